Background: an optimization exercise with open tools, aiming at small area and a short achievable clock period. Do not read the settings as production practice. Where RTL was checked, it was by simulation tests only, not by an equivalence proof against the original. Order is by start time. A run may have started before the one above it ended, and the first run may already hold edits. Not every run is shown, and edits may drop behaviour that the tests do not exercise. The RTL of runs 2, 3, 5 and 7 was laid out without a check of its function. No activity file was given, so power comes from the tool's default toggle rates.

`flow/run.sh`:
```
#!/bin/bash
# synth_recipe.tcl (not shown) runs the flow's synth.tcl, then flattens the netlist and writes it again
# the make line also repeats each setting of config.mk as NAME=value (left out here)
make -C /OpenROAD-flow-scripts/flow DESIGN_CONFIG=/design/flow/config.mk WORK_HOME=/design/flow/orfs CLKGATE_MAP_FILE= SYNTH_SCRIPT=/design/flow/synth_recipe.tcl finish
```
`flow/config.mk`:
```
export PLATFORM = sky130hd
export DESIGN_NAME = CPU
export DESIGN_NICKNAME = CPU
export VERILOG_FILES = /design/flow/design.v
export SDC_FILE = /design/flow/constraint.sdc
export NUM_CORES = 4
export LEC_CHECK = 0
export CAP_MARGIN = 20
export CELL_PAD_IN_SITES_DETAIL_PLACEMENT = 1
export CORE_MARGIN = 2
export CORE_UTILIZATION = 30
export PLACE_DENSITY = 0.38
export SETUP_SLACK_MARGIN = 0.5
export SLEW_MARGIN = 20
```
`flow/constraint.sdc`:
```
create_clock -name core_clock -period 12.0 [get_ports {clk}]
set_input_delay 2.4000 -clock core_clock [delete_from_list [all_inputs] [get_ports {clk}]]
set_output_delay 2.4000 -clock core_clock [all_outputs]
set_load 0.01 [all_outputs]
```
`flow/design.v`:
```
`timescale 1ns / 1ps
module PC(
    input clk,
    input RST,
    input [31:0]newpc,
    output reg [31:0]pc
    );
    always@(posedge clk or negedge RST) begin
        if (RST == 0) pc <= 0;
        else pc <= newpc;
    end
endmodule
module PCHelper(
    input [31:0] pc,
    input [15:0] immd16,
    input [25:0] immd26,
    input [1:0] sel,
    output reg [31:0] newpc
    );
    wire [31:0]exd_immd16 = { {16{immd16[15]}}, immd16};
    always@(*) begin
        case (sel)
            2'b00 : newpc = pc + 4;
            2'b01 : newpc = (pc + 4 + (exd_immd16 << 2));
            2'b10 : newpc = {pc[31:28], immd26, 2'b00};
            2'b11 : newpc = pc;
        endcase
    end
endmodule
`timescale 1ns / 1ps
module Decoder(
    input [31:0] ins,
    output [5:0] op,
    output [5:0] func,
    output [4:0] sftamt,
    output [4:0] rs,
    output [4:0] rt,
    output [4:0] rd,
    output [15:0] immd16,
    output [25:0] immd26
    );
    assign op = ins[31:26];
    assign func = ins[5:0];
    assign sftamt = ins[10:6];
    assign rs = ins[25:21];
    assign rt = ins[20:16];
    assign rd = ins[15:11];
    assign immd16 = ins[15:0];
    assign immd26 = ins[25:0];
endmodule
`timescale 1ns / 1ps
module CU (
    input [5:0]Op,
    input [5:0]Func,
    input ZERO,
    input SIGN,
    output ALUScrA,
    output reg ALUScrB,
    output DB,
    output reg RegWr,
    output nRD,
    output nWR,
    output RegDst,
    output ExtSel,
    output reg [1:0]PCSel,
    output reg [2:0]ALUop
    );
    assign ALUScrA = (Op == 6'b000000 && Func == 6'b000000) ? 1'b1 : 1'b0;
    always@(*) begin
        case (Op)
            6'b001000, 6'b001101, 6'b101011, 6'b100011 : ALUScrB = 1'b1;
            default : ALUScrB = 1'b0;
        endcase
    end
    assign DB = (Op == 6'b100011) ? 1'b1 : 1'b0;
    always@(*) begin
        case (Op)
            6'b101011, 6'b000100, 6'b000101, 6'b000111, 6'b000010, 6'b111111 : RegWr = 0;
            default : RegWr = 1;
        endcase
    end
    assign nRD = (Op == 6'b100011) ? 0 : 1;
    assign nWR = (Op == 6'b101011) ? 0: 1;
    assign RegDst = (Op == 6'b100011 || Op ==6'b001000 || Op == 6'b001101) ? 1'b0 : 1'b1;
    assign ExtSel = (Op == 6'b001101) ? 1'b0 : 1'b1;
    always@(*) begin
        case (Op) 
            6'b000100 : PCSel = ZERO == 1 ? 2'b01 : 2'b00;
            6'b000101 : PCSel = ZERO == 0 ? 2'b01 : 2'b00;
            6'b000111 : PCSel = (SIGN == 0 && ZERO == 0) ? 2'b01 : 2'b00;
            6'b000010 : PCSel = 2'b10;
            6'b111111 : PCSel = 2'b11;
            default : PCSel =  2'b00;
        endcase
    end
    always@(*) begin
        case (Op)
            6'b000000 : begin
                case(Func)
                    6'b100000 : ALUop = 3'b000;
                    6'b100011 : ALUop = 3'b001;
                    6'b100100 : ALUop = 3'b010;
                    6'b100101 : ALUop = 3'b011;
                    6'b000000 : ALUop = 3'b110;
                    6'b101010 : ALUop = 3'b101;
                    default : ALUop = 3'b000;  
                endcase
            end
            6'b001101 : ALUop = 3'b011;
            6'b000100, 6'b000101, 6'b000111 : ALUop = 3'b001;
            default : ALUop = 3'b000;
        endcase
    end
endmodule
`timescale 1ns / 1ps
module RegFile(
    input CLK,
    input RST,
    input RegWre,
    input [4:0] ReadReg1,
    input [4:0] ReadReg2,
    input [4:0] WriteReg,
    input [31:0] WriteData,
    output [31:0] ReadData1,
    output [31:0] ReadData2
    );
    reg [31:0] regFile[1:31];
    genvar i;
    generate
        for (i = 1; i < 32; i = i + 1) begin : r
            always @ (posedge CLK or negedge RST) begin
                if (RST==0)
                    regFile[i] <= 0;
                else if(RegWre == 1 && WriteReg == i)
                    regFile[i] <= WriteData;
            end
        end
    endgenerate
    assign ReadData1 = (ReadReg1 == 0) ? 0 : regFile[ReadReg1];
    assign ReadData2 = (ReadReg2 == 0) ? 0 : regFile[ReadReg2];
endmodule
`timescale 1ns/ 1ps
module Extend(
    input [15:0] immd16,
    input extSel,
    output [31:0] exd_immd
    );
    wire e;
    assign e = extSel & immd16[15];
    assign exd_immd = {{16{e}}, immd16};
endmodule
`timescale 1ns / 1ps
module ALU32(
    input [2:0] ALUopcode,
    input [31:0] rega,
    input [31:0] regb,
    output reg [31:0] result,
    output zero,
    output sign
    );
    assign zero = (result==0)?1:0;
    assign sign = result[31];
    always @(*) begin
        case (ALUopcode)
            3'b000 : result = rega + regb;
            3'b001 : result = rega - regb;
            3'b010 : result = rega & regb;
            3'b011 : result = rega | regb;
            3'b100 : result = (rega < regb)?1:0; 
            3'b101 : begin 
                if (rega<regb &&(( rega[31] == 0 && regb[31]==0) ||
                    (rega[31] == 1 && regb[31]==1))) result = 1;
                else if (rega[31] == 0 && regb[31]==1) result = 0;
                else if ( rega[31] == 1 && regb[31]==0) result = 1;
                else result = 0;
            end
            3'b110 : result = regb << rega;
            default : begin
                result = 32'h00000000;
            end
        endcase
    end
endmodule
`timescale 1ns / 1ps
module CPU (
    input clk,
    input RST,
    output [31:0] imem_addr,
    input  [31:0] imem_data,
    output [31:0] dmem_addr,
    output [31:0] dmem_wdata,
    output dmem_we,
    input  [31:0] dmem_rdata
    );
    wire [31:0] pc;
    wire [31:0] newpc;
    wire [15:0] immd16;
    wire [25:0] immd26;
    wire [1:0]PCSel;
    PC pcinstance(
        .clk(clk),
        .RST(RST),
        .newpc(newpc),
        .pc(pc)
    );
    PCHelper pchelper(
        .pc(pc),
        .immd16(immd16),
        .immd26(immd26),
        .sel(PCSel),
        .newpc(newpc)
    );
    wire [31:0]ins;
    assign imem_addr = pc;
    assign ins = imem_data;
    wire [5:0] op;
    wire [5:0] func;
    wire [4:0] rs;
    wire [4:0] rt;
    wire [4:0] rd;
    wire [4:0] sftamt;
    Decoder decoder(
        .ins(ins),
        .op(op),
        .func(func),
        .rs(rs),
        .rt(rt),
        .rd(rd),
        .immd16(immd16),
        .immd26(immd26),
        .sftamt(sftamt)
    );
    wire ZERO;
    wire SIGN;
    wire ALUScrA;
    wire ALUScrB;
    wire DB;
    wire RegWr;
    wire nRD;
    wire nWR;
    wire RegDst;
    wire ExtSel;
    wire [2:0]ALUop;
    CU cu(
        .Op(op),
        .Func(func),
        .ZERO(ZERO),
        .SIGN(SIGN),
        .ALUScrA(ALUScrA),
        .ALUScrB(ALUScrB),
        .DB(DB),
        .RegWr(RegWr),
        .nRD(nRD),
        .nWR(nWR),
        .RegDst(RegDst),
        .ExtSel(ExtSel),
        .PCSel(PCSel),
        .ALUop(ALUop)
    );
    wire [31:0] ReadData1;
    wire [31:0] ReadData2;
    wire [4:0] WriteReg;
    assign WriteReg = RegDst == 1'b0 ? rt : rd;
    wire [31:0] RegWriteData;
    wire [31:0] ALUResult;
    wire [31:0] RAMOut;
    assign RegWriteData = DB == 1'b0 ? ALUResult : RAMOut;
    RegFile regfile(
        .CLK(clk),
        .RST(RST),
        .RegWre(RegWr),
        .ReadReg1(rs),
        .ReadReg2(rt),
        .WriteReg(WriteReg),
        .WriteData(RegWriteData),
        .ReadData1(ReadData1),
        .ReadData2(ReadData2)
    );
    wire [31:0] exd_immd;
    Extend extend(
        .immd16(immd16),
        .extSel(ExtSel),
        .exd_immd(exd_immd)
    );
    wire [31:0] ALUa;
    wire [31:0] zexd_sftamt;
    assign zexd_sftamt = {{27{1'b0}}, sftamt};
    assign ALUa = ALUScrA == 1'b0 ? ReadData1 : zexd_sftamt;
    wire [31:0] ALUb;
    assign ALUb = ALUScrB == 1'b0 ? ReadData2 : exd_immd;
    ALU32 alu32(
        .ALUopcode(ALUop),
        .rega(ALUa),
        .regb(ALUb),
        .result(ALUResult),
        .zero(ZERO),
        .sign(SIGN)
    );
    assign dmem_addr = ALUResult;
    assign dmem_wdata = ReadData2;
    assign dmem_we = (nWR == 0);
    assign RAMOut = dmem_rdata;
endmodule
```
==> out/summary.json, run 1 <==
{
  "status": "no timing/DRC/antenna violations",
  "sequential_element_share_of_the_synthesized_area": 0.414,
  "setup_slack_ps": 640,
  "powerDensity_nw_per_um2": 254,
  "synth.distinct_cells": 99,
  "report.final.slew_viol_count": 0,
  "setup_viol_count_final": 0,
  "first_global_vias": 64600,
  "grt_first_pass_wirelength_um": 576000,
  "globalRouteMet1Util": 0.511,
  "path_clk_slew_ps": 60,
  "worst_pin_slew_ps": 1260,
  "sum_neg_setup_slack_ps": 0,
  "clk_root_buffer_cell": "clkbuf_16",
  "detail_route.first_pass.iterations": 6,
  "post-route-util": 0.363,
  "grt_start_max_net_pins": 148,
  "crit_end_category": "output port",
  "cts_tree": "yes",
  "grt_use_met2": 0.612,
  "timing.critical_path.required_ps": 9600,
  "detailedPlacementHpwl_um": 289000,
  "rows": 166,
  "arr_time_crit_path_ps": 8960,
  "grt_busiest_layer": "met2",
  "netlist_instances": 7324,
  "synth.avg_cell_area_um2": 8.44,
  "clock_tree.htree_level_count": 4,
  "design.core.area_um2": 205000,
  "rsz_0062_raised_after_global_routing": "yes",
  "synthTopCellsByArea": "dfrtp_1 41%, o21ai_0 8.8%, nand2_1 6.9%",
  "post_route_cells_drive_above_1_share": 0.148,
  "cell_taking_the_most_area_after_synthesis": "dfrtp_1",
  "cts.sink_count": 1022,
  "async_reset_ff_frac": 1.00,
  "min-delay-path-class": "reg2reg",
  "met3_usage": 0.0870,
  "cts-hold-fix-buffers": 0,
  "route.vias.total": 66600,
  "irDropWorstVdd_mv": 0.206,
  "gr-usage-all-layers": 0.396,
  "grt_antenna_before_repair": 47,
  "io_buffer_count": 160,
  "final_cell_count_no_fill": 10300,
  "mappedNetlistArea_um2": 61800,
  "die-area_um2": 210000,
  "crit_path_start_kind": "input pin",
  "drt-wirelength-per-cell_um": 41.5,
  "leakagePower_nw": 34.0,
  "clock_skew_ps": 58.7,
  "period_needed_ps": 11360,
  "y_dimension_of_the_die_um": 458,
  "timing_hold_violations_final": 0,
  "via_per_inst": 6.48,
  "synthMostInstantiatedCell": "nand2_1",
  "synth.cells.most_frequent": "1142 x nand2_1, 1083 x o21ai_0, 1022 x dfrtp_1",
  "max_freq_mhz": 88.0,
  "drc": 0,
  "initial_core_util": 0.302,
  "critical_path.max_fanout": 22,
  "tritoncts.num_buffers": 131,
  "grt_overflow": 0,
  "worstSkewPairLatency_ps": 830,
  "dpl-instance-area_um2": 69200,
  "max-cap-violations": 0,
  "antenna_left": 0,
  "floorplan.io_pins": 163,
  "drtIter0Drc": 8495,
  "place_worst_setup_slack_ps": -679,
  "synth_edf_count": 0,
  "yosys_warnings": 38,
  "max-clock-path-buffers": 3,
  "synth_flop_type": "dfrtp_1",
  "stdcell_area_um2": 74300,
  "fin_crit_sh": 0.947,
  "gp_congestion": 0.978,
  "register_bit_count_reported_by_yosys": 1022,
  "criticalPathCategory": "in2out",
  "postRouteWirelength_um": 426000,
  "dieWidth_um": 458,
  "synth.top_cell.area_share": 0.414,
  "post-place-cells": 9987,
  "worst_slew_margin_rel": 0.159,
  "area_growth_syn_to_layout_pct": 20.3,
  "final_nets": 7657
}
[routing by layer]
metal	vias up	routed length, µm
met4	24	28100
met2	3875	188000
li1	27200	-
met3	1115	36900
met1	34300	173000
met5	-	152
[placed cells by master (no fill, tap or decap), types with 63 or more instances in the layout]
cell	n
nand2_1	1111
o21ai_0	1066
dfrtp_1	1022
and3_1	616
buf_4	494
nand3_1	272
a22oi_1	255
nor2_1	206
a2111oi_0	167
nand4_1	164
a21oi_1	161
clkdlybuf4s50_1	149
inv_1	143
clkbuf_16	134
ha_1	128
mux2_2	111
a221oi_1	99
mux2i_1	75
nor3_1	63
[per-stage QoR]
step / total power [mW] / hold slack, ps
after floorplan: 9.89 / 450
after global placement: 14.4 / 465
after detailed placement: 14.5 / 474
after CTS: 18.7 / 488
after global routing: 19.7 / 521
final: 18.9 / 485
[what timing repair did]
item / CTS / global route
gates resized for setup: 46 / 62
endpoints found under the setup margin: 22 / 16
pin swaps: 6 / 8
setup buffers: 11 / 13
[sequential cells by signal, indices dropped and copies added (netlist names)]
signal           count
regfile.regFile    992
pcinstance.pc       30
[kinds of logic (layout without fill, tap and decap cells)]
kind of cell / Yosys count / count (layout) / synth area share
AO/OA/AOI/OAI: 2222 / 2222 / 0.232
XOR/XNOR: 73 / 73 / 0.0103
adder cells (fa/ha/maj): 134 / 134 / 0.0275
buffers and inverters: 845 / 1069 / 0.0537
flip-flops: 1022 / 1022 / 0.414
multiplexers: 214 / 214 / 0.0379
other: 1 / 30 / 0.0000607
AND/OR/NAND/NOR: 2813 / 2813 / 0.225
[final timing paths]
path | cells past startpoint | slack [ps] | endpoint | from
max in group asynchronous | 3 | 8010 | regfile.regFile[30][27] | RST
max | 27 | 640 | dmem_addr[26] | imem_data[18]
max reg2reg | 36 | 3330 | pcinstance.pc[24] | regfile.regFile[9][0]
min in group asynchronous | 1 | 1630 | pcinstance.pc[28] | RST
min reg2reg | 2 | 490 | regfile.regFile[2][1] | regfile.regFile[2][1]
min | 2 | 490 | regfile.regFile[2][1] | regfile.regFile[2][1]
[critical path, cell delays in order]
cell             delay, ps
buf_6                  220
or3b_2                 340
nor2_4                 120
buf_4                  220
buf_4                  330
a2111oi_0              800
nand4_1                350
o21ai_1                210
buf_4                  250
nand2_1                120
ha_1                   330
buf_4                  170
inv_1                   80
a21oi_1                 70
o41a_1                 140
a211o_1                300
a2111oi_4              360
buf_4                  210
o211a_1                200
o21a_2                 220
a21o_1                 140
a21oi_1                 70
o21ai_2                160
xor2_2                 250
buf_4                  150
a21o_1                 120
clkdlybuf4s50_1        540
[cell type report]
type	count	area [µm²]
antenna	28	70.1
clock inverter	39	597
tap	2688	3360
timing repair buffer	695	6100
multi-input combinational	5458	34300
fill	23500	130000
inverter	149	559
sequential	1022	25600
clock buffer	186	3780
[report_power, final]
| group | switching [mW] | internal (mW) |
|---|---|---|
| combinational | 5.35 | 2.75 |
| sequential | 1.72 | 4.95 |
| clock | 1.74 | 2.40 |
| total | 8.82 | 10.1 |
==> run 2: changes to the inputs <==
==> flow/design.v (replaced) <==
`timescale 1ns / 1ps
module CPU (
    input clk,
    input RST,
    output [31:0] imem_addr,
    input  [31:0] imem_data,
    output [31:0] dmem_addr,
    output [31:0] dmem_wdata,
    output dmem_we,
    input  [31:0] dmem_rdata
    );
    wire [31:0] ins = imem_data;
    wire [5:0]  op  = ins[31:26];
    wire [4:0]  rs  = ins[25:21];
    wire [4:0]  rt  = ins[20:16];
    wire [4:0]  rd  = ins[15:11];
    wire [4:0]  sa  = ins[10:6];
    wire [5:0]  fn  = ins[5:0];
    wire [15:0] imm = ins[15:0];
    wire op_r    = (op == 6'h00);
    wire op_addi = (op == 6'h08);
    wire op_ori  = (op == 6'h0d);
    wire op_lw   = (op == 6'h23);
    wire op_sw   = (op == 6'h2b);
    wire op_beq  = (op == 6'h04);
    wire op_bne  = (op == 6'h05);
    wire op_bgtz = (op == 6'h07);
    wire op_j    = (op == 6'h02);
    wire op_halt = (op == 6'h3f);
    wire f_sub = op_r & (fn == 6'h23);
    wire f_and = op_r & (fn == 6'h24);
    wire f_or  = op_r & (fn == 6'h25);
    wire f_sll = op_r & (fn == 6'h00);
    wire f_slt = op_r & (fn == 6'h2a);
    wire no_wr = op_sw | op_beq | op_bne | op_bgtz | op_j | op_halt;
    wire wr_rt = op_lw | op_addi | op_ori;
    wire is_branch = op_beq | op_bne | op_bgtz;
    wire sel_add = ~(wr_rt | f_sub | f_and | f_or | f_sll | f_slt);
    reg [31:0] rf [1:31];   
    reg [31:1] valid;
    wire [31:0] wdata;
    wire [4:0]  wa = wr_rt ? rt : rd;
    wire        we = ~no_wr;
    genvar i;
    generate
        for (i = 1; i < 32; i = i + 1) begin : r
            wire wen = we & (wa == i);
            always @(posedge clk)
                rf[i] <= ({32{wen}} & wdata) | ({32{~wen}} & rf[i]);
        end
    endgenerate
    always @(posedge clk or negedge RST) begin
        if (!RST) valid <= 31'd0;
        else if (we && wa != 5'd0) valid[wa] <= 1'b1;
    end
    wire [31:0] s1, s2;
    assign s1[0] = 1'b0;
    assign s2[0] = 1'b0;
    generate
        for (i = 1; i < 32; i = i + 1) begin : sel
            assign s1[i] = valid[i] & (rs == i);
            assign s2[i] = valid[i] & (rt == i);
        end
    endgenerate
    reg [31:0] a, b;
    integer k;
    always @(*) begin
        a = 32'd0;
        b = 32'd0;
        for (k = 1; k < 32; k = k + 1) begin
            a = a | ({32{s1[k]}} & rf[k]);
            b = b | ({32{s2[k]}} & rf[k]);
        end
    end
    wire [31:0] simm = {{16{imm[15]}}, imm};
    wire [31:0] asum = a + simm;
    wire        sub  = f_sub | f_slt | is_branch;
    wire [32:0] dsum = {1'b0, a} + {1'b0, b ^ {32{sub}}} + {32'd0, sub};
    wire [31:0] d    = dsum[31:0];
    wire        lt   = (a[31] ^ b[31]) ? a[31] : d[31];
    wire [31:0] ob   = op_ori ? {16'd0, imm} : b;
    wire [31:0] shl  = b << sa;
    wire [31:0] alu =
        ({32{op_addi}}          & asum) |
        ({32{sel_add | f_sub}}  & d) |
        ({32{f_and}}            & (a & b)) |
        ({32{f_or | op_ori}}    & (a | ob)) |
        ({32{f_sll}}            & shl) |
        ({32{f_slt}}            & {31'd0, lt});
    assign wdata = op_lw ? dmem_rdata : alu;
    assign dmem_addr  = asum;
    assign dmem_wdata = b;
    assign dmem_we    = op_sw;
    reg [31:2] pc;
    assign imem_addr = {pc, 2'b00};
    wire [31:2] pc4  = pc + 30'd1;
    wire [31:2] pcbr = pc4 + {{14{imm[15]}}, imm};
    wire eq   = (a == b);
    wire taken = (op_beq & eq) | (op_bne & ~eq) | (op_bgtz & ~eq & ~d[31]);
    wire [31:2] npc = op_halt ? pc :
                      op_j    ? {pc[31:28], ins[25:0]} :
                      taken   ? pcbr : pc4;
    always @(posedge clk or negedge RST) begin
        if (!RST) pc <= 30'd0;
        else pc <= npc;
    end
endmodule
==> run 2 against run 1 <==
Against the previous run:
- flip-flop and latch count up 31
- still clean on timing, DRC and antenna
- maximum frequency increased by 0.95%
- critical path depth shrank 4
- clock power fell by 4%
- first-iteration DRC count shrank 5.3%
- via count shrank 27%
- largest power group is now sequential cells
- hold slack better by 91 ps
- register-to-register slack gained 730 ps
- sequential share of layout area up 14 points
- clock skew grew 11 ps
- cell area down 14%
==> out/summary.json, run 2 <==
{
  "grt_antenna_before_repair": {"value": 10, "change": "-79%"},
  "period_needed": {"value": 11250, "unit": "ps", "change": "-107 ps"},
  "worst_hold_startpoint": "pc[5]",
  "grt_overflow": {"value": 0, "change": "unchanged"},
  "ff2ff_path_depth": {"value": 23, "change": "-36%"},
  "grt_first_pass_wirelength": {"value": 437000, "unit": "µm", "change": "-24%"},
  "powerDensity": {"value": 218, "unit": "nW/µm²", "change": "-14%"},
  "leakagePower": {"value": 22.4, "unit": "nW", "change": "-34%"},
  "mostFrequentLayoutCell": "edfxtp_1",
  "synth.top_cell.area_share": {"value": 0.559, "change": "+0.145"},
  "y_dimension_of_the_die": {"value": 425, "unit": "µm", "change": "-7.1%"},
  "worstSkewPairLatency": {"value": 810, "unit": "ps", "change": "-20 ps"},
  "status": "no timing/DRC/antenna violations",
  "yosys_warnings": {"value": 2, "change": "-95%"},
  "post_cts_buffers": {"value": 0, "change": "-11"},
  "drt-wirelength-per-cell": {"value": 46.2, "unit": "µm", "change": "+11%"},
  "detailedPlacementHpwl": {"value": 216000, "unit": "µm", "change": "-25%"},
  "min-delay-path-class": "reg2reg",
  "sum_neg_setup_slack": {"value": 0, "unit": "ps", "change": "unchanged"},
  "timing.reg2reg.setup_slack": {"value": 4060, "unit": "ps", "change": "+730 ps"},
  "whs": {"value": 576, "unit": "ps", "change": "+91.3 ps"},
  "cts-hold-fix-buffers": {"value": 0, "change": "unchanged"},
  "max-clock-path-buffers": {"value": 3, "change": "unchanged"},
  "rsz_0062_raised_after_global_routing": "yes",
  "sequential_element_share_of_the_synthesized_area": {"value": 0.588, "change": "+0.174"},
  "synth.avg_cell_area": {"value": 12.2, "unit": "µm²", "change": "+45%"},
  "worst_pin_slew": {"value": 1250, "unit": "ps", "change": "-15.9 ps"},
  "synthMostInstantiatedCell": "edfxtp_1",
  "timing_hold_violations_final": {"value": 0, "change": "unchanged"},
  "critical_path.max_stage_delay": {"value": 580, "unit": "ps", "change": "-220 ps"},
  "postRouteWirelength": {"value": 330000, "unit": "µm", "change": "-23%"},
  "gp_congestion": {"value": 0.975, "change": "-0.31%"},
  "clk_root_buffer_cell": "clkbuf_16",
  "gr-usage-all-layers": {"value": 0.355, "change": "-0.0402"},
  "criticalPathCategory": "in2out",
  "clock_skew": {"value": 70.2, "unit": "ps", "change": "+11.4 ps"},
  "irDropWorstVdd": {"value": 0.143, "unit": "mV", "change": "-31%"},
  "path_clk_slew": {"value": 70, "unit": "ps", "change": "about the same"},
  "synth_flop_type": "edfxtp_1",
  "post-route-util": {"value": 0.363, "change": "about the same"},
  "critical_path.max_fanout": {"value": 17, "change": "-23%"},
  "area_growth_syn_to_layout": {"value": 20.2, "unit": "%", "change": "about the same"},
  "ctsResizeCount": {"value": 17, "change": "-63%"},
  "via_per_inst": {"value": 6.78, "change": "+4.5%"},
  "dieWidth": {"value": 425, "unit": "µm", "change": "-7.1%"},
  "drtIter0Drc": {"value": 8045, "change": "-5.3%"},
  "cell_taking_the_most_area_after_synthesis": "edfxtp_1",
  "synth.distinct_cells": {"value": 88, "change": "-11%"},
  "route.vias.total": {"value": 48400, "change": "-27%"},
  "cts.sink_count": {"value": 1053, "change": "+3.0%"},
  "whs_endpoint": "pc[5]",
  "mappedNetlistArea": {"value": 53300, "unit": "µm²", "change": "-14%"},
  "cts_tree": "yes",
  "max_freq": {"value": 88.9, "unit": "MHz", "change": "+0.95%"},
  "tritoncts.num_buffers": {"value": 121, "change": "-7.6%"},
  "arr_time_crit_path": {"value": 8850, "unit": "ps", "change": "-110 ps"},
  "fin_crit_sh": {"value": 0.938, "change": "-0.00890"},
  "synth.cells.most_frequent": "992 x edfxtp_1, 688 x a22oi_1, 323 x nand2_1",
  "mostFrequentLayoutCells": "992 x edfxtp_1, 688 x a22oi_1, 323 x nand2_1",
  "antenna_left": {"value": 0, "change": "unchanged"},
  "rr_startpoint": "valid[28]",
  "floorplan.io_pins": {"value": 163, "change": "unchanged"},
  "drc": {"value": 0, "change": "unchanged"},
  "crit_path_start_kind": "input pin",
  "critical_path.cell_chain": "clkdlybuf4s15_2 > and3b_1 > and3_2 > a32oi_1 > nand4_1 > nor4_4 > inv_2 > ha_1 > fa_1 > a21o_1 > a21oi_1 > o21bai_1 > a21oi_1 > o21bai_1 > a21oi_2 > buf_4 > a311oi_1 > o2111ai_1 > a31oi_1 > a211o_1 > a21oi_1 > xnor2_1 > clkdlybuf4s50_1",
  "hold_depth": {"value": 2, "change": "unchanged"},
  "async_reset_ff_frac": {"value": 0.0579, "change": "-0.942"},
  "fillCellCount": {"value": 18700, "change": "-21%"},
  "worst_path_max_delay_cell": "clkdlybuf4s50_1",
  "netlist_instances": {"value": 4364, "change": "-40%"},
  "synthTopCellsByArea": "edfxtp_1 56%, a22oi_1 9.7%, ha_1 3.2%",
  "synth_edf_count": {"value": 992, "change": "+992"},
  "setup_viol_count_final": {"value": 0, "change": "unchanged"},
  "crit_end_category": "output port",
  "cell_with_the_most_instances_on_the_worst_path": "a21oi_1",
  "final_nets": {"value": 4894, "change": "-36%"},
  "io_buffer_count": {"value": 160, "change": "unchanged"},
  "register_bit_count_reported_by_yosys": {"value": 1053, "change": "+3.0%"},
  "post_route_cells_drive_above_1_share": {"value": 0.144, "change": "-0.00408"},
  "design.core.area": {"value": 176000, "unit": "µm²", "change": "-14%"},
  "timing.critical_path.required": {"value": 9600, "unit": "ps", "change": "about the same"},
  "detail_route.first_pass.iterations": {"value": 9, "change": "+3"},
  "worst_slew_margin_rel": {"value": 0.170, "change": "+0.0106"},
  "max-cap-violations": {"value": 0, "change": "unchanged"},
  "grt_start_max_net_pins": {"value": 62, "change": "-58%"},
  "first_global_vias": {"value": 47300, "change": "-27%"},
  "report.final.slew_viol_count": {"value": 0, "change": "unchanged"},
  "initial_core_util": {"value": 0.302, "change": "about the same"},
  "clock_tree.htree_level_count": {"value": 3, "change": "-1"},
  "die-area": {"value": 181000, "unit": "µm²", "change": "-14%"},
  "rows": {"value": 154, "change": "-7.2%"}
}
-- run 2: changes by cell type after synthesis, sizes merged, moves of 69 or more --
cell     previous run  this run
nand3             272       157
a22oi             256       688
edfxtp              0       992
mux2              112        12
nor2              268       164
clkbuf            618       207
dfrtp            1022        61
nand4             164        95
o21ai            1090        96
and3              618        82
a2111oi           185         6
nand2            1144       323
inv               147        46
-- run 2: per-stage QoR --
stage,instance area (µm²),std cells,setup slack [ps],total power [mW]
after floorplan,53300,4365,2190,7.54
after global placement,59700,6903,-643,9.94
after detailed placement,59700,6905,-714,9.94
after CTS,64000,7135,509,13.9
after global routing,64000,7136,475,14.4
final,64000,7145,746,13.9
-- run 2: worst max-delay path by stage --
stage / from / end / slack [ps]
after floorplan: imem_data[22] / dmem_addr[31] / 2190
after global placement: imem_data[21] / dmem_addr[31] / -640
after detailed placement: imem_data[21] / dmem_addr[31] / -710
after CTS: imem_data[21] / dmem_addr[31] / 510
after global routing: imem_data[24] / dmem_addr[30] / 480
final: imem_data[24] / dmem_addr[30] / 750
-- run 2: logic make-up (layout without fill, tap and decap cells) --
logic type	count (synthesis)	in the layout	synth area share
buffers and inverters	328	759	0.0241
adders and majority gates	139	139	0.0331
muxes	108	108	0.0206
other	1	11	0.0000704
AOI/OAI and AO/OA	1480	1480	0.206
and+or+nand+nor	1110	1110	0.104
DFF	1053	1053	0.588
xor gates and xnor gates	145	145	0.0241
-- run 2: report_power, final --
part           total (mW)  leakage [nW]  switching, mW  internal (mW)
sequential           5.46          9.72          0.340           5.12
combinational        4.51          10.6           3.09           1.43
clock                3.97          2.02           1.68           2.29
-- run 2: layer usage --
layer	vias to the layer above	wire (µm)	GRT usage
met5	-	10	0
met4	2	22200	0.201
met3	970	33800	0.0735
met2	3786	144000	0.544
met1	25100	130000	0.467
li1	18500	-	-
-- run 2: layout make-up --
type / count / area [µm²] / share of cell area
well taps: 2340 / 2930 / 0.0457
repair buffers: 482 / 4120 / 0.0644
clock inverters: 90 / 1100 / 0.0172
inverters: 47 / 176 / 0.00275
flip-flops and latches: 1053 / 31300 / 0.489
multi-input cells: 2984 / 21300 / 0.332
clock buffers: 140 / 3120 / 0.0487
diodes: 9 / 22.5 / 0.000352
-- run 2: worst max-delay path: cells and delay by family --
family          cells  cell delay (ps)
buf+inv             4             1230
xor+xnor            1              190
fa+ha+maj           2              700
compound gates     12             2820
simple gates        4             1500
==> run 3: changes to the inputs <==
--- a/flow/config.mk
+++ b/flow/config.mk
@@ -10,5 +10,7 @@
 export CORE_MARGIN = 2
-export CORE_UTILIZATION = 30
-export PLACE_DENSITY = 0.38
-export SETUP_SLACK_MARGIN = 0.5
+export CORE_UTILIZATION = 40
+export CTS_BUF_LIST = sky130_fd_sc_hd__clkbuf_8
+export CTS_CLUSTER_SIZE = 20
+export PLACE_DENSITY = 0.5
+export SETUP_SLACK_MARGIN = 4.5
 export SLEW_MARGIN = 20
==> run 3 against run 2 <==
Against the previous run:
- critical path depth grew 2
- still clean on timing, DRC and antenna
- count of clock-buffer cells in the layout up 46
- die area decreased by 25%
- largest cell class unchanged
- clock skew is 29 ps higher
- synthesized cell count stayed put
- sequential power is essentially flat
- combinational power up 15%
- via count rose by 5.5%
- sequential share of layout area fell by 2.7 points
==> out/summary.json, run 3 <==
{
  "status": "no timing/DRC/antenna violations",
  "worst_slew_margin_rel": {"value": 0.221, "change": "+0.0508"},
  "cts-hold-fix-buffers": {"value": 0, "change": "unchanged"},
  "netlist_instances": {"value": 4364, "change": "unchanged"},
  "drtIter0Drc": {"value": 10300, "change": "+28%"},
  "setup_slack": {"value": 2200, "unit": "ps", "change": "+1450 ps"},
  "synth.distinct_cells": {"value": 88, "change": "unchanged"},
  "antenna_left": {"value": 0, "change": "unchanged"},
  "sequential_element_share_of_the_synthesized_area": {"value": 0.588, "change": "unchanged"},
  "tritoncts.num_buffers": {"value": 182, "change": "+50%"},
  "max_freq": {"value": 102, "unit": "MHz", "change": "+15%"},
  "powerDensity": {"value": 206, "unit": "nW/µm²", "change": "-5.2%"},
  "mappedNetlistArea": {"value": 53300, "unit": "µm²", "change": "unchanged"},
  "critical_path.max_fanout": {"value": 11, "change": "-6"},
  "cell_with_the_most_instances_on_the_worst_path": "buf_4",
  "timing_hold_violations_final": {"value": 0, "change": "unchanged"},
  "rsz_0062_raised_after_global_routing": "yes",
  "postRouteWirelength": {"value": 311000, "unit": "µm", "change": "-5.7%"},
  "synth_edf_count": {"value": 992, "change": "unchanged"},
  "area_growth_syn_to_layout_pct": 27.1,
  "detail_route.first_pass.iterations": {"value": 10, "change": "+1"},
  "place_worst_setup_slack": {"value": 370, "unit": "ps", "change": "+1080 ps"},
  "cell_taking_the_most_area_after_synthesis": "edfxtp_1",
  "async_reset_ff_frac": {"value": 0.0579, "change": "unchanged"},
  "critical_path.max_stage_delay": {"value": 640, "unit": "ps", "change": "+60 ps"},
  "sum_neg_setup_slack": {"value": 0, "unit": "ps", "change": "unchanged"},
  "worst-path-buf-inv": {"value": 7, "change": "+3"},
  "mostFrequentLayoutCell": "edfxtp_1",
  "worst_path_dominant_cell_family": "compound AO/OA/AOI/OAI gates",
  "route.vias.total": {"value": 51100, "change": "+5.5%"},
  "setup_viol_count_final": {"value": 0, "change": "unchanged"},
  "initial_core_util": {"value": 0.404, "change": "+0.102"},
  "synth.top_cell.area_share": {"value": 0.559, "change": "unchanged"},
  "cts.sink_count": {"value": 1053, "change": "unchanged"},
  "path_clk_slew": {"value": 60, "unit": "ps", "change": "about the same"},
  "criticalPathCategory": "in2out",
  "io_buffer_count": {"value": 160, "change": "unchanged"},
  "design.core.area": {"value": 132000, "unit": "µm²", "change": "-25%"},
  "grt_start_max_net_pins": {"value": 62, "change": "unchanged"},
  "grt_antenna_before_repair": {"value": 14, "change": "+4"},
  "irDropWorstVdd": {"value": 0.113, "unit": "mV", "change": "-21%"},
  "synth_mux_area_frac": {"value": 0.0206, "change": "unchanged"},
  "period_needed": {"value": 9800, "unit": "ps", "change": "-1450 ps"},
  "die-area": {"value": 136000, "unit": "µm²", "change": "-25%"},
  "synth_flop_type": "edfxtp_1",
  "grt_overflow": {"value": 0, "change": "unchanged"},
  "register_bit_count_reported_by_yosys": {"value": 1053, "change": "unchanged"},
  "grt_first_pass_wirelength": {"value": 417000, "unit": "µm", "change": "-4.6%"},
  "drc": {"value": 0, "change": "unchanged"},
  "worstSkewPairLatency": {"value": 960, "unit": "ps", "change": "+150 ps"},
  "fin_crit_sh": {"value": 0.817, "change": "-0.121"},
  "cts_tree": "yes",
  "post_route_cells_drive_above_1_share": {"value": 0.252, "change": "+0.108"},
  "clock_skew": {"value": 98.8, "unit": "ps", "change": "+28.7 ps"},
  "drt-wirelength-per-cell": {"value": 45.1, "unit": "µm", "change": "-2.2%"},
  "max-cap-violations": {"value": 0, "change": "unchanged"},
  "arr_time_crit_path": {"value": 7400, "unit": "ps", "change": "-1450 ps"},
  "worst_pin_slew": {"value": 1170, "unit": "ps", "change": "-76.2 ps"},
  "synth_compound_area_frac": {"value": 0.206, "change": "unchanged"},
  "gp_congestion": {"value": 1.00, "change": "+2.7%"},
  "final_nets": {"value": 5182, "change": "+5.9%"},
  "max-clock-path-buffers": {"value": 3, "change": "unchanged"},
  "leakagePower": {"value": 24.6, "unit": "nW", "change": "+10%"},
  "clk_root_buffer_cell": "clkbuf_8",
  "dieWidth": {"value": 369, "unit": "µm", "change": "-13%"},
  "via_per_inst": {"value": 7.42, "change": "+9.4%"},
  "timing.critical_path.required": {"value": 9600, "unit": "ps", "change": "about the same"},
  "synthSimpleGateAreaFrac": {"value": 0.104, "change": "unchanged"},
  "yosys_warnings": {"value": 2, "change": "unchanged"},
  "detailedPlacementHpwl": {"value": 191000, "unit": "µm", "change": "-11%"},
  "gr-usage-all-layers": {"value": 0.445, "change": "+0.0891"},
  "clock_tree.htree_level_count": {"value": 4, "change": "+1"},
  "mostFrequentLayoutCells": "992 x edfxtp_1, 669 x a22oi_1, 405 x buf_4",
  "worst_path_max_delay_cell": "nor4_4",
  "y_dimension_of_the_die": {"value": 369, "unit": "µm", "change": "-13%"},
  "floorplan.io_pins": {"value": 163, "change": "unchanged"},
  "synth.avg_cell_area": {"value": 12.2, "unit": "µm²", "change": "unchanged"},
  "main_combinational_cell_family_by_area_after_synthesis": "compound AO/OA/AOI/OAI gates",
  "rows": {"value": 133, "change": "-14%"},
  "synthTopCellsByArea": "edfxtp_1 56%, a22oi_1 9.7%, ha_1 3.2%",
  "synth_fa_ha_area_frac": {"value": 0.0331, "change": "unchanged"},
  "synth_xor_xnor_area_share": {"value": 0.0241, "change": "unchanged"},
  "crit_path_start_kind": "input pin",
  "synthMostInstantiatedCell": "edfxtp_1",
  "synth.cells.most_frequent": "992 x edfxtp_1, 688 x a22oi_1, 323 x nand2_1",
  "report.final.slew_viol_count": {"value": 0, "change": "unchanged"},
  "first_global_vias": {"value": 49600, "change": "+5.0%"},
  "crit_end_category": "output port",
  "min-delay-path-class": "reg2reg"
}
[run 3: area by class of cell]
| class | instances | area, µm² |
|---|---|---|
| Multi-Input combinational cell | 2992 | 23700 |
| Tap cell | 1755 | 2200 |
| Clock inverter | 143 | 1000 |
| Timing Repair Buffer | 701 | 6690 |
| Antenna cell | 12 | 30.0 |
| Inverter | 47 | 180 |
| Fill cell | 13400 | 64100 |
| Sequential cell | 1053 | 31300 |
| Clock buffer | 186 | 2560 |
[run 3: cells by family after synthesis]
| logic type | count (synthesis) |
|---|---|
| AOI/OAI and AO/OA | 1480 |
| and+or+nand+nor | 1110 |
| DFF | 1053 |
| buffers and inverters | 328 |
| xor gates and xnor gates | 145 |
| adders and majority gates | 139 |
| muxes | 108 |
| other | 1 |
[run 3: tightest hold or removal path, delay by kind of cell (launching register included)]
family	cells	cell delay [ps]
AOI/OAI and AO/OA	1	60
and+or+nand+nor	1	60
DFF	1	390
[run 3: report_power, final]
| group | leakage (nW) | switching, mW | total (mW) | internal [mW] |
|---|---|---|---|---|
| Combinational | 12.9 | 3.32 | 5.20 | 1.87 |
| Sequential | 9.72 | 0.347 | 5.46 | 5.12 |
| Clock | 1.98 | 1.64 | 3.32 | 1.68 |
| Total | 24.6 | 5.31 | 14.0 | 8.67 |
[run 3: stage by stage]
| step | hold slack [ps] | std cells | area, µm² | power (mW) | util |
|---|---|---|---|---|---|
| floorplan | 464 | 4365 | 53900 | 7.61 | - |
| global placement | 543 | 6263 | 58800 | 9.67 | 0.446 |
| detailed placement | 542 | 6264 | 58900 | 9.71 | 0.447 |
| CTS | 555 | 6786 | 66000 | 13.5 | 0.501 |
| global route | 602 | 6880 | 67700 | 14.4 | 0.514 |
| finish | 546 | 6889 | 67700 | 14.0 | 0.514 |
[run 3: timing repair]
item / CTS / global route
resized for setup: 557 / 213
setup buffers: 184 / 87
pin swaps: 137 / 144
cloned: 9 / 3
endpoints found under the setup margin: 941 / 409
[run 3: worst paths after layout]
check                         startpoint       endpoint  slack [ps]  depth (start not counted)
max                        imem_data[22]  dmem_addr[31]        2200                         25
min                               pc[20]         pc[20]         550                          2
max reg2reg                    valid[22]           flop        5710                         25
min reg2reg                       pc[20]         pc[20]         550                          2
max in group asynchronous            RST         pc[29]        9720                          2
min in group asynchronous            RST      valid[30]        1660                          2
[run 3: layer usage]
layer  vias to the layer above  global-route usage  part of all wire
li1                      19200                   -                 -
met1                     25400               0.536              0.35
met2                      4939               0.646              0.42
met3                      1573               0.175              0.14
met4                        16               0.317             0.090
met5                         -             0.00677           0.00087
==> run 4: changes to the inputs <==
--- a/flow/design.v
+++ b/flow/design.v
@@ -1,2 +1,13 @@
 `timescale 1ns / 1ps
+module ReadPort (input [32*31-1:0] regs, input [31:1] sel, output reg [31:0] d);
+    integer k;
+    always @(*) begin
+        d = 32'd0;
+        for (k = 1; k < 32; k = k + 1)
+            d = d | ({32{sel[k]}} & regs[32*(k-1) +: 32]);
+    end
+endmodule
+module AddrAdd (input [31:0] a, input [15:0] imm, output [31:0] s);
+    assign s = a + {{16{imm[15]}}, imm};
+endmodule
 module CPU (
@@ -38,3 +49,2 @@
     wire sel_add = ~(wr_rt | f_sub | f_and | f_or | f_sll | f_slt);
-    reg [31:0] rf [1:31];   
     reg [31:1] valid;
@@ -43,10 +53,2 @@
     wire        we = ~no_wr;
-    genvar i;
-    generate
-        for (i = 1; i < 32; i = i + 1) begin : r
-            wire wen = we & (wa == i);
-            always @(posedge clk)
-                rf[i] <= ({32{wen}} & wdata) | ({32{~wen}} & rf[i]);
-        end
-    endgenerate
     always @(posedge clk or negedge RST) begin
@@ -55,23 +57,21 @@
     end
-    wire [31:0] s1, s2;
-    assign s1[0] = 1'b0;
-    assign s2[0] = 1'b0;
+    wire [32*31-1:0] regs;
+    wire [31:1] s1, s2;
+    genvar i;
     generate
-        for (i = 1; i < 32; i = i + 1) begin : sel
+        for (i = 1; i < 32; i = i + 1) begin : r
+            reg [31:0] q;
+            always @(posedge clk)
+                if (we && wa == i) q <= wdata;
             assign s1[i] = valid[i] & (rs == i);
             assign s2[i] = valid[i] & (rt == i);
+            assign regs[32*(i-1) +: 32] = q;
         end
     endgenerate
-    reg [31:0] a, b;
-    integer k;
-    always @(*) begin
-        a = 32'd0;
-        b = 32'd0;
-        for (k = 1; k < 32; k = k + 1) begin
-            a = a | ({32{s1[k]}} & rf[k]);
-            b = b | ({32{s2[k]}} & rf[k]);
-        end
-    end
+    wire [31:0] a, b;
+    ReadPort u_rp1 (.regs(regs), .sel(s1), .d(a));
+    ReadPort u_rp2 (.regs(regs), .sel(s2), .d(b));
     wire [31:0] simm = {{16{imm[15]}}, imm};
-    wire [31:0] asum = a + simm;
+    wire [31:0] asum;
+    AddrAdd u_aadd (.a(a), .imm(imm), .s(asum));
     wire        sub  = f_sub | f_slt | is_branch;
@@ -96,3 +96,3 @@
     wire [31:2] pc4  = pc + 30'd1;
-    wire [31:2] pcbr = pc4 + {{14{imm[15]}}, imm};
+    wire [31:2] pcbr = pc + {{14{imm[15]}}, imm} + 30'd1;
     wire eq   = (a == b);
==> flow/config.mk (replaced) <==
export PLATFORM = sky130hd
export DESIGN_NAME = CPU
export DESIGN_NICKNAME = CPU
export VERILOG_FILES = /design/flow/design.v
export SDC_FILE = /design/flow/constraint.sdc
export NUM_CORES = 4
export LEC_CHECK = 0
export CAP_MARGIN = 10
export CELL_PAD_IN_SITES_DETAIL_PLACEMENT = 1
export CORE_MARGIN = 2
export CORE_UTILIZATION = 45
export CTS_BUF_LIST = sky130_fd_sc_hd__clkbuf_16
export CTS_CLUSTER_DIAMETER = 60
export CTS_CLUSTER_SIZE = 24
export PLACE_DENSITY = 0.55
export SETUP_SLACK_MARGIN = 4.0
export SLEW_MARGIN = 10
export SYNTH_HIERARCHICAL = 1
export SYNTH_MINIMUM_KEEP_SIZE = 0
export TNS_END_PERCENT = 5
==> run 4 against run 3 <==
Against the previous run:
- worst setup slack improved by 740 ps
- global-route usage fell by 3.0 points
- synthesized cell count shrank 2.6%
- sequential share of layout area rose by 2.2 points
- final cell count down 9.7%
==> out/summary.json, run 4 <==
{
  "post_route_cells_drive_above_1_share": {"value": 0.220, "change": "-0.0322"},
  "timing_hold_violations_final": {"value": 0, "change": "unchanged"},
  "cts_tree": "yes",
  "netlist_instances": {"value": 4251, "change": "-2.6%"},
  "clk_root_buffer_cell": "clkbuf_16",
  "mostFrequentLayoutCells": "992 x edfxtp_1, 766 x a22oi_1, 259 x buf_4",
  "status": "no timing/DRC/antenna violations",
  "max-clock-path-buffers": {"value": 3, "change": "unchanged"},
  "synthSimpleGateAreaFrac": {"value": 0.100, "change": "-0.00403"},
  "mappedNetlistArea": {"value": 53500, "unit": "µm²", "change": "+0.41%"},
  "irDropWorstVdd": {"value": 0.138, "unit": "mV", "change": "+22%"},
  "path_clk_slew": {"value": 70, "unit": "ps", "change": "about the same"},
  "design.core.area": {"value": 118000, "unit": "µm²", "change": "-11%"},
  "post-place-cells": {"value": 5804, "change": "-7.3%"},
  "synth_xor_xnor_area_share": {"value": 0.0203, "change": "-0.00379"},
  "yosys_warnings": {"value": 8, "change": "+6"},
  "clock_skew": {"value": 36.3, "unit": "ps", "change": "-62.5 ps"},
  "grt_antenna_before_repair": {"value": 7, "change": "-7"},
  "setup_viol_count_final": {"value": 0, "change": "unchanged"},
  "detail_route.first_pass.iterations": {"value": 6, "change": "-4"},
  "area_growth_syn_to_layout_pct": 20.9,
  "max-cap-violations": {"value": 0, "change": "unchanged"},
  "synth_mux_area_frac": {"value": 0.0211, "change": "+0.000547"},
  "powerDensity": {"value": 202, "unit": "nW/µm²", "change": "-2.2%"},
  "final_cell_count_no_fill": {"value": 6222, "change": "-9.7%"},
  "grt_first_pass_wirelength": {"value": 353000, "unit": "µm", "change": "-15%"},
  "dpl-instance-area": {"value": 57600, "unit": "µm²", "change": "-2.2%"},
  "fillCellCount": {"value": 11600, "change": "-14%"},
  "grt_overflow": {"value": 0, "change": "unchanged"},
  "hold_depth": {"value": 1, "change": "-1"},
  "min-delay-path-class": "reg2reg",
  "first_global_vias": {"value": 46000, "change": "-7.2%"},
  "crit_end_category": "output port",
  "synthTopCellsByArea": "edfxtp_1 56%, a22oi_1 11%, ha_1 3.1%",
  "floorplan.io_pins": {"value": 163, "change": "unchanged"},
  "synth.top_cell.area_share": {"value": 0.557, "change": "-0.00229"},
  "synth.distinct_cells": {"value": 94, "change": "+6.8%"},
  "stdcell_area": {"value": 64700, "unit": "µm²", "change": "-4.5%"},
  "report.final.slew_viol_count": {"value": 0, "change": "unchanged"},
  "total_power": {"value": 13.1, "unit": "mW", "change": "-6.6%"},
  "register_bit_count_reported_by_yosys": {"value": 1053, "change": "unchanged"},
  "ff2ff_path_depth": {"value": 14, "change": "-44%"},
  "worst_pin_slew": {"value": 1420, "unit": "ps", "change": "+249 ps"},
  "main_combinational_cell_family_by_area_after_synthesis": "compound AO/OA/AOI/OAI gates",
  "synth_flop_type": "edfxtp_1",
  "final_nets": {"value": 4806, "change": "-7.3%"},
  "rsz_0062_raised_after_global_routing": "yes",
  "synth.cells.most_frequent": "992 x edfxtp_1, 773 x a22oi_1, 225 x clkbuf_1",
  "timing.critical_path.required": {"value": 9600, "unit": "ps", "change": "about the same"},
  "tritoncts.num_buffers": {"value": 96, "change": "-47%"},
  "drc": {"value": 0, "change": "unchanged"},
  "cts-hold-fix-buffers": {"value": 0, "change": "unchanged"},
  "worst_slew_margin_rel": {"value": 0.0509, "change": "-0.170"},
  "cell_taking_the_most_area_after_synthesis": "edfxtp_1",
  "period_needed": {"value": 9060, "unit": "ps", "change": "-743 ps"},
  "max_ffs_per_register": 992,
  "synth_compound_area_frac": {"value": 0.215, "change": "+0.00886"},
  "worstSkewPairLatency": {"value": 710, "unit": "ps", "change": "-250 ps"},
  "async_reset_ff_frac": {"value": 0.0579, "change": "unchanged"},
  "synth_fa_ha_area_frac": {"value": 0.0320, "change": "-0.00107"},
  "synth.avg_cell_area": {"value": 12.6, "unit": "µm²", "change": "+3.1%"},
  "leading_registers_by_flop_count": "r.q (992), valid (31), pc (30)",
  "y_dimension_of_the_die": {"value": 349, "unit": "µm", "change": "-5.5%"},
  "critical_path.max_fanout": {"value": 16, "change": "+5"},
  "leakagePower": {"value": 22.6, "unit": "nW", "change": "-8.0%"},
  "grt_start_max_net_pins": {"value": 62, "change": "unchanged"},
  "route.vias.total": {"value": 46500, "change": "-8.9%"},
  "multi_input_combinational_cell_area": {"value": 23000, "unit": "µm²", "change": "-2.9%"},
  "place_worst_setup_slack": {"value": 1470, "unit": "ps", "change": "+1100 ps"},
  "largest_register_by_flop_count": "r.q",
  "drtIter0Drc": {"value": 7132, "change": "-31%"},
  "max_freq": {"value": 110, "unit": "MHz", "change": "+8.2%"},
  "sum_neg_setup_slack": {"value": 0, "unit": "ps", "change": "unchanged"},
  "crit_path_start_kind": "input pin",
  "clock_tree.htree_level_count": {"value": 3, "change": "-1"},
  "cts.sink_count": {"value": 1053, "change": "unchanged"},
  "dieWidth": {"value": 349, "unit": "µm", "change": "-5.5%"},
  "gr-usage-all-layers": {"value": 0.414, "change": "-0.0301"},
  "detailedPlacementHpwl": {"value": 151000, "unit": "µm", "change": "-21%"},
  "via_per_inst": {"value": 7.48, "change": "+0.82%"},
  "arr_time_crit_path": {"value": 6660, "unit": "ps", "change": "-740 ps"},
  "postRouteWirelength": {"value": 259000, "unit": "µm", "change": "-17%"},
  "rows": {"value": 126, "change": "-5.3%"},
  "io_buffer_count": {"value": 160, "change": "unchanged"},
  "sequential_element_share_of_the_synthesized_area": {"value": 0.585, "change": "-0.00241"},
  "antenna_left": {"value": 0, "change": "unchanged"},
  "initial_core_util": {"value": 0.454, "change": "+0.0494"},
  "criticalPathCategory": "in2out",
  "synth_edf_count": {"value": 992, "change": "unchanged"},
  "synthMostInstantiatedCell": "edfxtp_1",
  "setup_slack": {"value": 2940, "unit": "ps", "change": "+743 ps"},
  "gp_congestion": {"value": 0.948, "change": "-5.4%"},
  "mostFrequentLayoutCell": "edfxtp_1",
  "whs": {"value": 478, "unit": "ps", "change": "-67.9 ps"},
  "ff_latch_area": {"value": 31300, "unit": "µm²", "change": "unchanged"},
  "fin_crit_sh": {"value": 0.755, "change": "-0.0619"},
  "die-area": {"value": 122000, "unit": "µm²", "change": "-11%"},
  "post-route-util": {"value": 0.548, "change": "+0.0347"},
  "drt-wirelength-per-cell": {"value": 41.7, "unit": "µm", "change": "-7.7%"}
}
==> run 4: cell families (layout without fill, tap and decap cells) <==
family / count (synthesis) / count (layout)
AO/OA/AOI/OAI: 1510 / 1513
flip-flops: 1053 / 1053
AND/OR/NAND/NOR: 1019 / 1044
buffers and inverters: 318 / 722
adder cells (fa/ha/maj): 135 / 135
XOR/XNOR: 122 / 122
multiplexers: 93 / 93
other: 1 / 4
==> run 4: area by class of cell <==
type | instances | share of cell area
clock inverter | 79 | 0.0134
sequential | 1053 | 0.484
tap | 1536 | 0.0297
clock buffer | 98 | 0.0379
inverter | 39 | 0.00226
multi-input combinational | 2909 | 0.356
timing repair buffer | 506 | 0.0762
antenna | 2 | 0.0000774
==> run 4: timing repair <==
action	4_1_cts	5_1_grt
endpoints found under the setup margin	869	581
resized for setup	409	85
pin swaps	117	48
setup buffers	161	41
cloned	32	3
==> run 4: worst paths after layout <==
| kind | from | to | slack (ps) |
|---|---|---|---|
| max | imem_data[24] | dmem_addr[29] | 2940 |
| min | pc[31] | pc[31] | 480 |
| max reg2reg | valid[1] | r[8].q[15] | 5370 |
| min reg2reg | pc[31] | pc[31] | 480 |
| max in group asynchronous | RST | valid[27] | 9510 |
| min in group asynchronous | RST | pc[15] | 1890 |
==> run 4: Yosys stat by module (local to each module, per instance) <==
module	cells inside	copies in the design	flip-flops and latches	area (µm²)
ReadPort	733	2	0	5340
CPU	2544	1	1053	41100
AddrAdd	241	1	0	1740
==> run 4: routing by layer <==
layer	vias up	routed length, µm	global-route usage
li1	18400	-	-
met1	23500	89700	0.491
met2	3542	114000	0.636
met3	1076	33400	0.139
met4	8	21700	0.290
met5	-	257	0
==> run 4: power breakdown <==
part / internal, mW / leakage, nW / switching (mW)
sequential: 5.04 / 9.77 / 0.342
clock: 1.65 / 1.61 / 1.63
combinational: 1.53 / 11.3 / 2.86
total: 8.22 / 22.6 / 4.83
==> run 4: critical path, stage by stage <==
cell	delay (ps)
buf_12	120
nor3b_4	610
and3_2	740
a22oi_1	220
nand3_1	140
or4_4	230
ha_4	230
o21a_1	200
o211ai_1	210
o21bai_4	210
buf_6	130
buf_6	80
buf_6	90
o211ai_1	90
buf_4	170
a2111o_1	370
nand2_2	100
xnor2_2	120
buf_2	160
==> run 5: changes to the inputs <==
--- a/flow/design.v
+++ b/flow/design.v
@@ -1,12 +1,20 @@
 `timescale 1ns / 1ps
-module ReadPort (input [32*31-1:0] regs, input [31:1] sel, output reg [31:0] d);
+module RegDec (input [4:0] r, input [31:1] valid, output [31:1] sel);
+    genvar i;
+    generate
+        for (i = 1; i < 32; i = i + 1) begin : d
+            assign sel[i] = valid[i] & (r == i);
+        end
+    endgenerate
+endmodule
+module ReadPortN (input [32*31-1:0] regs, input [31:1] sel, output reg [31:0] dn);
     integer k;
     always @(*) begin
-        d = 32'd0;
+        dn = 32'hffffffff;
         for (k = 1; k < 32; k = k + 1)
-            d = d | ({32{sel[k]}} & regs[32*(k-1) +: 32]);
+            dn = dn & ~({32{sel[k]}} & regs[32*(k-1) +: 32]);
     end
 endmodule
-module AddrAdd (input [31:0] a, input [15:0] imm, output [31:0] s);
-    assign s = a + {{16{imm[15]}}, imm};
+module AddrAdd (input [31:0] an, input [15:0] imm, output [31:0] s);
+    assign s = ~(an - {{16{imm[15]}}, imm});
 endmodule
@@ -65,4 +73,2 @@
                 if (we && wa == i) q <= wdata;
-            assign s1[i] = valid[i] & (rs == i);
-            assign s2[i] = valid[i] & (rt == i);
             assign regs[32*(i-1) +: 32] = q;
@@ -70,8 +76,12 @@
     endgenerate
-    wire [31:0] a, b;
-    ReadPort u_rp1 (.regs(regs), .sel(s1), .d(a));
-    ReadPort u_rp2 (.regs(regs), .sel(s2), .d(b));
+    RegDec u_dec1 (.r(rs), .valid(valid), .sel(s1));
+    RegDec u_dec2 (.r(rt), .valid(valid), .sel(s2));
+    wire [31:0] an, bn;
+    ReadPortN u_rp1 (.regs(regs), .sel(s1), .dn(an));
+    ReadPortN u_rp2 (.regs(regs), .sel(s2), .dn(bn));
+    wire [31:0] a = ~an;
+    wire [31:0] b = ~bn;
     wire [31:0] simm = {{16{imm[15]}}, imm};
     wire [31:0] asum;
-    AddrAdd u_aadd (.a(a), .imm(imm), .s(asum));
+    AddrAdd u_aadd (.an(an), .imm(imm), .s(asum));
     wire        sub  = f_sub | f_slt | is_branch;
==> flow/flow/run.sh (new file) <==
#!/bin/bash
# The standard ORFS layout, except that the port buffers are plain buf_2 cells
# (the resizer would otherwise pick a larger delay buffer for every port).
# The make output of the whole flow goes to flow_make.log in the work folder;
# ORFS keeps each tool's own log under orfs/logs/.
set -euo pipefail
bash standard.sh "BUFFER_PORTS_ARGS=-inputs -outputs -buffer_cell sky130_fd_sc_hd__buf_2" finish > flow_make.log 2>&1
==> flow/standard.sh (new file) <==
#!/bin/bash
# synth_recipe.tcl (not shown) runs the flow's synth.tcl, then flattens the netlist and writes it again
# the make line also repeats each setting of config.mk as NAME=value (left out here)
make -C /OpenROAD-flow-scripts/flow DESIGN_CONFIG=/design/flow/config.mk WORK_HOME=/design/flow/orfs CLKGATE_MAP_FILE= SYNTH_SCRIPT=/design/flow/synth_recipe.tcl "${@:-finish}"
removed: flow/run.sh
==> run 5 against run 4 <==
Against the previous run:
- highest routed layer unchanged
- register-to-register slack lost 400 ps
- flip-flop and latch count is the same
- still clean
- count of clock-buffer cells in the layout shrank 5
- utilization shrank 1.8 points
- global-route usage shrank 4.3 points
- maximum frequency grew 2.5%
- clock skew shrank 8.2 ps
==> out/summary.json, run 5 <==
{
  "total_power": {"value": 12.7, "unit": "mW", "change": "-2.5%"},
  "synth.top_cell.area_share": {"value": 0.551, "change": "-0.00582"},
  "hold_depth": {"value": 1, "change": "unchanged"},
  "initial_core_util": {"value": 0.452, "change": "-0.00123"},
  "largest_register_by_flop_count": "r.q",
  "rows": {"value": 127, "change": "+0.79%"},
  "timing_hold_violations_final": {"value": 0, "change": "unchanged"},
  "cell_taking_the_most_area_after_synthesis": "edfxtp_1",
  "area_growth_syn_to_layout_pct": 17.3,
  "whs": {"value": 531, "unit": "ps", "change": "+53.0 ps"},
  "powerDensity": {"value": 201, "unit": "nW/µm²", "change": "-0.57%"},
  "synth_mux_area_frac": {"value": 0.0162, "change": "-0.00496"},
  "post_route_cells_drive_above_1_share": {"value": 0.222, "change": "+0.00186"},
  "via_per_inst": {"value": 7.25, "change": "-3.0%"},
  "sum_neg_setup_slack": {"value": 0, "unit": "ps", "change": "unchanged"},
  "worst_path_dominant_cell_family": "simple AND/OR/NAND/NOR gates",
  "arr_time_crit_path": {"value": 6440, "unit": "ps", "change": "-220 ps"},
  "netlist_instances": {"value": 4246, "change": "-0.12%"},
  "io_buffer_count": {"value": 160, "change": "unchanged"},
  "synth.cells.most_frequent": "992 x edfxtp_1, 518 x a22oi_1, 218 x nand4_1",
  "timing.critical_path.required": {"value": 9600, "unit": "ps", "change": "about the same"},
  "setup_slack": {"value": 3160, "unit": "ps", "change": "+219 ps"},
  "clk_root_buffer_cell": "clkbuf_16",
  "critical_path.max_stage_delay": {"value": 550, "unit": "ps", "change": "-190 ps"},
  "main_combinational_cell_family_by_area_after_synthesis": "compound AO/OA/AOI/OAI gates",
  "mostFrequentLayoutCell": "edfxtp_1",
  "cell_with_the_most_instances_on_the_worst_path": "buf_6",
  "detailedPlacementHpwl": {"value": 139000, "unit": "µm", "change": "-7.7%"},
  "synthMostInstantiatedCell": "edfxtp_1",
  "gp_congestion": {"value": 0.953, "change": "+0.56%"},
  "path_clk_slew": {"value": 80, "unit": "ps", "change": "about the same"},
  "worst_pin_slew": {"value": 1350, "unit": "ps", "change": "-67.6 ps"},
  "register_bit_count_reported_by_yosys": {"value": 1053, "change": "unchanged"},
  "dpl-instance-area": {"value": 57100, "unit": "µm²", "change": "-0.85%"},
  "ff_latch_area": {"value": 31300, "unit": "µm²", "change": "unchanged"},
  "max-cap-violations": {"value": 0, "change": "unchanged"},
  "cts-hold-fix-buffers": {"value": 0, "change": "unchanged"},
  "clock_skew": {"value": 28.1, "unit": "ps", "change": "-8.24 ps"},
  "place_worst_setup_slack": {"value": 1970, "unit": "ps", "change": "+502 ps"},
  "worst_path_max_delay_cell": "nand4_1",
  "die-area": {"value": 123000, "unit": "µm²", "change": "+1.0%"},
  "synthSimpleGateAreaFrac": {"value": 0.0961, "change": "-0.00392"},
  "postRouteWirelength": {"value": 235000, "unit": "µm", "change": "-9.2%"},
  "synth.distinct_cells": {"value": 98, "change": "+4.3%"},
  "mostFrequentLayoutCells": "992 x edfxtp_1, 518 x a22oi_1, 222 x buf_4",
  "clock_tree.htree_level_count": {"value": 3, "change": "unchanged"},
  "seqPwrFrac": {"value": 0.415, "change": "+0.003"},
  "criticalPathCategory": "in2out",
  "cts.sink_count": {"value": 1053, "change": "unchanged"},
  "report.final.slew_viol_count": {"value": 0, "change": "unchanged"},
  "min-delay-path-class": "reg2reg",
  "tritoncts.num_buffers": {"value": 93, "change": "-3.1%"},
  "cts_tree": "yes",
  "clock_network_power_share": {"value": 0.257, "change": "+0.006"},
  "crit_end_category": "output port",
  "status": "no timing/DRC/antenna violations",
  "yosys_warnings": {"value": 8, "change": "unchanged"},
  "sequential_element_share_of_the_synthesized_area": {"value": 0.579, "change": "-0.00612"},
  "synth.avg_cell_area": {"value": 12.7, "unit": "µm²", "change": "+1.2%"},
  "synth_compound_area_frac": {"value": 0.222, "change": "+0.00650"},
  "critical_path.max_fanout": {"value": 7, "change": "-9"},
  "final_nets": {"value": 4727, "change": "-1.6%"},
  "drtIter0Drc": {"value": 6328, "change": "-11%"},
  "design.core.area": {"value": 119000, "unit": "µm²", "change": "+1.3%"},
  "multi_input_combinational_cell_area": {"value": 22800, "unit": "µm²", "change": "-1.2%"},
  "floorplan.io_pins": {"value": 163, "change": "unchanged"},
  "leakagePower": {"value": 22.3, "unit": "nW", "change": "-1.3%"},
  "synth_fa_ha_area_frac": {"value": 0.0319, "change": "-0.000103"},
  "grt_start_max_net_pins": {"value": 62, "change": "unchanged"},
  "synth_flop_type": "edfxtp_1",
  "async_reset_ff_frac": {"value": 0.0579, "change": "unchanged"},
  "intPower": {"value": 8.09, "unit": "mW", "change": "-1.7%"},
  "y_dimension_of_the_die": {"value": 351, "unit": "µm", "change": "+0.52%"},
  "period_needed": {"value": 8840, "unit": "ps", "change": "-219 ps"},
  "irDropWorstVdd": {"value": 0.114, "unit": "mV", "change": "-17%"},
  "drc": {"value": 0, "change": "unchanged"},
  "max_freq": {"value": 113, "unit": "MHz", "change": "+2.5%"},
  "first_global_vias": {"value": 45000, "change": "-2.3%"},
  "crit_path_start_kind": "input pin",
  "worst_slew_margin_rel": {"value": 0.0994, "change": "+0.0485"},
  "fin_crit_sh": {"value": 0.736, "change": "-0.0182"},
  "critical_path.cell_chain": "buf_12 > and2_4 > and3_4 > buf_6 > a22o_1 > a221oi_2 > nand4_1 > nor3_4 > buf_6 > ha_4 > a21oi_4 > nand2b_4 > o21ai_4 > o311ai_4 > a31o_4 > or3b_1 > nand3_2 > buf_6",
  "max-clock-path-buffers": {"value": 3, "change": "unchanged"},
  "setup_viol_count_final": {"value": 0, "change": "unchanged"},
  "gr-usage-all-layers": {"value": 0.372, "change": "-0.0427"},
  "grt_antenna_before_repair": {"value": 3, "change": "-4"},
  "drt-wirelength-per-cell": {"value": 37.9, "unit": "µm", "change": "-9.1%"},
  "rsz_0062_raised_after_global_routing": "yes",
  "worstSkewPairLatency": {"value": 720, "unit": "ps", "change": "about the same"},
  "comb_power_share": {"value": 0.328, "change": "-0.008"},
  "synth_xor_xnor_area_share": {"value": 0.0215, "change": "+0.00122"},
  "detail_route.first_pass.iterations": {"value": 7, "change": "+1"},
  "grt_overflow": {"value": 0, "change": "unchanged"},
  "leading_registers_by_flop_count": "r.q (992), valid (31), pc (30)",
  "power_switching": {"value": 4.64, "unit": "mW", "change": "-3.9%"},
  "power.switching_fraction": {"value": 0.365, "change": "-0.00548"},
  "dieWidth": {"value": 351, "unit": "µm", "change": "+0.52%"},
  "critical_path_depth": {"value": 18, "change": "-1"},
  "antenna_left": {"value": 0, "change": "unchanged"},
  "stdcell_area": {"value": 63400, "unit": "µm²", "change": "-1.9%"},
  "mappedNetlistArea": {"value": 54100, "unit": "µm²", "change": "+1.1%"},
  "route.vias.total": {"value": 45100, "change": "-3.0%"},
  "synth_edf_count": {"value": 992, "change": "unchanged"},
  "worst-path-buf-inv": {"value": 4, "change": "-2"},
  "max_ffs_per_register": {"value": 992, "change": "unchanged"},
  "synthTopCellsByArea": "edfxtp_1 55%, a22oi_1 7.2%, a22o_1 3.1%",
  "grt_first_pass_wirelength": {"value": 326000, "unit": "µm", "change": "-7.5%"},
  "ff2ff_path_depth": {"value": 21, "change": "+7"},
  "fillCellCount": {"value": 11900, "change": "+2.3%"}
}
-- run 5: timing repair --
action | in CTS | in global routing
pin swaps | 116 | 60
setup endpoints to repair | 371 | 548
buffers inserted | 106 | 25
gates resized for setup | 257 | 62
cloned | 10 | 5
-- run 5: cells by family after synthesis --
kind of cell,after synthesis
other,1
muxes,69
and+or+nand+nor,937
xor gates and xnor gates,133
adders and majority gates,136
buffers and inverters,387
AOI/OAI and AO/OA,1530
DFF,1053
-- run 5: stage by stage --
stage	cells	util
CTS	6186	0.525
detailed placement	5896	0.478
finish	6220	0.531
global route	6216	0.531
floorplan	4247	-
global placement	5896	0.478
-- run 5: layout make-up --
cell class / count / area share
clock buffers: 93 / 0.0367
inverters: 117 / 0.00692
repair buffers: 445 / 0.0563
flip-flops and latches: 1053 / 0.494
well taps: 1612 / 0.0318
diodes: 4 / 0.000158
clock inverters: 81 / 0.0153
multi-input cells: 2815 / 0.359
-- run 5: per-layer routing --
metal  global-route usage  wire length [µm]
met1                0.477             89200
met2                0.589            107000
met3               0.0787             25500
met4                0.202             13400
met5                    0                13
-- run 5: modules after synthesis (local to each module, per instance) --
module	flops+latches	cells inside
CPU	1053	2493
ReadPortN	0	701
AddrAdd	0	257
RegDec	0	47
-- run 5: final timing paths --
path	start	end	slack (ps)
min in group asynchronous	RST	valid[13]	1870
setup reg to reg	valid[29]	r[14].q[26]	4970
hold reg to reg	valid[8]	valid[8]	530
setup / recovery	imem_data[24]	dmem_addr[29]	3160
hold / removal	valid[8]	valid[8]	530
max in group asynchronous	RST	pc[10]	9530
-- run 5: power groups by stage --
stage	registers, mW	clock network (mW)	logic [mW]
floorplan	5.26	0	2.05
global placement	5.32	0	3.54
detailed placement	5.33	0	3.60
CTS	5.27	3.29	3.93
global route	5.29	3.42	4.43
finish	5.28	3.27	4.18
==> run 6: changes to the inputs <==
--- a/flow/design.v
+++ b/flow/design.v
@@ -1,20 +1,12 @@
 `timescale 1ns / 1ps
-module RegDec (input [4:0] r, input [31:1] valid, output [31:1] sel);
-    genvar i;
-    generate
-        for (i = 1; i < 32; i = i + 1) begin : d
-            assign sel[i] = valid[i] & (r == i);
-        end
-    endgenerate
-endmodule
-module ReadPortN (input [32*31-1:0] regs, input [31:1] sel, output reg [31:0] dn);
+module ReadPort (input [32*31-1:0] regs, input [31:1] sel, output reg [31:0] d);
     integer k;
     always @(*) begin
-        dn = 32'hffffffff;
+        d = 32'd0;
         for (k = 1; k < 32; k = k + 1)
-            dn = dn & ~({32{sel[k]}} & regs[32*(k-1) +: 32]);
+            d = d | ({32{sel[k]}} & regs[32*(k-1) +: 32]);
     end
 endmodule
-module AddrAdd (input [31:0] an, input [15:0] imm, output [31:0] s);
-    assign s = ~(an - {{16{imm[15]}}, imm});
+module AddrAdd (input [31:0] a, input [15:0] imm, output [31:0] s);
+    assign s = a + {{16{imm[15]}}, imm};
 endmodule
@@ -73,2 +65,4 @@
                 if (we && wa == i) q <= wdata;
+            assign s1[i] = valid[i] & (rs == i);
+            assign s2[i] = valid[i] & (rt == i);
             assign regs[32*(i-1) +: 32] = q;
@@ -76,12 +70,8 @@
     endgenerate
-    RegDec u_dec1 (.r(rs), .valid(valid), .sel(s1));
-    RegDec u_dec2 (.r(rt), .valid(valid), .sel(s2));
-    wire [31:0] an, bn;
-    ReadPortN u_rp1 (.regs(regs), .sel(s1), .dn(an));
-    ReadPortN u_rp2 (.regs(regs), .sel(s2), .dn(bn));
-    wire [31:0] a = ~an;
-    wire [31:0] b = ~bn;
+    wire [31:0] a, b;
+    ReadPort u_rp1 (.regs(regs), .sel(s1), .d(a));
+    ReadPort u_rp2 (.regs(regs), .sel(s2), .d(b));
     wire [31:0] simm = {{16{imm[15]}}, imm};
     wire [31:0] asum;
-    AddrAdd u_aadd (.an(an), .imm(imm), .s(asum));
+    AddrAdd u_aadd (.a(a), .imm(imm), .s(asum));
     wire        sub  = f_sub | f_slt | is_branch;
==> run 6 against run 5 <==
Against the previous run:
- sequential share of layout area is 0.10 points higher
- worst setup slack worse by 200 ps
- register-to-register slack improved by 30 ps
- sequential power is 1% higher
- first-iteration DRC count is 8.4% higher
- count of clock-buffer cells in the layout rose by 4
- non-clock buffer count rose by 10
- hold slack got worse by 53 ps
- largest cell class unchanged
- largest power group unchanged
==> out/summary.json, run 6 <==
{
  "sum_neg_setup_slack": {"value": 0, "unit": "ps", "change": "unchanged"},
  "detail_route.wirelength.met1": {"value": 90300, "unit": "µm", "change": "+1.3%"},
  "cts.sink_count": {"value": 1053, "change": "unchanged"},
  "leakagePower": {"value": 22.4, "unit": "nW", "change": "about the same"},
  "path_clk_slew": {"value": 80, "unit": "ps", "change": "about the same"},
  "max-clock-path-buffers": {"value": 3, "change": "unchanged"},
  "timing.critical_path.required": {"value": 9600, "unit": "ps", "change": "about the same"},
  "route.vias.total": {"value": 45600, "change": "+1.1%"},
  "die-area": {"value": 122000, "unit": "µm²", "change": "-1.0%"},
  "grt_overflow": {"value": 0, "change": "unchanged"},
  "highest_metal_used": "met5",
  "io_buffer_count": {"value": 160, "change": "unchanged"},
  "criticalPathCategory": "in2out",
  "status": "no timing/DRC/antenna violations",
  "timing_hold_violations_final": {"value": 0, "change": "unchanged"},
  "drt-wirelength-per-cell": {"value": 40.6, "unit": "µm", "change": "+7.2%"},
  "grt_antenna_before_repair": {"value": 13, "change": "+10"},
  "max-cap-violations": {"value": 0, "change": "unchanged"},
  "rr_startpoint": "valid[25]",
  "timing.reg2reg.setup_slack": {"value": 5000, "unit": "ps", "change": "+30 ps"},
  "postRouteWirelength": {"value": 250000, "unit": "µm", "change": "+6.3%"},
  "max_freq": {"value": 111, "unit": "MHz", "change": "-2.2%"},
  "fin_crit_sh": {"value": 0.753, "change": "+0.0163"},
  "clock_tree.htree_level_count": {"value": 3, "change": "unchanged"},
  "mostFrequentLayoutCells": "992 x edfxtp_1, 752 x a22oi_1, 233 x buf_4",
  "synth.top_cell.area_share": {"value": 0.557, "change": "+0.00582"},
  "clock_skew": {"value": 74.5, "unit": "ps", "change": "+46.4 ps"},
  "synth.avg_cell_area": {"value": 12.6, "unit": "µm²", "change": "-1.2%"},
  "netlist_instances": {"value": 4251, "change": "+0.12%"},
  "rsz_0062_raised_after_global_routing": "yes",
  "crit_path_start_kind": "input pin",
  "synth_xor_xnor_area_share": {"value": 0.0203, "change": "-0.00122"},
  "clk_root_buffer_cell": "clkbuf_16",
  "design.core.area": {"value": 118000, "unit": "µm²", "change": "-1.3%"},
  "gr-usage-all-layers": {"value": 0.401, "change": "+0.0288"},
  "setup_slack": {"value": 2970, "unit": "ps", "change": "-196 ps"},
  "place_worst_setup_slack": {"value": 2360, "unit": "ps", "change": "+389 ps"},
  "largest_register_by_flop_count": "r.q",
  "cell_taking_the_most_area_after_synthesis": "edfxtp_1",
  "grt_start_max_net_pins": {"value": 62, "change": "unchanged"},
  "leading_registers_by_flop_count": "r.q (992), valid (31), pc (30)",
  "rows": {"value": 126, "change": "-0.79%"},
  "detailed_routed_wire_length_on_met3": {"value": 28900, "unit": "µm", "change": "+13%"},
  "worst_hold_startpoint": "pc[31]",
  "synth.cells.most_frequent": "992 x edfxtp_1, 773 x a22oi_1, 225 x clkbuf_1",
  "cts_tree": "yes",
  "post-route-util": {"value": 0.537, "change": "+0.00597"},
  "powerDensity": {"value": 202, "unit": "nW/µm²", "change": "+0.78%"},
  "y_dimension_of_the_die": {"value": 349, "unit": "µm", "change": "-0.52%"},
  "mostFrequentLayoutCell": "edfxtp_1",
  "synth_mux_area_frac": {"value": 0.0211, "change": "+0.00496"},
  "detail_route.first_pass.iterations": {"value": 8, "change": "+1"},
  "worst_pin_slew": {"value": 1330, "unit": "ps", "change": "-19.6 ps"},
  "critical_path.max_fanout": {"value": 16, "change": "+9"},
  "drtIter0Drc": {"value": 6858, "change": "+8.4%"},
  "synth.distinct_cells": {"value": 94, "change": "-4.1%"},
  "worstReg2RegEnd": "r[21].q[30]",
  "main_combinational_cell_family_by_area_after_synthesis": "compound AO/OA/AOI/OAI gates",
  "post_route_cells_drive_above_1_share": {"value": 0.232, "change": "+0.0102"},
  "routed_length_on_met2": {"value": 112000, "unit": "µm", "change": "+4.4%"},
  "report.final.slew_viol_count": {"value": 0, "change": "unchanged"},
  "mappedNetlistArea": {"value": 53500, "unit": "µm²", "change": "-1.0%"},
  "timing.critical_path.from": "imem_data[25]",
  "crit_end_category": "output port",
  "period_needed": {"value": 9030, "unit": "ps", "change": "+196 ps"},
  "setup_viol_count_final": {"value": 0, "change": "unchanged"},
  "grt_first_pass_wirelength": {"value": 343000, "unit": "µm", "change": "+5.0%"},
  "final_nets": {"value": 4743, "change": "+0.34%"},
  "synth_edf_count": {"value": 992, "change": "unchanged"},
  "synth_flop_type": "edfxtp_1",
  "first_global_vias": {"value": 45000, "change": "+0.10%"},
  "synth_fa_ha_area_frac": {"value": 0.0320, "change": "+0.000103"},
  "area_growth_syn_to_layout_pct": 18.3,
  "synthTopCellsByArea": "edfxtp_1 56%, a22oi_1 11%, ha_1 3.1%",
  "ff2ff_path_depth": {"value": 19, "change": "-9.5%"},
  "hold_depth": {"value": 1, "change": "unchanged"},
  "worst_slew_margin_rel": {"value": 0.112, "change": "+0.0121"},
  "final_cell_count_no_fill": {"value": 6168, "change": "-0.84%"},
  "irDropWorstVdd": {"value": 0.143, "unit": "mV", "change": "+25%"},
  "tritoncts.num_buffers": {"value": 96, "change": "+3.2%"},
  "whs_endpoint": "pc[31]",
  "post-place-cells": {"value": 5801, "change": "-1.6%"},
  "register_bit_count_reported_by_yosys": {"value": 1053, "change": "unchanged"},
  "worstSkewPairLatency": {"value": 750, "unit": "ps", "change": "+30 ps"},
  "via_per_inst": {"value": 7.39, "change": "+2.0%"},
  "synthMostInstantiatedCell": "edfxtp_1",
  "synth_compound_area_frac": {"value": 0.215, "change": "-0.00650"},
  "antenna_left": {"value": 0, "change": "unchanged"},
  "async_reset_ff_frac": {"value": 0.0579, "change": "unchanged"},
  "yosys_warnings": {"value": 8, "change": "unchanged"},
  "initial_core_util": {"value": 0.454, "change": "+0.00123"},
  "detailedPlacementHpwl": {"value": 147000, "unit": "µm", "change": "+6.0%"},
  "dieWidth": {"value": 349, "unit": "µm", "change": "-0.52%"},
  "synthSimpleGateAreaFrac": {"value": 0.100, "change": "+0.00392"},
  "arr_time_crit_path": {"value": 6630, "unit": "ps", "change": "+190 ps"},
  "drc": {"value": 0, "change": "unchanged"},
  "floorplan.io_pins": {"value": 163, "change": "unchanged"},
  "whs": {"value": 478, "unit": "ps", "change": "-53.3 ps"},
  "sequential_element_share_of_the_synthesized_area": {"value": 0.585, "change": "+0.00612"},
  "gp_congestion": {"value": 0.915, "change": "-4.0%"},
  "max_ffs_per_register": {"value": 992, "change": "unchanged"},
  "min-delay-path-class": "reg2reg"
}
run 6: how the worst max path moves through the flow:
stage	to	slack (ps)
2_1_floorplan	dmem_addr[31]	3870
3_3_place_gp	dmem_addr[28]	2400
3_5_place_dp	dmem_addr[28]	2360
4_1_cts	dmem_addr[31]	3160
5_1_grt	dmem_addr[31]	2980
6_report	dmem_addr[31]	2970
run 6: layout make-up:
| class | instances | area (µm²) |
|---|---|---|
| sequential | 1053 | 31300 |
| timing repair buffer | 455 | 3750 |
| tap | 1536 | 1920 |
| antenna | 7 | 17.5 |
| inverter | 39 | 146 |
| multi-input combinational | 2897 | 22800 |
| clock buffer | 97 | 2430 |
| fill | 11700 | 54600 |
| clock inverter | 84 | 952 |
run 6: power breakdown:
group          total, mW  switching, mW  internal (mW)  leakage, nW
Clock               3.30           1.66           1.64         1.65
Combinational       4.16           2.80           1.36         10.9
Sequential          5.34          0.293           5.05         9.77
Total               12.8           4.76           8.04         22.4
run 6: logic make-up (layout without fill, tap and decap cells):
group	Yosys count	count (layout)
other	1	9
multiplexers	93	93
AND/OR/NAND/NOR	1019	1034
buffers and inverters	318	675
XOR/XNOR	122	122
adder cells (fa/ha/maj)	135	135
flip-flops	1053	1053
AO/OA/AOI/OAI	1510	1511
run 6: worst max-delay path: stages:
cell and delay [ps]:
clkbuf_16 130, and3b_2 230, and3_4 260, buf_12 210, a22oi_2 180, nand4_1 410
or4_4 630, ha_4 300, o21a_1 140, o211ai_1 110, o21bai_4 210, a22oi_4 300
a311oi_4 180, o311a_1 390, or3_4 400, buf_6 140
run 6: routing by layer:
metal,global-route usage,vias to the layer above
li1,-,18300
met3,0.119,899
met5,0.00560,-
met4,0.258,2
met2,0.626,3214
met1,0.483,23200
run 6: what timing repair did:
action	4_1_cts	5_1_grt
buffers inserted	122	30
hold buffers	0	0
gates resized for setup	233	58
pin swaps	110	43
cloned	23	3
setup endpoints to repair	669	409
endpoints found under the hold margin	0	0
run 6: modules after synthesis, one instance, submodules excluded:
| module | flops+latches | times used | cells | area (µm²) |
|---|---|---|---|---|
| CPU | 1053 | 1 | 2544 | 41100 |
| AddrAdd | 0 | 1 | 241 | 1740 |
| ReadPort | 0 | 2 | 733 | 5340 |
run 6: stage by stage:
step / area [µm²] / total power, mW
2_1_floorplan: 53900 / 7.35
3_3_place_gp: 56700 / 8.87
3_5_place_dp: 56700 / 8.95
4_1_cts: 62600 / 12.5
5_1_grt: 63300 / 13.2
6_report: 63300 / 12.8
==> run 7: changes to the inputs <==
--- a/flow/design.v
+++ b/flow/design.v
@@ -1,12 +1,20 @@
 `timescale 1ns / 1ps
-module ReadPort (input [32*31-1:0] regs, input [31:1] sel, output reg [31:0] d);
+module RegDec (input [4:0] r, input [31:1] valid, output [31:1] sel);
+    genvar i;
+    generate
+        for (i = 1; i < 32; i = i + 1) begin : d
+            assign sel[i] = valid[i] & (r == i);
+        end
+    endgenerate
+endmodule
+module ReadPortN (input [32*31-1:0] regs, input [31:1] sel, output reg [31:0] dn);
     integer k;
     always @(*) begin
-        d = 32'd0;
+        dn = 32'hffffffff;
         for (k = 1; k < 32; k = k + 1)
-            d = d | ({32{sel[k]}} & regs[32*(k-1) +: 32]);
+            dn = dn & ~({32{sel[k]}} & regs[32*(k-1) +: 32]);
     end
 endmodule
-module AddrAdd (input [31:0] a, input [15:0] imm, output [31:0] s);
-    assign s = a + {{16{imm[15]}}, imm};
+module AddrAdd (input [31:0] an, input [15:0] imm, output [31:0] s);
+    assign s = ~(an - {{16{imm[15]}}, imm});
 endmodule
@@ -65,4 +73,2 @@
                 if (we && wa == i) q <= wdata;
-            assign s1[i] = valid[i] & (rs == i);
-            assign s2[i] = valid[i] & (rt == i);
             assign regs[32*(i-1) +: 32] = q;
@@ -70,8 +76,12 @@
     endgenerate
-    wire [31:0] a, b;
-    ReadPort u_rp1 (.regs(regs), .sel(s1), .d(a));
-    ReadPort u_rp2 (.regs(regs), .sel(s2), .d(b));
+    RegDec u_dec1 (.r(rs), .valid(valid), .sel(s1));
+    RegDec u_dec2 (.r(rt), .valid(valid), .sel(s2));
+    wire [31:0] an, bn;
+    ReadPortN u_rp1 (.regs(regs), .sel(s1), .dn(an));
+    ReadPortN u_rp2 (.regs(regs), .sel(s2), .dn(bn));
+    wire [31:0] a = ~an;
+    wire [31:0] b = ~bn;
     wire [31:0] simm = {{16{imm[15]}}, imm};
     wire [31:0] asum;
-    AddrAdd u_aadd (.a(a), .imm(imm), .s(asum));
+    AddrAdd u_aadd (.an(an), .imm(imm), .s(asum));
     wire        sub  = f_sub | f_slt | is_branch;
--- a/flow/config.mk
+++ b/flow/config.mk
@@ -10,7 +10,7 @@
 export CORE_MARGIN = 2
-export CORE_UTILIZATION = 45
+export CORE_UTILIZATION = 50
 export CTS_BUF_LIST = sky130_fd_sc_hd__clkbuf_16
-export CTS_CLUSTER_DIAMETER = 60
-export CTS_CLUSTER_SIZE = 24
-export PLACE_DENSITY = 0.55
+export CTS_CLUSTER_DIAMETER = 80
+export CTS_CLUSTER_SIZE = 30
+export PLACE_DENSITY = 0.6
 export SETUP_SLACK_MARGIN = 4.0
==> run 7 against run 6 <==
Against the previous run:
- still clean on timing, DRC and antenna
- flip-flop and latch count stayed put
- area after synthesis grew 1.1%
- sequential power decreased by 0.9%
- cell area is 0.92% lower
- routed wire length decreased by 4.7%
- count of clock-buffer cells in the layout down 48
- critical path type unchanged
- largest cell class unchanged
==> out/summary.json, run 7 <==
{
  "status": "no timing/DRC/antenna violations",
  "ff2ff_path_depth": {"value": 34, "change": "+15"},
  "whs_endpoint": "valid[20]",
  "gp_congestion": {"value": 0.993, "change": "+8.6%"},
  "y_dimension_of_the_die": {"value": 333, "unit": "µm", "change": "-4.6%"},
  "route.vias.total": {"value": 46100, "change": "+1.1%"},
  "grt_antenna_before_repair": {"value": 4, "change": "-9"},
  "cts_tree": "yes",
  "max-cap-violations": {"value": 0, "change": "unchanged"},
  "powerDensity": {"value": 186, "unit": "nW/µm²", "change": "-8.1%"},
  "post-place-cells": {"value": 5678, "change": "-2.1%"},
  "total_power": {"value": 11.7, "unit": "mW", "change": "-8.9%"},
  "first_global_vias": {"value": 46600, "change": "+3.5%"},
  "worstReg2RegEnd": "r[14].q[26]",
  "largest_register_by_flop_count": "r.q",
  "criticalPathCategory": "in2out",
  "drt-wirelength-per-cell": {"value": 39.9, "unit": "µm", "change": "-1.8%"},
  "min-delay-path-class": "reg2reg",
  "cell_taking_the_most_area_after_synthesis": "edfxtp_1",
  "mappedNetlistArea": {"value": 54100, "unit": "µm²", "change": "+1.1%"},
  "dieWidth": {"value": 333, "unit": "µm", "change": "-4.6%"},
  "rr_startpoint": "valid[16]",
  "cts.sink_count": {"value": 1053, "change": "unchanged"},
  "synth.cells.most_frequent": "992 x edfxtp_1, 518 x a22oi_1, 218 x nand4_1",
  "critical_path.max_fanout": {"value": 7, "change": "-9"},
  "crit_end_category": "output port",
  "design.core.area": {"value": 107000, "unit": "µm²", "change": "-9.1%"},
  "grt_overflow": {"value": 0, "change": "unchanged"},
  "clock_skew": {"value": 54.5, "unit": "ps", "change": "-20.0 ps"},
  "comb_power_share": {"value": 0.369, "change": "+0.044"},
  "yosys_warnings": {"value": 8, "change": "unchanged"},
  "worst_path_max_delay_cell": "nand4_1",
  "final_nets": {"value": 4752, "change": "+0.19%"},
  "detailedPlacementHpwl": {"value": 136000, "unit": "µm", "change": "-8.0%"},
  "power_switching": {"value": 4.39, "unit": "mW", "change": "-7.8%"},
  "intPower": {"value": 7.27, "unit": "mW", "change": "-9.6%"},
  "critical_path.max_stage_delay": {"value": 510, "unit": "ps", "change": "-120 ps"},
  "drc": {"value": 0, "change": "unchanged"},
  "gr-usage-all-layers": {"value": 0.420, "change": "+0.0197"},
  "max_ffs_per_register": {"value": 992, "change": "unchanged"},
  "path_clk_slew": {"value": 100, "unit": "ps", "change": "+20 ps"},
  "fin_crit_sh": {"value": 0.736, "change": "-0.0172"},
  "synth_edf_count": {"value": 992, "change": "unchanged"},
  "crit_path_start_kind": "input pin",
  "detail_route.first_pass.iterations": {"value": 7, "change": "-1"},
  "worst_hold_startpoint": "valid[20]",
  "floorplan.io_pins": {"value": 163, "change": "unchanged"},
  "via_per_inst": {"value": 7.71, "change": "+4.2%"},
  "tritoncts.num_buffers": {"value": 47, "change": "-51%"},
  "worstSkewPairLatency": {"value": 720, "unit": "ps", "change": "-30 ps"},
  "clk_root_buffer_cell": "clkbuf_16",
  "arr_time_crit_path": {"value": 6430, "unit": "ps", "change": "-200 ps"},
  "synth.avg_cell_area": {"value": 12.7, "unit": "µm²", "change": "+1.2%"},
  "max-clock-path-buffers": {"value": 3, "change": "unchanged"},
  "synthTopCellsByArea": "edfxtp_1 55%, a22oi_1 7.2%, a22o_1 3.1%",
  "register_bit_count_reported_by_yosys": {"value": 1053, "change": "unchanged"},
  "sequential_element_share_of_the_synthesized_area": {"value": 0.579, "change": "-0.00612"},
  "clock_network_power_share": {"value": 0.177, "change": "-0.081"},
  "clock_tree.htree_level_count": {"value": 2, "change": "-1"},
  "synth_flop_type": "edfxtp_1",
  "period_needed": {"value": 8830, "unit": "ps", "change": "-206 ps"},
  "mostFrequentLayoutCells": "992 x edfxtp_1, 518 x a22oi_1, 230 x buf_4",
  "timing.reg2reg.setup_slack": {"value": 4920, "unit": "ps", "change": "-80 ps"},
  "report.final.slew_viol_count": {"value": 0, "change": "unchanged"},
  "netlist_instances": {"value": 4246, "change": "-0.12%"},
  "hold_depth": {"value": 1, "change": "unchanged"},
  "drtIter0Drc": {"value": 6758, "change": "-1.5%"},
  "worst_pin_slew": {"value": 1370, "unit": "ps", "change": "+39.8 ps"},
  "power.switching_fraction": {"value": 0.376, "change": "+0.00444"},
  "timing.critical_path.required": {"value": 9600, "unit": "ps", "change": "about the same"},
  "post_route_cells_drive_above_1_share": {"value": 0.221, "change": "-0.0107"},
  "initial_core_util": {"value": 0.504, "change": "+0.0506"},
  "rows": {"value": 120, "change": "-4.8%"},
  "rsz_0062_raised_after_global_routing": "yes",
  "mostFrequentLayoutCell": "edfxtp_1",
  "async_reset_ff_frac": {"value": 0.0579, "change": "unchanged"},
  "leading_registers_by_flop_count": "r.q (992), valid (31), pc (30)",
  "area_growth_syn_to_layout_pct": 16.0,
  "sum_neg_setup_slack": {"value": 0, "unit": "ps", "change": "unchanged"},
  "critical_path.cell_chain": "buf_12 > and3b_4 > and3_4 > buf_12 > buf_6 > a221oi_2 > nand4_1 > nor3_4 > buf_6 > ha_4 > and4_1 > o211ai_1 > nand4_1 > buf_6 > a21o_4 > a21oi_4 > buf_6 > xor2_1 > buf_2",
  "synth.top_cell.area_share": {"value": 0.551, "change": "-0.00582"},
  "io_buffer_count": {"value": 160, "change": "unchanged"},
  "grt_start_max_net_pins": {"value": 62, "change": "unchanged"},
  "worst_slew_margin_rel": {"value": 0.0860, "change": "-0.0256"},
  "leakagePower": {"value": 22.1, "unit": "nW", "change": "-1.1%"},
  "synthMostInstantiatedCell": "edfxtp_1",
  "max_freq": {"value": 113, "unit": "MHz", "change": "+2.3%"},
  "synth.distinct_cells": {"value": 98, "change": "+4.3%"},
  "postRouteWirelength": {"value": 239000, "unit": "µm", "change": "-4.7%"},
  "timing.critical_path.from": "imem_data[21]",
  "timing_hold_violations_final": {"value": 0, "change": "unchanged"},
  "worst_path_dominant_cell_family": "simple AND/OR/NAND/NOR gates",
  "antenna_left": {"value": 0, "change": "unchanged"},
  "cell_with_the_most_instances_on_the_worst_path": "buf_6",
  "irDropWorstVdd": {"value": 0.165, "unit": "mV", "change": "+15%"},
  "setup_viol_count_final": {"value": 0, "change": "unchanged"},
  "seqPwrFrac": {"value": 0.454, "change": "+0.037"},
  "worst-path-buf-inv": {"value": 7, "change": "+4"},
  "die-area": {"value": 111000, "unit": "µm²", "change": "-8.9%"},
  "final_cell_count_no_fill": {"value": 5984, "change": "-3.0%"},
  "grt_first_pass_wirelength": {"value": 335000, "unit": "µm", "change": "-2.1%"}
}
run 7: cell count changes after synthesis, sizes merged, moves of 44 or more:
cell,delta
inv,+77
or4,-66
nor2,-44
a22oi,-256
nand3,-126
nand4,+67
a22o,+127
a221oi,+145
nor3,+66
run 7: cells by family after synthesis:
group | synth area share
AO/OA/AOI/OAI | 0.222
XOR/XNOR | 0.0215
adder cells (fa/ha/maj) | 0.0319
buffers and inverters | 0.0334
flip-flops | 0.579
multiplexers | 0.0162
other | 0.0000694
AND/OR/NAND/NOR | 0.0961
run 7: worst max path at each step:
stage	end	slack [ps]	depth (start not counted)
floorplan	dmem_addr[26]	4140	17
CTS	dmem_addr[29]	3470	18
detailed placement	dmem_addr[20]	2080	18
finish	dmem_addr[16]	3170	19
global route	dmem_addr[31]	3150	19
global placement	dmem_addr[26]	2270	18
run 7: power groups by stage:
| stage | sequential [mW] | clock, mW | combinational, mW |
|---|---|---|---|
| finish | 5.29 | 2.07 | 4.30 |
| global route | 5.30 | 2.17 | 4.52 |
| CTS | 5.27 | 2.05 | 3.97 |
| detailed placement | 5.31 | 0 | 3.56 |
| global placement | 5.30 | 0 | 3.47 |
| floorplan | 5.26 | 0 | 2.05 |
run 7: repair_timing:
action	CTS	global route
hold endpoints to repair	0	0
gates cloned	29	2
buffers inserted	160	34
pin swaps	154	89
resized for setup	350	79
endpoints found under the setup margin	364	594
hold buffers	0	0
run 7: modules after synthesis, one instance, submodules excluded:
module,area [µm²],flops+latches,cells,copies in the design
CPU,40700,1053,2493,1
ReadPortN,5500,0,701,2
AddrAdd,1730,0,257,1
RegDec,318,0,47,2
run 7: layer usage:
| layer | vias to the layer above | track usage | part of all wire |
|---|---|---|---|
| li1 | 18200 | - | - |
| met1 | 23300 | 0.521 | 0.35 |
| met2 | 3605 | 0.649 | 0.44 |
| met3 | 913 | 0.117 | 0.13 |
| met4 | 6 | 0.269 | 0.075 |
| met5 | - | 0 | 0.00016 |
run 7: stage by stage:
step	utilization	area (µm²)	hold slack (ps)	setup slack (ps)
6_report	0.585	62700	524	3170
5_1_grt	0.585	62700	540	3150
4_1_cts	0.578	62000	513	3470
3_5_place_dp	0.529	56700	493	2080
3_3_place_gp	0.529	56700	483	2270
2_1_floorplan	-	54100	433	4140
run 7: cell type report:
class                           count  area [µm²]
Tap cell                         1403        1760
Fill cell                       10500       44500
Antenna cell                        4        10.0
Clock inverter                     27         304
Sequential cell                  1053       31300
Inverter                          117         439
Clock buffer                       49        1230
Multi-Input combinational cell   2822       23100
Timing Repair Buffer              509        4600
==> run 8: changes to the inputs <==
--- a/flow/design.v
+++ b/flow/design.v
@@ -105,4 +105,11 @@
     assign imem_addr = {pc, 2'b00};
-    wire [31:2] pc4  = pc + 30'd1;
-    wire [31:2] pcbr = pc + {{14{imm[15]}}, imm} + 30'd1;
+    wire [17:2] pc_lo = pc[17:2];
+    wire [31:18] pc_hi = pc[31:18];
+    wire [16:0] lo4  = {1'b0, pc_lo} + 17'd1;
+    wire [16:0] lobr = {1'b0, pc_lo} + {1'b0, imm} + 17'd1;
+    wire [31:18] hi_inc = pc_hi + 14'd1;
+    wire [31:18] hi_dec = pc_hi - 14'd1;
+    wire [31:2] pc4  = {lo4[16] ? hi_inc : pc_hi, lo4[15:0]};
+    wire [31:18] hibr = lobr[16] ? (imm[15] ? pc_hi : hi_inc) : (imm[15] ? hi_dec : pc_hi);
+    wire [31:2] pcbr = {hibr, lobr[15:0]};
     wire eq   = (a == b);
--- a/flow/config.mk
+++ b/flow/config.mk
@@ -12,4 +12,4 @@
 export CTS_BUF_LIST = sky130_fd_sc_hd__clkbuf_16
-export CTS_CLUSTER_DIAMETER = 80
-export CTS_CLUSTER_SIZE = 30
+export CTS_CLUSTER_DIAMETER = 70
+export CTS_CLUSTER_SIZE = 26
 export PLACE_DENSITY = 0.6
==> run 8 against run 7 <==
Against the previous run:
- now fails the layout checks on capacitance limit, slew limit
- sequential share of layout area up 0.62 points
- maximum frequency down 0.53%
- worst setup slack worse by 47 ps
- register-to-register slack worse by 230 ps
- largest cell class unchanged
==> out/summary.json, run 8 <==
{
  "max_freq": {"value": 113, "unit": "MHz", "change": "-0.53%"},
  "grt_overflow": {"value": 0, "change": "unchanged"},
  "arr_time_crit_path": {"value": 6470, "unit": "ps", "change": "+40 ps"},
  "period_needed": {"value": 8870, "unit": "ps", "change": "+46.8 ps"},
  "timing_hold_violations_final": {"value": 0, "change": "unchanged"},
  "leakagePower": {"value": 21.8, "unit": "nW", "change": "-1.3%"},
  "floorplan.io_pins": {"value": 163, "change": "unchanged"},
  "rsz_0062_raised_after_global_routing": "yes",
  "worst_slew_margin_rel": {"value": -0.0377, "change": "-0.124"},
  "post_route_cells_drive_above_1_share": {"value": 0.222, "change": "+0.000396"},
  "drc": {"value": 0, "change": "unchanged"},
  "crit_end_category": "output port",
  "fin_crit_sh": {"value": 0.740, "change": "+0.00390"},
  "io_buffer_count": {"value": 160, "change": "unchanged"},
  "cts_tree": "yes",
  "route.vias.total": {"value": 44900, "change": "-2.6%"},
  "sequential_element_share_of_the_synthesized_area": {"value": 0.586, "change": "+0.00638"},
  "mostFrequentLayoutCell": "edfxtp_1",
  "gp_congestion": {"value": 0.969, "change": "-2.4%"},
  "final_nets": {"value": 4615, "change": "-2.9%"},
  "detail_route.first_pass.iterations": {"value": 10, "change": "+3"},
  "report.final.slew_viol_count": {"value": 3, "change": "+3"},
  "clock_skew": {"value": 68.2, "unit": "ps", "change": "+13.7 ps"},
  "timing.critical_path.required": {"value": 9600, "unit": "ps", "change": "about the same"},
  "design.core.area": {"value": 106000, "unit": "µm²", "change": "-1.4%"},
  "powerDensity": {"value": 193, "unit": "nW/µm²", "change": "+3.8%"},
  "first_global_vias": {"value": 44700, "change": "-4.1%"},
  "postRouteWirelength": {"value": 235000, "unit": "µm", "change": "-1.6%"},
  "cts.sink_count": {"value": 1053, "change": "unchanged"},
  "final_cell_count_no_fill": {"value": 5868, "change": "-1.9%"},
  "antenna_left": {"value": 0, "change": "unchanged"},
  "checkFailReasons": "capacitance limit, slew limit",
  "grt_antenna_before_repair": {"value": 5, "change": "+1"},
  "synth_edf_count": {"value": 992, "change": "unchanged"},
  "min-delay-path-class": "reg2reg",
  "setup_viol_count_final": {"value": 0, "change": "unchanged"},
  "cts-hold-fix-buffers": {"value": 0, "change": "unchanged"},
  "synth.avg_cell_area": {"value": 12.9, "unit": "µm²", "change": "+1.0%"},
  "post-place-cells": {"value": 5572, "change": "-1.9%"},
  "synth.top_cell.area_share": {"value": 0.557, "change": "+0.00607"},
  "initial_core_util": {"value": 0.506, "change": "+0.00153"},
  "mostFrequentLayoutCells": "992 x edfxtp_1, 513 x a22oi_1, 223 x buf_4",
  "max-cap-violations": {"value": 1, "change": "+1"},
  "sum_neg_setup_slack": {"value": 0, "unit": "ps", "change": "unchanged"},
  "die-area": {"value": 110000, "unit": "µm²", "change": "-1.1%"},
  "critical_path.cell_chain": "buf_12 > nor3_4 > buf_12 > and3_4 > buf_6 > a22o_1 > a221oi_4 > nand4_1 > nor3_4 > buf_6 > ha_4 > buf_6 > o211ai_1 > a21oi_2 > o21ai_4 > o311ai_4 > buf_12 > a31o_4 > or3b_1 > nand3_2 > buf_6",
  "clk_root_buffer_cell": "clkbuf_16",
  "via_per_inst": {"value": 7.66, "change": "-0.65%"},
  "clock_tree.htree_level_count": {"value": 3, "change": "+1"},
  "area_growth_syn_to_layout_pct": 15.8,
  "yosys_warnings": {"value": 8, "change": "unchanged"},
  "synth.distinct_cells": {"value": 97, "change": "-1.0%"},
  "worst_pin_slew": {"value": 1540, "unit": "ps", "change": "+169 ps"},
  "tritoncts.num_buffers": {"value": 67, "change": "+43%"},
  "worstSkewPairLatency": {"value": 700, "unit": "ps", "change": "-20 ps"},
  "rows": {"value": 119, "change": "-0.83%"},
  "critical_path.max_stage_delay": {"value": 570, "unit": "ps", "change": "+60 ps"},
  "mappedNetlistArea": {"value": 53500, "unit": "µm²", "change": "-1.1%"},
  "leading_registers_by_flop_count": "r.q (992), valid (31), pc (30)",
  "grt_start_max_net_pins": {"value": 62, "change": "unchanged"},
  "synth.cells.most_frequent": "992 x edfxtp_1, 513 x a22oi_1, 215 x nand4_1",
  "gr-usage-all-layers": {"value": 0.417, "change": "-0.00321"},
  "total_power": {"value": 12.0, "unit": "mW", "change": "+2.6%"},
  "detailedPlacementHpwl": {"value": 137000, "unit": "µm", "change": "+1.2%"},
  "max_ffs_per_register": {"value": 992, "change": "unchanged"},
  "drt-wirelength-per-cell": {"value": 40.0, "unit": "µm", "change": "+0.32%"},
  "status": "finished with violations",
  "register_bit_count_reported_by_yosys": {"value": 1053, "change": "unchanged"},
  "cell_with_the_most_instances_on_the_worst_path": "buf_6",
  "critical_path.max_fanout": {"value": 6, "change": "-1"},
  "drtIter0Drc": {"value": 7212, "change": "+6.7%"},
  "irDropWorstVdd": {"value": 0.120, "unit": "mV", "change": "-27%"},
  "max-clock-path-buffers": {"value": 3, "change": "unchanged"},
  "synthTopCellsByArea": "edfxtp_1 56%, a22oi_1 7.2%, a22o_1 3.1%",
  "worst-path-buf-inv": {"value": 7, "change": "unchanged"},
  "netlist_instances": {"value": 4157, "change": "-2.1%"},
  "path_clk_slew": {"value": 90, "unit": "ps", "change": "about the same"},
  "dieWidth": {"value": 331, "unit": "µm", "change": "-0.54%"},
  "synth_flop_type": "edfxtp_1",
  "worst_path_dominant_cell_family": "simple AND/OR/NAND/NOR gates",
  "y_dimension_of_the_die": {"value": 331, "unit": "µm", "change": "-0.54%"},
  "async_reset_ff_frac": {"value": 0.0579, "change": "unchanged"},
  "crit_path_start_kind": "input pin",
  "criticalPathCategory": "in2out",
  "largest_register_by_flop_count": "r.q",
  "worst_path_max_delay_cell": "nand4_1",
  "cell_taking_the_most_area_after_synthesis": "edfxtp_1",
  "grt_first_pass_wirelength": {"value": 325000, "unit": "µm", "change": "-3.2%"},
  "synthMostInstantiatedCell": "edfxtp_1"
}
## run 8: changes by cell type after synthesis, sizes merged, moves of 10 or more
cell and change:
o21ai +10, mux2 +10, ha -11, nand2b +10, a21oi -10, nand2 -20
nand3 -10
## run 8: kinds of logic (layout without fill, tap and decap cells)
kind of cell	after synthesis	in the layout	synth area share
AOI/OAI and AO/OA	1489	1491	0.218
xor gates and xnor gates	129	129	0.0213
adders and majority gates	125	125	0.0297
buffers and inverters	391	688	0.0340
DFF	1053	1053	0.586
muxes	84	84	0.0187
other	1	5	0.0000701
and+or+nand+nor	885	902	0.0927
## run 8: worst reg2reg max path: cells and delay by family, from the launching register on
kind | cells | cell delay, ps
AO/OA/AOI/OAI | 9 | 2800
flip-flops | 1 | 630
adder cells (fa/ha/maj) | 1 | 370
XOR/XNOR | 2 | 310
buffers and inverters | 2 | 570
AND/OR/NAND/NOR | 6 | 2550
## run 8: Yosys stat by module, one instance, submodules excluded
module / flops+latches / times used / cells
CPU: 1053 / 1 / 2404
ReadPortN: 0 / 2 / 701
AddrAdd: 0 / 1 / 257
RegDec: 0 / 2 / 47
## run 8: path summary, 6_finish.rpt
kind                               start             to  slack [ps]  cells after the start
hold reg to reg                   pc[31]         pc[31]         470                      1
setup reg to reg                valid[2]         pc[30]        4690                     20
max in group asynchronous            RST          pc[7]        9500                      2
hold / removal                    pc[31]         pc[31]         470                      1
min in group asynchronous            RST         pc[26]        1920                      2
setup / recovery           imem_data[24]  dmem_addr[29]        3130                     21
## run 8: metrics by stage
stage,cell area (µm²),setup WS [ps],utilization,hold WS [ps]
floorplan,53500,4040,-,433
global placement,56100,2140,0.531,454
detailed placement,56100,2020,0.531,465
CTS,61500,3340,0.582,477
global route,61900,3120,0.586,488
finish,61900,3130,0.586,474
## run 8: timing repair
item | in CTS | in global routing
pin swaps | 131 | 46
gates resized for setup | 296 | 38
setup buffers | 128 | 17
cloned | 25 | 4
endpoints found under the setup margin | 596 | 579
## run 8: final cells by class
| class | instances | area (µm²) |
|---|---|---|
| tap | 1391 | 1740 |
| clock buffer | 68 | 1700 |
| sequential | 1053 | 31300 |
| antenna | 3 | 7.51 |
| clock inverter | 51 | 648 |
| fill | 10300 | 43800 |
| inverter | 117 | 439 |
| multi-input combinational | 2733 | 22300 |
| timing repair buffer | 452 | 3780 |
## run 8: per-layer routing
metal | vias up | wire length (µm) | part of all wire | track usage
met5 | - | 56 | 0.00024 | 0
met1 | 22800 | 84300 | 0.36 | 0.524
met2 | 3487 | 106000 | 0.45 | 0.649
met4 | 8 | 17000 | 0.072 | 0.268
met3 | 828 | 27800 | 0.12 | 0.0993
li1 | 17800 | - | - | -
## run 8: report_power, final
group / switching, mW / total (mW) / internal, mW
Combinational: 2.75 / 4.05 / 1.29
Clock: 1.45 / 2.61 / 1.15
Sequential: 0.262 / 5.30 / 5.04
==> run 9: changes to the inputs <==
--- a/flow/design.v
+++ b/flow/design.v
@@ -1,2 +1,5 @@
 `timescale 1ns / 1ps
+module AddSub (input [31:0] an, input [31:0] bn, input sub, output [31:0] d);
+    assign d = ~an + (~bn ^ {32{sub}}) + {31'd0, sub};
+endmodule
 module RegDec (input [4:0] r, input [31:1] valid, output [31:1] sel);
@@ -87,4 +90,4 @@
     wire        sub  = f_sub | f_slt | is_branch;
-    wire [32:0] dsum = {1'b0, a} + {1'b0, b ^ {32{sub}}} + {32'd0, sub};
-    wire [31:0] d    = dsum[31:0];
+    wire [31:0] d;
+    AddSub u_addsub (.an(an), .bn(bn), .sub(sub), .d(d));
     wire        lt   = (a[31] ^ b[31]) ? a[31] : d[31];
@@ -92,5 +95,6 @@
     wire [31:0] shl  = b << sa;
+    wire        use_asum = op_addi | op_lw | op_sw;
     wire [31:0] alu =
-        ({32{op_addi}}          & asum) |
-        ({32{sel_add | f_sub}}  & d) |
+        ({32{use_asum}}         & asum) |
+        ({32{(sel_add & ~op_sw) | f_sub}} & d) |
         ({32{f_and}}            & (a & b)) |
@@ -100,3 +104,3 @@
     assign wdata = op_lw ? dmem_rdata : alu;
-    assign dmem_addr  = asum;
+    assign dmem_addr  = alu;
     assign dmem_wdata = b;
==> run 9 against run 8 <==
Against the previous run:
- now clean on timing, DRC and antenna
- via count grew 2.5%
- register-to-register slack lost 160 ps
- non-clock buffer count grew 80
- critical path depth grew 4
- routed wire length grew 7.4%
- sequential share of layout area shrank 0.90 points
- cell area grew 1.8%
- hold slack gained 28 ps
- sequential power is essentially flat
- power grew 1.7%
- highest routed layer unchanged
==> out/summary.json, run 9 <==
{
  "max-cap-violations": {"value": 0, "change": "-1"},
  "synth.cells.most_frequent": "992 x edfxtp_1, 524 x a22oi_1, 223 x nand4_1",
  "powerDensity": {"value": 193, "unit": "nW/µm²", "change": "about the same"},
  "gp_congestion": {"value": 1.02, "change": "+5.4%"},
  "seqPwrFrac": {"value": 0.438, "change": "-0.005"},
  "antenna_left": {"value": 0, "change": "unchanged"},
  "grt_first_pass_wirelength": {"value": 349000, "unit": "µm", "change": "+7.5%"},
  "timing.reg2reg.setup_slack": {"value": 4530, "unit": "ps", "change": "-160 ps"},
  "final_nets": {"value": 4647, "change": "+0.69%"},
  "synth_flop_type": "edfxtp_1",
  "synth.top_cell.area_share": {"value": 0.554, "change": "-0.00290"},
  "synthTopCellsByArea": "edfxtp_1 55%, a22oi_1 7.3%, a22o_1 3.1%",
  "timing_hold_violations_final": {"value": 0, "change": "unchanged"},
  "synth_mux_area_frac": {"value": 0.0298, "change": "+0.0112"},
  "worstReg2RegEnd": "pc[26]",
  "worst-path-buf-inv": {"value": 5, "change": "-2"},
  "rr_startpoint": "valid[28]",
  "synthMostInstantiatedCell": "edfxtp_1",
  "cts_tree": "yes",
  "drc": {"value": 0, "change": "unchanged"},
  "max_ffs_per_register": {"value": 992, "change": "unchanged"},
  "fin_crit_sh": {"value": 0.840, "change": "+0.100"},
  "io_buffer_count": {"value": 160, "change": "unchanged"},
  "detail_route.first_pass.iterations": {"value": 10, "change": "unchanged"},
  "intPower": {"value": 7.50, "unit": "mW", "change": "+0.16%"},
  "min-delay-path-class": "reg2reg",
  "drt-wirelength-per-cell": {"value": 42.5, "unit": "µm", "change": "+6.4%"},
  "leakagePower": {"value": 22.4, "unit": "nW", "change": "+2.6%"},
  "worst_path_max_delay_cell": "nand4_1",
  "dieWidth": {"value": 332, "unit": "µm", "change": "+0.26%"},
  "cell_with_the_most_instances_on_the_worst_path": "nor3_4",
  "worstSkewPairLatency": {"value": 730, "unit": "ps", "change": "+30 ps"},
  "sequential_element_share_of_the_synthesized_area": {"value": 0.582, "change": "-0.00305"},
  "period_needed": {"value": 10080, "unit": "ps", "change": "+1200 ps"},
  "floorplan.io_pins": {"value": 163, "change": "unchanged"},
  "die-area": {"value": 110000, "unit": "µm²", "change": "+0.52%"},
  "final_cell_count_no_fill": {"value": 5923, "change": "+0.94%"},
  "report.final.slew_viol_count": {"value": 0, "change": "-3"},
  "crit_path_start_kind": "input pin",
  "cts.sink_count": {"value": 1053, "change": "unchanged"},
  "worst_pin_slew": {"value": 1200, "unit": "ps", "change": "-340 ps"},
  "y_dimension_of_the_die": {"value": 332, "unit": "µm", "change": "+0.26%"},
  "post_route_cells_drive_above_1_share": {"value": 0.256, "change": "+0.0340"},
  "synth.distinct_cells": {"value": 102, "change": "+5.2%"},
  "grt_start_max_net_pins": {"value": 62, "change": "unchanged"},
  "synth_fa_ha_area_frac": {"value": 0.0295, "change": "-0.000155"},
  "criticalPathCategory": "in2out",
  "ff2ff_path_depth": {"value": 28, "change": "+40%"},
  "first_global_vias": {"value": 45800, "change": "+2.4%"},
  "irDropWorstVdd": {"value": 0.157, "unit": "mV", "change": "+30%"},
  "gr-usage-all-layers": {"value": 0.447, "change": "+0.0295"},
  "mostFrequentLayoutCells": "992 x edfxtp_1, 524 x a22oi_1, 310 x buf_4",
  "register_bit_count_reported_by_yosys": {"value": 1053, "change": "unchanged"},
  "crit_end_category": "output port",
  "comb_power_share": {"value": 0.337, "change": "about the same"},
  "status": "no timing/DRC/antenna violations",
  "worst_path_dominant_cell_family": "simple AND/OR/NAND/NOR gates",
  "rows": {"value": 120, "change": "+0.84%"},
  "mappedNetlistArea": {"value": 53800, "unit": "µm²", "change": "+0.52%"},
  "via_per_inst": {"value": 7.77, "change": "+1.5%"},
  "worst_hold_startpoint": "pc[31]",
  "clock_network_power_share": {"value": 0.226, "change": "+0.008"},
  "drtIter0Drc": {"value": 7686, "change": "+6.6%"},
  "postRouteWirelength": {"value": 252000, "unit": "µm", "change": "+7.4%"},
  "synth_compound_area_frac": {"value": 0.209, "change": "-0.00858"},
  "worst_slew_margin_rel": {"value": 0.195, "change": "+0.232"},
  "clock_skew": {"value": 78.8, "unit": "ps", "change": "+10.6 ps"},
  "yosys_warnings": {"value": 8, "change": "unchanged"},
  "initial_core_util": {"value": 0.503, "change": "-0.00300"},
  "clk_root_buffer_cell": "clkbuf_16",
  "clock_tree.htree_level_count": {"value": 3, "change": "unchanged"},
  "mostFrequentLayoutCell": "edfxtp_1",
  "power.switching_fraction": {"value": 0.383, "change": "+0.00970"},
  "max-clock-path-buffers": {"value": 3, "change": "unchanged"},
  "max_freq": {"value": 99.2, "unit": "MHz", "change": "-12%"},
  "path_clk_slew": {"value": 70, "unit": "ps", "change": "-20 ps"},
  "cts-hold-fix-buffers": {"value": 0, "change": "unchanged"},
  "tritoncts.num_buffers": {"value": 69, "change": "+3.0%"},
  "grt_antenna_before_repair": {"value": 14, "change": "+9"},
  "main_combinational_cell_family_by_area_after_synthesis": "compound AO/OA/AOI/OAI gates",
  "design.core.area": {"value": 107000, "unit": "µm²", "change": "+1.1%"},
  "largest_register_by_flop_count": "r.q",
  "hold_depth": {"value": 1, "change": "unchanged"},
  "whs_endpoint": "pc[31]",
  "detailedPlacementHpwl": {"value": 144000, "unit": "µm", "change": "+4.7%"},
  "grt_overflow": {"value": 0, "change": "unchanged"},
  "critical_path.max_fanout": {"value": 16, "change": "+10"},
  "whs": {"value": 501, "unit": "ps", "change": "+27.6 ps"},
  "route.vias.total": {"value": 46000, "change": "+2.5%"},
  "area_growth_syn_to_layout_pct": 17.3,
  "leading_registers_by_flop_count": "r.q (992), valid (31), pc (30)",
  "rsz_0062_raised_after_global_routing": "yes",
  "synth.avg_cell_area": {"value": 13.1, "unit": "µm²", "change": "+2.1%"},
  "setup_viol_count_final": {"value": 0, "change": "unchanged"},
  "sum_neg_setup_slack": {"value": 0, "unit": "ps", "change": "unchanged"},
  "post-place-cells": {"value": 5534, "change": "-0.68%"},
  "total_power": {"value": 12.2, "unit": "mW", "change": "+1.7%"},
  "async_reset_ff_frac": {"value": 0.0579, "change": "unchanged"},
  "critical_path.max_stage_delay": {"value": 510, "unit": "ps", "change": "-60 ps"},
  "synthSimpleGateAreaFrac": {"value": 0.0908, "change": "-0.00193"},
  "timing.critical_path.required": {"value": 9600, "unit": "ps", "change": "about the same"},
  "power_switching": {"value": 4.67, "unit": "mW", "change": "+4.4%"},
  "synth_edf_count": {"value": 992, "change": "unchanged"},
  "arr_time_crit_path": {"value": 7680, "unit": "ps", "change": "+1210 ps"},
  "fillCellCount": {"value": 10400, "change": "+1.2%"},
  "netlist_instances": {"value": 4092, "change": "-1.6%"},
  "cell_taking_the_most_area_after_synthesis": "edfxtp_1",
  "synth_xor_xnor_area_share": {"value": 0.0225, "change": "+0.00119"}
}
run 9: cell count changes in the layout (fill, tap and decap cells not counted), sizes merged, moves of 10 or more:
| cell | delta |
|---|---|
| inv | +26 |
| a21oi | -39 |
| a22oi | +11 |
| o21bai | -10 |
| a221o | -15 |
| mux2i | -31 |
| nor2 | -28 |
| o21a | -11 |
| a221oi | -28 |
| mux2 | +27 |
| buf | +83 |
| o211ai | -12 |
| a222oi | +31 |
| mux4 | +27 |
run 9: how the worst max path moves through the flow:
stage	slack, ps	from	cells after the start	end
5_1_grt	1850	imem_data[20]	25	dmem_addr[0]
4_1_cts	2150	imem_data[20]	23	dmem_addr[0]
6_report	1920	imem_data[20]	25	dmem_addr[0]
3_5_place_dp	1160	imem_data[17]	22	dmem_addr[0]
2_1_floorplan	3560	imem_data[16]	22	dmem_addr[0]
3_3_place_gp	1240	imem_data[18]	21	dmem_addr[0]
run 9: power groups by stage:
stage	Combinational, mW	Sequential, mW	Clock, mW
floorplan	1.99	5.22	0
global placement	3.37	5.28	0
detailed placement	3.45	5.29	0
CTS	3.83	5.28	2.73
global route	4.23	5.32	2.85
finish	4.10	5.32	2.75
run 9: repair_timing:
| item | CTS | global route |
|---|---|---|
| endpoints found under the setup margin | 267 | 48 |
| gates cloned | 30 | 3 |
| setup buffers | 194 | 27 |
| gates resized for setup | 341 | 38 |
| pin swaps | 178 | 61 |
run 9: per-layer routing:
layer | track usage | share of wire | wire [µm]
met1 | 0.542 | 0.34 | 86100
met2 | 0.660 | 0.43 | 109000
met3 | 0.157 | 0.14 | 34800
met4 | 0.329 | 0.086 | 21600
met5 | 0 | 0.00021 | 53
run 9: cell families after synthesis:
family | after synthesis
mux | 107
flops | 1053
compound gates | 1412
buf+inv | 408
fa+ha+maj | 125
simple gates | 852
xor+xnor | 134
other cells | 1
run 9: cell type report:
type                            instances  area [µm²]  area share
Clock buffer                           69        1730      0.0274
Tap cell                             1403        1760      0.0278
Sequential cell                      1053       31300       0.497
Antenna cell                            8        20.0    0.000317
Multi-Input combinational cell       2661       22600       0.359
Inverter                              139         524     0.00831
Clock inverter                         58         773      0.0123
Timing Repair Buffer                  532        4310      0.0683
run 9: worst reg2reg max path: cells and delay by family, from the launching register on:
kind / cells / cell delay, ps
AO/OA/AOI/OAI: 9 / 1670
XOR/XNOR: 3 / 420
adder cells (fa/ha/maj): 1 / 350
buffers and inverters: 6 / 1160
flip-flops: 1 / 650
AND/OR/NAND/NOR: 9 / 3050
run 9: Yosys stat by module (local to each module, per instance):
module / cells / copies in the design / cell area (µm²)
CPU: 2031 / 1 / 38300
ReadPortN: 701 / 2 / 5500
AddSub: 308 / 1 / 2110
AddrAdd: 257 / 1 / 1730
RegDec: 47 / 2 / 318
run 9: stage by stage:
stage | utilization | area [µm²] | worst slack, ps
finish | 0.590 | 63100 | 1920
global route | 0.590 | 63000 | 1850
CTS | 0.585 | 62500 | 2150
detailed placement | 0.528 | 56500 | 1160
global placement | 0.528 | 56500 | 1240
floorplan | - | 53900 | 3560
==> run 10: changes to the inputs <==
--- a/flow/design.v
+++ b/flow/design.v
@@ -1,5 +1,2 @@
 `timescale 1ns / 1ps
-module AddSub (input [31:0] an, input [31:0] bn, input sub, output [31:0] d);
-    assign d = ~an + (~bn ^ {32{sub}}) + {31'd0, sub};
-endmodule
 module RegDec (input [4:0] r, input [31:1] valid, output [31:1] sel);
@@ -90,4 +87,4 @@
     wire        sub  = f_sub | f_slt | is_branch;
-    wire [31:0] d;
-    AddSub u_addsub (.an(an), .bn(bn), .sub(sub), .d(d));
+    wire [32:0] dsum = {1'b0, a} + {1'b0, b ^ {32{sub}}} + {32'd0, sub};
+    wire [31:0] d    = dsum[31:0];
     wire        lt   = (a[31] ^ b[31]) ? a[31] : d[31];
@@ -95,6 +92,5 @@
     wire [31:0] shl  = b << sa;
-    wire        use_asum = op_addi | op_lw | op_sw;
     wire [31:0] alu =
-        ({32{use_asum}}         & asum) |
-        ({32{(sel_add & ~op_sw) | f_sub}} & d) |
+        ({32{op_addi}}          & asum) |
+        ({32{sel_add | f_sub}}  & d) |
         ({32{f_and}}            & (a & b)) |
@@ -104,3 +100,3 @@
     assign wdata = op_lw ? dmem_rdata : alu;
-    assign dmem_addr  = alu;
+    assign dmem_addr  = asum;
     assign dmem_wdata = b;
--- a/flow/config.mk
+++ b/flow/config.mk
@@ -7,3 +7,3 @@
 export LEC_CHECK = 0
-export CAP_MARGIN = 10
+export CAP_MARGIN = 20
 export CELL_PAD_IN_SITES_DETAIL_PLACEMENT = 1
@@ -16,3 +16,3 @@
 export SETUP_SLACK_MARGIN = 4.0
-export SLEW_MARGIN = 10
+export SLEW_MARGIN = 20
 export SYNTH_HIERARCHICAL = 1
==> run 10 against run 9 <==
Against the previous run:
- now fails the layout checks on capacitance limit, slew limit
- critical path depth shrank 4
- count of clock-buffer cells in the layout shrank 1
- routed wire length shrank 6.9%
- first-iteration DRC count shrank 7.4%
- synthesized cell count grew 1.6%
- critical endpoint is now dmem_addr[29]
- via count shrank 2.4%
- sequential share of layout area grew 0.90 points
==> out/summary.json, run 10 <==
{
  "grt_first_pass_wirelength": {"value": 325000, "unit": "µm", "change": "-7.0%"},
  "crit_end_category": "output port",
  "timing.reg2reg.setup_slack": {"value": 4670, "unit": "ps", "change": "+140 ps"},
  "power.switching_fraction": {"value": 0.374, "change": "-0.00976"},
  "cts.sink_count": {"value": 1053, "change": "unchanged"},
  "dpl-instance-area": {"value": 56100, "unit": "µm²", "change": "-0.62%"},
  "mostFrequentLayoutCell": "edfxtp_1",
  "cts_tree": "yes",
  "synth.distinct_cells": {"value": 97, "change": "-4.9%"},
  "power_switching": {"value": 4.47, "unit": "mW", "change": "-4.2%"},
  "max_ffs_per_register": {"value": 992, "change": "unchanged"},
  "detailedPlacementHpwl": {"value": 137000, "unit": "µm", "change": "-4.5%"},
  "tritoncts.num_buffers": {"value": 67, "change": "-2.9%"},
  "max_freq": {"value": 112, "unit": "MHz", "change": "+13%"},
  "dieWidth": {"value": 331, "unit": "µm", "change": "-0.26%"},
  "first_global_vias": {"value": 44700, "change": "-2.3%"},
  "synth_edf_count": {"value": 992, "change": "unchanged"},
  "irDropWorstVdd": {"value": 0.119, "unit": "mV", "change": "-24%"},
  "grt_antenna_before_repair": {"value": 5, "change": "-9"},
  "io_buffer_count": {"value": 160, "change": "unchanged"},
  "synth.avg_cell_area": {"value": 12.9, "unit": "µm²", "change": "-2.1%"},
  "drc": {"value": 0, "change": "unchanged"},
  "intPower": {"value": 7.49, "unit": "mW", "change": "-0.19%"},
  "fillCellCount": {"value": 10300, "change": "-1.1%"},
  "criticalPathCategory": "in2out",
  "drtIter0Drc": {"value": 7120, "change": "-7.4%"},
  "synth_flop_type": "edfxtp_1",
  "worst_hold_startpoint": "pc[31]",
  "critical_path.max_fanout": {"value": 6, "change": "-10"},
  "worst_pin_slew": {"value": 1530, "unit": "ps", "change": "+329 ps"},
  "ff2ff_path_depth": {"value": 21, "change": "-25%"},
  "netlist_instances": {"value": 4157, "change": "+1.6%"},
  "worst_slew_margin_rel": {"value": -0.0299, "change": "-0.224"},
  "checkFailReasons": "capacitance limit, slew limit",
  "drt-wirelength-per-cell": {"value": 40.0, "unit": "µm", "change": "-6.0%"},
  "floorplan.io_pins": {"value": 163, "change": "unchanged"},
  "setup_viol_count_final": {"value": 0, "change": "unchanged"},
  "y_dimension_of_the_die": {"value": 331, "unit": "µm", "change": "-0.26%"},
  "clock_skew": {"value": 63.6, "unit": "ps", "change": "-15.1 ps"},
  "worstReg2RegEnd": "pc[30]",
  "sum_neg_setup_slack": {"value": 0, "unit": "ps", "change": "unchanged"},
  "synth.cells.most_frequent": "992 x edfxtp_1, 513 x a22oi_1, 215 x nand4_1",
  "min-delay-path-class": "reg2reg",
  "area_growth_syn_to_layout_pct": 15.8,
  "gr-usage-all-layers": {"value": 0.417, "change": "-0.0295"},
  "post-route-util": {"value": 0.586, "change": "-0.00396"},
  "detail_route.first_pass.iterations": {"value": 7, "change": "-3"},
  "report.final.slew_viol_count": {"value": 3, "change": "+3"},
  "route.vias.total": {"value": 44900, "change": "-2.4%"},
  "max-cap-violations": {"value": 1, "change": "+1"},
  "postRouteWirelength": {"value": 235000, "unit": "µm", "change": "-6.9%"},
  "yosys_warnings": {"value": 8, "change": "unchanged"},
  "async_reset_ff_frac": {"value": 0.0579, "change": "unchanged"},
  "powerDensity": {"value": 193, "unit": "nW/µm²", "change": "about the same"},
  "timing.critical_path.required": {"value": 9600, "unit": "ps", "change": "about the same"},
  "initial_core_util": {"value": 0.506, "change": "+0.00300"},
  "leakagePower": {"value": 21.8, "unit": "nW", "change": "-2.6%"},
  "whs_endpoint": "pc[31]",
  "arr_time_crit_path": {"value": 6510, "unit": "ps", "change": "-1170 ps"},
  "status": "finished with violations",
  "gp_congestion": {"value": 0.969, "change": "-5.1%"},
  "grt_start_max_net_pins": {"value": 62, "change": "unchanged"},
  "antenna_left": {"value": 0, "change": "unchanged"},
  "path_clk_slew": {"value": 90, "unit": "ps", "change": "+20 ps"},
  "rsz_0062_raised_after_global_routing": "yes",
  "via_per_inst": {"value": 7.66, "change": "-1.5%"},
  "largest_register_by_flop_count": "r.q",
  "leading_registers_by_flop_count": "r.q (992), valid (31), pc (30)",
  "synth.top_cell.area_share": {"value": 0.557, "change": "+0.00290"},
  "final_nets": {"value": 4614, "change": "-0.71%"},
  "clk_root_buffer_cell": "clkbuf_16",
  "grt_overflow": {"value": 0, "change": "unchanged"},
  "timing_hold_violations_final": {"value": 0, "change": "unchanged"},
  "seqPwrFrac": {"value": 0.443, "change": "+0.005"},
  "period_needed": {"value": 8910, "unit": "ps", "change": "-1160 ps"},
  "rows": {"value": 119, "change": "-0.83%"},
  "clock_network_power_share": {"value": 0.219, "change": "-0.007"},
  "max-clock-path-buffers": {"value": 3, "change": "unchanged"},
  "register_bit_count_reported_by_yosys": {"value": 1053, "change": "unchanged"},
  "hold_depth": {"value": 1, "change": "unchanged"},
  "clock_tree.htree_level_count": {"value": 3, "change": "unchanged"},
  "synthMostInstantiatedCell": "edfxtp_1",
  "sequential_element_share_of_the_synthesized_area": {"value": 0.586, "change": "+0.00305"},
  "worstSkewPairLatency": {"value": 690, "unit": "ps", "change": "-40 ps"},
  "stdcell_area": {"value": 61900, "unit": "µm²", "change": "-1.8%"},
  "fin_crit_sh": {"value": 0.743, "change": "-0.0971"},
  "mappedNetlistArea": {"value": 53500, "unit": "µm²", "change": "-0.52%"},
  "cell_taking_the_most_area_after_synthesis": "edfxtp_1",
  "mostFrequentLayoutCells": "992 x edfxtp_1, 513 x a22oi_1, 222 x buf_4",
  "synthTopCellsByArea": "edfxtp_1 56%, a22oi_1 7.2%, a22o_1 3.1%",
  "comb_power_share": {"value": 0.338, "change": "about the same"},
  "crit_path_start_kind": "input pin",
  "rr_startpoint": "valid[28]",
  "design.core.area": {"value": 106000, "unit": "µm²", "change": "-1.1%"},
  "die-area": {"value": 110000, "unit": "µm²", "change": "-0.52%"},
  "post_route_cells_drive_above_1_share": {"value": 0.222, "change": "-0.0335"}
}
[run 10: cell types whose count changed after synthesis, sizes merged, moves of 10 or more]
cell / change
o211ai: +12
a221oi: +28
nor2: +28
a221o: +15
a21oi: +39
a22oi: -11
inv: -24
mux2i: +31
mux4: -27
o21a: +11
o21bai: +10
a222oi: -31
mux2: -27
[run 10: area by class of cell]
type	instances	area [µm²]	share of cell area
inverters	117	439	0.00709
repair buffers	451	3770	0.0609
diodes	5	12.5	0.000202
flip-flops and latches	1053	31300	0.506
well taps	1391	1740	0.0281
clock buffers	68	1700	0.0275
clock inverters	51	648	0.0105
multi-input cells	2733	22300	0.360
[run 10: stage by stage]
stage	hold WS [ps]	power, mW	setup WS, ps	cells
after floorplan	433	7.19	4040	4158
after global routing	488	12.3	3120	5865
after detailed placement	465	8.75	2020	5572
after global placement	454	8.65	2140	5572
final	473	12.0	3090	5869
after CTS	477	11.7	3340	5844
[run 10: cells by family after synthesis]
| kind of cell | synth area share |
|---|---|
| adder cells (fa/ha/maj) | 0.0297 |
| flip-flops | 0.586 |
| other | 0.0000701 |
| XOR/XNOR | 0.0213 |
| AND/OR/NAND/NOR | 0.0927 |
| buffers and inverters | 0.0340 |
| multiplexers | 0.0187 |
| AO/OA/AOI/OAI | 0.218 |
[run 10: critical path, stage by stage]
cell	delay, ps
buf_12	110
nor3_4	50
buf_12	140
and3_4	240
buf_6	130
a22o_1	250
a221oi_4	190
nand4_1	590
nor3_4	350
buf_6	160
ha_4	210
buf_6	120
o211ai_1	130
a21oi_2	120
o21ai_4	220
o311ai_4	110
buf_12	160
a31o_4	230
or3b_1	360
nand3_2	100
buf_6	110
[run 10: worst max path at each step]
stage	start	endpoint	slack, ps	cells past startpoint
finish	imem_data[23]	dmem_addr[29]	3090	21
global route	imem_data[25]	dmem_addr[29]	3120	18
CTS	imem_data[25]	dmem_addr[29]	3340	18
detailed placement	imem_data[22]	dmem_addr[26]	2020	18
global placement	imem_data[22]	dmem_addr[26]	2140	18
floorplan	imem_data[25]	dmem_addr[26]	4040	17
[run 10: metal layers]
layer	vias up	part of all wire	wire (µm)	global-route usage
met3	820	0.12	28400	0.0993
met5	-	0.00024	57	0
li1	17800	-	-	-
met2	3496	0.45	106000	0.649
met4	8	0.072	16900	0.268
met1	22800	0.36	83300	0.524
[run 10: repair_timing]
item / in CTS / in global routing
buffers inserted: 128 / 16
hold buffers: 0 / 0
pin swaps: 131 / 47
cloned: 25 / 4
resized for setup: 296 / 37
setup endpoints to repair: 596 / 548
[run 10: power groups by stage]
stage / registers (mW) / logic [mW] / clock network (mW)
after floorplan: 5.26 / 1.93 / 0
after global placement: 5.30 / 3.35 / 0
after detailed placement: 5.31 / 3.44 / 0
after CTS: 5.28 / 3.80 / 2.61
after global routing: 5.31 / 4.24 / 2.72
final: 5.30 / 4.04 / 2.61
[run 10: modules after synthesis, one instance, submodules excluded]
module     cells inside  area (µm²)  times used
ReadPortN           701        5500           2
CPU                2404       40100           1
RegDec               47         318           2
AddrAdd             257        1730           1
==> run 11: changes to the inputs <==
--- a/flow/config.mk
+++ b/flow/config.mk
@@ -15,3 +15,3 @@
 export PLACE_DENSITY = 0.6
-export SETUP_SLACK_MARGIN = 4.0
+export SETUP_SLACK_MARGIN = 4.5
 export SLEW_MARGIN = 20
@@ -19,2 +19,2 @@
 export SYNTH_MINIMUM_KEEP_SIZE = 0
-export TNS_END_PERCENT = 5
+export TNS_END_PERCENT = 1
==> run 11 against run 10 <==
Against the previous run:
- the run now finishes clean
- routed wire length barely moved
- sequential power about the same
- non-clock buffer count down 45
- area after synthesis unchanged
- final cell count down 0.75%
- combinational power shrank 2%
- power is 0.15% higher
- critical path type unchanged
==> out/summary.json, run 11 <==
{
  "max_freq": {"value": 111, "unit": "MHz", "change": "-0.65%"},
  "tritoncts.num_buffers": {"value": 70, "change": "+4.5%"},
  "path_clk_slew": {"value": 90, "unit": "ps", "change": "about the same"},
  "leading_registers_by_flop_count": "r.q (992), valid (31), pc (30)",
  "cell_with_the_most_instances_on_the_worst_path": "nand4_1",
  "clk_root_buffer_cell": "clkbuf_16",
  "fin_crit_sh": {"value": 0.748, "change": "+0.00488"},
  "place_worst_setup_slack": {"value": 2390, "unit": "ps", "change": "+377 ps"},
  "synth.avg_cell_area": {"value": 12.9, "unit": "µm²", "change": "unchanged"},
  "intPower": {"value": 7.52, "unit": "mW", "change": "+0.38%"},
  "initial_core_util": {"value": 0.506, "change": "unchanged"},
  "rsz_0062_raised_after_global_routing": "yes",
  "fillCellCount": {"value": 10400, "change": "+1.1%"},
  "period_needed": {"value": 8970, "unit": "ps", "change": "+58.6 ps"},
  "grt_overflow": {"value": 0, "change": "unchanged"},
  "synth.top_cell.area_share": {"value": 0.557, "change": "unchanged"},
  "status": "no timing/DRC/antenna violations",
  "post_route_cells_drive_above_1_share": {"value": 0.206, "change": "-0.0156"},
  "synth_edf_count": {"value": 992, "change": "unchanged"},
  "critical_path.max_fanout": {"value": 16, "change": "+10"},
  "leakagePower": {"value": 21.5, "unit": "nW", "change": "-1.6%"},
  "mostFrequentLayoutCells": "992 x edfxtp_1, 513 x a22oi_1, 215 x nand4_1",
  "gp_congestion": {"value": 0.994, "change": "+2.6%"},
  "irDropWorstVdd": {"value": 0.140, "unit": "mV", "change": "+18%"},
  "register_bit_count_reported_by_yosys": {"value": 1053, "change": "unchanged"},
  "setup_viol_count_final": {"value": 0, "change": "unchanged"},
  "critical_path.cell_chain": "buf_8 > nor2b_4 > and3_4 > bufbuf_16 > a22o_1 > a221oi_1 > nand4_1 > nor3_4 > buf_4 > ha_4 > nand4_1 > nor2_1 > a211oi_1 > o21ai_0 > a21oi_2 > o21ai_2 > xnor2_1 > buf_2",
  "setup_slack": {"value": 3030, "unit": "ps", "change": "-58.6 ps"},
  "route.vias.total": {"value": 44700, "change": "-0.47%"},
  "via_per_inst": {"value": 7.68, "change": "+0.28%"},
  "crit_path_start_kind": "input pin",
  "crit_end_category": "output port",
  "timing_hold_violations_final": {"value": 0, "change": "unchanged"},
  "power.switching_fraction": {"value": 0.372, "change": "-0.00143"},
  "grt_first_pass_wirelength": {"value": 324000, "unit": "µm", "change": "-0.22%"},
  "drtIter0Drc": {"value": 6558, "change": "-7.9%"},
  "largest_register_by_flop_count": "r.q",
  "dieWidth": {"value": 331, "unit": "µm", "change": "unchanged"},
  "synth.cells.most_frequent": "992 x edfxtp_1, 513 x a22oi_1, 215 x nand4_1",
  "clock_tree.htree_level_count": {"value": 3, "change": "unchanged"},
  "mostFrequentLayoutCell": "edfxtp_1",
  "powerDensity": {"value": 196, "unit": "nW/µm²", "change": "+1.6%"},
  "final_nets": {"value": 4567, "change": "-1.0%"},
  "synthMostInstantiatedCell": "edfxtp_1",
  "min-delay-path-class": "reg2reg",
  "design.core.area": {"value": 106000, "unit": "µm²", "change": "unchanged"},
  "io_buffer_count": {"value": 160, "change": "unchanged"},
  "area_growth_syn_to_layout_pct": 14.2,
  "criticalPathCategory": "in2out",
  "critical_path.max_stage_delay": {"value": 500, "unit": "ps", "change": "-90 ps"},
  "timing.critical_path.required": {"value": 9600, "unit": "ps", "change": "about the same"},
  "grt_start_max_net_pins": {"value": 62, "change": "unchanged"},
  "cts-hold-fix-buffers": {"value": 0, "change": "unchanged"},
  "max-clock-path-buffers": {"value": 3, "change": "unchanged"},
  "total_power": {"value": 12.0, "unit": "mW", "change": "+0.15%"},
  "max-cap-violations": {"value": 0, "change": "-1"},
  "cts_tree": "yes",
  "synthTopCellsByArea": "edfxtp_1 56%, a22oi_1 7.2%, a22o_1 3.1%",
  "report.final.slew_viol_count": {"value": 0, "change": "-3"},
  "worst_pin_slew": {"value": 1130, "unit": "ps", "change": "-403 ps"},
  "worst_slew_margin_rel": {"value": 0.248, "change": "+0.278"},
  "sum_neg_setup_slack": {"value": 0, "unit": "ps", "change": "unchanged"},
  "worstSkewPairLatency": {"value": 720, "unit": "ps", "change": "+30 ps"},
  "detailedPlacementHpwl": {"value": 140000, "unit": "µm", "change": "+2.0%"},
  "seqPwrFrac": {"value": 0.441, "change": "-0.002"},
  "postRouteWirelength": {"value": 234000, "unit": "µm", "change": "about the same"},
  "grt_antenna_before_repair": {"value": 5, "change": "unchanged"},
  "cts.sink_count": {"value": 1053, "change": "unchanged"},
  "y_dimension_of_the_die": {"value": 331, "unit": "µm", "change": "unchanged"},
  "post-place-cells": {"value": 5579, "change": "+0.13%"},
  "arr_time_crit_path": {"value": 6570, "unit": "ps", "change": "+60 ps"},
  "netlist_instances": {"value": 4157, "change": "unchanged"},
  "floorplan.io_pins": {"value": 163, "change": "unchanged"},
  "final_cell_count_no_fill": {"value": 5825, "change": "-0.75%"},
  "drc": {"value": 0, "change": "unchanged"},
  "async_reset_ff_frac": {"value": 0.0579, "change": "unchanged"},
  "drt-wirelength-per-cell": {"value": 40.2, "unit": "µm", "change": "+0.67%"},
  "antenna_left": {"value": 0, "change": "unchanged"},
  "sequential_element_share_of_the_synthesized_area": {"value": 0.586, "change": "unchanged"},
  "synth_flop_type": "edfxtp_1",
  "comb_power_share": {"value": 0.330, "change": "-0.008"},
  "yosys_warnings": {"value": 8, "change": "unchanged"},
  "die-area": {"value": 110000, "unit": "µm²", "change": "unchanged"},
  "max_ffs_per_register": {"value": 992, "change": "unchanged"},
  "clock_network_power_share": {"value": 0.229, "change": "+0.010"},
  "power_switching": {"value": 4.46, "unit": "mW", "change": "-0.23%"},
  "post-route-util": {"value": 0.578, "change": "-0.00810"},
  "synth.distinct_cells": {"value": 97, "change": "unchanged"},
  "first_global_vias": {"value": 44500, "change": "-0.39%"},
  "gr-usage-all-layers": {"value": 0.417, "change": "-0.000486"},
  "cell_taking_the_most_area_after_synthesis": "edfxtp_1",
  "worst_path_max_delay_cell": "nand4_1",
  "mappedNetlistArea": {"value": 53500, "unit": "µm²", "change": "unchanged"},
  "clock_skew": {"value": 58.2, "unit": "ps", "change": "-5.47 ps"},
  "rows": {"value": 119, "change": "unchanged"},
  "detail_route.first_pass.iterations": {"value": 10, "change": "+3"}
}
## run 11: area by class of cell
type	instances	area [µm²]	share of cell area
antenna	5	12.5	0.000205
timing repair buffer	406	3120	0.0511
clock inverter	53	706	0.0116
inverter	117	439	0.00719
sequential	1053	31300	0.513
tap	1391	1740	0.0285
multi-input combinational	2728	22000	0.359
clock buffer	72	1800	0.0295
## run 11: routing by layer
| layer | vias to the layer above | GRT usage | wire length [µm] |
|---|---|---|---|
| li1 | 17700 | - | - |
| met3 | 891 | 0.0944 | 28400 |
| met4 | 4 | 0.263 | 17100 |
| met2 | 3405 | 0.653 | 106000 |
| met1 | 22700 | 0.524 | 82900 |
| met5 | - | 0 | 22 |
## run 11: what timing repair did
item,CTS,global route
endpoints found under the setup margin,804,881
pin swaps,97,42
resized for setup,181,60
gates cloned,17,3
buffers inserted,67,29
## run 11: worst max-delay path: cells and delay by family
kind,cells,cell delay (ps)
and+or+nand+nor,6,1590
adders and majority gates,1,250
xor gates and xnor gates,1,240
buffers and inverters,4,850
AOI/OAI and AO/OA,6,1210
## run 11: logic make-up (layout without fill, tap and decap cells)
logic type,after synthesis,in the layout,share of synthesized area
flip-flops,1053,1053,0.586
adder cells (fa/ha/maj),125,125,0.0297
AO/OA/AOI/OAI,1489,1490,0.218
AND/OR/NAND/NOR,885,898,0.0927
other,1,7,0.0000701
XOR/XNOR,129,129,0.0213
buffers and inverters,391,648,0.0340
multiplexers,84,84,0.0187
## run 11: power by group through the flow
stage          combinational [mW]  clock (mW)  sequential [mW]
2_1_floorplan                1.94           0             5.26
3_5_place_dp                 3.44           0             5.30
4_1_cts                      3.67        2.74             5.26
3_3_place_gp                 3.35           0             5.29
6_report                     3.95        2.74             5.28
5_1_grt                      4.15        2.86             5.29
## run 11: final timing paths
kind | start | end | slack [ps] | cells past startpoint
max | imem_data[22] | dmem_addr[31] | 3030 | 18
min | pc[31] | pc[31] | 510 | 1
max reg2reg | valid[1] | pc[25] | 4740 | 20
min reg2reg | pc[31] | pc[31] | 510 | 1
max in group asynchronous | RST | pc[4] | 9540 | 2
min in group asynchronous | RST | valid[23] | 1890 | 2
## run 11: Yosys stat by module, one instance, submodules excluded
module	area (µm²)	times used	flops+latches
AddrAdd	1730	1	0
CPU	40100	1	1053
ReadPortN	5500	2	0
RegDec	318	2	0
## run 11: metrics by stage
stage,hold slack (ps),cell area (µm²)
5_1_grt,528,61100
3_3_place_gp,472,56200
6_report,506,61100
4_1_cts,493,60500
2_1_floorplan,433,53600
3_5_place_dp,474,56300
==> run 12: changes to the inputs <==
==> flow/flow/run.sh (replaced) <==
#!/bin/bash
# The standard ORFS layout, except that:
#  - the port buffers are plain buf_2 cells (the resizer would otherwise pick a
#    larger delay buffer for every port), and
#  - timing repair does not clone gates (a clone made by the last repair can
#    overload its weak driver after routing, with no repair_design after it).
# The make output of the whole flow goes to flow_make.log in the work folder;
# ORFS keeps each tool's own log under orfs/logs/.
set -euo pipefail
bash standard.sh "BUFFER_PORTS_ARGS=-inputs -outputs -buffer_cell sky130_fd_sc_hd__buf_2" \
    SKIP_GATE_CLONING=1 finish > flow_make.log 2>&1
--- a/flow/config.mk
+++ b/flow/config.mk
@@ -15,3 +15,3 @@
 export PLACE_DENSITY = 0.6
-export SETUP_SLACK_MARGIN = 4.5
+export SETUP_SLACK_MARGIN = 4.0
 export SLEW_MARGIN = 20
@@ -19,2 +19,2 @@
 export SYNTH_MINIMUM_KEEP_SIZE = 0
-export TNS_END_PERCENT = 1
+export TNS_END_PERCENT = 5
==> run 12 against run 11 <==
Against the previous run:
- power fell by 1.2%
- hold slack got worse by 33 ps
- non-clock buffer count rose by 23
- area after synthesis did not move
- routed wire length fell by 4.7%
- clock power fell by 5%
- critical endpoint is now dmem_addr[23]
==> out/summary.json, run 12 <==
{
  "mostFrequentLayoutCells": "992 x edfxtp_1, 513 x a22oi_1, 215 x nand4_1",
  "drt-wirelength-per-cell": {"value": 38.3, "unit": "µm", "change": "-4.8%"},
  "rr_startpoint": "valid[1]",
  "synth.cells.most_frequent": "992 x edfxtp_1, 513 x a22oi_1, 215 x nand4_1",
  "timing.critical_path.required": {"value": 9600, "unit": "ps", "change": "about the same"},
  "sum_neg_setup_slack": {"value": 0, "unit": "ps", "change": "unchanged"},
  "grt_use_met2": {"value": 0.636, "change": "-0.0178"},
  "multi_input_combinational_cell_area": {"value": 21900, "unit": "µm²", "change": "-0.11%"},
  "initial_core_util": {"value": 0.506, "change": "unchanged"},
  "irDropWorstVdd": {"value": 0.130, "unit": "mV", "change": "-7.3%"},
  "critical_path.max_fanout": {"value": 7, "change": "-9"},
  "timing_hold_violations_final": {"value": 0, "change": "unchanged"},
  "io_buffer_count": {"value": 160, "change": "unchanged"},
  "y_dimension_of_the_die": {"value": 331, "unit": "µm", "change": "unchanged"},
  "drc": {"value": 0, "change": "unchanged"},
  "criticalPathCategory": "in2out",
  "synth.avg_cell_area": {"value": 12.9, "unit": "µm²", "change": "unchanged"},
  "tritoncts.num_buffers": {"value": 67, "change": "-4.3%"},
  "final_nets": {"value": 4573, "change": "+0.13%"},
  "report.final.slew_viol_count": {"value": 0, "change": "unchanged"},
  "synth.top_cell.area_share": {"value": 0.557, "change": "unchanged"},
  "dieWidth": {"value": 331, "unit": "µm", "change": "unchanged"},
  "route.vias.total": {"value": 43900, "change": "-1.9%"},
  "drtIter0Drc": {"value": 6219, "change": "-5.2%"},
  "synth_edf_count": {"value": 992, "change": "unchanged"},
  "worst_pin_slew": {"value": 1010, "unit": "ps", "change": "-118 ps"},
  "worstReg2RegEnd": "pc[25]",
  "powerDensity": {"value": 193, "unit": "nW/µm²", "change": "-1.4%"},
  "area_growth_syn_to_layout_pct": 14.4,
  "max_freq": {"value": 112, "unit": "MHz", "change": "+0.51%"},
  "first_global_vias": {"value": 44000, "change": "-1.1%"},
  "post-place-cells": {"value": 5572, "change": "-0.13%"},
  "clock_tree.htree_level_count": {"value": 3, "change": "unchanged"},
  "cts-hold-fix-buffers": {"value": 0, "change": "unchanged"},
  "postRouteWirelength": {"value": 223000, "unit": "µm", "change": "-4.7%"},
  "arr_time_crit_path": {"value": 6530, "unit": "ps", "change": "-40 ps"},
  "met3_usage": {"value": 0.0920, "change": "-0.00239"},
  "ff_latch_area": {"value": 31300, "unit": "µm²", "change": "unchanged"},
  "die-area": {"value": 110000, "unit": "µm²", "change": "unchanged"},
  "cts_tree": "yes",
  "grt_busiest_layer": "met2",
  "cts.sink_count": {"value": 1053, "change": "unchanged"},
  "rows": {"value": 119, "change": "unchanged"},
  "clock_skew": {"value": 68.3, "unit": "ps", "change": "+10.2 ps"},
  "grt_antenna_before_repair": {"value": 3, "change": "-2"},
  "worst_slew_margin_rel": {"value": 0.329, "change": "+0.0808"},
  "grt_start_max_net_pins": {"value": 62, "change": "unchanged"},
  "dpl-instance-area": {"value": 56100, "unit": "µm²", "change": "-0.22%"},
  "via_per_inst": {"value": 7.53, "change": "-1.9%"},
  "fin_crit_sh": {"value": 0.744, "change": "-0.00381"},
  "fillCellCount": {"value": 10300, "change": "-0.48%"},
  "globalRouteMet1Util": {"value": 0.504, "change": "-0.0206"},
  "gp_congestion": {"value": 0.969, "change": "-2.5%"},
  "synth.distinct_cells": {"value": 97, "change": "unchanged"},
  "worstSkewPairLatency": {"value": 700, "unit": "ps", "change": "-20 ps"},
  "register_bit_count_reported_by_yosys": {"value": 1053, "change": "unchanged"},
  "min-delay-path-class": "reg2reg",
  "synth_flop_type": "edfxtp_1",
  "max-cap-violations": {"value": 0, "change": "unchanged"},
  "floorplan.io_pins": {"value": 163, "change": "unchanged"},
  "synthTopCellsByArea": "edfxtp_1 56%, a22oi_1 7.2%, a22o_1 3.1%",
  "crit_end_category": "output port",
  "leading_registers_by_flop_count": "r.q (992), valid (31), pc (30)",
  "ff2ff_path_depth": {"value": 20, "change": "unchanged"},
  "grt_first_pass_wirelength": {"value": 312000, "unit": "µm", "change": "-3.6%"},
  "largest_register_by_flop_count": "r.q",
  "crit_path_start_kind": "input pin",
  "gr-usage-all-layers": {"value": 0.398, "change": "-0.0188"},
  "setup_viol_count_final": {"value": 0, "change": "unchanged"},
  "cell_taking_the_most_area_after_synthesis": "edfxtp_1",
  "period_needed": {"value": 8930, "unit": "ps", "change": "-45.7 ps"},
  "crit_path_end": "dmem_addr[23]",
  "max_ffs_per_register": {"value": 992, "change": "unchanged"},
  "max-clock-path-buffers": {"value": 3, "change": "unchanged"},
  "detail_route.first_pass.iterations": {"value": 7, "change": "-3"},
  "leakagePower": {"value": 21.5, "unit": "nW", "change": "+0.15%"},
  "path_clk_slew": {"value": 90, "unit": "ps", "change": "about the same"},
  "rsz_0062_raised_after_global_routing": "yes",
  "antenna_left": {"value": 0, "change": "unchanged"},
  "timing.reg2reg.setup_slack": {"value": 4990, "unit": "ps", "change": "+250 ps"},
  "clk_root_buffer_cell": "clkbuf_16",
  "synthMostInstantiatedCell": "edfxtp_1",
  "grt_overflow": {"value": 0, "change": "unchanged"},
  "netlist_instances": {"value": 4157, "change": "unchanged"},
  "sequential_element_share_of_the_synthesized_area": {"value": 0.586, "change": "unchanged"},
  "timing.critical_path.from": "imem_data[23]",
  "status": "no timing/DRC/antenna violations",
  "post_route_cells_drive_above_1_share": {"value": 0.211, "change": "+0.00437"},
  "mostFrequentLayoutCell": "edfxtp_1",
  "final_cell_count_no_fill": {"value": 5827, "change": "+0.034%"},
  "detailedPlacementHpwl": {"value": 137000, "unit": "µm", "change": "-1.9%"},
  "stdcell_area": {"value": 61200, "unit": "µm²", "change": "+0.13%"},
  "yosys_warnings": {"value": 8, "change": "unchanged"},
  "design.core.area": {"value": 106000, "unit": "µm²", "change": "unchanged"},
  "mappedNetlistArea": {"value": 53500, "unit": "µm²", "change": "unchanged"},
  "post-route-util": {"value": 0.579, "change": "+0.000758"},
  "async_reset_ff_frac": {"value": 0.0579, "change": "unchanged"}
}
==> run 12: cell counts after synthesis <==
No cell type changed its count.
==> run 12: cell type report <==
| type | instances | area share |
|---|---|---|
| Antenna cell | 4 | 0.000164 |
| Multi-Input combinational cell | 2714 | 0.358 |
| Inverter | 117 | 0.00718 |
| Timing Repair Buffer | 429 | 0.0554 |
| Tap cell | 1391 | 0.0285 |
| Clock buffer | 68 | 0.0278 |
| Sequential cell | 1053 | 0.512 |
| Clock inverter | 51 | 0.0106 |
==> run 12: worst min path at each step <==
stage | start | endpoint | slack (ps) | cells past startpoint
after floorplan | valid[10] | valid[10] | 430 | 1
after CTS | pc[31] | pc[31] | 480 | 1
after detailed placement | pc[31] | pc[31] | 460 | 1
after global placement | pc[31] | pc[31] | 450 | 1
after global routing | pc[31] | pc[31] | 490 | 1
final | pc[31] | pc[31] | 470 | 1
==> run 12: critical path: stages <==
cell and delay, ps:
buf_12 100, buf_8 120, buf_6 100, nor3b_4 50, and3_4 260, buf_6 140, a22o_4 240, a221oi_4 250
nand4_1 510, nor3_4 340, buf_6 150, ha_4 220, a21oi_4 170, buf_4 130, buf_4 110, nor4_1 50
a21oi_1 290, o21ai_4 120, a21oi_2 190, buf_4 140, xor2_1 240, buf_2 190
==> run 12: where the power goes <==
part / leakage [nW] / internal, mW / switching, mW
logic: 10.6 / 1.27 / 2.71
clock network: 1.13 / 1.15 / 1.45
registers: 9.79 / 5.04 / 0.202
==> run 12: kinds of logic after synthesis <==
logic type	share of synthesized area
AO/OA/AOI/OAI	0.218
flip-flops	0.586
AND/OR/NAND/NOR	0.0927
buffers and inverters	0.0340
XOR/XNOR	0.0213
adder cells (fa/ha/maj)	0.0297
multiplexers	0.0187
other	0.0000701
==> run 12: per-module statistics from Yosys (local to each module, per instance) <==
module     times used  cells
AddrAdd             1    257
CPU                 1   2404
ReadPortN           2    701
RegDec              2     47
==> run 12: routing by layer <==
layer | wire (µm) | share of wire
met1 | 81100 | 0.36
met2 | 102000 | 0.46
met3 | 25500 | 0.11
met4 | 14200 | 0.064
met5 | 0 | 0
==> run 12: per-stage QoR <==
stage               setup WS [ps]  total power, mW  hold WS [ps]
CTS                          3290             11.6           477
detailed placement           2020             8.75           465
finish                       3070             11.8           474
global placement             2140             8.65           454
global route                 2960             12.2           488
floorplan                    4040             7.19           433
==> run 12: what timing repair did <==
| item | in CTS | in global routing |
|---|---|---|
| pin swaps | 112 | 62 |
| setup endpoints to repair | 596 | 552 |
| gates resized for setup | 197 | 69 |
| setup buffers | 103 | 29 |
==> run 13: changes to the inputs <==
--- a/flow/config.mk
+++ b/flow/config.mk
@@ -10,3 +10,3 @@
 export CORE_MARGIN = 2
-export CORE_UTILIZATION = 50
+export CORE_UTILIZATION = 53
 export CTS_BUF_LIST = sky130_fd_sc_hd__clkbuf_16
@@ -14,4 +14,4 @@
 export CTS_CLUSTER_SIZE = 26
-export PLACE_DENSITY = 0.6
-export SETUP_SLACK_MARGIN = 4.0
+export PLACE_DENSITY = 0.63
+export SETUP_SLACK_MARGIN = 4.5
 export SLEW_MARGIN = 20
@@ -19,2 +19,2 @@
 export SYNTH_MINIMUM_KEEP_SIZE = 0
-export TNS_END_PERCENT = 5
+export TNS_END_PERCENT = 1
==> run 13 against run 12 <==
Against the previous run:
- still clean
- maximum frequency up 0.60%
- critical path depth shrank 3
- die area fell by 5.6%
- sequential share of layout area down 0.36 points
- power up 1.1%
- worst setup slack better by 54 ps
- register-to-register slack gained 260 ps
- critical endpoint is now dmem_addr[31]
==> out/summary.json, run 13 <==
{
  "grt_start_max_net_pins": {"value": 62, "change": "unchanged"},
  "register_bit_count_reported_by_yosys": {"value": 1053, "change": "unchanged"},
  "rows": {"value": 116, "change": "-2.5%"},
  "max_freq": {"value": 113, "unit": "MHz", "change": "+0.60%"},
  "path_clk_slew": {"value": 90, "unit": "ps", "change": "about the same"},
  "detail_route.first_pass.iterations": {"value": 11, "change": "+4"},
  "power.switching_fraction": {"value": 0.372, "change": "+0.00266"},
  "setup_slack": {"value": 3130, "unit": "ps", "change": "+53.5 ps"},
  "report.final.slew_viol_count": {"value": 0, "change": "unchanged"},
  "drc": {"value": 0, "change": "unchanged"},
  "rr_startpoint": "valid[2]",
  "initial_core_util": {"value": 0.535, "change": "+0.0289"},
  "antenna_left": {"value": 0, "change": "unchanged"},
  "timing.critical_path.required": {"value": 9600, "unit": "ps", "change": "about the same"},
  "mappedNetlistArea": {"value": 53500, "unit": "µm²", "change": "unchanged"},
  "detailedPlacementHpwl": {"value": 141000, "unit": "µm", "change": "+2.9%"},
  "cts.sink_count": {"value": 1053, "change": "unchanged"},
  "grt_overflow": {"value": 0, "change": "unchanged"},
  "rsz_0062_raised_after_global_routing": "yes",
  "intPower": {"value": 7.51, "unit": "mW", "change": "+0.64%"},
  "sum_neg_setup_slack": {"value": 0, "unit": "ps", "change": "unchanged"},
  "critical_path.max_fanout": {"value": 17, "change": "+10"},
  "max_ffs_per_register": {"value": 992, "change": "unchanged"},
  "sequential_element_share_of_the_synthesized_area": {"value": 0.586, "change": "unchanged"},
  "worstSkewPairLatency": {"value": 690, "unit": "ps", "change": "about the same"},
  "yosys_warnings": {"value": 8, "change": "unchanged"},
  "critical_path.cell_chain": "buf_12 > buf_6 > nor2_1 > and3_4 > buf_12 > a221oi_1 > nand4_1 > nor3_4 > buf_4 > ha_4 > o211ai_1 > nor2_2 > buf_4 > nand4_1 > o21ai_2 > a21oi_2 > o21ai_2 > xnor2_2 > buf_2",
  "largest_register_by_flop_count": "r.q",
  "synth_edf_count": {"value": 992, "change": "unchanged"},
  "clk_root_buffer_cell": "clkbuf_16",
  "floorplan.io_pins": {"value": 163, "change": "unchanged"},
  "seqPwrFrac": {"value": 0.439, "change": "-0.004"},
  "worst_slew_margin_rel": {"value": 0.196, "change": "-0.132"},
  "clock_skew": {"value": 49.2, "unit": "ps", "change": "-19.1 ps"},
  "async_reset_ff_frac": {"value": 0.0579, "change": "unchanged"},
  "mostFrequentLayoutCells": "992 x edfxtp_1, 513 x a22oi_1, 222 x buf_4",
  "clock_tree.htree_level_count": {"value": 3, "change": "unchanged"},
  "min-delay-path-class": "reg2reg",
  "max-cap-violations": {"value": 0, "change": "unchanged"},
  "period_needed": {"value": 8870, "unit": "ps", "change": "-53.5 ps"},
  "final_nets": {"value": 4596, "change": "+0.50%"},
  "irDropWorstVdd": {"value": 0.168, "unit": "mV", "change": "+29%"},
  "whs_endpoint": "pc[31]",
  "die-area": {"value": 103000, "unit": "µm²", "change": "-5.6%"},
  "route.vias.total": {"value": 45200, "change": "+3.1%"},
  "leading_registers_by_flop_count": "r.q (992), valid (31), pc (30)",
  "criticalPathCategory": "in2out",
  "gp_congestion": {"value": 0.994, "change": "+2.6%"},
  "setup_viol_count_final": {"value": 0, "change": "unchanged"},
  "y_dimension_of_the_die": {"value": 322, "unit": "µm", "change": "-2.8%"},
  "crit_end_category": "output port",
  "tritoncts.num_buffers": {"value": 66, "change": "-1.5%"},
  "first_global_vias": {"value": 45700, "change": "+3.7%"},
  "synth.cells.most_frequent": "992 x edfxtp_1, 513 x a22oi_1, 215 x nand4_1",
  "postRouteWirelength": {"value": 231000, "unit": "µm", "change": "+3.6%"},
  "drtIter0Drc": {"value": 6996, "change": "+12%"},
  "leakagePower": {"value": 21.7, "unit": "nW", "change": "+0.90%"},
  "synth.top_cell.area_share": {"value": 0.557, "change": "unchanged"},
  "synthMostInstantiatedCell": "edfxtp_1",
  "cts_tree": "yes",
  "post_route_cells_drive_above_1_share": {"value": 0.216, "change": "+0.00562"},
  "netlist_instances": {"value": 4157, "change": "unchanged"},
  "dieWidth": {"value": 322, "unit": "µm", "change": "-2.8%"},
  "status": "no timing/DRC/antenna violations",
  "grt_antenna_before_repair": {"value": 6, "change": "+3"},
  "max-clock-path-buffers": {"value": 3, "change": "unchanged"},
  "hold_depth": {"value": 1, "change": "unchanged"},
  "fin_crit_sh": {"value": 0.739, "change": "-0.00446"},
  "ff2ff_path_depth": {"value": 19, "change": "-5.0%"},
  "gr-usage-all-layers": {"value": 0.435, "change": "+0.0373"},
  "worst_pin_slew": {"value": 1210, "unit": "ps", "change": "+198 ps"},
  "worst_hold_startpoint": "pc[31]",
  "post-route-util": {"value": 0.616, "change": "+0.0373"},
  "crit_path_start_kind": "input pin",
  "io_buffer_count": {"value": 160, "change": "unchanged"},
  "worstReg2RegEnd": "pc[30]",
  "design.core.area": {"value": 100000, "unit": "µm²", "change": "-5.4%"},
  "synth_flop_type": "edfxtp_1",
  "synth.distinct_cells": {"value": 97, "change": "unchanged"},
  "cell_taking_the_most_area_after_synthesis": "edfxtp_1",
  "area_growth_syn_to_layout_pct": 15.2,
  "place_worst_setup_slack": {"value": 2210, "unit": "ps", "change": "+197 ps"},
  "drt-wirelength-per-cell": {"value": 40.3, "unit": "µm", "change": "+5.0%"},
  "worst_path_max_delay_cell": "and3_4",
  "grt_first_pass_wirelength": {"value": 322000, "unit": "µm", "change": "+3.1%"},
  "via_per_inst": {"value": 7.87, "change": "+4.5%"},
  "synth.avg_cell_area": {"value": 12.9, "unit": "µm²", "change": "unchanged"},
  "synthTopCellsByArea": "edfxtp_1 56%, a22oi_1 7.2%, a22o_1 3.1%",
  "clock_network_power_share": {"value": 0.219, "change": "about the same"},
  "critical_path.max_stage_delay": {"value": 590, "unit": "ps", "change": "+80 ps"},
  "comb_power_share": {"value": 0.342, "change": "+0.005"},
  "mostFrequentLayoutCell": "edfxtp_1",
  "timing.reg2reg.setup_slack": {"value": 5250, "unit": "ps", "change": "+260 ps"},
  "antennaDiodeCount": {"value": 0, "change": "-4"},
  "power_switching": {"value": 4.44, "unit": "mW", "change": "+1.8%"},
  "timing_hold_violations_final": {"value": 0, "change": "unchanged"},
  "arr_time_crit_path": {"value": 6470, "unit": "ps", "change": "-60 ps"},
  "powerDensity": {"value": 194, "unit": "nW/µm²", "change": "+0.36%"}
}
[run 13: cell counts after synthesis]
No cell type changed its count.
[run 13: timing repair]
action / in CTS / in global routing
hold buffers: 0 / 0
buffers inserted: 94 / 54
pin swaps: 92 / 73
endpoints found under the setup margin: 773 / 857
gates cloned: 0 / 0
gates resized for setup: 221 / 94
[run 13: metal layers]
metal	part of all wire	GRT usage	routed length (µm)	vias to the layer above
met2	0.45	0.684	105000	3780
met3	0.13	0.115	29800	932
li1	-	-	-	17700
met4	0.074	0.296	17200	8
met1	0.34	0.527	79100	22800
met5	0.00097	0.000473	225	-
[run 13: power by group through the flow]
stage          sequential [mW]  combinational, mW  clock [mW]
5_1_grt                   5.26               4.26        2.73
3_5_place_dp              5.31               3.43           0
6_report                  5.25               4.08        2.62
3_3_place_gp              5.30               3.32           0
4_1_cts                   5.23               3.71        2.62
2_1_floorplan             5.26               1.94           0
[run 13: critical path: cells and delay by family]
| family | cells | cell delay, ps |
|---|---|---|
| AO/OA/AOI/OAI | 5 | 900 |
| XOR/XNOR | 1 | 180 |
| adder cells (fa/ha/maj) | 1 | 320 |
| buffers and inverters | 6 | 1020 |
| AND/OR/NAND/NOR | 6 | 1610 |
[run 13: worst max path at each step]
stage | start | endpoint
after global placement | imem_data[17] | pc[30]
after CTS | imem_data[21] | dmem_addr[29]
after floorplan | imem_data[26] | r[10].q[0]
final | imem_data[25] | dmem_addr[31]
after detailed placement | imem_data[17] | pc[30]
after global routing | imem_data[22] | dmem_addr[31]
[run 13: kinds of logic after synthesis]
family,Yosys count,share of synthesized area
mux,84,0.0187
buf+inv,391,0.0340
compound gates,1489,0.218
simple gates,885,0.0927
fa+ha+maj,125,0.0297
other cells,1,0.0000701
flops,1053,0.586
xor+xnor,129,0.0213
[run 13: cell type report]
type	instances	area, µm²
Fill cell	9613	38400
Multi-Input combinational cell	2714	22100
Tap cell	1298	1620
Timing Repair Buffer	453	3780
Clock inverter	46	659
Inverter	117	439
Sequential cell	1053	31300
Clock buffer	68	1700
[run 13: per-module statistics from Yosys (local to each module, per instance)]
| module | flip-flops and latches | cells inside | copies in the design | cell area [µm²] |
|---|---|---|---|---|
| ReadPortN | 0 | 701 | 2 | 5500 |
| CPU | 1053 | 2404 | 1 | 40100 |
| RegDec | 0 | 47 | 2 | 318 |
| AddrAdd | 0 | 257 | 1 | 1730 |
[run 13: metrics by stage]
stage | std cells | area [µm²] | power (mW) | hold slack, ps
3_5_place_dp | 5487 | 56100 | 8.74 | 472
4_1_cts | 5695 | 60700 | 11.6 | 483
5_1_grt | 5749 | 61600 | 12.2 | 489
6_report | 5749 | 61600 | 12.0 | 483
2_1_floorplan | 4158 | 53600 | 7.20 | 433
3_3_place_gp | 5486 | 56100 | 8.62 | 474
==> run 14: changes to the inputs <==
--- a/flow/design.v
+++ b/flow/design.v
@@ -1,3 +1,3 @@
 `timescale 1ns / 1ps
-module RegDec (input [4:0] r, input [31:1] valid, output [31:1] sel);
+module RegDec (input [4:0] r, output [31:1] sel);
     genvar i;
@@ -5,3 +5,3 @@
         for (i = 1; i < 32; i = i + 1) begin : d
-            assign sel[i] = valid[i] & (r == i);
+            assign sel[i] = (r == i);
         end
@@ -57,3 +57,2 @@
     wire sel_add = ~(wr_rt | f_sub | f_and | f_or | f_sll | f_slt);
-    reg [31:1] valid;
     wire [31:0] wdata;
@@ -61,6 +60,3 @@
     wire        we = ~no_wr;
-    always @(posedge clk or negedge RST) begin
-        if (!RST) valid <= 31'd0;
-        else if (we && wa != 5'd0) valid[wa] <= 1'b1;
-    end
+    wire [31:0] wd = wdata & {32{RST}};
     wire [32*31-1:0] regs;
@@ -72,3 +68,3 @@
             always @(posedge clk)
-                if (we && wa == i) q <= wdata;
+                if (!RST || (we && wa == i)) q <= wd;
             assign regs[32*(i-1) +: 32] = q;
@@ -76,4 +72,4 @@
     endgenerate
-    RegDec u_dec1 (.r(rs), .valid(valid), .sel(s1));
-    RegDec u_dec2 (.r(rt), .valid(valid), .sel(s2));
+    RegDec u_dec1 (.r(rs), .sel(s1));
+    RegDec u_dec2 (.r(rt), .sel(s2));
     wire [31:0] an, bn;
--- a/flow/config.mk
+++ b/flow/config.mk
@@ -10,3 +10,3 @@
 export CORE_MARGIN = 2
-export CORE_UTILIZATION = 53
+export CORE_UTILIZATION = 50
 export CTS_BUF_LIST = sky130_fd_sc_hd__clkbuf_16
@@ -14,4 +14,4 @@
 export CTS_CLUSTER_SIZE = 26
-export PLACE_DENSITY = 0.63
-export SETUP_SLACK_MARGIN = 4.5
+export PLACE_DENSITY = 0.6
+export SETUP_SLACK_MARGIN = 4.0
 export SLEW_MARGIN = 20
@@ -19,2 +19,2 @@
 export SYNTH_MINIMUM_KEEP_SIZE = 0
-export TNS_END_PERCENT = 1
+export TNS_END_PERCENT = 5
==> run 14 against run 13 <==
Against the previous run:
- first-iteration DRC count down 8.2%
- critical path depth up 1
- cell area down 1.4%
- count of clock-buffer cells in the layout up 1
- routed wire length down 4.8%
- via count down 4.2%
- sequential power up about 30%
- final cell count down 0.23%
- hold slack worse by 2.0 ps
- combinational power up 19%
- largest cell class unchanged
==> out/summary.json, run 14 <==
{
  "synth.cells.most_frequent": "992 x edfxtp_1, 513 x a22oi_1, 217 x nand4_1",
  "max_freq": {"value": 110, "unit": "MHz", "change": "-2.6%"},
  "worst_slew_margin_rel": {"value": 0.265, "change": "+0.0683"},
  "sequential_element_share_of_the_synthesized_area": {"value": 0.587, "change": "+0.00133"},
  "synth_flop_type": "edfxtp_1",
  "detailedPlacementHpwl": {"value": 134000, "unit": "µm", "change": "-5.3%"},
  "rows": {"value": 118, "change": "+1.7%"},
  "clock_skew": {"value": 38.0, "unit": "ps", "change": "-11.3 ps"},
  "synthMostInstantiatedCell": "edfxtp_1",
  "crit_path_start_kind": "input pin",
  "max-cap-violations": {"value": 0, "change": "unchanged"},
  "highest_metal_used": "met4",
  "drtIter0Drc": {"value": 6419, "change": "-8.2%"},
  "grt_antenna_before_repair": {"value": 7, "change": "+1"},
  "powerDensity": {"value": 234, "unit": "nW/µm²", "change": "+21%"},
  "worst_pin_slew": {"value": 1100, "unit": "ps", "change": "-106 ps"},
  "clk_root_buffer_cell": "clkbuf_16",
  "clock_tree.htree_level_count": {"value": 3, "change": "unchanged"},
  "cts_tree": "yes",
  "drc": {"value": 0, "change": "unchanged"},
  "mostFrequentLayoutCell": "edfxtp_1",
  "tritoncts.num_buffers": {"value": 66, "change": "unchanged"},
  "synth.avg_cell_area": {"value": 12.9, "unit": "µm²", "change": "+0.27%"},
  "routed_length_on_met2": {"value": 103000, "unit": "µm", "change": "-2.4%"},
  "largest_register_by_flop_count": "r.q",
  "synthTopCellsByArea": "edfxtp_1 57%, a22oi_1 7.4%, a22o_1 3.2%",
  "sum_neg_setup_slack": {"value": 0, "unit": "ps", "change": "unchanged"},
  "timing_hold_violations_final": {"value": 0, "change": "unchanged"},
  "fillCellCount": {"value": 9967, "change": "+3.7%"},
  "timing.critical_path.required": {"value": 9600, "unit": "ps", "change": "about the same"},
  "cell_taking_the_most_area_after_synthesis": "edfxtp_1",
  "post_route_cells_drive_above_1_share": {"value": 0.234, "change": "+0.0173"},
  "critical_path.max_fanout": {"value": 32, "change": "+15"},
  "leakagePower": {"value": 21.4, "unit": "nW", "change": "-1.3%"},
  "postRouteWirelength": {"value": 220000, "unit": "µm", "change": "-4.8%"},
  "rsz_0062_raised_after_global_routing": "yes",
  "worstSkewPairLatency": {"value": 680, "unit": "ps", "change": "about the same"},
  "detailed_routed_wire_length_on_met3": {"value": 25200, "unit": "µm", "change": "-15%"},
  "design.core.area": {"value": 103000, "unit": "µm²", "change": "+3.3%"},
  "y_dimension_of_the_die": {"value": 327, "unit": "µm", "change": "+1.5%"},
  "die-area": {"value": 107000, "unit": "µm²", "change": "+3.1%"},
  "cts.sink_count": {"value": 1022, "change": "-2.9%"},
  "period_needed": {"value": 9110, "unit": "ps", "change": "+237 ps"},
  "drt-wirelength-per-cell": {"value": 38.4, "unit": "µm", "change": "-4.6%"},
  "synth_edf_count": {"value": 992, "change": "unchanged"},
  "grt_start_max_net_pins": {"value": 51, "change": "-18%"},
  "via_per_inst": {"value": 7.55, "change": "-4.0%"},
  "netlist_instances": {"value": 4034, "change": "-3.0%"},
  "arr_time_crit_path": {"value": 6710, "unit": "ps", "change": "+240 ps"},
  "synth.distinct_cells": {"value": 91, "change": "-6.2%"},
  "io_buffer_count": {"value": 160, "change": "unchanged"},
  "route.vias.total": {"value": 43300, "change": "-4.2%"},
  "synth.top_cell.area_share": {"value": 0.572, "change": "+0.0154"},
  "status": "no timing/DRC/antenna violations",
  "detail_route.first_pass.iterations": {"value": 6, "change": "-5"},
  "fin_crit_sh": {"value": 0.759, "change": "+0.0198"},
  "antenna_left": {"value": 0, "change": "unchanged"},
  "post-route-util": {"value": 0.588, "change": "-0.0283"},
  "final_nets": {"value": 4487, "change": "-2.4%"},
  "leading_registers_by_flop_count": "r.q (992), pc (30)",
  "crit_end_category": "output port",
  "max-clock-path-buffers": {"value": 3, "change": "unchanged"},
  "irDropWorstVdd": {"value": 0.147, "unit": "mV", "change": "-12%"},
  "gr-usage-all-layers": {"value": 0.402, "change": "-0.0331"},
  "initial_core_util": {"value": 0.504, "change": "-0.0313"},
  "final_cell_count_no_fill": {"value": 5736, "change": "-0.23%"},
  "grt_first_pass_wirelength": {"value": 310000, "unit": "µm", "change": "-3.7%"},
  "dieWidth": {"value": 327, "unit": "µm", "change": "+1.5%"},
  "max_ffs_per_register": {"value": 992, "change": "unchanged"},
  "grt_overflow": {"value": 0, "change": "unchanged"},
  "yosys_warnings": {"value": 8, "change": "unchanged"},
  "mappedNetlistArea": {"value": 52000, "unit": "µm²", "change": "-2.7%"},
  "register_bit_count_reported_by_yosys": {"value": 1022, "change": "-2.9%"},
  "floorplan.io_pins": {"value": 163, "change": "unchanged"},
  "detail_route.wirelength.met1": {"value": 78500, "unit": "µm", "change": "-0.76%"},
  "area_growth_syn_to_layout_pct": 16.7,
  "post-place-cells": {"value": 5449, "change": "-0.69%"},
  "report.final.slew_viol_count": {"value": 0, "change": "unchanged"},
  "criticalPathCategory": "in2out",
  "setup_viol_count_final": {"value": 0, "change": "unchanged"},
  "path_clk_slew": {"value": 70, "unit": "ps", "change": "-20 ps"},
  "mostFrequentLayoutCells": "992 x edfxtp_1, 513 x a22oi_1, 254 x buf_4",
  "min-delay-path-class": "reg2reg",
  "first_global_vias": {"value": 44100, "change": "-3.4%"},
  "async_reset_ff_frac": {"value": 0.0294, "change": "-0.0286"},
  "gp_congestion": {"value": 0.973, "change": "-2.1%"}
}
## run 14: cell types whose count changed after synthesis, sizes merged, moves of 13 or more
cell    change
and3       -63
dfrtp      -31
nor2       +13
o21bai     -20
a21o       -18
o21ai      +66
mux2i      -23
nand3      -17
nand2      -17
## run 14: metrics by stage
step,total power [mW],worst slack (ps),area [µm²],hold WS [ps]
after CTS,13.9,3290,60300,485
after global placement,10.6,2030,55300,466
after global routing,14.7,2880,60700,520
final,14.2,2890,60700,481
after detailed placement,10.9,1870,55400,475
after floorplan,8.92,4020,52000,507
## run 14: routing by layer
layer / up-vias / GRT usage
met5: - / 0
met4: 0 / 0.234
met3: 709 / 0.0768
met2: 3198 / 0.654
met1: 22100 / 0.503
li1: 17300 / -
## run 14: layout make-up
class | instances | area (µm²) | area share
multi-input cells | 2620 | 21800 | 0.359
repair buffers | 488 | 3980 | 0.0655
diodes | 4 | 10.0 | 0.000165
inverters | 107 | 402 | 0.00661
clock inverters | 46 | 548 | 0.00902
flip-flops and latches | 1022 | 30500 | 0.503
well taps | 1380 | 1730 | 0.0284
clock buffers | 69 | 1730 | 0.0284
## run 14: what timing repair did
item / CTS / global route
endpoints found under the hold margin: 0 / 0
gates resized for setup: 264 / 27
setup buffers: 142 / 26
hold buffers: 0 / 0
setup endpoints to repair: 641 / 669
pin swaps: 125 / 26
## run 14: Yosys stat by module, one instance, submodules excluded
module / times used / cell area [µm²] / cells inside / flops+latches
AddrAdd: 1 / 1730 / 257 / 0
ReadPortN: 2 / 5500 / 701 / 0
RegDec: 2 / 218 / 46 / 0
CPU: 1 / 38900 / 2283 / 1022
## run 14: cells by family (layout without fill, tap and decap cells)
| group | Yosys count | count (layout) | synth area share |
|---|---|---|---|
| other | 1 | 6 | 0.0000721 |
| flip-flops | 1022 | 1022 | 0.587 |
| AO/OA/AOI/OAI | 1514 | 1514 | 0.226 |
| buffers and inverters | 393 | 710 | 0.0352 |
| multiplexers | 67 | 67 | 0.0180 |
| AND/OR/NAND/NOR | 800 | 800 | 0.0851 |
| XOR/XNOR | 121 | 121 | 0.0204 |
| adder cells (fa/ha/maj) | 116 | 116 | 0.0283 |
## run 14: worst max-delay path: stages
cell	delay (ps)
buf_12	110
or3b_4	270
buf_4	130
nor2_4	40
buf_12	170
a22o_1	250
a221oi_2	200
nand4_1	530
nor3_4	330
buf_6	150
ha_4	200
nor2b_4	130
o211ai_1	380
nand4_1	230
buf_6	200
a21o_4	240
a21oi_4	230
buf_6	140
xor2_2	160
buf_2	150
## run 14: path summary, 6_finish.rpt
path,slack (ps),cells past startpoint,endpoint,from
worst max-delay path,2890,20,dmem_addr[16],imem_data[21]
worst min-delay path,480,1,pc[31],pc[31]
worst max register to register,5840,16,pc[31],r[9].q[29]
max in group asynchronous,9500,2,pc[10],RST
min in group asynchronous,1590,1,pc[28],RST
worst min register to register,480,1,pc[31],pc[31]
## run 14: power breakdown
part           switching (mW)  internal [mW]
Clock                    1.38           1.17
Combinational            3.14           1.70
Sequential              0.860           5.96
Total                    5.39           8.83

[re-timing with driven ports]
The flow's constraints put no driver on any port. The routed layouts listed below were extracted and timed again, unchanged, in two steps. Step 1, drivers: a clkbuf_16 drives clk and a buf_2 each remaining input, both assumed. Step 2 also shifts input and output timing later by t, the mid clock arrival at the registers, as if the neighbouring blocks saw the same clock. Slacks: no drivers / after step 1 / after step 2; pairs: no drivers / after step 1.
run	shift t [ns]	setup slack, ns	worst hold slack (ns)	worst slew at a driven data input, ns	cell pins on the clock port's net
run 1	0.887	0.640 / 0.597 / 0.597	0.485 / 0.485 / 0.485	0.10	1
run 2	0.862	0.746 / 0.727 / 0.677	0.576 / 0.576 / 0.576	0.09	1
run 3	0.994	2.200 / 2.141 / 2.141	0.546 / 0.546 / 0.546	0.08	1
run 4	0.774	2.943 / 2.808 / 2.808	0.478 / 0.478 / 0.478	0.19	1
run 5	0.781	3.162 / 3.040 / 2.703	0.531 / 0.531 / 0.531	0.15	1
run 6	0.788	2.966 / 2.795 / 2.548	0.478 / 0.478 / 0.478	0.18	1
run 7	0.764	3.172 / 2.995 / 2.695	0.524 / 0.524 / 0.524	0.18	1
run 8	0.744	3.125 / 2.969 / 2.515	0.474 / 0.474 / 0.474	0.17	1
run 9	0.760	1.923 / 1.847 / 1.847	0.501 / 0.501 / 0.501	0.14	1
run 10	0.740	3.088 / 2.938 / 2.540	0.473 / 0.473 / 0.473	0.17	1
run 11	0.766	3.029 / 2.979 / 2.522	0.506 / 0.506 / 0.506	0.07	1
run 12	0.746	3.075 / 2.997 / 2.573	0.474 / 0.474 / 0.474	0.08	1
run 13	0.742	3.128 / 3.052 / 2.781	0.483 / 0.483 / 0.483	0.11	1
run 14	0.742	2.891 / 2.829 / 2.726	0.481 / 0.481 / 0.481	0.11	1
The setup slack of run 8, which loses most, moves by -0.156 ns with the drivers and by -0.610 ns with both steps.
